What follows belongs to an exercise in optimizing a design on an open flow for small area, a short achievable clock period and few clock cycles per item; a production flow would make more cautious choices. At most, simulation tests tie the RTL to the original design; equivalence was not proved. Order is by start time. A run may have started before the one above it ended, and the first run may already hold edits. Not every run is shown, and edits may drop behaviour that the tests do not exercise. Function not checked in runs 1 to 6, 12 to 14, 16, 17, 19 and 26: the RTL went through the layout flow alone.

### config.mk
export PLATFORM = sky130hd
export DESIGN_NAME = Binary_to_BCD
export DESIGN_NICKNAME = Binary_to_BCD
export VERILOG_FILES = /design/flow/design.v
export SDC_FILE = /design/flow/constraint.sdc
export NUM_CORES = 4
export LEC_CHECK = 0
export CAP_MARGIN = 20
export CORE_MARGIN = 2
export CORE_UTILIZATION = 40
export PLACE_DENSITY = 0.6
export SLEW_MARGIN = 20
### constraint.sdc
create_clock -name core_clock -period 5.0 [get_ports {clk}]
set_input_delay 1.0000 -clock core_clock [delete_from_list [all_inputs] [get_ports {clk}]]
set_output_delay 1.0000 -clock core_clock [all_outputs]
set_load 0.01 [all_outputs]
### design.v
module Binary_to_BCD
  #(parameter INPUT_WIDTH = 28,
    parameter DECIMAL_DIGITS = 8,
    parameter s_IDLE              = 3'b000,
    parameter s_SHIFT             = 3'b001,
    parameter s_CHECK_SHIFT_INDEX = 3'b010,
    parameter s_ADD               = 3'b011,
    parameter s_CHECK_DIGIT_INDEX = 3'b100,
    parameter s_BCD_DONE          = 3'b101
    )
  (
   input                         clk,  
   input                         rst,  
   input [INPUT_WIDTH-1:0]       i_Binary,  
   input                         i_Start,  
   output [DECIMAL_DIGITS*4-1:0] o_BCD,  
   output                        o_DV    
   );
 reg [2:0] r_SM_Main;
  reg [DECIMAL_DIGITS*4-1:0] r_BCD;
  reg [INPUT_WIDTH-1:0]      r_Binary;
  reg [DECIMAL_DIGITS-1:0]   r_Digit_Index;
  reg [7:0]                  r_Loop_Count;
  wire [3:0]                 w_BCD_Digit;
  reg                        r_DV;                       
  always @(posedge clk)
    begin
     if (rst)
      begin
        r_SM_Main     <= s_IDLE;
        r_BCD         <= 0;
        r_Binary      <= 0;
        r_Digit_Index <= 0;
        r_Loop_Count  <= 0;
        r_DV          <= 1'b0;
      end
     else
      case (r_SM_Main) 
        s_IDLE :
          begin
            r_DV <= 1'b0;
            if (i_Start == 1'b1)
              begin
                r_Binary  <= i_Binary;
                r_SM_Main <= s_SHIFT;
                r_BCD     <= 0;
              end
            else
              r_SM_Main <= s_IDLE;
          end
        s_SHIFT :
          begin
            r_BCD     <= r_BCD << 1;
            r_BCD[0]  <= r_Binary[INPUT_WIDTH-1];
            r_Binary  <= r_Binary << 1;
            r_SM_Main <= s_CHECK_SHIFT_INDEX;
          end          
        s_CHECK_SHIFT_INDEX :
          begin
            if (r_Loop_Count == INPUT_WIDTH-1)
              begin
                r_Loop_Count <= 0;
                r_SM_Main    <= s_BCD_DONE;
              end
            else
              begin
                r_Loop_Count <= r_Loop_Count + 1;
                r_SM_Main    <= s_ADD;
              end
          end
        s_ADD :
          begin
            if (w_BCD_Digit > 4)
              begin                                     
                r_BCD[(r_Digit_Index*4)+:4] <= w_BCD_Digit + 3;  
              end
            r_SM_Main <= s_CHECK_DIGIT_INDEX; 
          end       
        s_CHECK_DIGIT_INDEX :
          begin
            if (r_Digit_Index == DECIMAL_DIGITS-1)
              begin
                r_Digit_Index <= 0;
                r_SM_Main     <= s_SHIFT;
              end
            else
              begin
                r_Digit_Index <= r_Digit_Index + 1;
                r_SM_Main     <= s_ADD;
              end
          end
        s_BCD_DONE :
          begin
            r_DV      <= 1'b1;
            r_SM_Main <= s_IDLE;
          end
        default :
          r_SM_Main <= s_IDLE;
      endcase
    end  
  assign w_BCD_Digit = r_BCD[r_Digit_Index*4 +: 4];
  assign o_BCD = r_BCD;
  assign o_DV  = r_DV;
endmodule  
### run.sh
#!/bin/bash
# synth_recipe.tcl (not shown) runs the flow's synth.tcl, then flattens the netlist and writes it again
# the make line also repeats each setting of config.mk as NAME=value (left out here)
make -C /OpenROAD-flow-scripts/flow DESIGN_CONFIG=/design/flow/config.mk WORK_HOME=/design/flow/orfs CLKGATE_MAP_FILE= SYNTH_SCRIPT=/design/flow/synth_recipe.tcl finish
==> results.cfg, run 1 <==
[setup_path]
timing.rr.end = r_BCD[15]
timing.rr.start = r_Digit_Index[1]
arrival_ns = 4.28
r2r_slack_ns = 1.01
endpoint_kind = flip-flop
path_max_fanout = 34
crit_required_ns = 5.29
reg2reg_depth = 13
start_kind = flip-flop
critPathKind = reg -> reg

[clocking]
insertion_delay_ns = 0.35
cts_tree = built
clk_path_buf_depth = 2
h-tree-depth = 3
cts_setup_buffers = 0
ctsResizeCount = 0
cts.clk_slew.worst_paths_ns = 0.06
ctsHoldBuffers = 0
cts.sinks = 80
cts_buffers = 9
ctsRootBufferMaster = clkbuf_16

[global_route]
gr-total-overflow = 0
grt_usage = 0.212
grt_pass1_vias = 4172
grt_max_degree = 55
antenna_found_initial = 0
grt_pass1_wl_um = 21000

[worst_hold_path]
hp-class = reg -> reg
holdPathEnd = r_Binary[20]
hold_depth = 2
hp-start = r_Binary[20]

[die]
die_area_um2 = 12300
core_area_um2 = 11300
fp.dieW_um = 111
ios = 64
fp.dieH_um = 111
rows = 39
start_util = 0.406

[route]
drt_iter0_drc = 369
wl_um = 12900
wl_per_cell_um = 16.8
drcViolationCount = 0
vias = 4426
ant_nets = 0
vias_per_cell = 5.77
dr.pass1.iters = 6

[cells_and_area]
final_nets = 656
antenna_cells = 0
drive_gt1_frac = 0.0737
area_growth_pct = 21.2
post-route-util = 0.492

[sta]
setup_tns_ns = 0
period_minus_slack_ns = 3.99
tightestPinTransition_ns = 1.08
finalCritPeriodShare = 0.798
fin_skew_ns = 0.00626
slew_viol_final = 0
max-slew-margin-rel = 0.273
hold_violations = 0
setup_viol = 0
rsz0062_at_grt = false
clock.fmax_mhz = 251

[placed_design]
gp_congestion = 0.950
io_buffers = 63
place_hpwl_um = 9050

[synthesis]
yosysMostFrequentCell = nand2_1
yosys_warnings = 1
synthTopCellsByCount = nand2_1, dfxtp_1, nor2_1, clkbuf_1, a311oi_1
synthesis.area_um2 = 4570
ys_types = 62
ys.flop_type = dfxtp_1
syn_inst = 580
synth_edf_count = 0
ys_ff_latch = 80
synth_top_area_share = 0.350
async_flop_share = 0
syn_avg_cell_area_um2 = 7.88
yosysSeqAreaShare = 0.350
yosysTopAreaCell = dfxtp_1
synth_area_leaders = dfxtp_1, nand2_1, a311oi_1, nor2_1, mux2i_1

[status]
status = no timing/DRC/antenna violations

[flow_run]
drv_cap = 0
[state kept, by name, summed over array words and instances (netlist names)]
signal         flops
r_BCD             32
r_Binary          28
r_DV               1
r_Digit_Index      8
r_Loop_Count       8
r_SM_Main          3
[critical path: stages (launching register included)]
cell      delay [ns]
dfxtp_1         0.61
buf_4           0.33
mux4_2          0.22
nand2_1         0.04
o21ai_0         0.15
nand2_1         0.28
ha_1            0.29
a211oi_1        0.22
nand4_1         0.15
a311o_1         0.33
buf_4           0.24
or2_1           0.51
nor4_1          0.41
a211o_1         0.14
[placed cells by master, fill, tap and decap left out, types with 7 or more instances in the layout]
| cell type | Yosys | routed |
|---|---|---|
| a21oi_1 | 22 | 22 |
| a22oi_1 | 7 | 7 |
| a311oi_1 | 27 | 27 |
| buf_4 | 3 | 10 |
| clkbuf_16 | 0 | 9 |
| clkdlybuf4s50_1 | 0 | 63 |
| dfxtp_1 | 80 | 80 |
| inv_1 | 10 | 10 |
| mux2i_1 | 21 | 21 |
| nand2_1 | 121 | 121 |
| nand2b_1 | 12 | 12 |
| nand3_1 | 10 | 10 |
| nand4_1 | 14 | 14 |
| nor2_1 | 58 | 58 |
| nor2b_1 | 9 | 9 |
| nor3_1 | 15 | 15 |
| o21ai_0 | 17 | 17 |
| o221ai_1 | 17 | 17 |
| xor2_1 | 10 | 10 |
[cells by family after synthesis]
group           count (synthesis)  share of synthesized area
compound gates                126                      0.206
xor+xnor                       15                     0.0287
fa+ha+maj                       6                     0.0164
buf+inv                        55                     0.0514
flops                          80                      0.350
mux                            29                     0.0739
simple gates                  269                      0.273
[worst max-delay path by stage]
stage / startpoint / endpoint / slack, ns / cells after the start
after floorplan: r_Digit_Index[1] / r_BCD[15] / 1.79 / 15
after global placement: r_Digit_Index[1] / r_BCD[15] / 1.28 / 13
after detailed placement: r_Digit_Index[1] / r_BCD[15] / 1.11 / 13
after CTS: r_Digit_Index[1] / r_BCD[15] / 1.05 / 13
after global routing: r_Digit_Index[1] / r_BCD[15] / 0.68 / 13
final: r_Digit_Index[1] / r_BCD[15] / 1.01 / 13
[per-layer routing]
metal,track usage,share of wire,vias to the layer above
li1,-,-,2170
met1,0.280,0.46,2112
met2,0.338,0.46,123
met3,0.0355,0.059,21
met4,0.0983,0.023,0
met5,0,0,-
[cell type report]
class | count | area (µm²)
flip-flops and latches | 80 | 1600
fillers | 1109 | 5730
repair buffers | 73 | 706
inverters | 10 | 37.5
clock inverters | 5 | 32.5
well taps | 143 | 179
clock buffers | 11 | 243
multi-input cells | 445 | 2740
[through the flow]
| stage | setup WS, ns | cells | cell area (µm²) | hold slack (ns) |
|---|---|---|---|---|
| global placement | 1.28 | 751 | 5270 | 0.470 |
| global route | 0.680 | 767 | 5540 | 0.506 |
| finish | 1.01 | 767 | 5540 | 0.481 |
| floorplan | 1.79 | 580 | 4570 | 0.459 |
| CTS | 1.05 | 767 | 5540 | 0.485 |
| detailed placement | 1.11 | 751 | 5270 | 0.473 |
Power of run 1 is not shown: the default activity estimate is doubtful for this run.
==> run 2: changes to the inputs <==
==> design.v (replaced) <==
module Binary_to_BCD
  #(parameter INPUT_WIDTH = 28,
    parameter DECIMAL_DIGITS = 8)
  (
   input                         clk,
   input                         rst,
   input [INPUT_WIDTH-1:0]       i_Binary,
   input                         i_Start,
   output [DECIMAL_DIGITS*4-1:0] o_BCD,
   output                        o_DV
   );
  function [3:0] add3(input [3:0] d);
    reg c;
    begin
      c = d[3] | (d[2] & (d[1] | d[0]));
      add3 = {c, c ? d[3] & d[0] : d[2], c ? (d[3] ? ~d[0] : d[1] & d[0]) : d[1], d[0] ^ c};
    end
  endfunction
  reg r_DV;
  wire [3:0] c3_0;
  assign c3_0 = add3({1'b0, i_Binary[27], i_Binary[26], i_Binary[25]});
  wire [3:0] c4_0;
  assign c4_0 = add3({c3_0[2], c3_0[1], c3_0[0], i_Binary[24]});
  wire [3:0] c5_0;
  assign c5_0 = add3({c4_0[2], c4_0[1], c4_0[0], i_Binary[23]});
  wire [3:0] c6_0;
  assign c6_0 = add3({c5_0[2], c5_0[1], c5_0[0], i_Binary[22]});
  wire [3:0] c6_1;
  assign c6_1 = add3({1'b0, c3_0[3], c4_0[3], c5_0[3]});
  wire [3:0] c7_0;
  assign c7_0 = add3({c6_0[2], c6_0[1], c6_0[0], i_Binary[21]});
  wire [3:0] c7_1;
  assign c7_1 = add3({c6_1[2], c6_1[1], c6_1[0], c6_0[3]});
  wire [3:0] c8_0;
  assign c8_0 = add3({c7_0[2], c7_0[1], c7_0[0], i_Binary[20]});
  wire [3:0] c8_1;
  assign c8_1 = add3({c7_1[2], c7_1[1], c7_1[0], c7_0[3]});
  wire [3:0] c9_0;
  assign c9_0 = add3({c8_0[2], c8_0[1], c8_0[0], i_Binary[19]});
  wire [3:0] c9_1;
  assign c9_1 = add3({c8_1[2], c8_1[1], c8_1[0], c8_0[3]});
  wire [3:0] c9_2;
  assign c9_2 = add3({1'b0, c6_1[3], c7_1[3], c8_1[3]});
  wire [3:0] c10_0;
  assign c10_0 = add3({c9_0[2], c9_0[1], c9_0[0], i_Binary[18]});
  wire [3:0] c10_1;
  assign c10_1 = add3({c9_1[2], c9_1[1], c9_1[0], c9_0[3]});
  wire [3:0] c10_2;
  assign c10_2 = add3({c9_2[2], c9_2[1], c9_2[0], c9_1[3]});
  wire [3:0] c11_0;
  assign c11_0 = add3({c10_0[2], c10_0[1], c10_0[0], i_Binary[17]});
  wire [3:0] c11_1;
  assign c11_1 = add3({c10_1[2], c10_1[1], c10_1[0], c10_0[3]});
  wire [3:0] c11_2;
  assign c11_2 = add3({c10_2[2], c10_2[1], c10_2[0], c10_1[3]});
  wire [3:0] c12_0;
  assign c12_0 = add3({c11_0[2], c11_0[1], c11_0[0], i_Binary[16]});
  wire [3:0] c12_1;
  assign c12_1 = add3({c11_1[2], c11_1[1], c11_1[0], c11_0[3]});
  wire [3:0] c12_2;
  assign c12_2 = add3({c11_2[2], c11_2[1], c11_2[0], c11_1[3]});
  wire [3:0] c13_0;
  assign c13_0 = add3({c12_0[2], c12_0[1], c12_0[0], i_Binary[15]});
  wire [3:0] c13_1;
  assign c13_1 = add3({c12_1[2], c12_1[1], c12_1[0], c12_0[3]});
  wire [3:0] c13_2;
  assign c13_2 = add3({c12_2[2], c12_2[1], c12_2[0], c12_1[3]});
  wire [3:0] c13_3;
  assign c13_3 = add3({c9_2[3], c10_2[3], c11_2[3], c12_2[3]});
  wire [3:0] c14_0;
  assign c14_0 = add3({c13_0[2], c13_0[1], c13_0[0], i_Binary[14]});
  wire [3:0] c14_1;
  assign c14_1 = add3({c13_1[2], c13_1[1], c13_1[0], c13_0[3]});
  wire [3:0] c14_2;
  assign c14_2 = add3({c13_2[2], c13_2[1], c13_2[0], c13_1[3]});
  wire [3:0] c14_3;
  assign c14_3 = add3({c13_3[2], c13_3[1], c13_3[0], c13_2[3]});
  wire [3:0] c15_0;
  assign c15_0 = add3({c14_0[2], c14_0[1], c14_0[0], i_Binary[13]});
  wire [3:0] c15_1;
  assign c15_1 = add3({c14_1[2], c14_1[1], c14_1[0], c14_0[3]});
  wire [3:0] c15_2;
  assign c15_2 = add3({c14_2[2], c14_2[1], c14_2[0], c14_1[3]});
  wire [3:0] c15_3;
  assign c15_3 = add3({c14_3[2], c14_3[1], c14_3[0], c14_2[3]});
  reg [18:0] r_BCD;
  wire [18:0] w_BCD = {c13_3[3], c14_3[3], c15_3[3], c15_3[2], c15_3[1], c15_3[0], c15_2[3], c15_2[2], c15_2[1], c15_2[0], c15_1[3], c15_1[2], c15_1[1], c15_1[0], c15_0[3], c15_0[2], c15_0[1], c15_0[0], i_Binary[12]};
  reg [11:0] r_Bin;
  always @(posedge clk) begin
    r_BCD <= w_BCD;
    r_Bin <= i_Binary[11:0];
    r_DV  <= i_Start & ~rst;
  end
  wire [3:0] c16_0;
  assign c16_0 = add3({r_BCD[3], r_BCD[2], r_BCD[1], r_BCD[0]});
  wire [3:0] c16_1;
  assign c16_1 = add3({r_BCD[7], r_BCD[6], r_BCD[5], r_BCD[4]});
  wire [3:0] c16_2;
  assign c16_2 = add3({r_BCD[11], r_BCD[10], r_BCD[9], r_BCD[8]});
  wire [3:0] c16_3;
  assign c16_3 = add3({r_BCD[15], r_BCD[14], r_BCD[13], r_BCD[12]});
  wire [3:0] c16_4;
  assign c16_4 = add3({1'b0, r_BCD[18], r_BCD[17], r_BCD[16]});
  wire [3:0] c17_0;
  assign c17_0 = add3({c16_0[2], c16_0[1], c16_0[0], r_Bin[11]});
  wire [3:0] c17_1;
  assign c17_1 = add3({c16_1[2], c16_1[1], c16_1[0], c16_0[3]});
  wire [3:0] c17_2;
  assign c17_2 = add3({c16_2[2], c16_2[1], c16_2[0], c16_1[3]});
  wire [3:0] c17_3;
  assign c17_3 = add3({c16_3[2], c16_3[1], c16_3[0], c16_2[3]});
  wire [3:0] c17_4;
  assign c17_4 = add3({c16_4[2], c16_4[1], c16_4[0], c16_3[3]});
  wire [3:0] c18_0;
  assign c18_0 = add3({c17_0[2], c17_0[1], c17_0[0], r_Bin[10]});
  wire [3:0] c18_1;
  assign c18_1 = add3({c17_1[2], c17_1[1], c17_1[0], c17_0[3]});
  wire [3:0] c18_2;
  assign c18_2 = add3({c17_2[2], c17_2[1], c17_2[0], c17_1[3]});
  wire [3:0] c18_3;
  assign c18_3 = add3({c17_3[2], c17_3[1], c17_3[0], c17_2[3]});
  wire [3:0] c18_4;
  assign c18_4 = add3({c17_4[2], c17_4[1], c17_4[0], c17_3[3]});
  wire [3:0] c19_0;
  assign c19_0 = add3({c18_0[2], c18_0[1], c18_0[0], r_Bin[9]});
  wire [3:0] c19_1;
  assign c19_1 = add3({c18_1[2], c18_1[1], c18_1[0], c18_0[3]});
  wire [3:0] c19_2;
  assign c19_2 = add3({c18_2[2], c18_2[1], c18_2[0], c18_1[3]});
  wire [3:0] c19_3;
  assign c19_3 = add3({c18_3[2], c18_3[1], c18_3[0], c18_2[3]});
  wire [3:0] c19_4;
  assign c19_4 = add3({c18_4[2], c18_4[1], c18_4[0], c18_3[3]});
  wire [3:0] c19_5;
  assign c19_5 = add3({1'b0, c16_4[3], c17_4[3], c18_4[3]});
  wire [3:0] c20_0;
  assign c20_0 = add3({c19_0[2], c19_0[1], c19_0[0], r_Bin[8]});
  wire [3:0] c20_1;
  assign c20_1 = add3({c19_1[2], c19_1[1], c19_1[0], c19_0[3]});
  wire [3:0] c20_2;
  assign c20_2 = add3({c19_2[2], c19_2[1], c19_2[0], c19_1[3]});
  wire [3:0] c20_3;
  assign c20_3 = add3({c19_3[2], c19_3[1], c19_3[0], c19_2[3]});
  wire [3:0] c20_4;
  assign c20_4 = add3({c19_4[2], c19_4[1], c19_4[0], c19_3[3]});
  wire [3:0] c20_5;
  assign c20_5 = add3({c19_5[2], c19_5[1], c19_5[0], c19_4[3]});
  wire [3:0] c21_0;
  assign c21_0 = add3({c20_0[2], c20_0[1], c20_0[0], r_Bin[7]});
  wire [3:0] c21_1;
  assign c21_1 = add3({c20_1[2], c20_1[1], c20_1[0], c20_0[3]});
  wire [3:0] c21_2;
  assign c21_2 = add3({c20_2[2], c20_2[1], c20_2[0], c20_1[3]});
  wire [3:0] c21_3;
  assign c21_3 = add3({c20_3[2], c20_3[1], c20_3[0], c20_2[3]});
  wire [3:0] c21_4;
  assign c21_4 = add3({c20_4[2], c20_4[1], c20_4[0], c20_3[3]});
  wire [3:0] c21_5;
  assign c21_5 = add3({c20_5[2], c20_5[1], c20_5[0], c20_4[3]});
  wire [3:0] c22_0;
  assign c22_0 = add3({c21_0[2], c21_0[1], c21_0[0], r_Bin[6]});
  wire [3:0] c22_1;
  assign c22_1 = add3({c21_1[2], c21_1[1], c21_1[0], c21_0[3]});
  wire [3:0] c22_2;
  assign c22_2 = add3({c21_2[2], c21_2[1], c21_2[0], c21_1[3]});
  wire [3:0] c22_3;
  assign c22_3 = add3({c21_3[2], c21_3[1], c21_3[0], c21_2[3]});
  wire [3:0] c22_4;
  assign c22_4 = add3({c21_4[2], c21_4[1], c21_4[0], c21_3[3]});
  wire [3:0] c22_5;
  assign c22_5 = add3({c21_5[2], c21_5[1], c21_5[0], c21_4[3]});
  wire [3:0] c23_0;
  assign c23_0 = add3({c22_0[2], c22_0[1], c22_0[0], r_Bin[5]});
  wire [3:0] c23_1;
  assign c23_1 = add3({c22_1[2], c22_1[1], c22_1[0], c22_0[3]});
  wire [3:0] c23_2;
  assign c23_2 = add3({c22_2[2], c22_2[1], c22_2[0], c22_1[3]});
  wire [3:0] c23_3;
  assign c23_3 = add3({c22_3[2], c22_3[1], c22_3[0], c22_2[3]});
  wire [3:0] c23_4;
  assign c23_4 = add3({c22_4[2], c22_4[1], c22_4[0], c22_3[3]});
  wire [3:0] c23_5;
  assign c23_5 = add3({c22_5[2], c22_5[1], c22_5[0], c22_4[3]});
  wire [3:0] c23_6;
  assign c23_6 = add3({c19_5[3], c20_5[3], c21_5[3], c22_5[3]});
  wire [3:0] c24_0;
  assign c24_0 = add3({c23_0[2], c23_0[1], c23_0[0], r_Bin[4]});
  wire [3:0] c24_1;
  assign c24_1 = add3({c23_1[2], c23_1[1], c23_1[0], c23_0[3]});
  wire [3:0] c24_2;
  assign c24_2 = add3({c23_2[2], c23_2[1], c23_2[0], c23_1[3]});
  wire [3:0] c24_3;
  assign c24_3 = add3({c23_3[2], c23_3[1], c23_3[0], c23_2[3]});
  wire [3:0] c24_4;
  assign c24_4 = add3({c23_4[2], c23_4[1], c23_4[0], c23_3[3]});
  wire [3:0] c24_5;
  assign c24_5 = add3({c23_5[2], c23_5[1], c23_5[0], c23_4[3]});
  wire [3:0] c24_6;
  assign c24_6 = add3({c23_6[2], c23_6[1], c23_6[0], c23_5[3]});
  wire [3:0] c25_0;
  assign c25_0 = add3({c24_0[2], c24_0[1], c24_0[0], r_Bin[3]});
  wire [3:0] c25_1;
  assign c25_1 = add3({c24_1[2], c24_1[1], c24_1[0], c24_0[3]});
  wire [3:0] c25_2;
  assign c25_2 = add3({c24_2[2], c24_2[1], c24_2[0], c24_1[3]});
  wire [3:0] c25_3;
  assign c25_3 = add3({c24_3[2], c24_3[1], c24_3[0], c24_2[3]});
  wire [3:0] c25_4;
  assign c25_4 = add3({c24_4[2], c24_4[1], c24_4[0], c24_3[3]});
  wire [3:0] c25_5;
  assign c25_5 = add3({c24_5[2], c24_5[1], c24_5[0], c24_4[3]});
  wire [3:0] c25_6;
  assign c25_6 = add3({c24_6[2], c24_6[1], c24_6[0], c24_5[3]});
  wire [3:0] c26_0;
  assign c26_0 = add3({c25_0[2], c25_0[1], c25_0[0], r_Bin[2]});
  wire [3:0] c26_1;
  assign c26_1 = add3({c25_1[2], c25_1[1], c25_1[0], c25_0[3]});
  wire [3:0] c26_2;
  assign c26_2 = add3({c25_2[2], c25_2[1], c25_2[0], c25_1[3]});
  wire [3:0] c26_3;
  assign c26_3 = add3({c25_3[2], c25_3[1], c25_3[0], c25_2[3]});
  wire [3:0] c26_4;
  assign c26_4 = add3({c25_4[2], c25_4[1], c25_4[0], c25_3[3]});
  wire [3:0] c26_5;
  assign c26_5 = add3({c25_5[2], c25_5[1], c25_5[0], c25_4[3]});
  wire [3:0] c26_6;
  assign c26_6 = add3({c25_6[2], c25_6[1], c25_6[0], c25_5[3]});
  wire [3:0] c26_7;
  assign c26_7 = add3({1'b0, c23_6[3], c24_6[3], c25_6[3]});
  wire [3:0] c27_0;
  assign c27_0 = add3({c26_0[2], c26_0[1], c26_0[0], r_Bin[1]});
  wire [3:0] c27_1;
  assign c27_1 = add3({c26_1[2], c26_1[1], c26_1[0], c26_0[3]});
  wire [3:0] c27_2;
  assign c27_2 = add3({c26_2[2], c26_2[1], c26_2[0], c26_1[3]});
  wire [3:0] c27_3;
  assign c27_3 = add3({c26_3[2], c26_3[1], c26_3[0], c26_2[3]});
  wire [3:0] c27_4;
  assign c27_4 = add3({c26_4[2], c26_4[1], c26_4[0], c26_3[3]});
  wire [3:0] c27_5;
  assign c27_5 = add3({c26_5[2], c26_5[1], c26_5[0], c26_4[3]});
  wire [3:0] c27_6;
  assign c27_6 = add3({c26_6[2], c26_6[1], c26_6[0], c26_5[3]});
  wire [3:0] c27_7;
  assign c27_7 = add3({c26_7[2], c26_7[1], c26_7[0], c26_6[3]});
  assign o_BCD = {c27_7[2], c27_7[1], c27_7[0], c27_6[3], c27_6[2], c27_6[1], c27_6[0], c27_5[3], c27_5[2], c27_5[1], c27_5[0], c27_4[3], c27_4[2], c27_4[1], c27_4[0], c27_3[3], c27_3[2], c27_3[1], c27_3[0], c27_2[3], c27_2[2], c27_2[1], c27_2[0], c27_1[3], c27_1[2], c27_1[1], c27_1[0], c27_0[3], c27_0[2], c27_0[1], c27_0[0], r_Bin[0]};
  assign o_DV  = r_DV;
endmodule
--- a/config.mk
+++ b/config.mk
@@ -5,6 +5,7 @@
 export SDC_FILE = /design/flow/constraint.sdc
 export NUM_CORES = 4
 export LEC_CHECK = 0
+export ABC_AREA = 1
 export CAP_MARGIN = 20
 export CORE_MARGIN = 2
 export CORE_UTILIZATION = 40
==> results.cfg, run 2 <==
[status]
status = finished with violations
check.faults = negative setup slack

[die]
fp.dieW_um = 146
start_util = 0.404
rows = 52
die_area_um2 = 21400
core_area_um2 = 20100
ios = 64
fp.dieH_um = 146

[global_route]
antenna_found_initial = 0
grt_max_degree = 12
grt_usage = 0.183
gr-total-overflow = 0
grt_pass1_wl_um = 35900
grt_pass1_vias = 9339

[setup_path]
crit_buf_inv = 10
path_max_fanout = 5
endpoint_kind = output pin
critPathKind = reg -> out
crit_required_ns = 4.00
cp_common_cell = nand2_2
startpoint = r_BCD[8]
start_kind = flip-flop
cpPeakStageDelay_ns = 0.36
cp.depth = 47
arrival_ns = 5.15
critPathSlowestCell = dfxtp_4
critical_path.top_delay_family = simple AND/OR/NAND/NOR gates
crit_path_end = o_BCD[21]

[synthesis]
ys_types = 39
syn_inst = 1507
synthesis.area_um2 = 8120
ys.flop_type = dfxtp_1
yosys_warnings = 1
synthTopCellsByCount = nand2_1, nand2_2, nand3_1, inv_1, inv_2
async_flop_share = 0
yosysMostFrequentCell = nand2_1
yosysSeqAreaShare = 0.0789
synth_top_area_share = 0.253
syn_avg_cell_area_um2 = 5.39
ys_ff_latch = 32
yosysTopAreaCell = nand2_1
synth_area_leaders = nand2_1, nand2_2, nand3_1, dfxtp_1, inv_1
synth_edf_count = 0

[placed_design]
dp_slack_ns = -1.08
io_buffers = 63
gp_congestion = 0.807
place_hpwl_um = 15000
placed_area_um2 = 11300

[sta]
period_minus_slack_ns = 6.15
tightestPinTransition_ns = 0.621
slew_viol_final = 0
hold_violations = 0
setup_slack_ns = -1.15
setup_viol = 43
finalCritPeriodShare = 1.23
max-slew-margin-rel = 0.581
whs_ns = 1.15
clock.fmax_mhz = 163
rsz0062_at_grt = true

[clocking]
ctsHoldBuffers = 0
clk_path_buf_depth = 2
cts.clk_slew.worst_paths_ns = 0.06
h-tree-depth = 2
ctsRootBufferMaster = clkbuf_16
cts.sinks = 32
cts_tree = built
cts_buffers = 5

[cells_and_area]
multi_input_area_um2 = 9570
fillers = 1210
area_growth_pct = 97.9
post-route-util = 0.799
antenna_cells = 0
final_cell_area_um2 = 16100
mostFrequentLayoutCells = buf_4, nand2_2, nand2_1
top_regs = r_BCD: 19 flops, r_Bin: 12 flops, r_DV: 1 flops
mostFrequentLayoutCell = buf_4
top_register = r_BCD
final_nets = 2026
largest_reg_flops = 19
layout.area.seq_um2 = 658
drive_gt1_frac = 0.738

[route]
wl_per_cell_um = 12.3
drt_iter0_drc = 329
dr.pass1.iters = 4
ant_nets = 0
vias_per_cell = 4.88
wl_um = 27800
vias = 11100
drcViolationCount = 0

[flow_run]
drv_cap = 0

[worst_hold_path]
hp-class = in -> reg
==> run 2: timing repair <==
item	4_1_cts	5_1_grt
pin swaps	170	368
buffers inserted	72	94
gates resized for setup	421	696
setup endpoints to repair	48	48
==> run 2: stage by stage <==
stage / std cells / setup TNS, ns
after floorplan: 1507 / -2.10
after global placement: 2103 / -36.78
after detailed placement: 2103 / -40.52
after CTS: 2182 / -23.40
after global routing: 2266 / -48.98
final: 2266 / -33.10
==> run 2: layout make-up <==
class | count | area share
timing repair buffer | 482 | 0.246
sequential | 32 | 0.0410
tap | 270 | 0.0210
inverter | 281 | 0.0855
clock inverter | 3 | 0.00265
multi-input combinational | 1193 | 0.596
clock buffer | 5 | 0.00779
==> run 2: worst min path at each step <==
stage,cells past startpoint,from,slack (ns),endpoint
2_1_floorplan,0,i_Binary[0],1.03,r_Bin[0]
3_3_place_gp,1,i_Binary[0],1.45,r_Bin[0]
3_5_place_dp,1,i_Binary[12],1.45,r_BCD[0]
4_1_cts,1,i_Binary[12],1.15,r_BCD[0]
5_1_grt,1,i_Binary[4],1.16,r_Bin[4]
6_report,1,i_Binary[5],1.15,r_Bin[5]
==> run 2: routing by layer <==
layer / up-vias / global-route usage / wire [µm]
li1: 5709 / - / -
met1: 5151 / 0.226 / 11000
met2: 138 / 0.353 / 15800
met3: 65 / 0.0109 / 389
met4: 0 / 0.0316 / 620
met5: - / 0 / 0
==> run 2: cell families after synthesis <==
group,share of synthesized area
AO/OA/AOI/OAI,0.220
XOR/XNOR,0.00324
buffers and inverters,0.138
flip-flops,0.0789
AND/OR/NAND/NOR,0.560
Power of run 2 is left out: the tool's default activity adds up to more than one toggle a clock period on the data nets, which glitch-free logic cannot reach.
==> run 3: changes to the inputs <==
--- a/design.v
+++ b/design.v
@@ -83,26 +83,18 @@
   assign c15_2 = add3({c14_2[2], c14_2[1], c14_2[0], c14_1[3]});
   wire [3:0] c15_3;
   assign c15_3 = add3({c14_3[2], c14_3[1], c14_3[0], c14_2[3]});
-  reg [18:0] r_BCD;
-  wire [18:0] w_BCD = {c13_3[3], c14_3[3], c15_3[3], c15_3[2], c15_3[1], c15_3[0], c15_2[3], c15_2[2], c15_2[1], c15_2[0], c15_1[3], c15_1[2], c15_1[1], c15_1[0], c15_0[3], c15_0[2], c15_0[1], c15_0[0], i_Binary[12]};
-  reg [11:0] r_Bin;
-  always @(posedge clk) begin
-    r_BCD <= w_BCD;
-    r_Bin <= i_Binary[11:0];
-    r_DV  <= i_Start & ~rst;
-  end
   wire [3:0] c16_0;
-  assign c16_0 = add3({r_BCD[3], r_BCD[2], r_BCD[1], r_BCD[0]});
+  assign c16_0 = add3({c15_0[2], c15_0[1], c15_0[0], i_Binary[12]});
   wire [3:0] c16_1;
-  assign c16_1 = add3({r_BCD[7], r_BCD[6], r_BCD[5], r_BCD[4]});
+  assign c16_1 = add3({c15_1[2], c15_1[1], c15_1[0], c15_0[3]});
   wire [3:0] c16_2;
-  assign c16_2 = add3({r_BCD[11], r_BCD[10], r_BCD[9], r_BCD[8]});
+  assign c16_2 = add3({c15_2[2], c15_2[1], c15_2[0], c15_1[3]});
   wire [3:0] c16_3;
-  assign c16_3 = add3({r_BCD[15], r_BCD[14], r_BCD[13], r_BCD[12]});
+  assign c16_3 = add3({c15_3[2], c15_3[1], c15_3[0], c15_2[3]});
   wire [3:0] c16_4;
-  assign c16_4 = add3({1'b0, r_BCD[18], r_BCD[17], r_BCD[16]});
+  assign c16_4 = add3({1'b0, c13_3[3], c14_3[3], c15_3[3]});
   wire [3:0] c17_0;
-  assign c17_0 = add3({c16_0[2], c16_0[1], c16_0[0], r_Bin[11]});
+  assign c17_0 = add3({c16_0[2], c16_0[1], c16_0[0], i_Binary[11]});
   wire [3:0] c17_1;
   assign c17_1 = add3({c16_1[2], c16_1[1], c16_1[0], c16_0[3]});
   wire [3:0] c17_2;
@@ -111,16 +103,24 @@
   assign c17_3 = add3({c16_3[2], c16_3[1], c16_3[0], c16_2[3]});
   wire [3:0] c17_4;
   assign c17_4 = add3({c16_4[2], c16_4[1], c16_4[0], c16_3[3]});
+  reg [21:0] r_BCD;
+  wire [21:0] w_BCD = {c16_4[3], c17_4[3], c17_4[2], c17_4[1], c17_4[0], c17_3[3], c17_3[2], c17_3[1], c17_3[0], c17_2[3], c17_2[2], c17_2[1], c17_2[0], c17_1[3], c17_1[2], c17_1[1], c17_1[0], c17_0[3], c17_0[2], c17_0[1], c17_0[0], i_Binary[10]};
+  reg [9:0] r_Bin;
+  always @(posedge clk) begin
+    r_BCD <= w_BCD;
+    r_Bin <= i_Binary[9:0];
+    r_DV  <= i_Start & ~rst;
+  end
   wire [3:0] c18_0;
-  assign c18_0 = add3({c17_0[2], c17_0[1], c17_0[0], r_Bin[10]});
+  assign c18_0 = add3({r_BCD[3], r_BCD[2], r_BCD[1], r_BCD[0]});
   wire [3:0] c18_1;
-  assign c18_1 = add3({c17_1[2], c17_1[1], c17_1[0], c17_0[3]});
+  assign c18_1 = add3({r_BCD[7], r_BCD[6], r_BCD[5], r_BCD[4]});
   wire [3:0] c18_2;
-  assign c18_2 = add3({c17_2[2], c17_2[1], c17_2[0], c17_1[3]});
+  assign c18_2 = add3({r_BCD[11], r_BCD[10], r_BCD[9], r_BCD[8]});
   wire [3:0] c18_3;
-  assign c18_3 = add3({c17_3[2], c17_3[1], c17_3[0], c17_2[3]});
+  assign c18_3 = add3({r_BCD[15], r_BCD[14], r_BCD[13], r_BCD[12]});
   wire [3:0] c18_4;
-  assign c18_4 = add3({c17_4[2], c17_4[1], c17_4[0], c17_3[3]});
+  assign c18_4 = add3({r_BCD[19], r_BCD[18], r_BCD[17], r_BCD[16]});
   wire [3:0] c19_0;
   assign c19_0 = add3({c18_0[2], c18_0[1], c18_0[0], r_Bin[9]});
   wire [3:0] c19_1;
@@ -132,7 +132,7 @@
   wire [3:0] c19_4;
   assign c19_4 = add3({c18_4[2], c18_4[1], c18_4[0], c18_3[3]});
   wire [3:0] c19_5;
-  assign c19_5 = add3({1'b0, c16_4[3], c17_4[3], c18_4[3]});
+  assign c19_5 = add3({1'b0, r_BCD[21], r_BCD[20], c18_4[3]});
   wire [3:0] c20_0;
   assign c20_0 = add3({c19_0[2], c19_0[1], c19_0[0], r_Bin[8]});
   wire [3:0] c20_1;
==> results.cfg, run 3 <==
[status]
status = finished with violations
check.faults = negative setup slack

[die]
core_area_um2 = 16000
ios = 64
fp.dieH_um = 132
rows = 46
fp.dieW_um = 132
start_util = 0.412
die_area_um2 = 17500

[sta]
slew_viol_final = 0
finalCritPeriodShare = 1.29
setup_slack_ns = -1.47
tightestPinTransition_ns = 0.433
rsz0062_at_grt = true
setup_viol = 52
hold_violations = 0
max-slew-margin-rel = 0.709
period_minus_slack_ns = 6.47
clock.fmax_mhz = 154

[synthesis]
muxShareOfSynthArea = 0
ys_ff_latch = 33
ys_types = 36
synth_top_area_share = 0.282
async_flop_share = 0
synth_top_family_by_area = simple AND/OR/NAND/NOR gates
synth_xor_xnor_area_share = 0.0878
synth_edf_count = 0
synthTopCellsByCount = nand2_1, inv_1, a21oi_1, o21ai_0, nand3_1
synth-simple-area-share = 0.431
synth_area_leaders = nand2_1, inv_1, dfxtp_1, xor2_1, a21oi_1
ys.flop_type = dfxtp_1
synthesis.area_um2 = 6590
yosys_warnings = 1
syn_inst = 1295
yosysSeqAreaShare = 0.100
syn_avg_cell_area_um2 = 5.08
synth_compound_area_frac = 0.241
yosysMostFrequentCell = nand2_1
synthAdderAreaFrac = 0
yosysTopAreaCell = nand2_1

[route]
ant_nets = 0
wl_um = 29400
vias_per_cell = 5.11
dr.pass1.iters = 6
drt_iter0_drc = 429
drcViolationCount = 0
vias = 10600
wl_per_cell_um = 14.2

[setup_path]
path_max_fanout = 5
critPathKind = in -> reg
endpoint_kind = flip-flop
arrival_ns = 6.65
cpPeakStageDelay_ns = 0.25
cp_common_cell = nand2_2
start_kind = input port
critPathSlowestCell = o211ai_1
crit_required_ns = 5.18

[placed_design]
place_hpwl_um = 13400
io_buffers = 63
dpl.cell_count = 1921
gp_congestion = 0.807

[cells_and_area]
drive_gt1_frac = 0.629
area_growth_pct = 117
final_nets = 1883
mostFrequentLayoutCell = buf_4
top_register = r_BCD
antenna_cells = 0
post-route-util = 0.895
final_cells = 2069
mostFrequentLayoutCells = buf_4, nand2_1, nand2_2
top_regs = r_BCD: 22 flops, r_Bin: 10 flops, r_DV: 1 flops
largest_reg_flops = 22

[clocking]
h-tree-depth = 2
clk_path_buf_depth = 2
ctsRootBufferMaster = clkbuf_16
cts.clk_slew.worst_paths_ns = 0.06
cts_buffers = 5
cts_tree = built
cts.sinks = 33
ctsHoldBuffers = 0

[worst_hold_path]
holdPathEnd = r_Bin[0]
hp-class = in -> reg
hp-start = i_Binary[0]
hold_depth = 1

[global_route]
grt_max_degree = 11
grt_pass1_vias = 9105
grt_usage = 0.221
gr-total-overflow = 0
grt_pass1_wl_um = 34900
antenna_found_initial = 0

[flow_run]
drv_cap = 0
==> run 3: area by class of cell <==
cell class              instances  area [µm²]
multi-input cells            1019        7660
well taps                     216         270
repair buffers                551        4500
clock buffers                   7         143
flip-flops and latches         33         669
clock inverters                 1        30.0
inverters                     242        1050
fillers                       733        1680
==> run 3: critical path, delay by kind of cell <==
family                 cells  cell delay (ns)
and+or+nand+nor           46             3.96
AOI/OAI and AO/OA          4             0.81
buffers and inverters      8             0.87
==> run 3: logic make-up (layout without fill, tap and decap cells) <==
family,Yosys count,after routing
AO/OA/AOI/OAI,272,272
buffers and inverters,243,801
flip-flops,33,33
AND/OR/NAND/NOR,681,681
XOR/XNOR,66,66
==> run 3: through the flow <==
stage | setup WS, ns | TNS (ns) | hold WS (ns) | area, µm²
3_5_place_dp | -1.59 | -66.53 | 1.45 | 10700
3_3_place_gp | -1.47 | -61.94 | 1.45 | 10700
6_report | -1.47 | -65.23 | 1.16 | 14300
2_1_floorplan | -0.696 | -23.73 | 1.03 | 7170
5_1_grt | -1.78 | -81.17 | 1.16 | 14300
4_1_cts | -1.17 | -45.14 | 1.16 | 12500
==> run 3: per-layer routing <==
| metal | routed length [µm] | GRT usage | share of wire | vias up |
|---|---|---|---|---|
| li1 | - | - | - | 5157 |
| met2 | 16600 | 0.470 | 0.56 | 302 |
| met5 | 0 | 0 | 0 | - |
| met3 | 848 | 0.0123 | 0.029 | 151 |
| met1 | 10600 | 0.233 | 0.36 | 4954 |
| met4 | 1470 | 0.0472 | 0.050 | 0 |
==> run 3: how the worst max path moves through the flow <==
stage                     depth (start not counted)   endpoint         start
after floorplan                                  30  o_BCD[13]     r_BCD[12]
after global placement                           57   r_BCD[1]  i_Binary[27]
after detailed placement                         56   r_BCD[1]  i_Binary[27]
after CTS                                        32  o_BCD[13]      r_BCD[9]
after global routing                             62   r_BCD[9]  i_Binary[25]
final                                            58  r_BCD[13]  i_Binary[27]
==> run 3: repair_timing <==
action | in CTS | in global routing
endpoints found under the setup margin | 52 | 52
pin swaps | 212 | 271
cloned | 0 | 0
resized for setup | 424 | 389
setup buffers | 94 | 63
Power of run 3 is left out for the same reason.
==> run 4: changes to the inputs <==
==> design.v (replaced) <==
module bcd_step1 (input [3:0] d, output [3:0] o);
  wire c = d[3] | (d[2] & (d[1] | d[0]));
  assign o = {c, c ? d[3] & d[0] : d[2], c ? (d[3] ? ~d[0] : d[1] & d[0]) : d[1], d[0] ^ c};
endmodule
module Binary_to_BCD
  #(parameter INPUT_WIDTH = 28,
    parameter DECIMAL_DIGITS = 8)
  (
   input                         clk,
   input                         rst,
   input [INPUT_WIDTH-1:0]       i_Binary,
   input                         i_Start,
   output [DECIMAL_DIGITS*4-1:0] o_BCD,
   output                        o_DV
   );
  reg r_DV;
  wire [3:0] a3_0;
  bcd_step1 u_a3_0 (.d({1'b0, i_Binary[27], i_Binary[26], i_Binary[25]}), .o(a3_0));
  wire [3:0] a4_0;
  bcd_step1 u_a4_0 (.d({a3_0[2], a3_0[1], a3_0[0], i_Binary[24]}), .o(a4_0));
  wire [3:0] a5_0;
  bcd_step1 u_a5_0 (.d({a4_0[2], a4_0[1], a4_0[0], i_Binary[23]}), .o(a5_0));
  wire [3:0] a6_0;
  bcd_step1 u_a6_0 (.d({a5_0[2], a5_0[1], a5_0[0], i_Binary[22]}), .o(a6_0));
  wire [3:0] a6_1;
  bcd_step1 u_a6_1 (.d({1'b0, a3_0[3], a4_0[3], a5_0[3]}), .o(a6_1));
  wire [3:0] a7_0;
  bcd_step1 u_a7_0 (.d({a6_0[2], a6_0[1], a6_0[0], i_Binary[21]}), .o(a7_0));
  wire [3:0] a7_1;
  bcd_step1 u_a7_1 (.d({a6_1[2], a6_1[1], a6_1[0], a6_0[3]}), .o(a7_1));
  wire [3:0] a8_0;
  bcd_step1 u_a8_0 (.d({a7_0[2], a7_0[1], a7_0[0], i_Binary[20]}), .o(a8_0));
  wire [3:0] a8_1;
  bcd_step1 u_a8_1 (.d({a7_1[2], a7_1[1], a7_1[0], a7_0[3]}), .o(a8_1));
  wire [3:0] a9_0;
  bcd_step1 u_a9_0 (.d({a8_0[2], a8_0[1], a8_0[0], i_Binary[19]}), .o(a9_0));
  wire [3:0] a9_1;
  bcd_step1 u_a9_1 (.d({a8_1[2], a8_1[1], a8_1[0], a8_0[3]}), .o(a9_1));
  wire [3:0] a9_2;
  bcd_step1 u_a9_2 (.d({1'b0, a6_1[3], a7_1[3], a8_1[3]}), .o(a9_2));
  wire [3:0] a10_0;
  bcd_step1 u_a10_0 (.d({a9_0[2], a9_0[1], a9_0[0], i_Binary[18]}), .o(a10_0));
  wire [3:0] a10_1;
  bcd_step1 u_a10_1 (.d({a9_1[2], a9_1[1], a9_1[0], a9_0[3]}), .o(a10_1));
  wire [3:0] a10_2;
  bcd_step1 u_a10_2 (.d({a9_2[2], a9_2[1], a9_2[0], a9_1[3]}), .o(a10_2));
  wire [3:0] a11_0;
  bcd_step1 u_a11_0 (.d({a10_0[2], a10_0[1], a10_0[0], i_Binary[17]}), .o(a11_0));
  wire [3:0] a11_1;
  bcd_step1 u_a11_1 (.d({a10_1[2], a10_1[1], a10_1[0], a10_0[3]}), .o(a11_1));
  wire [3:0] a11_2;
  bcd_step1 u_a11_2 (.d({a10_2[2], a10_2[1], a10_2[0], a10_1[3]}), .o(a11_2));
  wire [3:0] a12_0;
  bcd_step1 u_a12_0 (.d({a11_0[2], a11_0[1], a11_0[0], i_Binary[16]}), .o(a12_0));
  wire [3:0] a12_1;
  bcd_step1 u_a12_1 (.d({a11_1[2], a11_1[1], a11_1[0], a11_0[3]}), .o(a12_1));
  wire [3:0] a12_2;
  bcd_step1 u_a12_2 (.d({a11_2[2], a11_2[1], a11_2[0], a11_1[3]}), .o(a12_2));
  wire [3:0] a13_0;
  bcd_step1 u_a13_0 (.d({a12_0[2], a12_0[1], a12_0[0], i_Binary[15]}), .o(a13_0));
  wire [3:0] a13_1;
  bcd_step1 u_a13_1 (.d({a12_1[2], a12_1[1], a12_1[0], a12_0[3]}), .o(a13_1));
  wire [3:0] a13_2;
  bcd_step1 u_a13_2 (.d({a12_2[2], a12_2[1], a12_2[0], a12_1[3]}), .o(a13_2));
  wire [3:0] a13_3;
  bcd_step1 u_a13_3 (.d({a9_2[3], a10_2[3], a11_2[3], a12_2[3]}), .o(a13_3));
  reg [16:0] r_BCD;
  wire [16:0] w_BCD = {a13_3[3], a13_3[2], a13_3[1], a13_3[0], a13_2[3], a13_2[2], a13_2[1], a13_2[0], a13_1[3], a13_1[2], a13_1[1], a13_1[0], a13_0[3], a13_0[2], a13_0[1], a13_0[0], i_Binary[14]};
  reg [13:0] r_Bin;
  always @(posedge clk) begin
    r_BCD <= w_BCD;
    r_Bin <= i_Binary[13:0];
    r_DV  <= i_Start & ~rst;
  end
  wire [3:0] a14_0;
  bcd_step1 u_a14_0 (.d({r_BCD[3], r_BCD[2], r_BCD[1], r_BCD[0]}), .o(a14_0));
  wire [3:0] a14_1;
  bcd_step1 u_a14_1 (.d({r_BCD[7], r_BCD[6], r_BCD[5], r_BCD[4]}), .o(a14_1));
  wire [3:0] a14_2;
  bcd_step1 u_a14_2 (.d({r_BCD[11], r_BCD[10], r_BCD[9], r_BCD[8]}), .o(a14_2));
  wire [3:0] a14_3;
  bcd_step1 u_a14_3 (.d({r_BCD[15], r_BCD[14], r_BCD[13], r_BCD[12]}), .o(a14_3));
  wire [3:0] a15_0;
  bcd_step1 u_a15_0 (.d({a14_0[2], a14_0[1], a14_0[0], r_Bin[13]}), .o(a15_0));
  wire [3:0] a15_1;
  bcd_step1 u_a15_1 (.d({a14_1[2], a14_1[1], a14_1[0], a14_0[3]}), .o(a15_1));
  wire [3:0] a15_2;
  bcd_step1 u_a15_2 (.d({a14_2[2], a14_2[1], a14_2[0], a14_1[3]}), .o(a15_2));
  wire [3:0] a15_3;
  bcd_step1 u_a15_3 (.d({a14_3[2], a14_3[1], a14_3[0], a14_2[3]}), .o(a15_3));
  wire [3:0] a16_0;
  bcd_step1 u_a16_0 (.d({a15_0[2], a15_0[1], a15_0[0], r_Bin[12]}), .o(a16_0));
  wire [3:0] a16_1;
  bcd_step1 u_a16_1 (.d({a15_1[2], a15_1[1], a15_1[0], a15_0[3]}), .o(a16_1));
  wire [3:0] a16_2;
  bcd_step1 u_a16_2 (.d({a15_2[2], a15_2[1], a15_2[0], a15_1[3]}), .o(a16_2));
  wire [3:0] a16_3;
  bcd_step1 u_a16_3 (.d({a15_3[2], a15_3[1], a15_3[0], a15_2[3]}), .o(a16_3));
  wire [3:0] a16_4;
  bcd_step1 u_a16_4 (.d({1'b0, r_BCD[16], a14_3[3], a15_3[3]}), .o(a16_4));
  wire [3:0] a17_0;
  bcd_step1 u_a17_0 (.d({a16_0[2], a16_0[1], a16_0[0], r_Bin[11]}), .o(a17_0));
  wire [3:0] a17_1;
  bcd_step1 u_a17_1 (.d({a16_1[2], a16_1[1], a16_1[0], a16_0[3]}), .o(a17_1));
  wire [3:0] a17_2;
  bcd_step1 u_a17_2 (.d({a16_2[2], a16_2[1], a16_2[0], a16_1[3]}), .o(a17_2));
  wire [3:0] a17_3;
  bcd_step1 u_a17_3 (.d({a16_3[2], a16_3[1], a16_3[0], a16_2[3]}), .o(a17_3));
  wire [3:0] a17_4;
  bcd_step1 u_a17_4 (.d({a16_4[2], a16_4[1], a16_4[0], a16_3[3]}), .o(a17_4));
  wire [3:0] a18_0;
  bcd_step1 u_a18_0 (.d({a17_0[2], a17_0[1], a17_0[0], r_Bin[10]}), .o(a18_0));
  wire [3:0] a18_1;
  bcd_step1 u_a18_1 (.d({a17_1[2], a17_1[1], a17_1[0], a17_0[3]}), .o(a18_1));
  wire [3:0] a18_2;
  bcd_step1 u_a18_2 (.d({a17_2[2], a17_2[1], a17_2[0], a17_1[3]}), .o(a18_2));
  wire [3:0] a18_3;
  bcd_step1 u_a18_3 (.d({a17_3[2], a17_3[1], a17_3[0], a17_2[3]}), .o(a18_3));
  wire [3:0] a18_4;
  bcd_step1 u_a18_4 (.d({a17_4[2], a17_4[1], a17_4[0], a17_3[3]}), .o(a18_4));
  wire [3:0] a19_0;
  bcd_step1 u_a19_0 (.d({a18_0[2], a18_0[1], a18_0[0], r_Bin[9]}), .o(a19_0));
  wire [3:0] a19_1;
  bcd_step1 u_a19_1 (.d({a18_1[2], a18_1[1], a18_1[0], a18_0[3]}), .o(a19_1));
  wire [3:0] a19_2;
  bcd_step1 u_a19_2 (.d({a18_2[2], a18_2[1], a18_2[0], a18_1[3]}), .o(a19_2));
  wire [3:0] a19_3;
  bcd_step1 u_a19_3 (.d({a18_3[2], a18_3[1], a18_3[0], a18_2[3]}), .o(a19_3));
  wire [3:0] a19_4;
  bcd_step1 u_a19_4 (.d({a18_4[2], a18_4[1], a18_4[0], a18_3[3]}), .o(a19_4));
  wire [3:0] a19_5;
  bcd_step1 u_a19_5 (.d({1'b0, a16_4[3], a17_4[3], a18_4[3]}), .o(a19_5));
  wire [3:0] a20_0;
  bcd_step1 u_a20_0 (.d({a19_0[2], a19_0[1], a19_0[0], r_Bin[8]}), .o(a20_0));
  wire [3:0] a20_1;
  bcd_step1 u_a20_1 (.d({a19_1[2], a19_1[1], a19_1[0], a19_0[3]}), .o(a20_1));
  wire [3:0] a20_2;
  bcd_step1 u_a20_2 (.d({a19_2[2], a19_2[1], a19_2[0], a19_1[3]}), .o(a20_2));
  wire [3:0] a20_3;
  bcd_step1 u_a20_3 (.d({a19_3[2], a19_3[1], a19_3[0], a19_2[3]}), .o(a20_3));
  wire [3:0] a20_4;
  bcd_step1 u_a20_4 (.d({a19_4[2], a19_4[1], a19_4[0], a19_3[3]}), .o(a20_4));
  wire [3:0] a20_5;
  bcd_step1 u_a20_5 (.d({a19_5[2], a19_5[1], a19_5[0], a19_4[3]}), .o(a20_5));
  wire [3:0] a21_0;
  bcd_step1 u_a21_0 (.d({a20_0[2], a20_0[1], a20_0[0], r_Bin[7]}), .o(a21_0));
  wire [3:0] a21_1;
  bcd_step1 u_a21_1 (.d({a20_1[2], a20_1[1], a20_1[0], a20_0[3]}), .o(a21_1));
  wire [3:0] a21_2;
  bcd_step1 u_a21_2 (.d({a20_2[2], a20_2[1], a20_2[0], a20_1[3]}), .o(a21_2));
  wire [3:0] a21_3;
  bcd_step1 u_a21_3 (.d({a20_3[2], a20_3[1], a20_3[0], a20_2[3]}), .o(a21_3));
  wire [3:0] a21_4;
  bcd_step1 u_a21_4 (.d({a20_4[2], a20_4[1], a20_4[0], a20_3[3]}), .o(a21_4));
  wire [3:0] a21_5;
  bcd_step1 u_a21_5 (.d({a20_5[2], a20_5[1], a20_5[0], a20_4[3]}), .o(a21_5));
  wire [3:0] a22_0;
  bcd_step1 u_a22_0 (.d({a21_0[2], a21_0[1], a21_0[0], r_Bin[6]}), .o(a22_0));
  wire [3:0] a22_1;
  bcd_step1 u_a22_1 (.d({a21_1[2], a21_1[1], a21_1[0], a21_0[3]}), .o(a22_1));
  wire [3:0] a22_2;
  bcd_step1 u_a22_2 (.d({a21_2[2], a21_2[1], a21_2[0], a21_1[3]}), .o(a22_2));
  wire [3:0] a22_3;
  bcd_step1 u_a22_3 (.d({a21_3[2], a21_3[1], a21_3[0], a21_2[3]}), .o(a22_3));
  wire [3:0] a22_4;
  bcd_step1 u_a22_4 (.d({a21_4[2], a21_4[1], a21_4[0], a21_3[3]}), .o(a22_4));
  wire [3:0] a22_5;
  bcd_step1 u_a22_5 (.d({a21_5[2], a21_5[1], a21_5[0], a21_4[3]}), .o(a22_5));
  wire [3:0] a23_0;
  bcd_step1 u_a23_0 (.d({a22_0[2], a22_0[1], a22_0[0], r_Bin[5]}), .o(a23_0));
  wire [3:0] a23_1;
  bcd_step1 u_a23_1 (.d({a22_1[2], a22_1[1], a22_1[0], a22_0[3]}), .o(a23_1));
  wire [3:0] a23_2;
  bcd_step1 u_a23_2 (.d({a22_2[2], a22_2[1], a22_2[0], a22_1[3]}), .o(a23_2));
  wire [3:0] a23_3;
  bcd_step1 u_a23_3 (.d({a22_3[2], a22_3[1], a22_3[0], a22_2[3]}), .o(a23_3));
  wire [3:0] a23_4;
  bcd_step1 u_a23_4 (.d({a22_4[2], a22_4[1], a22_4[0], a22_3[3]}), .o(a23_4));
  wire [3:0] a23_5;
  bcd_step1 u_a23_5 (.d({a22_5[2], a22_5[1], a22_5[0], a22_4[3]}), .o(a23_5));
  wire [3:0] a23_6;
  bcd_step1 u_a23_6 (.d({a19_5[3], a20_5[3], a21_5[3], a22_5[3]}), .o(a23_6));
  wire [3:0] a24_0;
  bcd_step1 u_a24_0 (.d({a23_0[2], a23_0[1], a23_0[0], r_Bin[4]}), .o(a24_0));
  wire [3:0] a24_1;
  bcd_step1 u_a24_1 (.d({a23_1[2], a23_1[1], a23_1[0], a23_0[3]}), .o(a24_1));
  wire [3:0] a24_2;
  bcd_step1 u_a24_2 (.d({a23_2[2], a23_2[1], a23_2[0], a23_1[3]}), .o(a24_2));
  wire [3:0] a24_3;
  bcd_step1 u_a24_3 (.d({a23_3[2], a23_3[1], a23_3[0], a23_2[3]}), .o(a24_3));
  wire [3:0] a24_4;
  bcd_step1 u_a24_4 (.d({a23_4[2], a23_4[1], a23_4[0], a23_3[3]}), .o(a24_4));
  wire [3:0] a24_5;
  bcd_step1 u_a24_5 (.d({a23_5[2], a23_5[1], a23_5[0], a23_4[3]}), .o(a24_5));
  wire [3:0] a24_6;
  bcd_step1 u_a24_6 (.d({a23_6[2], a23_6[1], a23_6[0], a23_5[3]}), .o(a24_6));
  wire [3:0] a25_0;
  bcd_step1 u_a25_0 (.d({a24_0[2], a24_0[1], a24_0[0], r_Bin[3]}), .o(a25_0));
  wire [3:0] a25_1;
  bcd_step1 u_a25_1 (.d({a24_1[2], a24_1[1], a24_1[0], a24_0[3]}), .o(a25_1));
  wire [3:0] a25_2;
  bcd_step1 u_a25_2 (.d({a24_2[2], a24_2[1], a24_2[0], a24_1[3]}), .o(a25_2));
  wire [3:0] a25_3;
  bcd_step1 u_a25_3 (.d({a24_3[2], a24_3[1], a24_3[0], a24_2[3]}), .o(a25_3));
  wire [3:0] a25_4;
  bcd_step1 u_a25_4 (.d({a24_4[2], a24_4[1], a24_4[0], a24_3[3]}), .o(a25_4));
  wire [3:0] a25_5;
  bcd_step1 u_a25_5 (.d({a24_5[2], a24_5[1], a24_5[0], a24_4[3]}), .o(a25_5));
  wire [3:0] a25_6;
  bcd_step1 u_a25_6 (.d({a24_6[2], a24_6[1], a24_6[0], a24_5[3]}), .o(a25_6));
  wire [3:0] a26_0;
  bcd_step1 u_a26_0 (.d({a25_0[2], a25_0[1], a25_0[0], r_Bin[2]}), .o(a26_0));
  wire [3:0] a26_1;
  bcd_step1 u_a26_1 (.d({a25_1[2], a25_1[1], a25_1[0], a25_0[3]}), .o(a26_1));
  wire [3:0] a26_2;
  bcd_step1 u_a26_2 (.d({a25_2[2], a25_2[1], a25_2[0], a25_1[3]}), .o(a26_2));
  wire [3:0] a26_3;
  bcd_step1 u_a26_3 (.d({a25_3[2], a25_3[1], a25_3[0], a25_2[3]}), .o(a26_3));
  wire [3:0] a26_4;
  bcd_step1 u_a26_4 (.d({a25_4[2], a25_4[1], a25_4[0], a25_3[3]}), .o(a26_4));
  wire [3:0] a26_5;
  bcd_step1 u_a26_5 (.d({a25_5[2], a25_5[1], a25_5[0], a25_4[3]}), .o(a26_5));
  wire [3:0] a26_6;
  bcd_step1 u_a26_6 (.d({a25_6[2], a25_6[1], a25_6[0], a25_5[3]}), .o(a26_6));
  wire [3:0] a26_7;
  bcd_step1 u_a26_7 (.d({1'b0, a23_6[3], a24_6[3], a25_6[3]}), .o(a26_7));
  wire [3:0] a27_0;
  bcd_step1 u_a27_0 (.d({a26_0[2], a26_0[1], a26_0[0], r_Bin[1]}), .o(a27_0));
  wire [3:0] a27_1;
  bcd_step1 u_a27_1 (.d({a26_1[2], a26_1[1], a26_1[0], a26_0[3]}), .o(a27_1));
  wire [3:0] a27_2;
  bcd_step1 u_a27_2 (.d({a26_2[2], a26_2[1], a26_2[0], a26_1[3]}), .o(a27_2));
  wire [3:0] a27_3;
  bcd_step1 u_a27_3 (.d({a26_3[2], a26_3[1], a26_3[0], a26_2[3]}), .o(a27_3));
  wire [3:0] a27_4;
  bcd_step1 u_a27_4 (.d({a26_4[2], a26_4[1], a26_4[0], a26_3[3]}), .o(a27_4));
  wire [3:0] a27_5;
  bcd_step1 u_a27_5 (.d({a26_5[2], a26_5[1], a26_5[0], a26_4[3]}), .o(a27_5));
  wire [3:0] a27_6;
  bcd_step1 u_a27_6 (.d({a26_6[2], a26_6[1], a26_6[0], a26_5[3]}), .o(a27_6));
  wire [3:0] a27_7;
  bcd_step1 u_a27_7 (.d({a26_7[2], a26_7[1], a26_7[0], a26_6[3]}), .o(a27_7));
  assign o_BCD = {{a27_7[2], a27_7[1], a27_7[0], a27_6[3]}, {a27_6[2], a27_6[1], a27_6[0], a27_5[3]}, {a27_5[2], a27_5[1], a27_5[0], a27_4[3]}, {a27_4[2], a27_4[1], a27_4[0], a27_3[3]}, {a27_3[2], a27_3[1], a27_3[0], a27_2[3]}, {a27_2[2], a27_2[1], a27_2[0], a27_1[3]}, {a27_1[2], a27_1[1], a27_1[0], a27_0[3]}, {a27_0[2], a27_0[1], a27_0[0], r_Bin[0]}};
  assign o_DV  = r_DV;
endmodule
--- a/config.mk
+++ b/config.mk
@@ -5,9 +5,10 @@
 export SDC_FILE = /design/flow/constraint.sdc
 export NUM_CORES = 4
 export LEC_CHECK = 0
-export ABC_AREA = 1
+export ABC_AREA = 0
 export CAP_MARGIN = 20
 export CORE_MARGIN = 2
 export CORE_UTILIZATION = 40
 export PLACE_DENSITY = 0.6
 export SLEW_MARGIN = 20
+export SYNTH_HIERARCHICAL = 1
==> results.cfg, run 4 <==
[status]
status = finished with violations
check.faults = negative setup slack

[setup_path]
arrival_ns = 6.55
cp_common_cell = buf_4
cpPeakStageDelay_ns = 0.40
path_max_fanout = 6
critPathKind = reg -> out
endpoint_kind = output pin
critPathSlowestCell = or3b_4
crit_required_ns = 4.00
start_kind = flip-flop
critical_path.top_delay_family = simple AND/OR/NAND/NOR gates
crit_buf_inv = 7

[clocking]
cts_tree = built
ctsRootBufferMaster = clkbuf_16
cts_buffers = 5
cts.clk_slew.worst_paths_ns = 0.06
h-tree-depth = 2
cts.sinks = 32
clk_path_buf_depth = 2
ctsHoldBuffers = 0

[synthesis]
syn_inst = 1337
yosys_warnings = 7
syn_avg_cell_area_um2 = 6.80
synthesis.area_um2 = 9090

[route]
vias_per_cell = 5.35
vias = 10300
drt_iter0_drc = 238
ant_nets = 0
wl_per_cell_um = 12.3
dr.pass1.iters = 4
drcViolationCount = 0
wl_um = 23700

[sta]
rsz0062_at_grt = true
period_minus_slack_ns = 7.55
slew_viol_final = 0
hold_violations = 0
setup_viol = 47
clock.fmax_mhz = 132
finalCritPeriodShare = 1.51
setup_slack_ns = -2.55
whs_ns = 1.14

[placed_design]
place_hpwl_um = 15400
io_buffers = 63
gp_congestion = 0.738
dp_slack_ns = -2.53

[global_route]
gr-total-overflow = 0
grt_usage = 0.175
grt_pass1_vias = 9366
grt_pass1_wl_um = 38000
antenna_found_initial = 0
grt_max_degree = 13

[die]
fp.dieW_um = 155
ios = 64
fp.dieH_um = 155
core_area_um2 = 22500
die_area_um2 = 23900
start_util = 0.404
rows = 55

[cells_and_area]
top_register = r_BCD
area_growth_pct = 66.7
antenna_cells = 0
final_nets = 1673
largest_reg_flops = 17
top_regs = r_BCD: 17 flops, r_Bin: 14 flops, r_DV: 1 flops
drive_gt1_frac = 0.649
mostFrequentLayoutCell = buf_4
mostFrequentLayoutCells = buf_4, and2b_2, nand2b_1

[flow_run]
drv_cap = 0

[worst_hold_path]
hp-class = in -> reg
## run 4: cell count changes in the layout (fill, tap and decap cells not counted), moves of 47 or more
cell      change
nand2_1     -226
o22ai_2      +60
nand2_2     -118
nand2b_1     +97
buf_6        -47
buf_4       -135
or3b_1       +66
nand2_4      -87
nor4b_2      +57
inv_1        -69
a21o_2       +96
and2b_2     +109
## run 4: per-layer routing
layer / wire length [µm] / global-route usage
met5: 0 / 0
met2: 12700 / 0.339
met3: 217 / 0.00869
met1: 10500 / 0.211
met4: 255 / 0.0366
## run 4: area by class of cell
class                   instances  area (µm²)
clock buffers                   5         125
clock inverters                 3        22.5
fillers                      1740        7350
inverters                     109         409
multi-input cells            1123       10700
flip-flops and latches         32         668
well taps                     285         357
repair buffers                371        2900
## run 4: path summary, 6_finish.rpt
kind,startpoint,to,slack (ns),depth (start not counted)
setup / recovery,r_BCD[0],o_BCD[11],-2.55,33
hold / removal,i_Binary[14],r_BCD[0],1.14,1
## run 4: what timing repair did
item / in CTS / in global routing
endpoints found under the setup margin: 47 / 47
buffers inserted: 76 / 34
pin swaps: 90 / 35
cloned: 0 / 0
resized for setup: 327 / 275
## run 4: metrics by stage
stage | utilization | setup TNS (ns) | area, µm² | std cells
floorplan | - | -46.09 | 10500 | 1372
detailed placement | 0.535 | -88.04 | 12000 | 1812
CTS | 0.599 | -70.17 | 13500 | 1894
global placement | 0.535 | -80.83 | 12000 | 1812
finish | 0.673 | -76.94 | 15200 | 1928
global route | 0.673 | -92.18 | 15200 | 1928
Power of run 4 is left out for the same reason.
==> run 5: changes to the inputs <==
--- a/config.mk
+++ b/config.mk
@@ -5,7 +5,7 @@
 export SDC_FILE = /design/flow/constraint.sdc
 export NUM_CORES = 4
 export LEC_CHECK = 0
-export ABC_AREA = 0
+export ABC_AREA = 1
 export CAP_MARGIN = 20
 export CORE_MARGIN = 2
 export CORE_UTILIZATION = 40
==> results.cfg, run 5 <==
[cells_and_area]
top_regs = r_BCD: 17 flops, r_Bin: 14 flops, r_DV: 1 flops
post-route-util = 0.726
antenna_cells = 0
mostFrequentLayoutCell = nand2_2
mostFrequentLayoutCells = nand2_2, buf_4, nand2_1
area_growth_pct = 76.7
fillers = 1424
final_nets = 1923
final_cell_area_um2 = 15400
drive_gt1_frac = 0.672
largest_reg_flops = 17
top_register = r_BCD

[clocking]
h-tree-depth = 2
cts.clk_slew.worst_paths_ns = 0.06
ctsRootBufferMaster = clkbuf_16
cts_tree = built
ctsHoldBuffers = 0
cts_buffers = 5
cts.sinks = 32
clk_path_buf_depth = 2

[setup_path]
critPathSlowestCell = dfxtp_4
start_kind = flip-flop
cpPeakStageDelay_ns = 0.36
path_max_fanout = 4
endpoint_kind = output pin
crit_required_ns = 4.00
cp_common_cell = nand2_2
critPathKind = reg -> out
arrival_ns = 6.56

[placed_design]
io_buffers = 63
dp_slack_ns = -2.27
placed_area_um2 = 10700
place_hpwl_um = 14500
gp_congestion = 0.800

[synthesis]
syn_avg_cell_area_um2 = 5.57
synthesis.area_um2 = 8690
syn_inst = 1560
yosys_warnings = 7

[die]
ios = 64
die_area_um2 = 22900
core_area_um2 = 21200
fp.dieH_um = 151
start_util = 0.411
rows = 53
fp.dieW_um = 151

[sta]
setup_viol = 40
setup_slack_ns = -2.56
rsz0062_at_grt = true
slew_viol_final = 0
hold_violations = 0
setup_tns_ns = -73.54
clock.fmax_mhz = 132
period_minus_slack_ns = 7.56
finalCritPeriodShare = 1.51

[route]
vias_per_cell = 5.02
vias = 10900
drt_iter0_drc = 314
wl_per_cell_um = 12.1
ant_nets = 0
drcViolationCount = 0
wl_um = 26200
dr.pass1.iters = 9

[global_route]
antenna_found_initial = 0
grt_pass1_wl_um = 36800
gr-total-overflow = 0
grt_max_degree = 12
grt_usage = 0.182
grt_pass1_vias = 9337

[worst_hold_path]
holdPathEnd = r_BCD[0]
hold_depth = 1
hp-start = i_Binary[14]
hp-class = in -> reg

[flow_run]
drv_cap = 0

[status]
status = finished with violations
check.faults = negative setup slack
run 5: per-layer routing:
| metal | vias up | share of wire | global-route usage |
|---|---|---|---|
| met1 | 5019 | 0.41 | 0.223 |
| met4 | 0 | 0.018 | 0.0388 |
| li1 | 5652 | - | - |
| met5 | - | 0 | 0 |
| met2 | 164 | 0.56 | 0.345 |
| met3 | 50 | 0.018 | 0.0111 |
run 5: stage by stage:
step | hold WS (ns) | cells
2_1_floorplan | 1.03 | 1571
3_3_place_gp | 1.45 | 1991
3_5_place_dp | 1.45 | 1991
4_1_cts | 1.14 | 2105
5_1_grt | 1.14 | 2168
6_report | 1.14 | 2168
run 5: worst max-delay path: cells and delay by family, from the launching register on:
family	cells	cell delay [ns]
AO/OA/AOI/OAI	12	1.91
multiplexers	1	0.23
AND/OR/NAND/NOR	32	2.81
buffers and inverters	8	0.91
flip-flops	1	0.36
run 5: final cells by class:
class / count / area [µm²] / share of cell area
Inverter: 219 / 892 / 0.0581
Timing Repair Buffer: 422 / 3690 / 0.240
Clock buffer: 5 / 125 / 0.00815
Clock inverter: 3 / 42.5 / 0.00277
Tap cell: 275 / 344 / 0.0224
Multi-Input combinational cell: 1212 / 9610 / 0.625
Sequential cell: 32 / 658 / 0.0428
run 5: how the worst max path moves through the flow:
| stage | cells after the start | to | startpoint |
|---|---|---|---|
| finish | 53 | o_BCD[13] | r_BCD[0] |
| global route | 54 | o_BCD[13] | r_BCD[0] |
| CTS | 55 | o_BCD[22] | r_BCD[0] |
| detailed placement | 56 | o_BCD[9] | r_BCD[8] |
| global placement | 56 | o_BCD[1] | r_BCD[1] |
| floorplan | 50 | o_BCD[29] | r_BCD[8] |
run 5: repair_timing:
action | CTS | global route
pin swaps | 169 | 212
setup buffers | 108 | 67
gates resized for setup | 483 | 459
endpoints found under the setup margin | 47 | 47
hold endpoints to repair | 0 | 0
Power of run 5 is left out for the same reason.
==> run 6: changes to the inputs <==
==> design.v (replaced) <==
module Binary_to_BCD
  #(parameter INPUT_WIDTH = 28,
    parameter DECIMAL_DIGITS = 8)
  (
   input                         clk,
   input                         rst,
   input [INPUT_WIDTH-1:0]       i_Binary,
   input                         i_Start,
   output [DECIMAL_DIGITS*4-1:0] o_BCD,
   output                        o_DV
   );
  function [3:0] add3(input [3:0] d, input en);
    reg c;
    begin
      c = en & (d[3] | (d[2] & (d[1] | d[0])));
      add3 = {c | d[3], c ? d[3] & d[0] : d[2], c ? (d[3] ? ~d[0] : d[1] & d[0]) : d[1], d[0] ^ c};
    end
  endfunction
  reg [33:0] r_R;
  reg        r_Busy, r_DV;
  reg [4:0] r_T;    
  reg [33:0] w_L;
  always @* begin
    w_L = {i_Binary, 6'b0};
    w_L = {w_L[32:0], w_L[33]};
    w_L = {w_L[32:0], w_L[33]};
    w_L = {w_L[32:0], w_L[33]};
    w_L[3:0] = add3(w_L[3:0], 1'b1);
    w_L = {w_L[32:0], w_L[33]};
  end
  reg [33:0] w_S;
  always @* begin
    w_S = r_R;
    w_S[3:0] = add3(w_S[3:0], 1'b1);
    w_S[7:4] = add3(w_S[7:4], 1'b1);
    w_S[11:8] = add3(w_S[11:8], r_T[0]);
    w_S[15:12] = add3(w_S[15:12], r_T[1]);
    w_S[19:16] = add3(w_S[19:16], r_T[2]);
    w_S[23:20] = add3(w_S[23:20], r_T[3]);
    w_S[27:24] = add3(w_S[27:24], r_T[4]);
    w_S = {w_S[32:0], w_S[33]};
    w_S[3:0] = add3(w_S[3:0], 1'b1);
    w_S[7:4] = add3(w_S[7:4], 1'b1);
    w_S[11:8] = add3(w_S[11:8], r_T[0]);
    w_S[15:12] = add3(w_S[15:12], r_T[1]);
    w_S[19:16] = add3(w_S[19:16], r_T[2]);
    w_S[23:20] = add3(w_S[23:20], r_T[3]);
    w_S[27:24] = add3(w_S[27:24], r_T[4]);
    w_S = {w_S[32:0], w_S[33]};
    w_S[3:0] = add3(w_S[3:0], 1'b1);
    w_S[7:4] = add3(w_S[7:4], 1'b1);
    w_S[11:8] = add3(w_S[11:8], 1'b1);
    w_S[15:12] = add3(w_S[15:12], r_T[0]);
    w_S[19:16] = add3(w_S[19:16], r_T[1]);
    w_S[23:20] = add3(w_S[23:20], r_T[2]);
    w_S[27:24] = add3(w_S[27:24], r_T[3]);
    w_S[31:28] = add3(w_S[31:28], r_T[4]);
    w_S = {w_S[32:0], w_S[33]};
    w_S[3:0] = add3(w_S[3:0], 1'b1);
    w_S[7:4] = add3(w_S[7:4], 1'b1);
    w_S[11:8] = add3(w_S[11:8], 1'b1);
    w_S[15:12] = add3(w_S[15:12], r_T[0]);
    w_S[19:16] = add3(w_S[19:16], r_T[1]);
    w_S[23:20] = add3(w_S[23:20], r_T[2]);
    w_S[27:24] = add3(w_S[27:24], r_T[3]);
    w_S[31:28] = add3(w_S[31:28], r_T[4]);
    w_S = {w_S[32:0], w_S[33]};
  end
  always @(posedge clk) begin
    r_R <= r_Busy ? w_S : w_L;
    r_T <= r_Busy ? {r_T[3:0], 1'b1} : 5'b0;
    if (rst) begin
      r_Busy <= 1'b0;
      r_DV   <= 1'b0;
    end else if (r_Busy) begin
      r_Busy <= ~r_T[4];
      r_DV   <= r_T[4];
    end else begin
      r_Busy <= i_Start;
      r_DV   <= 1'b0;
    end
  end
  assign o_BCD = r_R[31:0];
  assign o_DV  = r_DV;
endmodule
--- a/config.mk
+++ b/config.mk
@@ -11,4 +11,3 @@
 export CORE_UTILIZATION = 40
 export PLACE_DENSITY = 0.6
 export SLEW_MARGIN = 20
-export SYNTH_HIERARCHICAL = 1
==> results.cfg, run 6 <==
[status]
status = no timing/DRC/antenna violations

[setup_path]
r2r_slack_ns = 2.20
path_max_fanout = 17
critPathKind = reg -> reg
endpoint_kind = flip-flop
cp_common_cell = nand2_1
crit_required_ns = 5.24
cpPeakStageDelay_ns = 0.76
path_cells = nand2_1 > nand3_1 > nand2_1 > inv_1 > nand3_1 > o21ai_0 > nand3_1 > nand2_1 > nand2_2 > nand2_2 > nand2_2 > a21oi_2 > inv_1 > nand2_1 > nand2_1 > nand3_1 > nand3_1 > nand2_1
critPathSlowestCell = dfxtp_1
critical_path.top_delay_family = simple AND/OR/NAND/NOR gates
crit_buf_inv = 2
arrival_ns = 3.05
start_kind = flip-flop

[synthesis]
yosysSeqAreaShare = 0.214
synth_compound_area_frac = 0.145
muxShareOfSynthArea = 0
yosys_warnings = 1
yosysMostFrequentCell = nand2_1
synthesis.area_um2 = 3840
ys_ff_latch = 41
syn_inst = 656
synth_xor_xnor_area_share = 0.0156
syn_avg_cell_area_um2 = 5.85
synth_edf_count = 0
yosysTopAreaCell = dfxtp_1
synth_area_leaders = dfxtp_1, nand2_1, nand3_1, nand2_2, buf_4
synthTopCellsByCount = nand2_1, nand3_1, inv_1, nand2_2, dfxtp_1
ys.flop_type = dfxtp_1
synth-simple-area-share = 0.465
synthAdderAreaFrac = 0
synth_top_area_share = 0.214
ys_types = 37
synth_top_family_by_area = simple AND/OR/NAND/NOR gates
async_flop_share = 0

[die]
fp.dieH_um = 102
core_area_um2 = 9280
start_util = 0.413
rows = 35
fp.dieW_um = 102
ios = 64
die_area_um2 = 10400

[cells_and_area]
fillers = 993
mostFrequentLayoutCell = nand2_1
mostFrequentLayoutCells = nand2_1, nand3_1, inv_1
area_growth_pct = 16.0
drive_gt1_frac = 0.141
top_register = r_R
top_regs = r_R: 34 flops, r_T: 5 flops
largest_reg_flops = 34
final_nets = 711
antenna_cells = 0

[clocking]
ctsResizeCount = 0
insertion_delay_ns = 0.29
ctsHoldBuffers = 0
cts.sinks = 41
cts_buffers = 5
cts.clk_slew.worst_paths_ns = 0.09
ctsRootBufferMaster = clkbuf_8
h-tree-depth = 2
cts_setup_buffers = 0
clk_path_buf_depth = 2
cts_tree = built

[route]
wl_um = 9430
vias_per_cell = 4.93
drcViolationCount = 0
dr.pass1.iters = 4
drt_iter0_drc = 114
ant_nets = 0
vias = 3996
wl_per_cell_um = 11.6

[sta]
fin_skew_ns = 0.00564
max-slew-margin-rel = 0.268
setup_tns_ns = 0
slew_viol_final = 0
clock.fmax_mhz = 357
finalCritPeriodShare = 0.561
hold_violations = 0
tightestPinTransition_ns = 1.10
period_minus_slack_ns = 2.80
setup_viol = 0
rsz0062_at_grt = false

[global_route]
grt_max_degree = 40
gr-total-overflow = 0
grt_pass1_wl_um = 15700
antenna_found_initial = 0
grt_usage = 0.185
grt_pass1_vias = 3640

[placed_design]
io_buffers = 63
place_hpwl_um = 7370
gp_congestion = 0.936

[worst_hold_path]
hp-class = reg -> reg

[flow_run]
drv_cap = 0
==> run 6: cell types whose count changed in the layout (fill, tap and decap cells not counted), sizes merged, moves of 22 or more <==
cell,before,now
a21oi,0,22
buf,393,1
clkdlybuf4s50,28,63
inv,219,79
mux2i,109,0
nand2,545,265
nand3,218,94
nor2,110,34
o21ai,218,40
==> run 6: kinds of logic after synthesis <==
| family | Yosys count |
|---|---|
| AOI/OAI and AO/OA | 85 |
| xor gates and xnor gates | 6 |
| buffers and inverters | 126 |
| DFF | 41 |
| and+or+nand+nor | 398 |
==> run 6: final cells by class <==
type | instances | area [µm²] | area share
timing repair buffer | 64 | 638 | 0.143
sequential | 41 | 821 | 0.184
tap | 129 | 161 | 0.0362
multi-input combinational | 489 | 2400 | 0.539
clock buffer | 5 | 68.8 | 0.0155
clock inverter | 3 | 65.1 | 0.0146
inverter | 79 | 297 | 0.0666
==> run 6: path summary, 6_finish.rpt <==
| kind | start | to | depth (start not counted) |
|---|---|---|---|
| max | r_T[3] | r_R[22] | 18 |
| min | r_R[30] | r_R[0] | 2 |
| max reg2reg | r_T[3] | r_R[22] | 18 |
| min reg2reg | r_R[30] | r_R[0] | 2 |
==> run 6: metrics by stage <==
stage               std cells  cell area [µm²]  hold slack [ns]   util  setup WS [ns]
global placement          802             4320            0.485  0.465           2.32
global route              810             4450            0.497  0.480           1.86
finish                    810             4450            0.474  0.480           2.20
CTS                       810             4450            0.485  0.480           2.20
floorplan                 656             3840            0.361      -           2.99
detailed placement        802             4320            0.474  0.465           2.21
==> run 6: per-layer routing <==
| layer | GRT usage | up-vias | part of all wire | wire (µm) |
|---|---|---|---|---|
| li1 | - | 2100 | - | - |
| met1 | 0.233 | 1809 | 0.47 | 4450 |
| met2 | 0.331 | 73 | 0.49 | 4610 |
| met3 | 0.0239 | 14 | 0.024 | 229 |
| met4 | 0.0472 | 0 | 0.015 | 140 |
| met5 | 0 | - | 0 | 0 |
==> run 6: worst reg2reg max path: stages, from the launching register on <==
cell,delay (ns)
dfxtp_1,0.76
nand2_1,0.26
nand3_1,0.15
nand2_1,0.07
inv_1,0.11
nand3_1,0.07
o21ai_0,0.08
nand3_1,0.09
nand2_1,0.16
nand2_2,0.08
nand2_2,0.08
nand2_2,0.09
a21oi_2,0.27
inv_1,0.10
nand2_1,0.07
nand2_1,0.05
nand3_1,0.06
nand3_1,0.11
nand2_1,0.08
Power of run 6 is not shown: the default activity estimate is doubtful for this run.
==> run 7: changes to the inputs <==
==> design.v (replaced) <==
module Binary_to_BCD
  #(parameter INPUT_WIDTH = 28,
    parameter DECIMAL_DIGITS = 8)
  (
   input                         clk,
   input                         rst,
   input [INPUT_WIDTH-1:0]       i_Binary,
   input                         i_Start,
   output [DECIMAL_DIGITS*4-1:0] o_BCD,
   output                        o_DV
   );
  function [3:0] add3(input [3:0] d, input en);
    reg c;
    begin
      c = en & (d[3] | (d[2] & (d[1] | d[0])));
      add3 = {c | d[3], c ? d[3] & d[0] : d[2], c ? (d[3] ? ~d[0] : d[1] & d[0]) : d[1], d[0] ^ c};
    end
  endfunction
  reg [33:0] r_R;
  reg        r_Busy, r_DV;
  reg [6:0] r_T;    
  reg [33:0] w_L;
  always @* begin
    w_L = {i_Binary, 6'b0};
    w_L = {w_L[32:0], w_L[33]};
    w_L = {w_L[32:0], w_L[33]};
    w_L = {w_L[32:0], w_L[33]};
    w_L[3:0] = add3(w_L[3:0], 1'b1);
    w_L = {w_L[32:0], w_L[33]};
  end
  reg [33:0] w_S;
  always @* begin
    w_S = r_R;
    w_S[3:0] = add3(w_S[3:0], 1'b1);
    w_S[7:4] = add3(w_S[7:4], 1'b1);
    w_S[11:8] = add3(w_S[11:8], r_T[0]);
    w_S[15:12] = add3(w_S[15:12], r_T[1]);
    w_S[19:16] = add3(w_S[19:16], r_T[3]);
    w_S[23:20] = add3(w_S[23:20], r_T[4]);
    w_S[27:24] = add3(w_S[27:24], r_T[5]);
    w_S = {w_S[32:0], w_S[33]};
    w_S[3:0] = add3(w_S[3:0], 1'b1);
    w_S[7:4] = add3(w_S[7:4], 1'b1);
    w_S[11:8] = add3(w_S[11:8], r_T[0]);
    w_S[15:12] = add3(w_S[15:12], r_T[1]);
    w_S[19:16] = add3(w_S[19:16], r_T[2]);
    w_S[23:20] = add3(w_S[23:20], r_T[4]);
    w_S[27:24] = add3(w_S[27:24], r_T[5]);
    w_S[31:28] = add3(w_S[31:28], r_T[6]);
    w_S = {w_S[32:0], w_S[33]};
    w_S[3:0] = add3(w_S[3:0], 1'b1);
    w_S[7:4] = add3(w_S[7:4], 1'b1);
    w_S[11:8] = add3(w_S[11:8], 1'b1);
    w_S[15:12] = add3(w_S[15:12], r_T[1]);
    w_S[19:16] = add3(w_S[19:16], r_T[2]);
    w_S[23:20] = add3(w_S[23:20], r_T[3]);
    w_S[27:24] = add3(w_S[27:24], r_T[5]);
    w_S[31:28] = add3(w_S[31:28], r_T[6]);
    w_S = {w_S[32:0], w_S[33]};
  end
  always @(posedge clk) begin
    r_R <= r_Busy ? w_S : w_L;
    r_T <= r_Busy ? {r_T[5:0], 1'b1} : 7'b0;
    if (rst) begin
      r_Busy <= 1'b0;
      r_DV   <= 1'b0;
    end else if (r_Busy) begin
      r_Busy <= ~r_T[6];
      r_DV   <= r_T[6];
    end else begin
      r_Busy <= i_Start;
      r_DV   <= 1'b0;
    end
  end
  assign o_BCD = r_R[31:0];
  assign o_DV  = r_DV;
endmodule
==> results.cfg, run 7 <==
[cells_and_area]
top_regs = r_R: 34 flops, r_T: 7 flops
fillers = 856
area_growth_pct = 18.0
mostFrequentLayoutCell = nand2_1
multi_input_area_um2 = 1880
drive_gt1_frac = 0.0939
largest_reg_flops = 34
top_register = r_R
mostFrequentLayoutCells = nand2_1, nand3_1, clkdlybuf4s50_1
final_nets = 605
antenna_cells = 0
layout.area.seq_um2 = 861

[setup_path]
critPathKind = reg -> out
endpoint_kind = output pin
crit_required_ns = 4.00
path_max_fanout = 7
cp.depth = 1
arrival_ns = 1.32
crit_buf_inv = 1
critical_path.top_delay_family = buffers and inverters
start_kind = flip-flop
cpPeakStageDelay_ns = 0.58
critPathSlowestCell = clkdlybuf4s50_1
reg2reg_depth = 13
path_cells = clkdlybuf4s50_1

[global_route]
grt_usage = 0.173
antenna_found_initial = 0
gr-total-overflow = 0
grt_pass1_wl_um = 12400
grt_pass1_vias = 2875
grt_max_degree = 49

[synthesis]
synth_area_leaders = dfxtp_1, nand2_1, nand3_1, buf_4, inv_1
yosysMostFrequentCell = nand2_1
ys_types = 33
synth_edf_count = 0
ys_ff_latch = 43
ys.flop_type = dfxtp_1
yosysTopAreaCell = dfxtp_1
yosysSeqAreaShare = 0.262
synthTopCellsByCount = nand2_1, nand3_1, inv_1, dfxtp_1, buf_4
syn_inst = 544
syn_avg_cell_area_um2 = 6.03
synth_top_area_share = 0.262
async_flop_share = 0
yosys_warnings = 1
synthesis.area_um2 = 3280

[sta]
setup_tns_ns = 0
setup_viol = 0
clock.fmax_mhz = 430
period_minus_slack_ns = 2.32
slew_viol_final = 0
fin_skew_ns = 0.0105
hold_violations = 0
max-slew-margin-rel = 0.433
rsz0062_at_grt = false
finalCritPeriodShare = 0.465
tightestPinTransition_ns = 0.849

[route]
dr.pass1.iters = 4
vias = 3322
drcViolationCount = 0
vias_per_cell = 4.89
wl_per_cell_um = 11.1
drt_iter0_drc = 113
wl_um = 7580
ant_nets = 0

[worst_hold_path]
hold_depth = 2
hp-class = reg -> reg

[die]
rows = 33
fp.dieW_um = 94.5
ios = 64
core_area_um2 = 8090
die_area_um2 = 8940
fp.dieH_um = 94.5
start_util = 0.405

[clocking]
ctsResizeCount = 0
ctsHoldBuffers = 0
clk_path_buf_depth = 2
insertion_delay_ns = 0.30
cts_setup_buffers = 0
cts_tree = built
cts.sinks = 43
h-tree-depth = 2
cts.clk_slew.worst_paths_ns = 0.10
ctsRootBufferMaster = clkbuf_8
cts_buffers = 5

[placed_design]
gp_congestion = 0.871
io_buffers = 63
place_hpwl_um = 5790

[status]
status = no timing/DRC/antenna violations

[flow_run]
drv_cap = 0
[run 7: cell types whose count changed after synthesis, moves of 4 or more]
cell / change
nand2_2: -29
nand2_1: -25
nand3_1: -25
inv_2: -9
o21ai_1: -8
inv_1: -7
o211ai_1: -4
[run 7: cell type report]
cell class,count,area share
clock inverters,3,0.0113
well taps,105,0.0340
clock buffers,5,0.0178
multi-input cells,395,0.486
repair buffers,64,0.165
flip-flops and latches,43,0.223
inverters,65,0.0634
[run 7: cell families after synthesis]
kind of cell,share of synthesized area
compound gates,0.116
xor+xnor,0.0107
buf+inv,0.164
flops,0.262
simple gates,0.447
[run 7: layer usage]
layer / track usage / vias up / share of wire
met3: 0.0279 / 11 / 0.042
met4: 0.0592 / 0 / 0.016
met1: 0.219 / 1472 / 0.48
met5: 0 / - / 0
li1: - / 1765 / -
met2: 0.298 / 74 / 0.47
[run 7: worst paths after layout]
kind | start | endpoint | slack [ns]
max | r_R[12] | o_BCD[12] | 2.68
min | r_T[4] | r_T[5] | 0.43
max reg2reg | r_R[23] | r_R[22] | 2.92
min reg2reg | r_T[4] | r_T[5] | 0.43
[run 7: stage by stage]
stage	hold slack [ns]	cells	area, µm²	utilization	worst slack, ns
2_1_floorplan	0.374	544	3280	-	3.28
3_3_place_gp	0.438	672	3760	0.464	2.85
3_5_place_dp	0.440	672	3760	0.464	2.82
4_1_cts	0.442	680	3870	0.478	2.66
5_1_grt	0.456	680	3870	0.478	2.61
6_report	0.434	680	3870	0.478	2.68
Testbench counts for the RTL of run 7, summed over its fixed seeds: cycles 11,520, items 1,280.
Power of run 7 is not shown: the default activity estimate is doubtful for this run.
==> run 8: changes to the inputs <==
--- a/config.mk
+++ b/config.mk
@@ -10,4 +10,5 @@
 export CORE_MARGIN = 2
 export CORE_UTILIZATION = 40
 export PLACE_DENSITY = 0.6
+export SETUP_SLACK_MARGIN = 3.1
 export SLEW_MARGIN = 20
==> results.cfg, run 8 <==
[status]
status = no timing/DRC/antenna violations

[sta]
fin_skew_ns = 0.0104
max-slew-margin-rel = 0.436
setup_tns_ns = 0
hold_violations = 0
slew_viol_final = 0
rsz0062_at_grt = true
tightestPinTransition_ns = 0.845
finalCritPeriodShare = 0.398
clock.fmax_mhz = 502
period_minus_slack_ns = 1.99
setup_viol = 0

[route]
drt_iter0_drc = 88
top_layer = met4
dr_wl_met2_um = 4880
vias = 3695
wl_um = 9590
wl_per_cell_um = 13.1
ant_nets = 0
wl_met3_um = 305
dr.pass1.iters = 4
drcViolationCount = 0
wl_met1_um = 4210
vias_per_cell = 5.05

[global_route]
antenna_found_initial = 0
grt_usage = 0.184
grt_pass1_vias = 2988
grt_max_degree = 49
gr-total-overflow = 0
grt_pass1_wl_um = 13200

[setup_path]
start_kind = flip-flop
path_cells = inv_4 > nand3b_1 > nand2_4 > nand2_1 > nand2_2 > nand3_4 > nand2_8 > buf_4 > nand2_1 > o21ai_1 > nand2_1 > nand2_1 > nand3_2 > nand3_2 > nand2_1
critical_path.top_delay_family = simple AND/OR/NAND/NOR gates
reg2reg_depth = 15
timing.rr.start = r_R[23]
r2r_slack_ns = 3.01
endpoint_kind = flip-flop
cpPeakStageDelay_ns = 0.38
crit_buf_inv = 2
critPathSlowestCell = dfxtp_4
cp_common_cell = nand2_1
path_max_fanout = 5
arrival_ns = 2.19
critPathKind = reg -> reg
crit_required_ns = 5.20
timing.rr.end = r_R[22]

[cells_and_area]
top_register = r_R
largest_reg_flops = 34
mostFrequentLayoutCells = nand2_1, buf_4, nand2_2
mostFrequentLayoutCell = nand2_1
drive_gt1_frac = 0.472
antenna_cells = 0
top_regs = r_R: 34 flops, r_T: 7 flops
final_nets = 657
fillers = 760
area_growth_pct = 48.3

[synthesis]
synthAdderAreaFrac = 0
muxShareOfSynthArea = 0
yosysMostFrequentCell = nand2_1
synth_xor_xnor_area_share = 0.0107
synth_compound_area_frac = 0.116
ys.flop_type = dfxtp_1
synthesis.area_um2 = 3280
syn_inst = 544
yosysSeqAreaShare = 0.262
synthTopCellsByCount = nand2_1, nand3_1, inv_1, dfxtp_1, buf_4
ys_types = 33
synth-simple-area-share = 0.447
async_flop_share = 0
yosysTopAreaCell = dfxtp_1
yosys_warnings = 1
synth_top_area_share = 0.262
synth_edf_count = 0
synth_area_leaders = dfxtp_1, nand2_1, nand3_1, buf_4, inv_1
ys_ff_latch = 43
synth_top_family_by_area = simple AND/OR/NAND/NOR gates
syn_avg_cell_area_um2 = 6.03

[clocking]
cts_buffers = 5
h-tree-depth = 2
clk_path_buf_depth = 2
insertion_delay_ns = 0.31
cts.clk_slew.worst_paths_ns = 0.10
cts.sinks = 43
ctsRootBufferMaster = clkbuf_8
cts_tree = built

[die]
core_area_um2 = 8090
start_util = 0.405
rows = 33
fp.dieW_um = 94.5
ios = 64
die_area_um2 = 8940
fp.dieH_um = 94.5

[worst_hold_path]
hp-start = r_T[4]
hp-class = reg -> reg
hold_depth = 2
holdPathEnd = r_T[5]

[placed_design]
place_hpwl_um = 5790
io_buffers = 63
gp_congestion = 0.871

[flow_run]
drv_cap = 0
## run 8: worst reg2reg max path, stage by stage (launching register included)
cell,delay (ns)
dfxtp_4,0.38
inv_4,0.06
nand3b_1,0.13
nand2_4,0.16
nand2_1,0.11
nand2_2,0.12
nand3_4,0.12
nand2_8,0.13
buf_4,0.11
nand2_1,0.04
o21ai_1,0.12
nand2_1,0.08
nand2_1,0.09
nand3_2,0.08
nand3_2,0.08
nand2_1,0.05
## run 8: worst max-delay path by stage
stage / startpoint / end / slack (ns) / cells after the start
after global routing: r_R[23] / r_R[22] / 2.91 / 15
final: r_R[23] / r_R[22] / 3.01 / 15
after global placement: i_Binary[26] / r_R[1] / 2.85 / 7
after CTS: r_R[12] / o_BCD[12] / 3.08 / 1
after floorplan: r_T[5] / r_R[25] / 3.28 / 15
after detailed placement: i_Binary[26] / r_R[1] / 2.82 / 7
## run 8: final cells by class
type                    count  area, µm²  share of cell area
clock buffers               5       68.8              0.0142
well taps                 105        131              0.0270
inverters                  65        268              0.0551
clock inverters             3       43.8             0.00901
multi-input cells         395       2520               0.519
repair buffers            116        886               0.182
flip-flops and latches     43        942               0.194
## run 8: logic make-up after synthesis
| family | count (synthesis) |
|---|---|
| buf+inv | 106 |
| xor+xnor | 4 |
| flops | 43 |
| compound gates | 63 |
| simple gates | 328 |
## run 8: what timing repair did
action	CTS	global route
buffers inserted	16	36
hold buffers	0	0
gates resized for setup	176	190
pin swaps	12	75
endpoints found under the setup margin	58	59
## run 8: metal layers
layer,up-vias,track usage
met3,19,0.0279
met5,-,0
met1,1720,0.224
met4,0,0.0568
li1,1882,-
met2,74,0.332
## run 8: metrics by stage
| stage | utilization | cell area (µm²) | instances | hold slack [ns] | worst slack (ns) |
|---|---|---|---|---|---|
| after floorplan | - | 3280 | 544 | 0.374 | 3.28 |
| after global placement | 0.464 | 3760 | 672 | 0.438 | 2.85 |
| after detailed placement | 0.464 | 3760 | 672 | 0.440 | 2.82 |
| after CTS | 0.515 | 4170 | 696 | 0.432 | 3.08 |
| after global routing | 0.601 | 4860 | 732 | 0.448 | 2.91 |
| final | 0.601 | 4860 | 732 | 0.421 | 3.01 |
Power of run 8 is not shown: the default activity estimate is doubtful for this run.
==> run 9: changes to the inputs <==
--- a/config.mk
+++ b/config.mk
@@ -5,10 +5,9 @@
 export SDC_FILE = /design/flow/constraint.sdc
 export NUM_CORES = 4
 export LEC_CHECK = 0
-export ABC_AREA = 1
+export ABC_AREA = 0
 export CAP_MARGIN = 20
 export CORE_MARGIN = 2
 export CORE_UTILIZATION = 40
 export PLACE_DENSITY = 0.6
-export SETUP_SLACK_MARGIN = 3.1
 export SLEW_MARGIN = 20
==> results.cfg, run 9 <==
[status]
status = no timing/DRC/antenna violations

[synthesis]
synthesis.area_um2 = 3930
yosysTopAreaCell = dfxtp_1
synth_edf_count = 0
async_flop_share = 0
ys.flop_type = dfxtp_1
synth_area_leaders = dfxtp_1, buf_4, a21oi_1, nor2_1, o21ai_0
yosysSeqAreaShare = 0.219
synth_top_area_share = 0.219
syn_inst = 560
yosysMostFrequentCell = nor2_1
ys_ff_latch = 43
ys_types = 75
synthTopCellsByCount = nor2_1, a21oi_1, dfxtp_1, o21ai_0, nand2_1
syn_avg_cell_area_um2 = 7.02
yosys_warnings = 1

[setup_path]
r2r_slack_ns = 2.43
cpPeakStageDelay_ns = 0.72
arrival_ns = 1.68
path_cells = clkdlybuf4s50_1
start_kind = flip-flop
timing.rr.start = r_T[3]
critPathKind = reg -> out
reg2reg_depth = 7
crit_buf_inv = 1
critical_path.top_delay_family = flip-flops
timing.rr.end = r_R[21]
crit_required_ns = 4.00
endpoint_kind = output pin
path_max_fanout = 18
critPathSlowestCell = dfxtp_1

[global_route]
grt_pass1_wl_um = 16500
grt_pass1_vias = 3485
gr-total-overflow = 0
grt_usage = 0.189
grt_max_degree = 55
antenna_found_initial = 0

[sta]
setup_viol = 0
whs_ns = 0.555
hold_violations = 0
rsz0062_at_grt = false
clock.fmax_mhz = 373
tightestPinTransition_ns = 0.832
period_minus_slack_ns = 2.68
max-slew-margin-rel = 0.445
finalCritPeriodShare = 0.537
slew_viol_final = 0
setup_tns_ns = 0
fin_skew_ns = 0.00500

[clocking]
cts_buffers = 5
ctsResizeCount = 0
ctsRootBufferMaster = clkbuf_8
cts_tree = built
cts.clk_slew.worst_paths_ns = 0.09
clk_path_buf_depth = 2
cts_setup_buffers = 0
ctsHoldBuffers = 0
cts.sinks = 43
insertion_delay_ns = 0.30
h-tree-depth = 2

[cells_and_area]
mostFrequentLayoutCells = clkdlybuf4s50_1, nor2_1, a21oi_1
final_cell_area_um2 = 4420
mostFrequentLayoutCell = clkdlybuf4s50_1
final_nets = 584
area_growth_pct = 12.4
largest_reg_flops = 34
antenna_cells = 0
top_register = r_R
post-route-util = 0.459
top_regs = r_R: 34 flops, r_T: 7 flops
drive_gt1_frac = 0.0542

[die]
start_util = 0.408
fp.dieH_um = 103
fp.dieW_um = 103
rows = 36
die_area_um2 = 10600
core_area_um2 = 9640
ios = 64

[worst_hold_path]
hold_depth = 1
hp-start = r_R[31]
holdPathEnd = r_R[0]
hp-class = reg -> reg

[placed_design]
place_hpwl_um = 6720
io_buffers = 63
gp_congestion = 0.870
placed_area_um2 = 4300

[route]
wl_um = 10000
wl_per_cell_um = 14.6
drt_iter0_drc = 203
vias = 4051
ant_nets = 0
dr.pass1.iters = 6
drcViolationCount = 0
vias_per_cell = 5.90

[flow_run]
drv_cap = 0
==> run 9: logic make-up (layout without fill, tap and decap cells) <==
group	after synthesis	after routing	synth area share
flip-flops	43	43	0.219
multiplexers	5	5	0.0137
AND/OR/NAND/NOR	180	180	0.225
adder cells (fa/ha/maj)	2	2	0.00509
AO/OA/AOI/OAI	218	218	0.384
XOR/XNOR	8	8	0.0178
buffers and inverters	104	98	0.135
==> run 9: area by class of cell <==
class                      count  area, µm²
clock inverter                 2       35.0
sequential                    43        862
multi-input combinational    413       2540
fill                         997       5220
tap                          133        166
clock buffer                   6       82.6
timing repair buffer          64        638
inverter                      26       97.6
==> run 9: worst max path at each step <==
stage             from        to  slack (ns)  depth (start not counted)
5_1_grt         r_R[2]  o_BCD[2]        2.20                          1
2_1_floorplan  r_R[17]   r_R[17]        2.87                          7
4_1_cts         r_R[2]  o_BCD[2]        2.29                          1
6_report        r_R[2]  o_BCD[2]        2.32                          1
3_5_place_dp   r_R[20]   r_R[25]        2.47                          7
3_3_place_gp   r_R[20]   r_R[25]        2.51                          7
==> run 9: metrics by stage <==
step,worst slack [ns],cells
final,2.32,687
after global routing,2.20,687
after CTS,2.29,687
after detailed placement,2.47,679
after global placement,2.51,679
after floorplan,2.87,560
==> run 9: per-layer routing <==
metal	share of wire	wire length [µm]	track usage
met5	0	0	0
met3	0.055	552	0.0292
met4	0.0075	75	0.0445
met1	0.48	4760	0.262
met2	0.46	4610	0.307
Power of run 9 is not shown: the default activity estimate is doubtful for this run.
==> run 10: changes to the inputs <==
==> flow/run.sh (new file) <==
#!/bin/bash
# The standard layout (standard.sh, unchanged synthesis and steps), with
# the port buffers that buffer_ports inserts made sky130_fd_sc_hd__buf_1 cells
# instead of its default pick. Every tool's output goes to standard_flow.log here;
# ORFS also keeps each step's log under orfs/logs.
set -euo pipefail
bash standard.sh 'BUFFER_PORTS_ARGS=-buffer_cell sky130_fd_sc_hd__buf_1' finish > standard_flow.log 2>&1
==> standard.sh (new file) <==
#!/bin/bash
# synth_recipe.tcl (not shown) runs the flow's synth.tcl, then flattens the netlist and writes it again
# the make line also repeats each setting of config.mk as NAME=value (left out here)
make -C /OpenROAD-flow-scripts/flow DESIGN_CONFIG=/design/flow/config.mk WORK_HOME=/design/flow/orfs CLKGATE_MAP_FILE= SYNTH_SCRIPT=/design/flow/synth_recipe.tcl "${@:-finish}"
--- a/config.mk
+++ b/config.mk
@@ -5,7 +5,7 @@
 export SDC_FILE = /design/flow/constraint.sdc
 export NUM_CORES = 4
 export LEC_CHECK = 0
-export ABC_AREA = 0
+export ABC_AREA = 1
 export CAP_MARGIN = 20
 export CORE_MARGIN = 2
 export CORE_UTILIZATION = 40
removed: run.sh
==> results.cfg, run 10 <==
[synthesis]
synthTopCellsByCount = nand2_1, nand3_1, inv_1, dfxtp_1, buf_4
synth_area_leaders = dfxtp_1, nand2_1, nand3_1, buf_4, inv_1
ys.flop_type = dfxtp_1
syn_avg_cell_area_um2 = 6.03
syn_inst = 544
ys_types = 33
yosysTopAreaCell = dfxtp_1
muxShareOfSynthArea = 0
yosysSeqAreaShare = 0.262
async_flop_share = 0
synthAdderAreaFrac = 0
synth_compound_area_frac = 0.116
synthesis.area_um2 = 3280
synth_top_area_share = 0.262
ys_ff_latch = 43
yosys_warnings = 1
synth_edf_count = 0
synth_xor_xnor_area_share = 0.0107
yosysMostFrequentCell = nand2_1
synth-simple-area-share = 0.447
synth_top_family_by_area = simple AND/OR/NAND/NOR gates

[die]
fp.dieW_um = 94.5
ios = 64
die_area_um2 = 8940
core_area_um2 = 8090
fp.dieH_um = 94.5
rows = 33
start_util = 0.405

[cells_and_area]
drive_gt1_frac = 0.0939
fillers = 916
top_regs = r_R: 34 flops, r_T: 7 flops
final_nets = 605
top_register = r_R
mostFrequentLayoutCells = nand2_1, nand3_1, buf_1
largest_reg_flops = 34
multi_input_area_um2 = 1880
antenna_cells = 0
layout.area.seq_um2 = 861
area_growth_pct = 6.10
mostFrequentLayoutCell = nand2_1

[route]
dr_wl_met2_um = 3730
wl_per_cell_um = 11.0
drt_iter0_drc = 111
vias = 3285
vias_per_cell = 4.83
dr.pass1.iters = 4
wl_met3_um = 229
drcViolationCount = 0
wl_um = 7510
wl_met1_um = 3500
top_layer = met4
ant_nets = 0

[setup_path]
start_kind = flip-flop
crit_buf_inv = 2
critical_path.top_delay_family = simple AND/OR/NAND/NOR gates
startpoint = r_T[1]
crit_required_ns = 5.18
cp_common_cell = nand2_1
critPathSlowestCell = dfxtp_1
critPathKind = reg -> reg
cpPeakStageDelay_ns = 0.61
timing.rr.start = r_T[1]
path_cells = nand2_1 > nand2_1 > nand2_1 > inv_1 > nand2_2 > nand2_2 > nand2_1 > inv_1 > nand2_1 > nand2_1 > nand2_2 > nand2_2 > nand2_1 > nand3_1 > nand2_1
arrival_ns = 2.29
endpoint_kind = flip-flop
path_max_fanout = 13

[placed_design]
io_buffers = 63
gp_congestion = 0.836
dp_slack_ns = 2.92
place_hpwl_um = 5910

[sta]
tightestPinTransition_ns = 0.759
clock.fmax_mhz = 475
hold_violations = 0
max-slew-margin-rel = 0.493
setup_slack_ns = 2.90
finalCritPeriodShare = 0.421
setup_viol = 0
period_minus_slack_ns = 2.10
slew_viol_final = 0
setup_tns_ns = 0
fin_skew_ns = 0.0102
rsz0062_at_grt = false

[clocking]
ctsHoldBuffers = 0
ctsRootBufferMaster = clkbuf_8
cts_setup_buffers = 0
ctsResizeCount = 0
h-tree-depth = 2
insertion_delay_ns = 0.29
cts.sinks = 43
cts.clk_slew.worst_paths_ns = 0.09
clk_path_buf_depth = 2
cts_buffers = 5
cts_tree = built

[worst_hold_path]
hp-start = r_T[4]
hp-class = reg -> reg

[global_route]
grt_max_degree = 49
antenna_found_initial = 0
gr-total-overflow = 0
grt_usage = 0.177
grt_pass1_vias = 3111
grt_pass1_wl_um = 12900

[flow_run]
drv_cap = 0

[status]
status = no timing/DRC/antenna violations
run 10: changes by cell type in the layout (fill, tap and decap cells not counted), moves of 16 or more:
cell / delta
buf_1: +63
nand3_1: +52
inv_1: +34
a21oi_1: -35
o21ai_0: -19
nand2_2: +16
nand2_1: +156
nor2_1: -29
clkdlybuf4s50_1: -63
run 10: cells by family (layout without fill, tap and decap cells):
logic type	count (synthesis)	after routing
compound gates	63	63
xor+xnor	4	4
buf+inv	106	137
flops	43	43
simple gates	328	328
run 10: metal layers:
metal | GRT usage | vias up
met5 | 0 | -
met4 | 0.0447 | 0
met3 | 0.0351 | 4
met2 | 0.318 | 44
met1 | 0.215 | 1478
li1 | - | 1759
run 10: final cells by class:
cell class                 count  share of cell area
clock inverter                 2              0.0101
timing repair buffer          64              0.0701
tap                          105              0.0378
multi-input combinational    395               0.540
inverter                      65              0.0705
sequential                    43               0.247
clock buffer                   6              0.0237
run 10: final timing paths:
| kind | end | slack, ns | cells past startpoint |
|---|---|---|---|
| hold / removal | r_T[5] | 0.44 | 2 |
| setup / recovery | r_R[18] | 2.90 | 15 |
| hold reg to reg | r_T[5] | 0.44 | 2 |
| setup reg to reg | r_R[18] | 2.90 | 15 |
run 10: metrics by stage:
stage	std cells	hold WS (ns)	utilization	instance area, µm²
floorplan	544	0.374	-	3280
global placement	672	0.440	0.415	3360
detailed placement	672	0.442	0.415	3360
CTS	680	0.445	0.430	3480
global route	680	0.469	0.430	3480
finish	680	0.441	0.430	3480
run 10: worst register-to-register path, delay by kind of cell, from the launching register on:
| kind | cells | cell delay [ns] |
|---|---|---|
| simple gates | 13 | 1.16 |
| flops | 1 | 0.61 |
| buf+inv | 2 | 0.22 |
Power of run 10 is not shown: the default activity estimate is doubtful for this run.
==> run 11: changes to the inputs <==
--- a/config.mk
+++ b/config.mk
@@ -8,6 +8,6 @@
 export ABC_AREA = 1
 export CAP_MARGIN = 20
 export CORE_MARGIN = 2
-export CORE_UTILIZATION = 40
-export PLACE_DENSITY = 0.6
+export CORE_UTILIZATION = 60
+export PLACE_DENSITY = 0.75
 export SLEW_MARGIN = 20
==> results.cfg, run 11 <==
[placed_design]
gp_congestion = 0.943
place_hpwl_um = 5380
io_buffers = 63
dpl.cell_count = 637
dp_slack_ns = 2.92

[global_route]
grt_usage = 0.239
grt_pass1_vias = 2953
grt_pass1_wl_um = 12100
gr-total-overflow = 0
antenna_found_initial = 0
grt_max_degree = 49

[setup_path]
path_max_fanout = 13
arrival_ns = 2.33
critPathKind = reg -> reg
crit_required_ns = 5.19
start_kind = flip-flop
endpoint_kind = flip-flop

[synthesis]
yosysSeqAreaShare = 0.262
ys.flop_type = dfxtp_1
syn_inst = 544
syn_avg_cell_area_um2 = 6.03
ys_types = 33
synth_top_area_share = 0.262
async_flop_share = 0
yosysMostFrequentCell = nand2_1
synthesis.area_um2 = 3280
synthTopCellsByCount = nand2_1, nand3_1, inv_1, dfxtp_1, buf_4
yosys_warnings = 1
synth_area_leaders = dfxtp_1, nand2_1, nand3_1, buf_4, inv_1
yosysTopAreaCell = dfxtp_1
ys_ff_latch = 43
synth_edf_count = 0

[clocking]
cts_setup_buffers = 0
clk_path_buf_depth = 2
cts_buffers = 5
insertion_delay_ns = 0.30
cts_tree = built
ctsHoldBuffers = 0
cts.clk_slew.worst_paths_ns = 0.09
ctsResizeCount = 0
h-tree-depth = 2
cts.sinks = 43
ctsRootBufferMaster = clkbuf_8

[cells_and_area]
drive_gt1_frac = 0.0939
area_growth_pct = 4.35
final_cells = 645
largest_reg_flops = 34
fillers = 542
mostFrequentLayoutCell = nand2_1
mostFrequentLayoutCells = nand2_1, nand3_1, buf_1
final_nets = 605
top_regs = r_R: 34 flops, r_T: 7 flops
antenna_cells = 0
top_register = r_R

[route]
ant_nets = 0
vias = 3292
drcViolationCount = 0
wl_um = 6980
vias_per_cell = 5.10
drt_iter0_drc = 137
dr.pass1.iters = 4
wl_per_cell_um = 10.8

[sta]
hold_violations = 0
tightestPinTransition_ns = 0.733
finalCritPeriodShare = 0.428
slew_viol_final = 0
clock.fmax_mhz = 467
setup_slack_ns = 2.86
fin_skew_ns = 0.00941
setup_viol = 0
setup_tns_ns = 0
period_minus_slack_ns = 2.14
rsz0062_at_grt = false
max-slew-margin-rel = 0.511

[die]
rows = 26
fp.dieW_um = 77.9
ios = 64
fp.dieH_um = 77.9
start_util = 0.630
core_area_um2 = 5200
die_area_um2 = 6070

[status]
status = no timing/DRC/antenna violations

[flow_run]
drv_cap = 0

[worst_hold_path]
hp-class = reg -> reg
==> run 11: cell types whose count changed in the layout (fill, tap and decap cells not counted), sizes merged <==
cell      before  now
bufinv         1    0
clkbuf         6    7
clkinv         3    2
clkinvlp       0    1
==> run 11: final cells by class <==
cell class	count	area (µm²)	area share
well taps	70	87.6	0.0256
clock inverters	1	7.51	0.00219
clock buffers	7	96.3	0.0282
multi-input cells	395	1880	0.550
inverters	65	245	0.0717
flip-flops and latches	43	861	0.252
repair buffers	64	244	0.0713
==> run 11: cells by family after synthesis <==
| kind of cell | count (synthesis) | synth area share |
|---|---|---|
| AOI/OAI and AO/OA | 63 | 0.116 |
| xor gates and xnor gates | 4 | 0.0107 |
| and+or+nand+nor | 328 | 0.447 |
| buffers and inverters | 106 | 0.164 |
| DFF | 43 | 0.262 |
==> run 11: through the flow <==
step	hold WS, ns	util	cell area, µm²
floorplan	0.374	-	3280
global placement	0.435	0.638	3320
detailed placement	0.447	0.638	3320
CTS	0.460	0.657	3420
global route	0.480	0.657	3420
finish	0.457	0.657	3420
==> run 11: metal layers <==
| metal | GRT usage | part of all wire |
|---|---|---|
| met5 | 0 | 0 |
| met4 | 0.0614 | 0.011 |
| met3 | 0.0407 | 0.043 |
| met2 | 0.402 | 0.45 |
| met1 | 0.319 | 0.50 |
==> run 11: worst paths after layout <==
kind / from / end / slack (ns) / cells after the start
worst max register to register: r_T[1] / r_R[18] / 2.86 / 15
worst min-delay path: r_T[4] / r_T[5] / 0.46 / 2
worst max-delay path: r_T[1] / r_R[18] / 2.86 / 15
worst min register to register: r_T[4] / r_T[5] / 0.46 / 2
==> run 11: critical path, cell delays in order, from the launching register on <==
cell     delay [ns]
dfxtp_1        0.59
nand2_1        0.19
nand2_1        0.09
nand2_1        0.06
inv_1          0.11
nand2_2        0.10
nand2_2        0.11
nand2_1        0.16
inv_1          0.11
nand2_1        0.06
nand2_1        0.07
nand2_2        0.07
nand2_2        0.10
nand2_1        0.05
nand3_1        0.09
nand2_1        0.06
Power of run 11 is not shown: the default activity estimate is doubtful for this run.
==> run 12: changes to the inputs <==
==> design.v (replaced) <==
module Binary_to_BCD
  #(parameter INPUT_WIDTH = 28,
    parameter DECIMAL_DIGITS = 8)
  (
   input                         clk,
   input                         rst,
   input [INPUT_WIDTH-1:0]       i_Binary,
   input                         i_Start,
   output [DECIMAL_DIGITS*4-1:0] o_BCD,
   output                        o_DV
   );
  function [3:0] add3(input [3:0] d, input en);
    reg c;
    begin
      c = en & (d[3] | (d[2] & (d[1] | d[0])));
      add3 = {c | d[3], c ? d[3] & d[0] : d[2], c ? (d[3] ? ~d[0] : d[1] & d[0]) : d[1], d[0] ^ c};
    end
  endfunction
  reg [33:0] r_R;
  reg        r_Busy, r_DV;
  reg [2:0] r_C;    
  reg [33:0] w_L;
  always @* begin
    w_L = {i_Binary, 6'b0};
    w_L = {w_L[32:0], w_L[33]};
    w_L = {w_L[32:0], w_L[33]};
    w_L = {w_L[32:0], w_L[33]};
    w_L[3:0] = add3(w_L[3:0], 1'b1);
    w_L = {w_L[32:0], w_L[33]};
  end
  reg [33:0] w_S;
  always @* begin
    w_S = r_R;
    w_S[3:0] = add3(w_S[3:0], 1'b1);
    w_S[7:4] = add3(w_S[7:4], 1'b1);
    w_S[11:8] = add3(w_S[11:8], (r_C >= 1));
    w_S[15:12] = add3(w_S[15:12], (r_C >= 2));
    w_S[19:16] = add3(w_S[19:16], (r_C >= 4));
    w_S[23:20] = add3(w_S[23:20], (r_C >= 5));
    w_S[27:24] = add3(w_S[27:24], (r_C >= 6));
    w_S = {w_S[32:0], w_S[33]};
    w_S[3:0] = add3(w_S[3:0], 1'b1);
    w_S[7:4] = add3(w_S[7:4], 1'b1);
    w_S[11:8] = add3(w_S[11:8], (r_C >= 1));
    w_S[15:12] = add3(w_S[15:12], (r_C >= 2));
    w_S[19:16] = add3(w_S[19:16], (r_C >= 3));
    w_S[23:20] = add3(w_S[23:20], (r_C >= 5));
    w_S[27:24] = add3(w_S[27:24], (r_C >= 6));
    w_S[31:28] = add3(w_S[31:28], (r_C >= 7));
    w_S = {w_S[32:0], w_S[33]};
    w_S[3:0] = add3(w_S[3:0], 1'b1);
    w_S[7:4] = add3(w_S[7:4], 1'b1);
    w_S[11:8] = add3(w_S[11:8], 1'b1);
    w_S[15:12] = add3(w_S[15:12], (r_C >= 2));
    w_S[19:16] = add3(w_S[19:16], (r_C >= 3));
    w_S[23:20] = add3(w_S[23:20], (r_C >= 4));
    w_S[27:24] = add3(w_S[27:24], (r_C >= 6));
    w_S[31:28] = add3(w_S[31:28], (r_C >= 7));
    w_S = {w_S[32:0], w_S[33]};
  end
  always @(posedge clk) begin
    r_R <= r_Busy ? w_S : w_L;
    r_C <= r_Busy ? r_C + 1'b1 : 3'd0;
    if (rst) begin
      r_Busy <= 1'b0;
      r_DV   <= 1'b0;
    end else if (r_Busy) begin
      r_Busy <= ~(r_C == 3'd7);
      r_DV   <= (r_C == 3'd7);
    end else begin
      r_Busy <= i_Start;
      r_DV   <= 1'b0;
    end
  end
  assign o_BCD = r_R[31:0];
  assign o_DV  = r_DV;
endmodule
--- a/config.mk
+++ b/config.mk
@@ -8,6 +8,6 @@
 export ABC_AREA = 1
 export CAP_MARGIN = 20
 export CORE_MARGIN = 2
-export CORE_UTILIZATION = 60
-export PLACE_DENSITY = 0.75
+export CORE_UTILIZATION = 40
+export PLACE_DENSITY = 0.6
 export SLEW_MARGIN = 20
==> results.cfg, run 12 <==
[global_route]
grt_use_met2 = 0.308
grt_pass1_vias = 3009
globalRouteMet3Util = 0.0316
grt_max_degree = 41
gr-total-overflow = 0
antenna_found_initial = 0
grt_pass1_wl_um = 12900
grt-busiest-layer = met2
grtUsageMet1 = 0.219
grt_usage = 0.175

[cells_and_area]
largest_reg_flops = 34
top_register = r_R
top_regs = r_R: 34 flops, r_C: 3 flops
final_cells = 681
final_nets = 611
drive_gt1_frac = 0.120
antenna_cells = 0
mostFrequentLayoutCells = nand2_1, nand3_1, buf_1
fillers = 917
mostFrequentLayoutCell = nand2_1
area_growth_pct = 5.69

[sta]
hold_violations = 0
setup_viol = 0
fin_skew_ns = 0.00388
period_minus_slack_ns = 2.44
max-slew-margin-rel = 0.430
setup_tns_ns = 0
clock.fmax_mhz = 411
finalCritPeriodShare = 0.487
slew_viol_final = 0
rsz0062_at_grt = false
tightestPinTransition_ns = 0.850

[clocking]
ctsResizeCount = 0
ctsRootBufferMaster = clkbuf_8
cts.sinks = 39
ctsHoldBuffers = 0
insertion_delay_ns = 0.30
cts.clk_slew.worst_paths_ns = 0.09
cts_tree = built
cts_buffers = 5
cts_setup_buffers = 0
h-tree-depth = 2
clk_path_buf_depth = 2

[synthesis]
yosysSeqAreaShare = 0.235
yosysMostFrequentCell = nand2_1
synthesis.area_um2 = 3320
syn_avg_cell_area_um2 = 6.11
synthTopCellsByCount = nand2_1, nand3_1, inv_1, dfxtp_1, nor2_1
synth_edf_count = 0
ys_types = 34
syn_inst = 544
ys.flop_type = dfxtp_1
synth_top_area_share = 0.235
synth_area_leaders = dfxtp_1, nand2_1, nand3_1, buf_4, inv_1
yosysTopAreaCell = dfxtp_1
ys_ff_latch = 39
yosys_warnings = 1
async_flop_share = 0

[die]
fp.dieH_um = 95.1
rows = 33
start_util = 0.408
core_area_um2 = 8130
die_area_um2 = 9050
fp.dieW_um = 95.1
ios = 64

[setup_path]
reg2reg_depth = 17
path_max_fanout = 6
critPathKind = reg -> reg
startpoint = r_C[1]
endpoint_kind = flip-flop
start_kind = flip-flop
arrival_ns = 2.63
crit_path_end = r_R[17]
timing.rr.start = r_C[1]
r2r_slack_ns = 2.56
crit_required_ns = 5.20
timing.rr.end = r_R[17]

[placed_design]
dpl.cell_count = 673
place_hpwl_um = 5960
gp_congestion = 0.828
io_buffers = 63

[route]
drt_iter0_drc = 99
wl_per_cell_um = 11.2
ant_nets = 0
drcViolationCount = 0
wl_um = 7660
vias = 3342
vias_per_cell = 4.91
dr.pass1.iters = 4

[flow_run]
drv_cap = 0

[status]
status = no timing/DRC/antenna violations

[worst_hold_path]
hp-class = reg -> reg
-- run 12: final cells by class --
| cell class | instances | area [µm²] | share of cell area |
|---|---|---|---|
| timing repair buffer | 64 | 244 | 0.0695 |
| multi-input combinational | 396 | 2000 | 0.570 |
| sequential | 39 | 781 | 0.222 |
| tap | 105 | 131 | 0.0374 |
| inverter | 69 | 262 | 0.0745 |
| clock inverter | 3 | 23.8 | 0.00677 |
| clock buffer | 5 | 68.8 | 0.0196 |
-- run 12: how the worst min path moves through the flow --
stage,to,slack (ns),from,depth (start not counted)
5_1_grt,r_R[0],0.48,r_R[31],2
3_5_place_dp,r_R[0],0.45,r_R[31],2
3_3_place_gp,r_R[0],0.43,r_R[31],2
4_1_cts,r_R[0],0.46,r_R[31],2
6_report,r_R[0],0.46,r_R[31],2
2_1_floorplan,r_R[0],0.43,r_R[31],2
-- run 12: logic make-up after synthesis --
kind of cell	count (synthesis)	synth area share
XOR/XNOR	6	0.0158
AO/OA/AOI/OAI	76	0.144
buffers and inverters	109	0.163
flip-flops	39	0.235
AND/OR/NAND/NOR	309	0.424
adder cells (fa/ha/maj)	5	0.0188
-- run 12: critical path, stage by stage, from the launching register on --
cell and delay, ns:
dfxtp_1 0.53, inv_1 0.12, ha_1 0.21, nor2_1 0.23
nand2_4 0.11, nand2_2 0.13, nand2_2 0.09, inv_2 0.07
nand3_1 0.08, nand3_2 0.10, and2_4 0.18, nand3_1 0.08
nand2_1 0.09, nand2_2 0.07, nand2_2 0.08, nand2_1 0.05
nand3_1 0.06, nand2_1 0.05
-- run 12: per-stage QoR --
step	worst slack [ns]	area, µm²	utilization	hold WS [ns]
6_report	2.56	3510	0.432	0.463
5_1_grt	2.35	3510	0.432	0.478
4_1_cts	2.58	3510	0.432	0.461
3_5_place_dp	2.63	3420	0.420	0.446
3_3_place_gp	2.66	3420	0.420	0.435
2_1_floorplan	2.90	3320	-	0.427
-- run 12: per-layer routing --
metal / share of wire / wire [µm] / up-vias
li1: - / - / 1767
met2: 0.48 / 3710 / 60
met4: 0.0094 / 72 / 0
met1: 0.47 / 3570 / 1508
met3: 0.040 / 306 / 7
met5: 0 / 0 / -
Power of run 12 is not shown: the default activity estimate is doubtful for this run.
==> run 13: changes to the inputs <==
==> design.v: back to that of run 6 <==
==> results.cfg, run 13 <==
[clocking]
cts_setup_buffers = 0
ctsRootBufferMaster = clkbuf_8
ctsResizeCount = 0
clk_path_buf_depth = 2
insertion_delay_ns = 0.30
cts_buffers = 5
cts.sinks = 41
cts_tree = built
ctsHoldBuffers = 0
cts.clk_slew.worst_paths_ns = 0.10
h-tree-depth = 2

[die]
ios = 64
start_util = 0.413
rows = 35
fp.dieW_um = 102
core_area_um2 = 9280
die_area_um2 = 10400
fp.dieH_um = 102

[placed_design]
gp_congestion = 0.935
io_buffers = 63
place_hpwl_um = 7230
dp_slack_ns = 2.20
dpl.cell_count = 802

[cells_and_area]
area_growth_pct = 4.76
fillers = 1003
mostFrequentLayoutCell = nand2_1
final_cells = 810
drive_gt1_frac = 0.141
largest_reg_flops = 34
top_register = r_R
multi_input_area_um2 = 2400
mostFrequentLayoutCells = nand2_1, nand3_1, inv_1
top_regs = r_R: 34 flops, r_T: 5 flops
layout.area.seq_um2 = 821
final_nets = 711
antenna_cells = 0

[route]
drt_iter0_drc = 119
wl_met3_um = 300
dr.pass1.iters = 4
vias = 3945
dr_wl_met2_um = 4460
vias_per_cell = 4.87
wl_um = 9260
ant_nets = 0
wl_per_cell_um = 11.4
top_layer = met4
drcViolationCount = 0
wl_met1_um = 4370

[synthesis]
syn_inst = 656
yosysSeqAreaShare = 0.214
ys_ff_latch = 41
ys_types = 37
yosys_warnings = 1
ys.flop_type = dfxtp_1
syn_avg_cell_area_um2 = 5.85
yosysMostFrequentCell = nand2_1
synth_area_leaders = dfxtp_1, nand2_1, nand3_1, nand2_2, buf_4
synth_top_area_share = 0.214
async_flop_share = 0
synth_edf_count = 0
synthTopCellsByCount = nand2_1, nand3_1, inv_1, nand2_2, dfxtp_1
synthesis.area_um2 = 3840
yosysTopAreaCell = dfxtp_1

[setup_path]
path_max_fanout = 17
critPathKind = reg -> reg
critical_path.top_delay_family = simple AND/OR/NAND/NOR gates
critPathSlowestCell = dfxtp_1
crit_required_ns = 5.21
endpoint_kind = flip-flop
cpPeakStageDelay_ns = 0.77
arrival_ns = 3.06
crit_buf_inv = 0
path_cells = nand2_1 > nand3_2 > nand2_1 > nand2_2 > nand2_1 > nand2_2 > nand2_2 > a21oi_2 > nand3_1 > o21ai_0 > nand3_1 > nand2_1 > nand2_1 > nand2_2 > nand2_2 > a31oi_1
start_kind = flip-flop

[sta]
tightestPinTransition_ns = 0.986
fin_skew_ns = 0.0131
max-slew-margin-rel = 0.342
rsz0062_at_grt = false
setup_tns_ns = 0
slew_viol_final = 0
clock.fmax_mhz = 351
hold_violations = 0
period_minus_slack_ns = 2.85
setup_slack_ns = 2.15
whs_ns = 0.505
setup_viol = 0
finalCritPeriodShare = 0.570

[global_route]
grt_pass1_wl_um = 15500
grt_usage = 0.183
antenna_found_initial = 0
grt_pass1_vias = 3569
gr-total-overflow = 0
grt_max_degree = 40

[worst_hold_path]
hp-class = reg -> reg

[status]
status = no timing/DRC/antenna violations

[flow_run]
drv_cap = 0
==> run 13: cell types whose count changed after synthesis, moves of 3 or more <==
cell and delta:
a21boi_2 +3, ha_1 -5, o21ai_0 -8, inv_1 +7
nand3_1 +21, nand2_4 -5, o21ai_1 +9, nand2_1 +51
inv_2 +5, buf_2 +4, nand2_2 +20
==> run 13: area by class of cell <==
class / count / area share
well taps: 129 / 0.0401
multi-input cells: 489 / 0.597
repair buffers: 64 / 0.0607
flip-flops and latches: 41 / 0.204
inverters: 79 / 0.0737
clock inverters: 2 / 0.00342
clock buffers: 6 / 0.0205
==> run 13: logic make-up after synthesis <==
| group | count (synthesis) | synth area share |
|---|---|---|
| AOI/OAI and AO/OA | 85 | 0.145 |
| xor gates and xnor gates | 6 | 0.0156 |
| and+or+nand+nor | 398 | 0.465 |
| DFF | 41 | 0.214 |
| buffers and inverters | 126 | 0.160 |
==> run 13: path summary, 6_finish.rpt <==
check / from / to / slack, ns / depth (start not counted)
hold reg to reg: r_R[30] / r_R[0] / 0.50 / 2
hold / removal: r_R[30] / r_R[0] / 0.50 / 2
setup reg to reg: r_T[3] / r_R[24] / 2.15 / 16
setup / recovery: r_T[3] / r_R[24] / 2.15 / 16
==> run 13: worst reg2reg max path, stage by stage (launching register included) <==
cell and delay, ns:
dfxtp_1 0.77, nand2_1 0.25, nand3_2 0.13, nand2_1 0.09
nand2_2 0.07, nand2_1 0.06, nand2_2 0.10, nand2_2 0.08
a21oi_2 0.31, nand3_1 0.11, o21ai_0 0.10, nand3_1 0.09
nand2_1 0.12, nand2_1 0.07, nand2_2 0.08, nand2_2 0.08
a31oi_1 0.25
==> run 13: per-layer routing <==
metal | up-vias | track usage
met1 | 1762 | 0.235
met5 | - | 0
met4 | 0 | 0.0533
met2 | 65 | 0.319
met3 | 11 | 0.0246
li1 | 2107 | -
==> run 13: through the flow <==
| step | util | cell area, µm² |
|---|---|---|
| after floorplan | - | 3840 |
| after global placement | 0.423 | 3930 |
| after detailed placement | 0.423 | 3930 |
| after CTS | 0.433 | 4020 |
| after global routing | 0.433 | 4020 |
| final | 0.433 | 4020 |
Power of run 13 is not shown: the default activity estimate is doubtful for this run.
==> run 14: changes to the inputs <==
==> design.v (replaced) <==
module Binary_to_BCD
  #(parameter INPUT_WIDTH = 28,
    parameter DECIMAL_DIGITS = 8)
  (
   input                         clk,
   input                         rst,
   input [INPUT_WIDTH-1:0]       i_Binary,
   input                         i_Start,
   output [DECIMAL_DIGITS*4-1:0] o_BCD,
   output                        o_DV
   );
  function [3:0] add3(input [3:0] d, input en);
    reg c;
    begin
      c = en & (d[3] | (d[2] & (d[1] | d[0])));
      add3 = {c | d[3], c ? d[3] & d[0] : d[2], c ? (d[3] ? ~d[0] : d[1] & d[0]) : d[1], d[0] ^ c};
    end
  endfunction
  reg [33:0] r_R;
  reg        r_Busy, r_DV;
  reg [3:0] r_J;    
  reg [33:0] w_L;
  always @* begin
    w_L = {i_Binary, 6'b0};
    w_L = {w_L[32:0], w_L[33]};
    w_L = {w_L[32:0], w_L[33]};
    w_L = {w_L[32:0], w_L[33]};
    w_L[3:0] = add3(w_L[3:0], 1'b1);
    w_L = {w_L[32:0], w_L[33]};
  end
  reg [33:0] w_S;
  always @* begin
    w_S = r_R;
    w_S[3:0] = add3(w_S[3:0], 1'b1);
    w_S[7:4] = add3(w_S[7:4], 1'b1);
    w_S[11:8] = add3(w_S[11:8], (r_J[0] | r_J[3]));
    w_S[15:12] = add3(w_S[15:12], (r_J[1] | r_J[3]));
    w_S[19:16] = add3(w_S[19:16], r_J[3]);
    w_S[23:20] = add3(w_S[23:20], (r_J[3] & ~r_J[0]));
    w_S[27:24] = add3(w_S[27:24], (r_J[3] & ~r_J[1]));
    w_S = {w_S[32:0], w_S[33]};
    w_S[3:0] = add3(w_S[3:0], 1'b1);
    w_S[7:4] = add3(w_S[7:4], 1'b1);
    w_S[11:8] = add3(w_S[11:8], (r_J[0] | r_J[3]));
    w_S[15:12] = add3(w_S[15:12], (r_J[1] | r_J[3]));
    w_S[19:16] = add3(w_S[19:16], (r_J[2] | r_J[3]));
    w_S[23:20] = add3(w_S[23:20], (r_J[3] & ~r_J[0]));
    w_S[27:24] = add3(w_S[27:24], (r_J[3] & ~r_J[1]));
    w_S[31:28] = add3(w_S[31:28], (r_J[3] & ~r_J[2]));
    w_S = {w_S[32:0], w_S[33]};
    w_S[3:0] = add3(w_S[3:0], 1'b1);
    w_S[7:4] = add3(w_S[7:4], 1'b1);
    w_S[11:8] = add3(w_S[11:8], 1'b1);
    w_S[15:12] = add3(w_S[15:12], (r_J[1] | r_J[3]));
    w_S[19:16] = add3(w_S[19:16], (r_J[2] | r_J[3]));
    w_S[23:20] = add3(w_S[23:20], r_J[3]);
    w_S[27:24] = add3(w_S[27:24], (r_J[3] & ~r_J[1]));
    w_S[31:28] = add3(w_S[31:28], (r_J[3] & ~r_J[2]));
    w_S = {w_S[32:0], w_S[33]};
  end
  always @(posedge clk) begin
    r_R <= r_Busy ? w_S : w_L;
    r_J <= r_Busy ? {r_J[2:0], ~r_J[3]} : 4'd0;
    if (rst) begin
      r_Busy <= 1'b0;
      r_DV   <= 1'b0;
    end else if (r_Busy) begin
      r_Busy <= ~(r_J[3] & ~r_J[2]);
      r_DV   <= (r_J[3] & ~r_J[2]);
    end else begin
      r_Busy <= i_Start;
      r_DV   <= 1'b0;
    end
  end
  assign o_BCD = r_R[31:0];
  assign o_DV  = r_DV;
endmodule
==> results.cfg, run 14 <==
[status]
status = no timing/DRC/antenna violations

[placed_design]
placed_area_um2 = 3340
gp_congestion = 0.830
place_hpwl_um = 5880
io_buffers = 63
dp_slack_ns = 2.55

[clocking]
clk_path_buf_depth = 2
cts_buffers = 5
ctsRootBufferMaster = clkbuf_8
ctsResizeCount = 0
cts_tree = built
cts_setup_buffers = 0
insertion_delay_ns = 0.30
h-tree-depth = 2
ctsHoldBuffers = 0
cts.sinks = 40
cts.clk_slew.worst_paths_ns = 0.09

[cells_and_area]
drive_gt1_frac = 0.105
final_cell_area_um2 = 3440
top_register = r_R
mostFrequentLayoutCells = nand2_1, nand3_1, buf_1
antenna_cells = 0
top_regs = r_R: 34 flops, r_J: 4 flops
layout.area.seq_um2 = 801
largest_reg_flops = 34
final_nets = 604
fillers = 856
area_growth_pct = 5.49
multi_input_area_um2 = 1950
mostFrequentLayoutCell = nand2_1

[sta]
finalCritPeriodShare = 0.491
tightestPinTransition_ns = 0.752
clock.fmax_mhz = 408
setup_viol = 0
rsz0062_at_grt = false
whs_ns = 0.458
setup_slack_ns = 2.55
slew_viol_final = 0
hold_violations = 0
max-slew-margin-rel = 0.498
setup_tns_ns = 0
period_minus_slack_ns = 2.45
fin_skew_ns = 0.00962

[setup_path]
endpoint_kind = flip-flop
path_max_fanout = 14
crit_required_ns = 5.19
start_kind = flip-flop
r2r_slack_ns = 2.55
arrival_ns = 2.65
critPathKind = reg -> reg

[flow_run]
drv_cap = 0

[die]
start_util = 0.418
fp.dieW_um = 94.3
die_area_um2 = 8890
ios = 64
core_area_um2 = 7810
fp.dieH_um = 94.3
rows = 32

[synthesis]
yosysTopAreaCell = dfxtp_1
syn_inst = 543
synthTopCellsByCount = nand2_1, nand3_1, inv_1, nor2_1, dfxtp_1
yosys_warnings = 1
synth_top_area_share = 0.245
yosysSeqAreaShare = 0.245
synthesis.area_um2 = 3260
ys_types = 37
yosysMostFrequentCell = nand2_1
async_flop_share = 0
synth_area_leaders = dfxtp_1, nand2_1, nand3_1, buf_4, inv_1
ys_ff_latch = 40
syn_avg_cell_area_um2 = 6.01
ys.flop_type = dfxtp_1
synth_edf_count = 0

[route]
dr.pass1.iters = 4
drt_iter0_drc = 157
vias_per_cell = 4.87
ant_nets = 0
wl_um = 7560
drcViolationCount = 0
wl_per_cell_um = 11.2
vias = 3291

[global_route]
grt_use_met2 = 0.292
grt_pass1_vias = 2962
grt_usage = 0.176
grtUsageMet1 = 0.235
antenna_found_initial = 0
globalRouteMet3Util = 0.0321
grt-busiest-layer = met2
grt_pass1_wl_um = 12900
grt_max_degree = 47
gr-total-overflow = 0

[worst_hold_path]
hp-class = reg -> reg
[run 14: path summary, 6_finish.rpt]
kind                             start  endpoint  cells after the start
worst max-delay path            r_J[3]   r_R[15]                     15
worst min register to register  r_J[0]    r_J[1]                      2
worst max register to register  r_J[3]   r_R[15]                     15
worst min-delay path            r_J[0]    r_J[1]                      2
[run 14: cell families (layout without fill, tap and decap cells)]
logic type | after synthesis | count (layout) | share of synthesized area
xor gates and xnor gates | 5 | 5 | 0.0134
buffers and inverters | 99 | 130 | 0.157
and+or+nand+nor | 318 | 318 | 0.433
AOI/OAI and AO/OA | 81 | 81 | 0.152
DFF | 40 | 40 | 0.245
[run 14: cell type report]
type / instances / area share
multi-input combinational: 404 / 0.567
sequential: 40 / 0.233
timing repair buffer: 64 / 0.0709
inverter: 58 / 0.0640
tap: 102 / 0.0371
clock buffer: 6 / 0.0240
clock inverter: 2 / 0.00436
[run 14: routing by layer]
| layer | part of all wire | vias to the layer above |
|---|---|---|
| met5 | 0 | - |
| met4 | 0.0081 | 0 |
| met3 | 0.032 | 8 |
| met2 | 0.47 | 58 |
| met1 | 0.49 | 1459 |
| li1 | - | 1766 |
[run 14: per-stage QoR]
step / util / cells
4_1_cts: 0.441 / 676
3_5_place_dp: 0.428 / 668
2_1_floorplan: - / 543
3_3_place_gp: 0.428 / 668
6_report: 0.441 / 676
5_1_grt: 0.441 / 676
[run 14: worst max-delay path, stage by stage, from the launching register on]
cell     delay (ns)
dfxtp_1        0.69
nor2_1         0.17
inv_2          0.25
nand2_1        0.14
nand2_1        0.07
nand2_1        0.10
nand2_1        0.11
nand2_2        0.08
nand2_2        0.12
nand2_1        0.06
nand2_1        0.10
nand2_1        0.07
nand2_2        0.08
nand2_2        0.08
a21oi_1        0.16
nor2_1         0.05
Power of run 14 is not shown: the default activity estimate is doubtful for this run.
==> run 15: changes to the inputs <==
==> design.v (replaced) <==
module Binary_to_BCD
  #(parameter INPUT_WIDTH = 28,
    parameter DECIMAL_DIGITS = 8)
  (
   input                         clk,
   input                         rst,
   input [INPUT_WIDTH-1:0]       i_Binary,
   input                         i_Start,
   output [DECIMAL_DIGITS*4-1:0] o_BCD,
   output                        o_DV
   );
  function [3:0] add3(input [3:0] d, input en);
    reg c;
    begin
      c = en & (d[3] | (d[2] & (d[1] | d[0])));
      add3 = {c | d[3], c ? d[3] & d[0] : d[2], c ? (d[3] ? ~d[0] : d[1] & d[0]) : d[1], d[0] ^ c};
    end
  endfunction
  reg [33:0] r_R;
  reg        r_Busy, r_DV;
  reg [6:0] r_T;    
  reg [33:0] w_L;
  always @* begin
    w_L = {i_Binary, 6'b0};
    w_L = {w_L[32:0], w_L[33]};
    w_L = {w_L[32:0], w_L[33]};
    w_L = {w_L[32:0], w_L[33]};
    w_L[3:0] = add3(w_L[3:0], 1'b1);
    w_L = {w_L[32:0], w_L[33]};
  end
  reg [33:0] w_S;
  always @* begin
    w_S = r_R;
    w_S[3:0] = add3(w_S[3:0], 1'b1);
    w_S[7:4] = add3(w_S[7:4], 1'b1);
    w_S[11:8] = add3(w_S[11:8], r_T[0]);
    w_S[15:12] = add3(w_S[15:12], r_T[1]);
    w_S[19:16] = add3(w_S[19:16], r_T[3]);
    w_S[23:20] = add3(w_S[23:20], r_T[4]);
    w_S[27:24] = add3(w_S[27:24], r_T[5]);
    w_S = {w_S[32:0], w_S[33]};
    w_S[3:0] = add3(w_S[3:0], 1'b1);
    w_S[7:4] = add3(w_S[7:4], 1'b1);
    w_S[11:8] = add3(w_S[11:8], r_T[0]);
    w_S[15:12] = add3(w_S[15:12], r_T[1]);
    w_S[19:16] = add3(w_S[19:16], r_T[2]);
    w_S[23:20] = add3(w_S[23:20], r_T[4]);
    w_S[27:24] = add3(w_S[27:24], r_T[5]);
    w_S[31:28] = add3(w_S[31:28], r_T[6]);
    w_S = {w_S[32:0], w_S[33]};
    w_S[3:0] = add3(w_S[3:0], 1'b1);
    w_S[7:4] = add3(w_S[7:4], 1'b1);
    w_S[11:8] = add3(w_S[11:8], 1'b1);
    w_S[15:12] = add3(w_S[15:12], r_T[1]);
    w_S[19:16] = add3(w_S[19:16], r_T[2]);
    w_S[23:20] = add3(w_S[23:20], r_T[3]);
    w_S[27:24] = add3(w_S[27:24], r_T[5]);
    w_S[31:28] = add3(w_S[31:28], r_T[6]);
    w_S = {w_S[32:0], w_S[33]};
  end
  always @(posedge clk) begin
    r_R <= r_Busy ? w_S : w_L;
    r_T <= r_Busy ? {r_T[5:0], 1'b1} : 7'b0;
    if (rst) begin
      r_Busy <= 1'b0;
      r_DV   <= 1'b0;
    end else if (r_Busy) begin
      r_Busy <= ~r_T[6];
      r_DV   <= r_T[6];
    end else begin
      r_Busy <= i_Start;
      r_DV   <= 1'b0;
    end
  end
  assign o_BCD = r_R[31:0];
  assign o_DV  = r_DV;
endmodule
--- a/config.mk
+++ b/config.mk
@@ -10,4 +10,5 @@
 export CORE_MARGIN = 2
 export CORE_UTILIZATION = 40
 export PLACE_DENSITY = 0.6
+export SETUP_SLACK_MARGIN = 3.05
 export SLEW_MARGIN = 20
==> results.cfg, run 15 <==
[die]
ios = 64
core_area_um2 = 8090
die_area_um2 = 8940
rows = 33
fp.dieW_um = 94.5
fp.dieH_um = 94.5
start_util = 0.405

[cells_and_area]
antenna_cells = 0
layout.area.seq_um2 = 923
largest_reg_flops = 34
final_nets = 633
area_growth_pct = 29.6
multi_input_area_um2 = 2370
drive_gt1_frac = 0.325
top_register = r_R
fillers = 837
top_regs = r_R: 34 flops, r_T: 7 flops
mostFrequentLayoutCells = nand2_1, buf_1, nand3_1
mostFrequentLayoutCell = nand2_1

[sta]
setup_viol = 0
setup_tns_ns = 0
tightestPinTransition_ns = 0.785
finalCritPeriodShare = 0.387
hold_violations = 0
fin_skew_ns = 0.0113
clock.fmax_mhz = 516
max-slew-margin-rel = 0.476
rsz0062_at_grt = true
period_minus_slack_ns = 1.94
slew_viol_final = 0

[clocking]
insertion_delay_ns = 0.30
cts_tree = built
h-tree-depth = 2
cts.clk_slew.worst_paths_ns = 0.09
clk_path_buf_depth = 2
ctsHoldBuffers = 0
cts_buffers = 5
cts.sinks = 43
ctsRootBufferMaster = clkbuf_8

[synthesis]
synth_area_leaders = dfxtp_1, nand2_1, nand3_1, buf_4, inv_1
async_flop_share = 0
yosysSeqAreaShare = 0.262
yosysTopAreaCell = dfxtp_1
synthTopCellsByCount = nand2_1, nand3_1, inv_1, dfxtp_1, buf_4
synthesis.area_um2 = 3280
ys_types = 33
yosys_warnings = 1
syn_avg_cell_area_um2 = 6.03
synth_top_area_share = 0.262
synth_edf_count = 0
ys.flop_type = dfxtp_1
ys_ff_latch = 43
syn_inst = 544
yosysMostFrequentCell = nand2_1

[route]
vias_per_cell = 4.98
wl_met3_um = 276
drt_iter0_drc = 149
wl_um = 8500
vias = 3524
wl_per_cell_um = 12.0
dr.pass1.iters = 4
top_layer = met4
wl_met1_um = 3740
dr_wl_met2_um = 4400
drcViolationCount = 0
ant_nets = 0

[setup_path]
endpoint_kind = output pin
critPathKind = reg -> out
path_max_fanout = 3
cpPeakStageDelay_ns = 0.38
reg2reg_depth = 15
critPathSlowestCell = dfxtp_4
startpoint = r_R[8]
start_kind = flip-flop
timing.rr.start = r_R[21]
arrival_ns = 0.94
path_cells = buf_4 > buf_1
crit_required_ns = 4.00

[status]
status = no timing/DRC/antenna violations

[placed_design]
io_buffers = 63
place_hpwl_um = 5910
gp_congestion = 0.836

[global_route]
grt_pass1_wl_um = 13000
grt_usage = 0.179
gr-total-overflow = 0
antenna_found_initial = 0
grt_pass1_vias = 3120
grt_max_degree = 49

[flow_run]
drv_cap = 0

[worst_hold_path]
hp-class = reg -> reg
hold_depth = 2
hp-start = r_T[4]
## run 15: cell count changes after synthesis, sizes merged, moves of 3 or more
cell and change:
nand4 +4, dfxtp +3, nand3 +3, o21ai -7
inv +7, nand2 +10, a21boi -3, nor2 -8
a21oi -5
## run 15: kinds of logic (layout without fill, tap and decap cells)
group | after synthesis | after routing | synth area share
AOI/OAI and AO/OA | 63 | 63 | 0.116
buffers and inverters | 106 | 165 | 0.164
and+or+nand+nor | 328 | 328 | 0.447
xor gates and xnor gates | 4 | 4 | 0.0107
DFF | 43 | 43 | 0.262
## run 15: layout make-up
| class | count | share of cell area |
|---|---|---|
| Tap cell | 105 | 0.0309 |
| Sequential cell | 43 | 0.217 |
| Inverter | 65 | 0.0592 |
| Clock buffer | 6 | 0.0194 |
| Clock inverter | 2 | 0.00824 |
| Multi-Input combinational cell | 395 | 0.557 |
| Timing Repair Buffer | 92 | 0.108 |
## run 15: per-stage QoR
step	utilization	area (µm²)	hold slack, ns	instances	worst slack [ns]
2_1_floorplan	-	3280	0.374	544	3.28
3_3_place_gp	0.415	3360	0.440	672	2.95
3_5_place_dp	0.415	3360	0.442	672	2.92
4_1_cts	0.437	3540	0.438	682	3.05
5_1_grt	0.525	4250	0.453	708	2.94
6_report	0.525	4250	0.430	708	3.06
## run 15: what timing repair did
| item | in CTS | in global routing |
|---|---|---|
| pin swaps | 3 | 50 |
| resized for setup | 21 | 159 |
| setup buffers | 2 | 26 |
| endpoints found under the setup margin | 21 | 35 |
## run 15: worst max-delay path: cells and delay by family, from the launching register on
| family | cells | cell delay (ns) |
|---|---|---|
| buffers and inverters | 2 | 0.26 |
| flip-flops | 1 | 0.38 |
## run 15: path summary, 6_finish.rpt
path	slack, ns	endpoint
setup / recovery	3.06	o_BCD[8]
hold / removal	0.43	r_T[5]
setup reg to reg	3.08	r_R[22]
hold reg to reg	0.43	r_T[5]
## run 15: layer usage
metal | track usage | up-vias
li1 | - | 1818
met1 | 0.218 | 1632
met2 | 0.326 | 66
met3 | 0.0327 | 8
met4 | 0.0411 | 0
met5 | 0 | -
Testbench counts for the RTL of run 15, summed over its fixed seeds: cycles 11,520, items 1,280.
Power of run 15 is not shown: the default activity estimate is doubtful for this run.
==> run 16: changes to the inputs <==
--- a/design.v
+++ b/design.v
@@ -17,7 +17,7 @@
     end
   endfunction
   reg [33:0] r_R;
-  reg        r_Busy, r_DV;
+  reg        r_Busy;
   reg [6:0] r_T;    
   reg [33:0] w_L;
   always @* begin
@@ -60,18 +60,15 @@
   end
   always @(posedge clk) begin
     r_R <= r_Busy ? w_S : w_L;
-    r_T <= r_Busy ? {r_T[5:0], 1'b1} : 7'b0;
+    r_T <= r_Busy & ~rst ? {r_T[5:0], 1'b1} : 7'b0;
     if (rst) begin
       r_Busy <= 1'b0;
-      r_DV   <= 1'b0;
     end else if (r_Busy) begin
       r_Busy <= ~r_T[6];
-      r_DV   <= r_T[6];
     end else begin
       r_Busy <= i_Start;
-      r_DV   <= 1'b0;
     end
   end
   assign o_BCD = r_R[31:0];
-  assign o_DV  = r_DV;
+  assign o_DV  = r_T[6] & ~r_Busy;
 endmodule
--- a/config.mk
+++ b/config.mk
@@ -10,5 +10,4 @@
 export CORE_MARGIN = 2
 export CORE_UTILIZATION = 40
 export PLACE_DENSITY = 0.6
-export SETUP_SLACK_MARGIN = 3.05
 export SLEW_MARGIN = 20
==> results.cfg, run 16 <==
[cells_and_area]
area_growth_pct = 5.25
drive_gt1_frac = 0.101
largest_reg_flops = 34
top_regs = r_R: 34 flops, r_T: 7 flops, r_Busy: 1 flops
final_cell_area_um2 = 3390
top_register = r_R
mostFrequentLayoutCell = nand2_1
final_nets = 594
fillers = 880
mostFrequentLayoutCells = nand2_1, buf_1, nand3_1
final_cells = 666
antenna_cells = 0

[clocking]
cts_tree = built
ctsRootBufferMaster = clkbuf_8
cts.sinks = 42
cts_buffers = 5
h-tree-depth = 2
ctsResizeCount = 0
cts.clk_slew.worst_paths_ns = 0.08
insertion_delay_ns = 0.29
ctsHoldBuffers = 0
cts_setup_buffers = 0
clk_path_buf_depth = 2

[die]
fp.dieW_um = 93.7
die_area_um2 = 8780
fp.dieH_um = 93.7
core_area_um2 = 7770
start_util = 0.414
ios = 64
rows = 32

[setup_path]
critPathKind = reg -> out
arrival_ns = 1.61
cpPeakStageDelay_ns = 0.95
r2r_slack_ns = 2.53
critPathSlowestCell = dfxtp_1
timing.rr.start = r_Busy
endpoint_kind = output pin
crit_required_ns = 4.00
path_cells = nor2_1 > buf_1
reg2reg_depth = 4
start_kind = flip-flop
timing.rr.end = r_R[2]
path_max_fanout = 28

[synthesis]
synthesis.area_um2 = 3220
ys.flop_type = dfxtp_1
ys_ff_latch = 42
synthAdderAreaFrac = 0
yosysTopAreaCell = dfxtp_1
synthTopCellsByCount = nand2_1, nand3_1, inv_1, nor2_1, dfxtp_1
syn_inst = 533
synth_xor_xnor_area_share = 0.0109
async_flop_share = 0
synth_top_family_by_area = simple AND/OR/NAND/NOR gates
muxShareOfSynthArea = 0
synth_edf_count = 0
yosysMostFrequentCell = nand2_1
synth-simple-area-share = 0.431
yosys_warnings = 1
ys_types = 34
synth_top_area_share = 0.261
synth_compound_area_frac = 0.138
syn_avg_cell_area_um2 = 6.04
yosysSeqAreaShare = 0.261
synth_area_leaders = dfxtp_1, nand2_1, nand3_1, buf_4, inv_1

[global_route]
grt_pass1_wl_um = 12400
grt_pass1_vias = 2853
grt_max_degree = 29
grt_usage = 0.173
gr-total-overflow = 0
antenna_found_initial = 0

[route]
dr.pass1.iters = 4
wl_um = 7390
drt_iter0_drc = 135
ant_nets = 0
drcViolationCount = 0
wl_per_cell_um = 11.1
vias = 3229
vias_per_cell = 4.85

[sta]
fin_skew_ns = 0.00579
period_minus_slack_ns = 2.61
rsz0062_at_grt = false
hold_violations = 0
slew_viol_final = 0
setup_viol = 0
max-slew-margin-rel = 0.370
clock.fmax_mhz = 384
setup_tns_ns = 0
finalCritPeriodShare = 0.521
tightestPinTransition_ns = 0.944

[worst_hold_path]
hp-class = reg -> reg
hp-start = r_R[31]
hold_depth = 2
holdPathEnd = r_R[0]

[placed_design]
placed_area_um2 = 3300
gp_congestion = 0.831
io_buffers = 63
place_hpwl_um = 5820
dpl.cell_count = 658

[flow_run]
drv_cap = 0

[status]
status = no timing/DRC/antenna violations
## run 16: worst max-delay path, delay by kind of cell, from the launching register on
kind | cells | cell delay, ns
and+or+nand+nor | 1 | 0.18
DFF | 1 | 0.95
buffers and inverters | 1 | 0.18
## run 16: kinds of logic (layout without fill, tap and decap cells)
| logic type | after synthesis | count (layout) |
|---|---|---|
| DFF | 42 | 42 |
| buffers and inverters | 99 | 130 |
| xor gates and xnor gates | 4 | 4 |
| AOI/OAI and AO/OA | 74 | 74 |
| and+or+nand+nor | 314 | 314 |
## run 16: metal layers
layer  part of all wire  routed length [µm]  up-vias  track usage
met3              0.039                 287        8       0.0297
met1               0.49                3600     1430        0.233
met4              0.013                  97        0       0.0399
li1                   -                   -     1732            -
met5                  0                   0        -            0
met2               0.46                3400       59        0.288
## run 16: worst max path at each step
stage                     endpoint  slack [ns]  depth (start not counted)  startpoint
final                         o_DV        2.39                          2      r_Busy
after global routing        r_T[2]        2.17                          4      r_Busy
after CTS                     o_DV        2.41                          2      r_Busy
after detailed placement    r_T[5]        2.54                          4      r_Busy
after global placement      r_R[2]        2.59                          4      r_Busy
after floorplan               o_DV        3.23                          3      r_T[6]
## run 16: area by class of cell
class	count	area [µm²]	area share
Clock buffer	7	86.3	0.0255
Clock inverter	1	5.00	0.00148
Inverter	58	219	0.0646
Multi-Input combinational cell	392	1860	0.550
Sequential cell	42	841	0.248
Tap cell	102	128	0.0377
Timing Repair Buffer	64	244	0.0720
## run 16: stage by stage
step	hold slack, ns	worst slack [ns]	utilization
after floorplan	0.427	3.23	-
after global placement	0.462	2.59	0.424
after detailed placement	0.461	2.54	0.424
after CTS	0.473	2.41	0.436
after global routing	0.497	2.17	0.436
final	0.466	2.39	0.436
Power of run 16 is not shown: the default activity estimate is doubtful for this run.
==> run 17: changes to the inputs <==
--- a/config.mk
+++ b/config.mk
@@ -10,4 +10,5 @@
 export CORE_MARGIN = 2
 export CORE_UTILIZATION = 40
 export PLACE_DENSITY = 0.6
+export SETUP_SLACK_MARGIN = 2.95
 export SLEW_MARGIN = 20
==> results.cfg, run 17 <==
[setup_path]
path_cells = nor2_1 > buf_2
arrival_ns = 1.03
cpPeakStageDelay_ns = 0.41
start_kind = flip-flop
endpoint_kind = output pin
critPathSlowestCell = dfxtp_4
path_max_fanout = 15
crit_required_ns = 4.00
critPathKind = reg -> out

[worst_hold_path]
hp-class = reg -> reg

[placed_design]
dpl.cell_count = 658
placed_area_um2 = 3300
place_hpwl_um = 5820
gp_congestion = 0.831
io_buffers = 63

[cells_and_area]
drive_gt1_frac = 0.262
mostFrequentLayoutCells = nand2_1, buf_1, nand3_1
final_cell_area_um2 = 3890
final_nets = 611
antenna_cells = 0
top_regs = r_R: 34 flops, r_T: 7 flops, r_Busy: 1 flops
largest_reg_flops = 34
top_register = r_R
mostFrequentLayoutCell = nand2_1
post-route-util = 0.501
fillers = 851
area_growth_pct = 20.8
final_cells = 683

[synthesis]
synthesis.area_um2 = 3220
yosysSeqAreaShare = 0.261
yosys_warnings = 1
yosysTopAreaCell = dfxtp_1
ys.flop_type = dfxtp_1
async_flop_share = 0
yosysMostFrequentCell = nand2_1
syn_inst = 533
syn_avg_cell_area_um2 = 6.04
synth_top_area_share = 0.261
synthTopCellsByCount = nand2_1, nand3_1, inv_1, nor2_1, dfxtp_1
ys_ff_latch = 42
ys_types = 34
synth_area_leaders = dfxtp_1, nand2_1, nand3_1, buf_4, inv_1
synth_edf_count = 0

[route]
ant_nets = 0
top_layer = met4
wl_per_cell_um = 12.0
wl_met1_um = 3740
wl_met3_um = 292
dr_wl_met2_um = 4020
vias_per_cell = 4.97
drcViolationCount = 0
drt_iter0_drc = 148
dr.pass1.iters = 4
vias = 3397
wl_um = 8180

[global_route]
gr-total-overflow = 0
grt_pass1_vias = 2889
grt_pass1_wl_um = 12500
grt_max_degree = 21
grt_usage = 0.174
antenna_found_initial = 0

[sta]
setup_tns_ns = 0
rsz0062_at_grt = true
finalCritPeriodShare = 0.405
tightestPinTransition_ns = 0.684
max-slew-margin-rel = 0.541
clock.fmax_mhz = 493
period_minus_slack_ns = 2.03
hold_violations = 0
fin_skew_ns = 0.00466
setup_viol = 0
slew_viol_final = 0

[clocking]
clk_path_buf_depth = 2
h-tree-depth = 2
cts_buffers = 5
cts.sinks = 42
insertion_delay_ns = 0.29
cts.clk_slew.worst_paths_ns = 0.08
ctsRootBufferMaster = clkbuf_8
cts_tree = built

[die]
core_area_um2 = 7770
rows = 32
start_util = 0.414
fp.dieH_um = 93.7
fp.dieW_um = 93.7
die_area_um2 = 8780
ios = 64

[status]
status = no timing/DRC/antenna violations

[flow_run]
drv_cap = 0
## run 17: cell count changes in the layout (fill, tap and decap cells not counted), moves of 8 or more
cell     delta
nand2_4     +9
nand2_2    +22
dfxtp_2    +11
buf_4      +16
dfxtp_4     +8
dfxtp_1    -19
nand2_1    -33
## run 17: critical path: cells and delay by family (launching register included)
| family | cells | cell delay, ns |
|---|---|---|
| flip-flops | 1 | 0.41 |
| AND/OR/NAND/NOR | 1 | 0.17 |
| buffers and inverters | 1 | 0.16 |
## run 17: through the flow
step / worst slack (ns) / hold slack, ns
floorplan: 3.23 / 0.427
global placement: 2.59 / 0.462
detailed placement: 2.54 / 0.461
CTS: 2.97 / 0.473
global route: 2.89 / 0.481
finish: 2.97 / 0.459
## run 17: cell families after synthesis
kind of cell / share of synthesized area
buf+inv: 0.159
compound gates: 0.138
xor+xnor: 0.0109
flops: 0.261
simple gates: 0.431
## run 17: timing repair
action	CTS	global route
endpoints found under the hold margin	0	0
buffers inserted	1	16
pin swaps	0	34
hold buffers	0	0
gates resized for setup	8	112
setup endpoints to repair	28	27
## run 17: area by class of cell
type	instances	area [µm²]	area share
multi-input combinational	392	2180	0.562
sequential	42	885	0.227
timing repair buffer	81	377	0.0968
inverter	58	224	0.0576
tap	102	128	0.0328
clock buffer	7	86.3	0.0222
clock inverter	1	5.00	0.00129
## run 17: final timing paths
kind / cells after the start / slack, ns / start / end
setup reg to reg: 14 / 3.01 / r_R[23] / r_R[23]
hold reg to reg: 1 / 0.46 / r_T[6] / r_Busy
setup / recovery: 2 / 2.97 / r_Busy / o_DV
hold / removal: 1 / 0.46 / r_T[6] / r_Busy
## run 17: layer usage
metal,vias up,global-route usage
met1,1541,0.231
met5,-,0
met3,12,0.0297
met4,0,0.0423
li1,1775,-
met2,69,0.295
Power of run 17 is not shown: the default activity estimate is doubtful for this run.
==> run 18: changes to the inputs <==
--- a/design.v
+++ b/design.v
@@ -17,7 +17,7 @@
     end
   endfunction
   reg [33:0] r_R;
-  reg        r_Busy;
+  reg        r_Busy, r_DV;
   reg [6:0] r_T;    
   reg [33:0] w_L;
   always @* begin
@@ -60,15 +60,18 @@
   end
   always @(posedge clk) begin
     r_R <= r_Busy ? w_S : w_L;
-    r_T <= r_Busy & ~rst ? {r_T[5:0], 1'b1} : 7'b0;
+    r_T <= r_Busy ? {r_T[5:0], 1'b1} : 7'b0;
     if (rst) begin
       r_Busy <= 1'b0;
+      r_DV   <= 1'b0;
     end else if (r_Busy) begin
       r_Busy <= ~r_T[6];
+      r_DV   <= r_T[6];
     end else begin
       r_Busy <= i_Start;
+      r_DV   <= 1'b0;
     end
   end
   assign o_BCD = r_R[31:0];
-  assign o_DV  = r_T[6] & ~r_Busy;
+  assign o_DV  = r_DV;
 endmodule
==> results.cfg, run 18 <==
[placed_design]
gp_congestion = 0.836
io_buffers = 63
dpl.cell_count = 672
place_hpwl_um = 5910

[cells_and_area]
top_register = r_R
mostFrequentLayoutCells = nand2_1, nand3_1, buf_1
multi_input_area_um2 = 2040
final_cells = 685
drive_gt1_frac = 0.200
top_regs = r_R: 34 flops, r_T: 7 flops
largest_reg_flops = 34
layout.area.seq_um2 = 898
final_nets = 610
fillers = 908
antenna_cells = 0
area_growth_pct = 13.3
mostFrequentLayoutCell = nand2_1

[die]
start_util = 0.405
die_area_um2 = 8940
core_area_um2 = 8090
fp.dieH_um = 94.5
ios = 64
rows = 33
fp.dieW_um = 94.5

[sta]
fin_skew_ns = 0.0110
max-slew-margin-rel = 0.492
rsz0062_at_grt = true
slew_viol_final = 0
period_minus_slack_ns = 1.94
tightestPinTransition_ns = 0.761
setup_viol = 0
clock.fmax_mhz = 515
setup_tns_ns = 0
finalCritPeriodShare = 0.388
hold_violations = 0
whs_ns = 0.430

[global_route]
grt_usage = 0.177
gr-total-overflow = 0
grt_pass1_wl_um = 12900
antenna_found_initial = 0
grt_pass1_vias = 3111
grt_max_degree = 49

[route]
ant_nets = 0
wl_met3_um = 290
vias_per_cell = 4.87
top_layer = met4
wl_met1_um = 3520
dr_wl_met2_um = 3940
wl_um = 7810
wl_per_cell_um = 11.4
drt_iter0_drc = 107
drcViolationCount = 0
vias = 3339
dr.pass1.iters = 4

[status]
status = no timing/DRC/antenna violations

[flow_run]
drv_cap = 0

[synthesis]
async_flop_share = 0
yosysTopAreaCell = dfxtp_1
synth_top_area_share = 0.262
syn_avg_cell_area_um2 = 6.03
ys.flop_type = dfxtp_1
ys_types = 33
synth_edf_count = 0
ys_ff_latch = 43
synthesis.area_um2 = 3280
synth_area_leaders = dfxtp_1, nand2_1, nand3_1, buf_4, inv_1
yosysSeqAreaShare = 0.262
yosys_warnings = 1
syn_inst = 544
synthTopCellsByCount = nand2_1, nand3_1, inv_1, dfxtp_1, buf_4
yosysMostFrequentCell = nand2_1

[setup_path]
crit_required_ns = 5.18
critPathKind = reg -> reg
arrival_ns = 2.12
path_max_fanout = 5
start_kind = flip-flop
endpoint_kind = flip-flop

[clocking]
ctsRootBufferMaster = clkbuf_8
cts.sinks = 43
cts_buffers = 5
cts_tree = built
h-tree-depth = 2
cts.clk_slew.worst_paths_ns = 0.08
clk_path_buf_depth = 2
insertion_delay_ns = 0.29

[worst_hold_path]
hp-class = reg -> reg
## run 18: changes by cell type after synthesis, moves of 4 or more
| cell | before | now |
|---|---|---|
| nor2_1 | 45 | 31 |
| inv_1 | 46 | 59 |
| inv_2 | 8 | 4 |
| nand3_1 | 58 | 66 |
| o21ai_1 | 9 | 4 |
| nand2_1 | 176 | 192 |
| a21oi_1 | 18 | 14 |
## run 18: kinds of logic after synthesis
family | share of synthesized area
simple gates | 0.447
buf+inv | 0.164
compound gates | 0.116
flops | 0.262
xor+xnor | 0.0107
## run 18: layout make-up
class | count | area share
Clock buffer | 6 | 0.0222
Clock inverter | 2 | 0.00943
Inverter | 65 | 0.0660
Multi-Input combinational cell | 395 | 0.549
Sequential cell | 43 | 0.242
Tap cell | 105 | 0.0354
Timing Repair Buffer | 69 | 0.0758
## run 18: worst max-delay path: stages, from the launching register on
cell      delay (ns)
dfxtp_2         0.34
inv_1           0.10
nand3b_1        0.13
nand2_2         0.14
nand2_1         0.13
inv_2           0.11
nand3_2         0.13
nand2_4         0.14
nand2_2         0.07
nand2_1         0.08
nand2_1         0.05
nand2_1         0.06
nand2_2         0.08
nand2_4         0.08
nand2_1         0.05
nand3_1         0.07
nand2_1         0.06
## run 18: final timing paths
kind | from | endpoint | slack [ns] | cells after the start
setup / recovery | r_R[19] | r_R[21] | 3.06 | 16
setup reg to reg | r_R[19] | r_R[21] | 3.06 | 16
hold reg to reg | r_T[4] | r_T[5] | 0.43 | 2
hold / removal | r_T[4] | r_T[5] | 0.43 | 2
## run 18: what timing repair did
action                     CTS  global route
pin swaps                    0            19
buffers inserted             0             5
gates resized for setup      2            80
setup endpoints to repair    4            30
hold buffers                 0             0
## run 18: routing by layer
layer / global-route usage / vias up
met1: 0.215 / 1509
met3: 0.0351 / 4
li1: - / 1774
met2: 0.318 / 52
met4: 0.0447 / 0
met5: 0 / -
## run 18: stage by stage
step,utilization,setup WS (ns),cell area [µm²]
5_1_grt,0.459,2.88,3720
4_1_cts,0.430,2.96,3480
3_5_place_dp,0.415,2.92,3360
6_report,0.459,3.06,3720
3_3_place_gp,0.415,2.95,3360
2_1_floorplan,-,3.28,3280
Testbench counts for the RTL of run 18, summed over its fixed seeds: cycles 11,520, items 1,280.
Power of run 18 is not shown: the default activity estimate is doubtful for this run.
==> run 19: changes to the inputs <==
==> design.v: back to that of run 14 <==
==> results.cfg, run 19 <==
[cells_and_area]
final_nets = 636
multi_input_area_um2 = 2280
antenna_cells = 0
fillers = 812
post-route-util = 0.517
mostFrequentLayoutCells = nand2_1, buf_1, nand3_1
largest_reg_flops = 34
area_growth_pct = 23.8
top_regs = r_R: 34 flops, r_J: 4 flops
drive_gt1_frac = 0.252
final_cells = 708
layout.area.seq_um2 = 812
top_register = r_R
mostFrequentLayoutCell = nand2_1

[clocking]
insertion_delay_ns = 0.30
ctsHoldBuffers = 0
cts_tree = built
clk_path_buf_depth = 2
h-tree-depth = 2
cts.clk_slew.worst_paths_ns = 0.09
cts.sinks = 40
ctsRootBufferMaster = clkbuf_8
cts_buffers = 5

[synthesis]
yosysMostFrequentCell = nand2_1
synth_top_area_share = 0.245
synthTopCellsByCount = nand2_1, nand3_1, inv_1, nor2_1, dfxtp_1
syn_inst = 543
yosys_warnings = 1
synth_area_leaders = dfxtp_1, nand2_1, nand3_1, buf_4, inv_1
async_flop_share = 0
ys_types = 37
yosysTopAreaCell = dfxtp_1
yosysSeqAreaShare = 0.245
syn_avg_cell_area_um2 = 6.01
synth_edf_count = 0
synthesis.area_um2 = 3260
ys_ff_latch = 40
ys.flop_type = dfxtp_1

[global_route]
grt_pass1_wl_um = 13000
grt_usage = 0.177
grt_max_degree = 47
grt_pass1_vias = 2981
gr-total-overflow = 0
antenna_found_initial = 0

[sta]
tightestPinTransition_ns = 0.768
fin_skew_ns = 0.00813
max-slew-margin-rel = 0.487
clock.fmax_mhz = 483
setup_slack_ns = 2.93
slew_viol_final = 0
period_minus_slack_ns = 2.07
finalCritPeriodShare = 0.414
rsz0062_at_grt = true
hold_violations = 0
setup_tns_ns = 0
setup_viol = 0

[route]
vias_per_cell = 5.01
dr.pass1.iters = 4
wl_per_cell_um = 12.0
drcViolationCount = 0
drt_iter0_drc = 123
ant_nets = 0
vias = 3548
wl_um = 8500

[die]
fp.dieW_um = 94.3
rows = 32
ios = 64
die_area_um2 = 8890
start_util = 0.418
fp.dieH_um = 94.3
core_area_um2 = 7810

[placed_design]
dpl.cell_count = 668
dp_slack_ns = 2.55
place_hpwl_um = 5880
gp_congestion = 0.830
io_buffers = 63

[setup_path]
critPathKind = reg -> reg
reg2reg_depth = 15
path_max_fanout = 7
start_kind = flip-flop
crit_required_ns = 5.20
timing.rr.start = r_J[3]
arrival_ns = 2.27
timing.rr.end = r_R[22]
endpoint_kind = flip-flop
r2r_slack_ns = 2.93

[worst_hold_path]
holdPathEnd = r_R[0]
hold_depth = 2
hp-start = r_R[31]
hp-class = reg -> reg

[status]
status = no timing/DRC/antenna violations

[flow_run]
drv_cap = 0
## run 19: cell count changes in the layout (fill, tap and decap cells not counted), sizes merged, moves of 2 or more
cell      change
inv           -7
nand4         -4
nand3         -3
nor2          +8
nand2        -10
a21boi        +3
a21oi         +5
clkinvlp      +2
dfxtp         -3
nand3b        -2
buf          +27
o21ai         +7
a31oi         +2
## run 19: what timing repair did
item | CTS | global route
pin swaps | 1 | 36
gates cloned | 0 | 0
setup buffers | 2 | 30
endpoints found under the setup margin | 25 | 32
endpoints found under the hold margin | 0 | 0
gates resized for setup | 9 | 97
## run 19: kinds of logic after synthesis
kind of cell	share of synthesized area
simple gates	0.433
buf+inv	0.157
compound gates	0.152
flops	0.245
xor+xnor	0.0134
## run 19: worst max-delay path by stage
stage,start,end,slack [ns],depth (start not counted)
finish,r_J[3],r_R[22],2.93,15
global route,r_J[3],r_R[21],2.82,15
CTS,r_J[3],r_R[21],2.94,16
detailed placement,r_J[3],r_R[15],2.55,15
global placement,r_J[3],r_R[15],2.63,15
floorplan,r_J[3],r_R[22],3.20,15
## run 19: final cells by class
cell class / count / area share
Multi-Input combinational cell: 404 / 0.566
Sequential cell: 40 / 0.201
Timing Repair Buffer: 96 / 0.121
Inverter: 58 / 0.0564
Tap cell: 102 / 0.0316
Clock buffer: 6 / 0.0205
Clock inverter: 2 / 0.00372
## run 19: critical path: stages (launching register included)
cell	delay (ns)
dfxtp_4	0.47
nand2_8	0.09
nor2_4	0.17
nand2_4	0.10
a21oi_4	0.27
nand3_4	0.16
nand2_4	0.12
nand2_4	0.05
nand2_2	0.08
nand2_2	0.05
nand2_2	0.07
nand2_4	0.06
nand2_4	0.10
nand2_1	0.07
nand3_2	0.07
nand2_1	0.05
## run 19: stage by stage
step	hold slack (ns)	cell area, µm²
floorplan	0.427	3260
global placement	0.438	3340
detailed placement	0.451	3340
CTS	0.464	3490
global route	0.503	4040
finish	0.466	4040
## run 19: per-layer routing
metal	GRT usage	up-vias	wire (µm)	part of all wire
met4	0.0459	0	102	0.012
li1	-	1835	-	-
met2	0.295	86	4180	0.49
met3	0.0321	14	341	0.040
met5	0	-	0	0
met1	0.237	1613	3880	0.46
Power of run 19 is not shown: the default activity estimate is doubtful for this run.
==> run 20: changes to the inputs <==
==> design.v (replaced) <==
module Binary_to_BCD
  #(parameter INPUT_WIDTH = 28,
    parameter DECIMAL_DIGITS = 8)
  (
   input                         clk,
   input                         rst,
   input [INPUT_WIDTH-1:0]       i_Binary,
   input                         i_Start,
   output [DECIMAL_DIGITS*4-1:0] o_BCD,
   output                        o_DV
   );
  function [3:0] add3(input [3:0] d, input en);
    reg c;
    begin
      c = en & (d[3] | (d[2] & (d[1] | d[0])));
      add3 = {c | d[3], c ? d[3] & d[0] : d[2], c ? (d[3] ? ~d[0] : d[1] & d[0]) : d[1], d[0] ^ c};
    end
  endfunction
  reg [33:0] r_R;
  reg        r_Busy, r_DV;
  reg [6:0] r_T;    
  reg [33:0] w_L;
  always @* begin
    w_L = {i_Binary, 6'b0};
    w_L = {w_L[32:0], w_L[33]};
    w_L = {w_L[32:0], w_L[33]};
    w_L = {w_L[32:0], w_L[33]};
    w_L[3:0] = add3(w_L[3:0], 1'b1);
    w_L = {w_L[32:0], w_L[33]};
  end
  reg [33:0] w_S;
  always @* begin
    w_S = r_R;
    w_S[3:0] = add3(w_S[3:0], 1'b1);
    w_S[7:4] = add3(w_S[7:4], 1'b1);
    w_S[11:8] = add3(w_S[11:8], r_T[0]);
    w_S[15:12] = add3(w_S[15:12], r_T[1]);
    w_S[19:16] = add3(w_S[19:16], r_T[3]);
    w_S[23:20] = add3(w_S[23:20], r_T[4]);
    w_S[27:24] = add3(w_S[27:24], r_T[5]);
    w_S = {w_S[32:0], w_S[33]};
    w_S[3:0] = add3(w_S[3:0], 1'b1);
    w_S[7:4] = add3(w_S[7:4], 1'b1);
    w_S[11:8] = add3(w_S[11:8], r_T[0]);
    w_S[15:12] = add3(w_S[15:12], r_T[1]);
    w_S[19:16] = add3(w_S[19:16], r_T[2]);
    w_S[23:20] = add3(w_S[23:20], r_T[4]);
    w_S[27:24] = add3(w_S[27:24], r_T[5]);
    w_S[31:28] = add3(w_S[31:28], r_T[6]);
    w_S = {w_S[32:0], w_S[33]};
    w_S[3:0] = add3(w_S[3:0], 1'b1);
    w_S[7:4] = add3(w_S[7:4], 1'b1);
    w_S[11:8] = add3(w_S[11:8], 1'b1);
    w_S[15:12] = add3(w_S[15:12], r_T[1]);
    w_S[19:16] = add3(w_S[19:16], r_T[2]);
    w_S[23:20] = add3(w_S[23:20], r_T[3]);
    w_S[27:24] = add3(w_S[27:24], r_T[5]);
    w_S[31:28] = add3(w_S[31:28], r_T[6]);
    w_S = {w_S[32:0], w_S[33]};
  end
  always @(posedge clk) begin
    r_R <= r_Busy ? w_S : w_L;
    r_T <= r_Busy ? {r_T[5:0], 1'b1} : 7'b0;
    if (rst) begin
      r_Busy <= 1'b0;
      r_DV   <= 1'b0;
    end else if (r_Busy) begin
      r_Busy <= ~r_T[6];
      r_DV   <= r_T[6];
    end else begin
      r_Busy <= i_Start;
      r_DV   <= 1'b0;
    end
  end
  assign o_BCD = r_R[31:0];
  assign o_DV  = r_DV;
endmodule
==> flow/run.sh (replaced) <==
#!/bin/bash
# The standard layout (standard.sh: ORFS with the standard flow's synthesis script),
# with two changes:
#  - synthesis maps the logic with the ABC script flow/abc_area.script (an
#    area-first mapping) in place of ORFS's abc_area.script; everything else in
#    ORFS's scripts folder is used as it is, from a copy made here;
#  - the port buffers that buffer_ports inserts are sky130_fd_sc_hd__buf_1.
# Every tool's output goes to standard_flow.log here; ORFS also keeps each
# step's log under orfs/logs.
set -euo pipefail
rm -rf scripts_abc
cp -r "$FLOW_HOME/scripts" scripts_abc
cp flow/abc_area.script scripts_abc/abc_area.script
bash standard.sh "SCRIPTS_DIR=$PWD/scripts_abc" 'BUFFER_PORTS_ARGS=-buffer_cell sky130_fd_sc_hd__buf_1' finish > standard_flow.log 2>&1
==> flow/abc_area.script (new file) <==
strash
dch
map -a
topo
stime -c
buffer -c
upsize -c
dnsize -c
==> results.cfg, run 20 <==
[clocking]
cts_buffers = 5
insertion_delay_ns = 0.30
cts.clk_slew.worst_paths_ns = 0.08
cts.sinks = 43
cts_tree = built
ctsHoldBuffers = 0
h-tree-depth = 2
ctsRootBufferMaster = clkbuf_8
clk_path_buf_depth = 2

[route]
dr.pass1.iters = 4
vias = 3209
wl_um = 8620
wl_per_cell_um = 13.5
vias_per_cell = 5.01
ant_nets = 0
drt_iter0_drc = 96
drcViolationCount = 0

[sta]
fin_skew_ns = 0.00605
finalCritPeriodShare = 0.458
period_minus_slack_ns = 2.29
whs_ns = 0.483
setup_viol = 0
rsz0062_at_grt = true
tightestPinTransition_ns = 0.498
slew_viol_final = 0
clock.fmax_mhz = 436
setup_tns_ns = 0
hold_violations = 0
max-slew-margin-rel = 0.668

[global_route]
grt_pass1_vias = 2953
grt_max_degree = 28
antenna_found_initial = 0
grt_pass1_wl_um = 12700
gr-total-overflow = 0
grt_usage = 0.200

[setup_path]
path_max_fanout = 4
r2r_slack_ns = 2.71
critPathKind = reg -> reg
arrival_ns = 2.48
endpoint_kind = flip-flop
crit_required_ns = 5.19
start_kind = flip-flop

[synthesis]
ys_types = 39
ys.flop_type = dfxtp_1
async_flop_share = 0
yosysTopAreaCell = dfxtp_1
synthesis.area_um2 = 2930
synth_edf_count = 0
yosys_warnings = 1
synthTopCellsByCount = nor2_1, nand2_1, inv_1, dfxtp_1, a21oi_1
synth_top_area_share = 0.294
yosysSeqAreaShare = 0.294
synth_area_leaders = dfxtp_1, nor2_1, buf_4, nand2_1, a21oi_1
syn_avg_cell_area_um2 = 6.59
syn_inst = 445
yosysMostFrequentCell = nor2_1
ys_ff_latch = 43

[die]
core_area_um2 = 7180
start_util = 0.409
fp.dieH_um = 89.6
ios = 64
rows = 31
fp.dieW_um = 89.6
die_area_um2 = 8030

[cells_and_area]
final_nets = 571
fillers = 646
area_growth_pct = 50.0
drive_gt1_frac = 0.453
top_register = r_R
mostFrequentLayoutCells = buf_1, buf_4, nor2_1
antenna_cells = 0
top_regs = r_R: 34 flops, r_T: 7 flops
largest_reg_flops = 34
mostFrequentLayoutCell = buf_1

[placed_design]
gp_congestion = 0.826
place_hpwl_um = 5250
io_buffers = 63

[flow_run]
drv_cap = 0

[status]
status = no timing/DRC/antenna violations

[worst_hold_path]
hp-class = reg -> reg
## run 20: cell count changes after synthesis, moves of 4 or more
cell	delta
a21oi_1	+20
a22o_1	+5
a22oi_1	+4
a31oi_1	-4
inv_2	+14
nand2_1	-112
nand2_2	-25
nand2_4	-4
nand3_1	-54
nor2_1	+23
nor2_2	+5
o21ai_0	-11
o21ai_1	+21
xor2_1	+10
## run 20: final cells by class
cell class	count	area [µm²]	share of cell area
multi-input combinational	293	2170	0.494
sequential	43	921	0.209
timing repair buffer	127	759	0.173
inverter	70	288	0.0655
tap	99	124	0.0282
clock buffer	6	72.6	0.0165
clock inverter	2	60.1	0.0137
## run 20: layer usage
layer,global-route usage,vias up,share of wire
met5,0,-,0
met4,0.0638,0,0.021
li1,-,1598,-
met1,0.236,1525,0.43
met3,0.0338,16,0.034
met2,0.368,70,0.52
## run 20: cells by family (layout without fill, tap and decap cells)
group,count (synthesis),in the layout,share of synthesized area
xor+xnor,17,17,0.0508
compound gates,123,123,0.258
simple gates,153,153,0.217
buf+inv,109,205,0.181
flops,43,43,0.294
## run 20: worst paths after layout
check                           startpoint      end  cells past startpoint
worst min register to register      r_T[0]   r_T[1]                      2
worst max register to register     r_R[16]  r_R[18]                     14
worst max-delay path               r_R[16]  r_R[18]                     14
worst min-delay path                r_T[0]   r_T[1]                      2
## run 20: repair_timing
item | in CTS | in global routing
pin swaps | 42 | 58
setup endpoints to repair | 40 | 31
setup buffers | 40 | 23
gates resized for setup | 102 | 100
## run 20: critical path: stages (launching register included)
cell,delay (ns)
dfxtp_4,0.37
o31ai_4,0.38
inv_2,0.12
o21ai_4,0.19
inv_2,0.06
nand3_2,0.09
nand3_4,0.14
nand2_1,0.09
o21a_1,0.17
inv_2,0.07
a21oi_4,0.13
nor2_4,0.07
inv_2,0.07
a21oi_2,0.05
a22o_1,0.18
## run 20: through the flow
step                cell area, µm²  utilization  instances  worst slack [ns]
floorplan                     2960            -        445              2.90
global placement              3070        0.427        569              2.48
detailed placement            3070        0.427        569              2.44
CTS                           3840        0.535        617              2.75
global route                  4400        0.613        640              2.61
finish                        4400        0.613        640              2.71
Testbench counts for the RTL of run 20, summed over its fixed seeds: cycles 11,520, items 1,280.
Power of run 20 is not shown: the default activity estimate is doubtful for this run.
==> run 21: changes to the inputs <==
==> flow/abc_area.script (replaced) <==
strash
dch
map -a
topo
stime -c
upsize -c
dnsize -c
==> results.cfg, run 21 <==
[synthesis]
syn_inst = 438
yosysTopAreaCell = dfxtp_1
synth-simple-area-share = 0.218
yosysSeqAreaShare = 0.298
synth_top_area_share = 0.298
synth_area_leaders = dfxtp_1, nor2_1, buf_4, nand2_1, a21oi_1
muxShareOfSynthArea = 0
synth_edf_count = 0
yosysMostFrequentCell = nor2_1
synthTopCellsByCount = nor2_1, nand2_1, dfxtp_1, a21oi_1, clkinv_1
synthesis.area_um2 = 2890
synth_xor_xnor_area_share = 0.0516
yosys_warnings = 1
ys_ff_latch = 43
synthAdderAreaFrac = 0
async_flop_share = 0
ys_types = 36
syn_avg_cell_area_um2 = 6.59
ys.flop_type = dfxtp_1
synth_compound_area_frac = 0.258
synth_top_family_by_area = compound AO/OA/AOI/OAI gates

[setup_path]
start_kind = flip-flop
startpoint = r_R[9]
timing.rr.start = r_R[9]
path_max_fanout = 4
endpoint_kind = flip-flop
arrival_ns = 2.47
path_cells = o21ai_4 > a21oi_4 > inv_4 > nor3_4 > a21oi_4 > inv_2 > nor2_2 > nor2_2 > buf_4 > nor2_4 > a21boi_2 > o21ai_2 > o21bai_1 > a22o_1
critPathKind = reg -> reg
cpPeakStageDelay_ns = 0.36
crit_required_ns = 5.19
critPathSlowestCell = dfxtp_2

[global_route]
grt_pass1_vias = 2966
grt_usage = 0.200
grt_pass1_wl_um = 12600
gr-total-overflow = 0
antenna_found_initial = 0
grt_max_degree = 46

[route]
dr.pass1.iters = 4
vias_per_cell = 4.94
vias = 3204
drcViolationCount = 0
ant_nets = 0
wl_um = 8470
wl_per_cell_um = 13.1
drt_iter0_drc = 94

[cells_and_area]
fillers = 608
final_nets = 582
antenna_cells = 0
largest_reg_flops = 34
top_regs = r_R: 34 flops, r_T: 7 flops
mostFrequentLayoutCells = buf_4, buf_1, nand2_1
mostFrequentLayoutCell = buf_4
top_register = r_R
area_growth_pct = 53.2
drive_gt1_frac = 0.471

[clocking]
ctsHoldBuffers = 0
cts_buffers = 5
ctsRootBufferMaster = clkbuf_8
insertion_delay_ns = 0.30
cts.sinks = 43
cts.clk_slew.worst_paths_ns = 0.08
clk_path_buf_depth = 2
cts_tree = built
h-tree-depth = 2

[die]
rows = 30
start_util = 0.420
fp.dieH_um = 88.9
fp.dieW_um = 88.9
ios = 64
die_area_um2 = 7910
core_area_um2 = 6870

[sta]
rsz0062_at_grt = true
max-slew-margin-rel = 0.470
slew_viol_final = 0
clock.fmax_mhz = 439
hold_violations = 0
setup_viol = 0
fin_skew_ns = 0.00357
whs_ns = 0.458
finalCritPeriodShare = 0.456
setup_tns_ns = 0
tightestPinTransition_ns = 0.794
period_minus_slack_ns = 2.28

[placed_design]
gp_congestion = 0.835
io_buffers = 63
place_hpwl_um = 5050

[status]
status = no timing/DRC/antenna violations

[worst_hold_path]
hp-class = reg -> reg
hp-start = r_R[31]

[flow_run]
drv_cap = 0
-- run 21: changes by cell type after synthesis, sizes merged --
cell	before	now
clkinv	4	36
inv	66	34
clkbuf	6	0
buf	33	32
-- run 21: path summary, 6_finish.rpt --
path / cells after the start / end / slack [ns]
worst max-delay path: 14 / r_R[14] / 2.72
worst min-delay path: 2 / r_R[0] / 0.46
worst max register to register: 14 / r_R[14] / 2.72
worst min register to register: 2 / r_R[0] / 0.46
-- run 21: cell families after synthesis --
family | after synthesis
compound gates | 123
flops | 43
xor+xnor | 17
buf+inv | 102
simple gates | 153
-- run 21: final cells by class --
class,count,area (µm²),area share
multi-input cells,293,2120,0.481
clock buffers,8,100,0.0227
repair buffers,138,852,0.193
flip-flops and latches,43,933,0.211
well taps,96,120,0.0272
inverters,70,289,0.0654
-- run 21: critical path: cells and delay by family, from the launching register on --
| kind | cells | cell delay, ns |
|---|---|---|
| AO/OA/AOI/OAI | 7 | 0.94 |
| buffers and inverters | 3 | 0.32 |
| flip-flops | 1 | 0.36 |
| AND/OR/NAND/NOR | 4 | 0.55 |
-- run 21: metal layers --
layer  part of all wire  vias to the layer above  track usage
met3              0.038                       14       0.0379
met1               0.43                     1491        0.247
met5                  0                        -            0
li1                   -                     1627            -
met4              0.014                        0       0.0488
met2               0.52                       72        0.360
-- run 21: stage by stage --
| stage | setup WS, ns | std cells | utilization | instance area (µm²) |
|---|---|---|---|---|
| 2_1_floorplan | 2.90 | 438 | - | 2960 |
| 3_3_place_gp | 2.67 | 565 | 0.448 | 3080 |
| 3_5_place_dp | 2.65 | 565 | 0.448 | 3080 |
| 4_1_cts | 2.82 | 616 | 0.555 | 3810 |
| 5_1_grt | 2.56 | 648 | 0.643 | 4420 |
| 6_report | 2.72 | 648 | 0.643 | 4420 |
-- run 21: timing repair --
item,in CTS,in global routing
gates resized for setup,94,106
pin swaps,37,49
setup buffers,43,32
endpoints found under the setup margin,31,33
hold endpoints to repair,0,0
Power of run 21 is not shown: the default activity estimate is doubtful for this run.
==> run 22: changes to the inputs <==
==> flow/run.sh (replaced) <==
#!/bin/bash
# The standard layout (standard.sh, unchanged synthesis and steps), with
# the port buffers that buffer_ports inserts made sky130_fd_sc_hd__buf_1 cells
# instead of its default pick. Every tool's output goes to standard_flow.log here;
# ORFS also keeps each step's log under orfs/logs.
set -euo pipefail
bash standard.sh 'BUFFER_PORTS_ARGS=-buffer_cell sky130_fd_sc_hd__buf_1' finish > standard_flow.log 2>&1
--- a/config.mk
+++ b/config.mk
@@ -10,5 +10,5 @@
 export CORE_MARGIN = 2
 export CORE_UTILIZATION = 40
 export PLACE_DENSITY = 0.6
-export SETUP_SLACK_MARGIN = 2.95
+export SETUP_SLACK_MARGIN = 2.9
 export SLEW_MARGIN = 20
removed: flow/abc_area.script
==> results.cfg, run 22 <==
[die]
fp.dieH_um = 94.5
rows = 33
fp.dieW_um = 94.5
ios = 64
core_area_um2 = 8090
die_area_um2 = 8940
start_util = 0.405

[clocking]
insertion_delay_ns = 0.29
cts_tree = built
clk_path_buf_depth = 2
ctsHoldBuffers = 0
h-tree-depth = 2
ctsRootBufferMaster = clkbuf_8
cts.sinks = 43
cts.clk_slew.worst_paths_ns = 0.08
cts_buffers = 5

[route]
wl_per_cell_um = 11.4
dr.pass1.iters = 4
ant_nets = 0
vias = 3344
wl_um = 7750
drt_iter0_drc = 124
drcViolationCount = 0
vias_per_cell = 4.90

[cells_and_area]
mostFrequentLayoutCells = nand2_1, nand3_1, buf_1
area_growth_pct = 10.6
largest_reg_flops = 34
top_register = r_R
mostFrequentLayoutCell = nand2_1
final_cell_area_um2 = 3630
drive_gt1_frac = 0.172
top_regs = r_R: 34 flops, r_T: 7 flops
antenna_cells = 0
final_nets = 607

[synthesis]
yosysSeqAreaShare = 0.262
synthesis.area_um2 = 3280
ys.flop_type = dfxtp_1
synthTopCellsByCount = nand2_1, nand3_1, inv_1, dfxtp_1, buf_4
syn_avg_cell_area_um2 = 6.03
synth_top_area_share = 0.262
async_flop_share = 0
ys_ff_latch = 43
yosys_warnings = 1
yosysMostFrequentCell = nand2_1
synth_area_leaders = dfxtp_1, nand2_1, nand3_1, buf_4, inv_1
ys_types = 33
synth_edf_count = 0
yosysTopAreaCell = dfxtp_1
syn_inst = 544

[sta]
period_minus_slack_ns = 1.96
fin_skew_ns = 0.0105
clock.fmax_mhz = 510
hold_violations = 0
setup_tns_ns = 0
tightestPinTransition_ns = 0.764
setup_viol = 0
slew_viol_final = 0
finalCritPeriodShare = 0.392
max-slew-margin-rel = 0.490
whs_ns = 0.431
rsz0062_at_grt = false

[setup_path]
endpoint_kind = flip-flop
reg2reg_depth = 16
path_max_fanout = 5
critPathKind = reg -> reg
arrival_ns = 2.14
timing.rr.start = r_R[19]
timing.rr.end = r_R[22]
start_kind = flip-flop
crit_required_ns = 5.18
r2r_slack_ns = 3.04

[global_route]
antenna_found_initial = 0
grt_pass1_wl_um = 12900
gr-total-overflow = 0
grt_pass1_vias = 3111
grt_usage = 0.177
grt_max_degree = 49

[placed_design]
place_hpwl_um = 5910
placed_area_um2 = 3360
io_buffers = 63
gp_congestion = 0.836

[worst_hold_path]
hold_depth = 2
holdPathEnd = r_T[5]
hp-class = reg -> reg
hp-start = r_T[4]

[status]
status = no timing/DRC/antenna violations

[flow_run]
drv_cap = 0
-- run 22: changes by cell type in the layout (fill, tap and decap cells not counted), sizes merged, moves of 11 or more --
cell,before,now
nand3,13,69
xor2,15,4
nand2,61,212
a21oi,43,18
clkinv,31,2
o21ai,47,31
nor2,72,38
buf,138,66
inv,39,64
-- run 22: worst max path at each step --
stage	slack, ns	endpoint	cells after the start	from
floorplan	3.28	r_R[25]	15	r_T[5]
global placement	2.95	r_R[17]	15	r_T[1]
detailed placement	2.92	r_R[18]	15	r_T[1]
CTS	2.93	r_R[18]	17	r_R[12]
global route	2.89	r_R[14]	16	r_R[12]
finish	3.04	r_R[22]	16	r_R[19]
-- run 22: worst max-delay path: stages (launching register included) --
cell and delay [ns]:
dfxtp_2 0.34, inv_1 0.10, nand3b_1 0.13, nand2_2 0.14, nand2_1 0.14, inv_2 0.11, nand3_2 0.14, nand2_4 0.13
nand2_2 0.06, nand2_1 0.09, nand2_1 0.06, nand2_1 0.06, nand2_2 0.08, nand2_4 0.08, nand2_1 0.05, nand3_1 0.09
nand2_1 0.06
-- run 22: cell type report --
class	instances	area, µm²
clock buffers	6	82.6
clock inverters	2	35.0
fillers	917	4460
inverters	65	245
multi-input cells	395	1990
flip-flops and latches	43	887
well taps	105	131
repair buffers	66	259
-- run 22: through the flow --
step,util,instances,worst slack (ns)
2_1_floorplan,-,544,3.28
3_3_place_gp,0.415,672,2.95
3_5_place_dp,0.415,672,2.92
4_1_cts,0.430,680,2.93
5_1_grt,0.448,682,2.89
6_report,0.448,682,3.04
-- run 22: what timing repair did --
item / CTS / global route
endpoints found under the hold margin: 0 / 0
setup buffers: 0 / 2
setup endpoints to repair: 2 / 26
resized for setup: 1 / 58
pin swaps: 0 / 12
-- run 22: cell families after synthesis --
kind of cell / Yosys count / share of synthesized area
simple gates: 328 / 0.447
xor+xnor: 4 / 0.0107
compound gates: 63 / 0.116
flops: 43 / 0.262
buf+inv: 106 / 0.164
-- run 22: routing by layer --
metal / vias up / routed length (µm) / GRT usage
met4: 0 / 57 / 0.0447
met5: - / 0 / 0
met2: 57 / 3910 / 0.318
met3: 4 / 279 / 0.0351
met1: 1512 / 3500 / 0.215
li1: 1771 / - / -
Power of run 22 is not shown: the default activity estimate is doubtful for this run.
==> run 23: changes to the inputs <==
--- a/config.mk
+++ b/config.mk
@@ -8,7 +8,7 @@
 export ABC_AREA = 1
 export CAP_MARGIN = 20
 export CORE_MARGIN = 2
-export CORE_UTILIZATION = 40
-export PLACE_DENSITY = 0.6
-export SETUP_SLACK_MARGIN = 2.9
+export CORE_UTILIZATION = 55
+export PLACE_DENSITY = 0.7
+export SETUP_SLACK_MARGIN = 2.95
 export SLEW_MARGIN = 20
==> results.cfg, run 23 <==
[synthesis]
synthTopCellsByCount = nand2_1, nand3_1, inv_1, dfxtp_1, buf_4
async_flop_share = 0
synth_area_leaders = dfxtp_1, nand2_1, nand3_1, buf_4, inv_1
yosysSeqAreaShare = 0.262
syn_inst = 544
ys_ff_latch = 43
yosysMostFrequentCell = nand2_1
synth_edf_count = 0
syn_avg_cell_area_um2 = 6.03
synthesis.area_um2 = 3280
ys.flop_type = dfxtp_1
yosysTopAreaCell = dfxtp_1
ys_types = 33
yosys_warnings = 1
synth_top_area_share = 0.262

[global_route]
grtUsageMet1 = 0.290
grt_pass1_wl_um = 12000
grt_max_degree = 49
gr-total-overflow = 0
globalRouteMet3Util = 0.0422
grt_pass1_vias = 2883
grt-busiest-layer = met2
grt_usage = 0.227
grt_use_met2 = 0.392
antenna_found_initial = 0

[cells_and_area]
multi_input_area_um2 = 2070
mostFrequentLayoutCells = nand2_1, nand3_1, buf_1
final_nets = 618
mostFrequentLayoutCell = nand2_1
top_regs = r_R: 34 flops, r_T: 7 flops
largest_reg_flops = 34
antenna_cells = 0
fillers = 559
drive_gt1_frac = 0.207
area_growth_pct = 13.8
layout.area.seq_um2 = 900
top_register = r_R

[sta]
slew_viol_final = 0
setup_slack_ns = 3.10
max-slew-margin-rel = 0.476
hold_violations = 0
period_minus_slack_ns = 1.90
finalCritPeriodShare = 0.380
clock.fmax_mhz = 526
setup_viol = 0
setup_tns_ns = 0
fin_skew_ns = 0.00936
tightestPinTransition_ns = 0.785
rsz0062_at_grt = true

[setup_path]
crit_required_ns = 5.19
arrival_ns = 2.10
start_kind = flip-flop
endpoint_kind = flip-flop
critPathKind = reg -> reg
path_max_fanout = 7

[route]
vias = 3419
ant_nets = 0
vias_per_cell = 5.16
dr.pass1.iters = 5
drt_iter0_drc = 149
wl_um = 7660
wl_per_cell_um = 11.5
drcViolationCount = 0

[clocking]
insertion_delay_ns = 0.30
ctsRootBufferMaster = clkbuf_8
cts.clk_slew.worst_paths_ns = 0.08
h-tree-depth = 2
ctsHoldBuffers = 0
cts.sinks = 43
cts_buffers = 5
clk_path_buf_depth = 2
cts_tree = built

[die]
ios = 64
core_area_um2 = 5850
fp.dieH_um = 81.2
die_area_um2 = 6600
start_util = 0.561
fp.dieW_um = 81.2
rows = 28

[worst_hold_path]
hp-class = reg -> reg

[flow_run]
drv_cap = 0

[status]
status = no timing/DRC/antenna violations

[placed_design]
dp_slack_ns = 2.93
place_hpwl_um = 5520
gp_congestion = 0.909
io_buffers = 63
[run 23: cell families after synthesis]
family,count (synthesis),synth area share
buf+inv,106,0.164
compound gates,63,0.116
flops,43,0.262
xor+xnor,4,0.0107
simple gates,328,0.447
[run 23: area by class of cell]
cell class	instances	area share
clock buffers	6	0.0194
clock inverters	2	0.00335
inverters	65	0.0657
multi-input cells	395	0.554
flip-flops and latches	43	0.241
well taps	75	0.0251
repair buffers	77	0.0915
[run 23: path summary, 6_finish.rpt]
check | slack, ns | cells after the start | endpoint | start
max | 3.10 | 15 | r_R[29] | r_T[5]
min | 0.44 | 2 | r_T[5] | r_T[4]
min reg2reg | 0.44 | 2 | r_T[5] | r_T[4]
max reg2reg | 3.10 | 15 | r_R[29] | r_T[5]
[run 23: what timing repair did]
item                       in CTS  in global routing
setup endpoints to repair       3                 29
pin swaps                       1                 20
resized for setup               4                 80
setup buffers                   0                 13
[run 23: metrics by stage]
stage	hold slack [ns]	instances	util	cell area [µm²]
6_report	0.443	663	0.638	3730
4_1_cts	0.453	650	0.584	3420
2_1_floorplan	0.374	544	-	3280
3_3_place_gp	0.437	642	0.568	3320
5_1_grt	0.451	663	0.638	3730
3_5_place_dp	0.446	642	0.568	3320
[run 23: per-layer routing]
metal  share of wire  vias to the layer above  wire length (µm)
li1                -                     1795                 -
met1            0.47                     1519              3590
met2            0.47                       89              3610
met3           0.042                       16               321
met4           0.017                        0               132
met5               0                        -                 0
[run 23: worst max-delay path: stages, from the launching register on]
cell and delay, ns:
dfxtp_4 0.39, inv_2 0.08, nor2_4 0.14, nand2_4 0.09, nand2_1 0.11, o21ai_4 0.09, nor2_2 0.13, nor2_4 0.06
nand2_4 0.13, nand2_4 0.08, o21ai_2 0.13, nand2_2 0.08, nand2_2 0.09, nand3_1 0.07, nand3_1 0.08, nand2_1 0.05
Power of run 23 is not shown: the default activity estimate is doubtful for this run.
==> run 24: changes to the inputs <==
--- a/config.mk
+++ b/config.mk
@@ -8,7 +8,7 @@
 export ABC_AREA = 1
 export CAP_MARGIN = 20
 export CORE_MARGIN = 2
-export CORE_UTILIZATION = 55
-export PLACE_DENSITY = 0.7
-export SETUP_SLACK_MARGIN = 2.95
+export CORE_UTILIZATION = 40
+export PLACE_DENSITY = 0.6
+export SETUP_SLACK_MARGIN = 2.85
 export SLEW_MARGIN = 20
==> results.cfg, run 24 <==
[clocking]
clk_path_buf_depth = 2
cts.sinks = 43
cts_tree = built
cts.clk_slew.worst_paths_ns = 0.09
ctsHoldBuffers = 0
cts_buffers = 5
ctsRootBufferMaster = clkbuf_8
h-tree-depth = 2
insertion_delay_ns = 0.29

[die]
core_area_um2 = 8090
ios = 64
rows = 33
start_util = 0.405
die_area_um2 = 8940
fp.dieH_um = 94.5
fp.dieW_um = 94.5

[setup_path]
critPathKind = reg -> reg
crit_required_ns = 5.19
start_kind = flip-flop
arrival_ns = 2.19
path_max_fanout = 4
endpoint_kind = flip-flop

[route]
vias_per_cell = 4.88
ant_nets = 0
drt_iter0_drc = 117
dr.pass1.iters = 4
drcViolationCount = 0
wl_per_cell_um = 11.2
vias = 3330
wl_um = 7620

[synthesis]
ys_types = 33
yosys_warnings = 1
synthTopCellsByCount = nand2_1, nand3_1, inv_1, dfxtp_1, buf_4
syn_avg_cell_area_um2 = 6.03
yosysSeqAreaShare = 0.262
yosysTopAreaCell = dfxtp_1
synth_edf_count = 0
ys.flop_type = dfxtp_1
syn_inst = 544
yosysMostFrequentCell = nand2_1
synth_top_area_share = 0.262
synthesis.area_um2 = 3280
synth_area_leaders = dfxtp_1, nand2_1, nand3_1, buf_4, inv_1
ys_ff_latch = 43
async_flop_share = 0

[sta]
clock.fmax_mhz = 500
finalCritPeriodShare = 0.400
fin_skew_ns = 0.00900
tightestPinTransition_ns = 0.766
max-slew-margin-rel = 0.489
period_minus_slack_ns = 2.00
setup_slack_ns = 3.00
slew_viol_final = 0
hold_violations = 0
setup_tns_ns = 0
setup_viol = 0
rsz0062_at_grt = true

[cells_and_area]
final_nets = 607
area_growth_pct = 7.90
mostFrequentLayoutCells = nand2_1, nand3_1, buf_1
final_cells = 682
top_register = r_R
drive_gt1_frac = 0.132
mostFrequentLayoutCell = nand2_1
antenna_cells = 0
top_regs = r_R: 34 flops, r_T: 7 flops
fillers = 915
final_cell_area_um2 = 3540
largest_reg_flops = 34

[placed_design]
gp_congestion = 0.836
place_hpwl_um = 5910
dp_slack_ns = 2.92
dpl.cell_count = 672
placed_area_um2 = 3360
io_buffers = 63

[worst_hold_path]
hp-class = reg -> reg

[global_route]
grt_pass1_vias = 3111
grt_max_degree = 49
antenna_found_initial = 0
grt_pass1_wl_um = 12900
grt_usage = 0.177
gr-total-overflow = 0

[flow_run]
drv_cap = 0

[status]
status = no timing/DRC/antenna violations
run 24: routing by layer:
layer	vias to the layer above	GRT usage	wire length, µm
li1	1764	-	-
met1	1503	0.215	3430
met2	59	0.318	3840
met3	4	0.0351	289
met4	0	0.0447	57
met5	-	0	0
run 24: cell type report:
class	instances	area, µm²	share of cell area
clock buffers	6	82.6	0.0233
clock inverters	2	35.0	0.00990
inverters	65	245	0.0693
multi-input cells	395	1910	0.540
flip-flops and latches	43	873	0.247
well taps	105	131	0.0371
repair buffers	66	259	0.0732
run 24: final timing paths:
path | start | endpoint | slack, ns | depth (start not counted)
worst max-delay path | r_R[10] | r_R[9] | 3.00 | 14
worst min-delay path | r_T[4] | r_T[5] | 0.43 | 2
worst max register to register | r_R[10] | r_R[9] | 3.00 | 14
worst min register to register | r_T[4] | r_T[5] | 0.43 | 2
run 24: metrics by stage:
stage | utilization | hold WS (ns)
3_5_place_dp | 0.415 | 0.442
2_1_floorplan | - | 0.374
4_1_cts | 0.430 | 0.445
5_1_grt | 0.437 | 0.462
6_report | 0.437 | 0.434
3_3_place_gp | 0.415 | 0.440
run 24: what timing repair did:
action,4_1_cts,5_1_grt
endpoints found under the hold margin,0,0
buffers inserted,0,2
setup endpoints to repair,0,21
gates resized for setup,0,25
run 24: logic make-up after synthesis:
| group | synth area share |
|---|---|
| xor+xnor | 0.0107 |
| buf+inv | 0.164 |
| flops | 0.262 |
| simple gates | 0.447 |
| compound gates | 0.116 |
run 24: critical path, stage by stage (launching register included):
cell     delay (ns)
dfxtp_1        0.39
inv_1          0.08
o21ai_2        0.19
nand2_1        0.13
a21oi_2        0.21
buf_4          0.14
nand2_1        0.04
nand2_1        0.12
inv_1          0.08
nand2_1        0.06
nand2_1        0.07
o21ai_2        0.18
nand3_1        0.10
nand2_1        0.07
nor2_1         0.04
Power of run 24 is not shown: the default activity estimate is doubtful for this run.
==> run 25: changes to the inputs <==
--- a/config.mk
+++ b/config.mk
@@ -8,7 +8,7 @@
 export ABC_AREA = 1
 export CAP_MARGIN = 20
 export CORE_MARGIN = 2
-export CORE_UTILIZATION = 40
-export PLACE_DENSITY = 0.6
-export SETUP_SLACK_MARGIN = 2.85
+export CORE_UTILIZATION = 55
+export PLACE_DENSITY = 0.7
+export SETUP_SLACK_MARGIN = 2.9
 export SLEW_MARGIN = 20
==> results.cfg, run 25 <==
[status]
status = no timing/DRC/antenna violations

[clocking]
ctsHoldBuffers = 0
cts_tree = built
cts.sinks = 43
cts.clk_slew.worst_paths_ns = 0.08
ctsRootBufferMaster = clkbuf_8
clk_path_buf_depth = 2
cts_buffers = 5
h-tree-depth = 2
insertion_delay_ns = 0.30

[synthesis]
synthesis.area_um2 = 3280
ys_types = 33
synth_edf_count = 0
yosysMostFrequentCell = nand2_1
yosysSeqAreaShare = 0.262
ys_ff_latch = 43
syn_avg_cell_area_um2 = 6.03
synthTopCellsByCount = nand2_1, nand3_1, inv_1, dfxtp_1, buf_4
ys.flop_type = dfxtp_1
async_flop_share = 0
syn_inst = 544
yosysTopAreaCell = dfxtp_1
synth_top_area_share = 0.262
synth_area_leaders = dfxtp_1, nand2_1, nand3_1, buf_4, inv_1
yosys_warnings = 1

[sta]
clock.fmax_mhz = 519
tightestPinTransition_ns = 0.803
finalCritPeriodShare = 0.386
slew_viol_final = 0
fin_skew_ns = 0.00821
period_minus_slack_ns = 1.93
setup_tns_ns = 0
max-slew-margin-rel = 0.464
setup_viol = 0
hold_violations = 0
rsz0062_at_grt = true

[global_route]
gr-total-overflow = 0
grt_usage = 0.227
grt_max_degree = 49
antenna_found_initial = 0
grt_pass1_vias = 2883
grt_pass1_wl_um = 12000

[placed_design]
io_buffers = 63
gp_congestion = 0.909
place_hpwl_um = 5520

[cells_and_area]
mostFrequentLayoutCell = nand2_1
area_growth_pct = 10.1
top_register = r_R
largest_reg_flops = 34
final_nets = 610
fillers = 575
top_regs = r_R: 34 flops, r_T: 7 flops
mostFrequentLayoutCells = nand2_1, nand3_1, buf_1
antenna_cells = 0
drive_gt1_frac = 0.183

[worst_hold_path]
hp-class = reg -> reg

[setup_path]
crit_required_ns = 5.19
path_cells = inv_2 > nor2_4 > nand2_4 > nand2_1 > o21ai_4 > nor2_2 > nor2_4 > nand2_4 > nand2_4 > o21ai_2 > nand2_2 > nand2_2 > nand3_1 > nand3_1 > nand2_1
arrival_ns = 2.12
start_kind = flip-flop
path_max_fanout = 7
cp_common_cell = nand2_4
cpPeakStageDelay_ns = 0.40
critPathSlowestCell = dfxtp_2
endpoint_kind = flip-flop
critPathKind = reg -> reg

[route]
dr.pass1.iters = 4
vias_per_cell = 5.16
vias = 3381
wl_um = 7550
wl_per_cell_um = 11.5
ant_nets = 0
drcViolationCount = 0
drt_iter0_drc = 163

[die]
core_area_um2 = 5850
start_util = 0.561
die_area_um2 = 6600
fp.dieW_um = 81.2
fp.dieH_um = 81.2
rows = 28
ios = 64

[flow_run]
drv_cap = 0
-- run 25: cell counts after synthesis --
No cell type changed its count.
-- run 25: area by class of cell --
class | instances | area, µm² | area share
Clock inverter | 2 | 12.5 | 0.00346
Sequential cell | 43 | 893 | 0.247
Inverter | 65 | 245 | 0.0679
Tap cell | 75 | 93.8 | 0.0260
Multi-Input combinational cell | 395 | 2010 | 0.557
Timing Repair Buffer | 69 | 282 | 0.0779
Clock buffer | 6 | 72.6 | 0.0201
-- run 25: through the flow --
step                      instance area (µm²)  setup WS (ns)  hold slack [ns]  cells   util
after floorplan                          3280           3.28            0.374    544      -
after global placement                   3320           2.93            0.437    642  0.568
after detailed placement                 3320           2.93            0.446    642  0.568
after CTS                                3410           2.90            0.453    650  0.583
after global routing                     3610           2.87            0.453    655  0.617
final                                    3610           3.07            0.447    655  0.617
-- run 25: logic make-up (layout without fill, tap and decap cells) --
group           count (synthesis)  after routing  share of synthesized area
compound gates                 63             63                      0.116
xor+xnor                        4              4                     0.0107
simple gates                  328            328                      0.447
flops                          43             43                      0.262
buf+inv                       106            142                      0.164
-- run 25: timing repair --
action / 4_1_cts / 5_1_grt
pin swaps: 0 / 16
buffers inserted: 0 / 5
endpoints found under the setup margin: 1 / 27
resized for setup: 1 / 65
-- run 25: metal layers --
| metal | wire length, µm | vias to the layer above | GRT usage |
|---|---|---|---|
| met3 | 312 | 10 | 0.0422 |
| met4 | 99 | 0 | 0.0644 |
| met5 | 0 | - | 0 |
| li1 | - | 1770 | - |
| met2 | 3630 | 77 | 0.392 |
| met1 | 3520 | 1524 | 0.290 |
-- run 25: critical path: cells and delay by family (launching register included) --
family | cells | cell delay (ns)
simple gates | 12 | 1.11
flops | 1 | 0.40
compound gates | 2 | 0.22
buf+inv | 1 | 0.09
-- run 25: path summary, 6_finish.rpt --
path	startpoint	endpoint	slack, ns	depth (start not counted)
worst max-delay path	r_T[5]	r_R[29]	3.07	15
worst max register to register	r_T[5]	r_R[29]	3.07	15
worst min register to register	r_T[4]	r_T[5]	0.45	2
worst min-delay path	r_T[4]	r_T[5]	0.45	2
Power of run 25 is not shown: the default activity estimate is doubtful for this run.
==> run 26: changes to the inputs <==
--- a/design.v
+++ b/design.v
@@ -16,21 +16,32 @@
       add3 = {c | d[3], c ? d[3] & d[0] : d[2], c ? (d[3] ? ~d[0] : d[1] & d[0]) : d[1], d[0] ^ c};
     end
   endfunction
-  reg [33:0] r_R;
+  function [2:0] mod5(input en, input [2:0] v);
+    mod5 = (en & v[2] & (v[1] | v[0])) ? v - 3'd5 : v;
+  endfunction
+  reg [32:0] r_R;
   reg        r_Busy, r_DV;
   reg [6:0] r_T;    
-  reg [33:0] w_L;
+  reg [32:0] w_L;
   always @* begin
-    w_L = {i_Binary, 6'b0};
-    w_L = {w_L[32:0], w_L[33]};
-    w_L = {w_L[32:0], w_L[33]};
-    w_L = {w_L[32:0], w_L[33]};
+    w_L = {i_Binary, 5'b0};
+    w_L = {w_L[31:0], w_L[32]};
+    w_L = {w_L[31:0], w_L[32]};
+    w_L = {w_L[31:0], w_L[32]};
     w_L[3:0] = add3(w_L[3:0], 1'b1);
-    w_L = {w_L[32:0], w_L[33]};
+    w_L = {w_L[31:0], w_L[32]};
   end
-  reg [33:0] w_S;
+  reg [32:0] w_S;
   always @* begin
     w_S = r_R;
+    w_S[3:0] = add3(w_S[3:0], 1'b1);
+    w_S[7:4] = add3(w_S[7:4], 1'b1);
+    w_S[11:8] = add3(w_S[11:8], r_T[0]);
+    w_S[15:12] = add3(w_S[15:12], r_T[2]);
+    w_S[19:16] = add3(w_S[19:16], r_T[3]);
+    w_S[23:20] = add3(w_S[23:20], r_T[4]);
+    w_S[27:24] = add3(w_S[27:24], r_T[6]);
+    w_S = {w_S[31:0], w_S[32]};
     w_S[3:0] = add3(w_S[3:0], 1'b1);
     w_S[7:4] = add3(w_S[7:4], 1'b1);
     w_S[11:8] = add3(w_S[11:8], r_T[0]);
@@ -38,7 +49,8 @@
     w_S[19:16] = add3(w_S[19:16], r_T[3]);
     w_S[23:20] = add3(w_S[23:20], r_T[4]);
     w_S[27:24] = add3(w_S[27:24], r_T[5]);
-    w_S = {w_S[32:0], w_S[33]};
+    w_S[30:28] = mod5(r_T[6], w_S[30:28]);
+    w_S = {w_S[31:0], w_S[32]};
     w_S[3:0] = add3(w_S[3:0], 1'b1);
     w_S[7:4] = add3(w_S[7:4], 1'b1);
     w_S[11:8] = add3(w_S[11:8], r_T[0]);
@@ -47,16 +59,7 @@
     w_S[23:20] = add3(w_S[23:20], r_T[4]);
     w_S[27:24] = add3(w_S[27:24], r_T[5]);
     w_S[31:28] = add3(w_S[31:28], r_T[6]);
-    w_S = {w_S[32:0], w_S[33]};
-    w_S[3:0] = add3(w_S[3:0], 1'b1);
-    w_S[7:4] = add3(w_S[7:4], 1'b1);
-    w_S[11:8] = add3(w_S[11:8], 1'b1);
-    w_S[15:12] = add3(w_S[15:12], r_T[1]);
-    w_S[19:16] = add3(w_S[19:16], r_T[2]);
-    w_S[23:20] = add3(w_S[23:20], r_T[3]);
-    w_S[27:24] = add3(w_S[27:24], r_T[5]);
-    w_S[31:28] = add3(w_S[31:28], r_T[6]);
-    w_S = {w_S[32:0], w_S[33]};
+    w_S = {w_S[31:0], w_S[32]};
   end
   always @(posedge clk) begin
     r_R <= r_Busy ? w_S : w_L;
==> results.cfg, run 26 <==
[status]
status = no timing/DRC/antenna violations

[setup_path]
arrival_ns = 2.18
path_max_fanout = 6
critPathKind = reg -> reg
reg2reg_depth = 13
endpoint_kind = flip-flop
start_kind = flip-flop
timing.rr.end = r_R[29]
timing.rr.start = r_R[24]
crit_required_ns = 5.20
r2r_slack_ns = 3.02

[worst_hold_path]
hp-class = reg -> reg
holdPathEnd = r_T[4]
hp-start = r_T[3]
hold_depth = 2

[global_route]
grt_pass1_vias = 2833
antenna_found_initial = 0
grt_pass1_wl_um = 12000
gr-total-overflow = 0
grt_max_degree = 50
grt_usage = 0.224

[synthesis]
ys.flop_type = dfxtp_1
yosysTopAreaCell = dfxtp_1
ys_types = 36
yosys_warnings = 1
synthTopCellsByCount = nand2_1, nand3_1, inv_1, dfxtp_1, buf_4
async_flop_share = 0
ys_ff_latch = 42
yosysSeqAreaShare = 0.252
syn_inst = 549
syn_avg_cell_area_um2 = 6.08
synthesis.area_um2 = 3340
synth_top_area_share = 0.252
synth_area_leaders = dfxtp_1, nand2_1, nand3_1, buf_4, inv_1
yosysMostFrequentCell = nand2_1
synth_edf_count = 0

[route]
wl_um = 7470
drcViolationCount = 0
vias_per_cell = 5.15
ant_nets = 0
vias = 3376
wl_per_cell_um = 11.4
drt_iter0_drc = 177
dr.pass1.iters = 5

[die]
die_area_um2 = 6710
core_area_um2 = 5890
ios = 64
rows = 28
fp.dieH_um = 81.9
fp.dieW_um = 81.9
start_util = 0.567

[sta]
whs_ns = 0.459
max-slew-margin-rel = 0.490
setup_tns_ns = 0
finalCritPeriodShare = 0.397
rsz0062_at_grt = true
slew_viol_final = 0
hold_violations = 0
setup_viol = 0
fin_skew_ns = 0.00729
period_minus_slack_ns = 1.98
clock.fmax_mhz = 504
tightestPinTransition_ns = 0.764

[flow_run]
drv_cap = 0

[clocking]
cts.sinks = 42
cts_tree = built
clk_path_buf_depth = 2
h-tree-depth = 2
cts.clk_slew.worst_paths_ns = 0.09
insertion_delay_ns = 0.30
cts_buffers = 5
ctsRootBufferMaster = clkbuf_8

[cells_and_area]
post-route-util = 0.619
final_cell_area_um2 = 3640
mostFrequentLayoutCell = nand2_1
mostFrequentLayoutCells = nand2_1, nand3_1, buf_1
final_nets = 611
antenna_cells = 0
top_register = r_R
drive_gt1_frac = 0.193
top_regs = r_R: 33 flops, r_T: 7 flops
largest_reg_flops = 33
area_growth_pct = 9.10

[placed_design]
gp_congestion = 0.857
place_hpwl_um = 5600
io_buffers = 63
placed_area_um2 = 3380
-- run 26: metal layers --
| layer | vias up | track usage | routed length, µm |
|---|---|---|---|
| met5 | - | 0 | 0 |
| met4 | 0 | 0.0517 | 56 |
| met3 | 7 | 0.0374 | 406 |
| met2 | 74 | 0.372 | 3490 |
| met1 | 1495 | 0.301 | 3520 |
| li1 | 1800 | - | - |
-- run 26: timing repair --
action,CTS,global route
gates resized for setup,8,42
gates cloned,0,0
pin swaps,0,7
buffers inserted,0,2
endpoints found under the setup margin,3,25
hold buffers,0,0
-- run 26: worst max path at each step --
stage,start,to,slack [ns],cells after the start
2_1_floorplan,r_R[24],r_R[29],3.07,13
3_3_place_gp,r_R[24],r_R[30],2.94,14
3_5_place_dp,r_R[24],r_R[30],2.82,14
4_1_cts,r_R[24],r_R[29],2.95,13
5_1_grt,r_R[15],r_R[13],2.88,17
6_report,r_R[24],r_R[29],3.02,13
-- run 26: logic make-up (layout without fill, tap and decap cells) --
logic type / count (synthesis) / in the layout / synth area share
and+or+nand+nor: 335 / 335 / 0.462
buffers and inverters: 105 / 136 / 0.158
AOI/OAI and AO/OA: 61 / 61 / 0.111
DFF: 42 / 42 / 0.252
xor gates and xnor gates: 4 / 4 / 0.0105
adders and majority gates: 1 / 1 / 0.00375
muxes: 1 / 1 / 0.00300
-- run 26: per-stage QoR --
stage / setup WS, ns / instances
floorplan: 3.07 / 549
global placement: 2.94 / 645
detailed placement: 2.82 / 645
CTS: 2.95 / 653
global route: 2.88 / 655
finish: 3.02 / 655
-- run 26: layout make-up --
type	count	area, µm²
Inverter	62	233
Tap cell	75	93.8
Clock inverter	2	12.5
Fill cell	565	2240
Timing Repair Buffer	66	259
Sequential cell	42	867
Multi-Input combinational cell	402	2100
Clock buffer	6	82.6
-- run 26: critical path, cell delays in order (launching register included) --
cell and delay, ns:
dfxtp_4 0.37, o21ai_1 0.08, nand2_2 0.13, a21oi_4 0.08, ha_1 0.19, nor3_2 0.21, inv_2 0.10, xor2_2 0.19
o21ai_1 0.12, nand2_1 0.11, nand2_2 0.11, nand3_1 0.08, nand3_1 0.07, nand2_1 0.05
Power of run 26 is not shown: the default activity estimate is doubtful for this run.
==> run 27: changes to the inputs <==
--- a/design.v
+++ b/design.v
@@ -16,32 +16,21 @@
       add3 = {c | d[3], c ? d[3] & d[0] : d[2], c ? (d[3] ? ~d[0] : d[1] & d[0]) : d[1], d[0] ^ c};
     end
   endfunction
-  function [2:0] mod5(input en, input [2:0] v);
-    mod5 = (en & v[2] & (v[1] | v[0])) ? v - 3'd5 : v;
-  endfunction
-  reg [32:0] r_R;
+  reg [33:0] r_R;
   reg        r_Busy, r_DV;
   reg [6:0] r_T;    
-  reg [32:0] w_L;
+  reg [33:0] w_L;
   always @* begin
-    w_L = {i_Binary, 5'b0};
-    w_L = {w_L[31:0], w_L[32]};
-    w_L = {w_L[31:0], w_L[32]};
-    w_L = {w_L[31:0], w_L[32]};
+    w_L = {i_Binary, 6'b0};
+    w_L = {w_L[32:0], w_L[33]};
+    w_L = {w_L[32:0], w_L[33]};
+    w_L = {w_L[32:0], w_L[33]};
     w_L[3:0] = add3(w_L[3:0], 1'b1);
-    w_L = {w_L[31:0], w_L[32]};
+    w_L = {w_L[32:0], w_L[33]};
   end
-  reg [32:0] w_S;
+  reg [33:0] w_S;
   always @* begin
     w_S = r_R;
-    w_S[3:0] = add3(w_S[3:0], 1'b1);
-    w_S[7:4] = add3(w_S[7:4], 1'b1);
-    w_S[11:8] = add3(w_S[11:8], r_T[0]);
-    w_S[15:12] = add3(w_S[15:12], r_T[2]);
-    w_S[19:16] = add3(w_S[19:16], r_T[3]);
-    w_S[23:20] = add3(w_S[23:20], r_T[4]);
-    w_S[27:24] = add3(w_S[27:24], r_T[6]);
-    w_S = {w_S[31:0], w_S[32]};
     w_S[3:0] = add3(w_S[3:0], 1'b1);
     w_S[7:4] = add3(w_S[7:4], 1'b1);
     w_S[11:8] = add3(w_S[11:8], r_T[0]);
@@ -49,8 +38,7 @@
     w_S[19:16] = add3(w_S[19:16], r_T[3]);
     w_S[23:20] = add3(w_S[23:20], r_T[4]);
     w_S[27:24] = add3(w_S[27:24], r_T[5]);
-    w_S[30:28] = mod5(r_T[6], w_S[30:28]);
-    w_S = {w_S[31:0], w_S[32]};
+    w_S = {w_S[32:0], w_S[33]};
     w_S[3:0] = add3(w_S[3:0], 1'b1);
     w_S[7:4] = add3(w_S[7:4], 1'b1);
     w_S[11:8] = add3(w_S[11:8], r_T[0]);
@@ -59,7 +47,16 @@
     w_S[23:20] = add3(w_S[23:20], r_T[4]);
     w_S[27:24] = add3(w_S[27:24], r_T[5]);
     w_S[31:28] = add3(w_S[31:28], r_T[6]);
-    w_S = {w_S[31:0], w_S[32]};
+    w_S = {w_S[32:0], w_S[33]};
+    w_S[3:0] = add3(w_S[3:0], 1'b1);
+    w_S[7:4] = add3(w_S[7:4], 1'b1);
+    w_S[11:8] = add3(w_S[11:8], 1'b1);
+    w_S[15:12] = add3(w_S[15:12], r_T[1]);
+    w_S[19:16] = add3(w_S[19:16], r_T[2]);
+    w_S[23:20] = add3(w_S[23:20], r_T[3]);
+    w_S[27:24] = add3(w_S[27:24], r_T[5]);
+    w_S[31:28] = add3(w_S[31:28], r_T[6]);
+    w_S = {w_S[32:0], w_S[33]};
   end
   always @(posedge clk) begin
     r_R <= r_Busy ? w_S : w_L;
--- a/config.mk
+++ b/config.mk
@@ -9,6 +9,7 @@
 export CAP_MARGIN = 20
 export CORE_MARGIN = 2
 export CORE_UTILIZATION = 55
+export GPL_TIMING_DRIVEN = 1
 export PLACE_DENSITY = 0.7
 export SETUP_SLACK_MARGIN = 2.9
 export SLEW_MARGIN = 20
==> results.cfg, run 27 <==
[synthesis]
synth_top_area_share = 0.262
yosys_warnings = 1
syn_avg_cell_area_um2 = 6.03
syn_inst = 544
synth_area_leaders = dfxtp_1, nand2_1, nand3_1, buf_4, inv_1
synthTopCellsByCount = nand2_1, nand3_1, inv_1, dfxtp_1, buf_4
synth_edf_count = 0
async_flop_share = 0
ys_ff_latch = 43
ys.flop_type = dfxtp_1
synthesis.area_um2 = 3280
ys_types = 33
yosysSeqAreaShare = 0.262
yosysTopAreaCell = dfxtp_1
yosysMostFrequentCell = nand2_1

[route]
ant_nets = 0
drt_iter0_drc = 163
wl_per_cell_um = 11.5
drcViolationCount = 0
dr.pass1.iters = 4
vias_per_cell = 5.16
wl_met1_um = 3520
wl_um = 7550
top_layer = met4
wl_met3_um = 312
dr_wl_met2_um = 3630
vias = 3381

[die]
rows = 28
fp.dieW_um = 81.2
fp.dieH_um = 81.2
start_util = 0.561
ios = 64
die_area_um2 = 6600
core_area_um2 = 5850

[sta]
setup_tns_ns = 0
finalCritPeriodShare = 0.386
clock.fmax_mhz = 519
fin_skew_ns = 0.00821
setup_slack_ns = 3.07
setup_viol = 0
period_minus_slack_ns = 1.93
hold_violations = 0
max-slew-margin-rel = 0.464
slew_viol_final = 0
tightestPinTransition_ns = 0.803
rsz0062_at_grt = true

[global_route]
grt_pass1_wl_um = 12000
gr-total-overflow = 0
grt_usage = 0.227
grt_max_degree = 49
grt_pass1_vias = 2883
antenna_found_initial = 0

[placed_design]
io_buffers = 63
dp_slack_ns = 2.93
gp_congestion = 0.909
place_hpwl_um = 5520

[setup_path]
cp_common_cell = nand2_4
path_cells = inv_2 > nor2_4 > nand2_4 > nand2_1 > o21ai_4 > nor2_2 > nor2_4 > nand2_4 > nand2_4 > o21ai_2 > nand2_2 > nand2_2 > nand3_1 > nand3_1 > nand2_1
arrival_ns = 2.12
start_kind = flip-flop
path_max_fanout = 7
critPathSlowestCell = dfxtp_2
crit_required_ns = 5.19
endpoint_kind = flip-flop
critPathKind = reg -> reg
cpPeakStageDelay_ns = 0.40

[cells_and_area]
antenna_cells = 0
top_regs = r_R: 34 flops, r_T: 7 flops
mostFrequentLayoutCells = nand2_1, nand3_1, buf_1
final_nets = 610
top_register = r_R
multi_input_area_um2 = 2010
drive_gt1_frac = 0.183
mostFrequentLayoutCell = nand2_1
largest_reg_flops = 34
fillers = 575
area_growth_pct = 10.1
layout.area.seq_um2 = 893

[clocking]
cts.clk_slew.worst_paths_ns = 0.08
h-tree-depth = 2
cts_tree = built
insertion_delay_ns = 0.30
cts_buffers = 5
clk_path_buf_depth = 2
cts.sinks = 43
ctsHoldBuffers = 0
ctsRootBufferMaster = clkbuf_8

[flow_run]
drv_cap = 0

[status]
status = no timing/DRC/antenna violations

[worst_hold_path]
hp-class = reg -> reg
-- run 27: changes by cell type after synthesis, moves of 3 or more --
| cell | before | now |
|---|---|---|
| inv_1 | 47 | 59 |
| nand3_1 | 77 | 66 |
| nor2_1 | 20 | 31 |
| inv_2 | 14 | 4 |
| nand2_2 | 24 | 16 |
| o21ai_0 | 13 | 21 |
| nand2_1 | 185 | 192 |
| o21ai_1 | 11 | 4 |
| nand4_1 | 9 | 4 |
| nand3_2 | 6 | 2 |
| buf_4 | 35 | 32 |
-- run 27: layout make-up --
class | instances | area share
multi-input cells | 395 | 0.557
flip-flops and latches | 43 | 0.247
repair buffers | 69 | 0.0779
inverters | 65 | 0.0679
well taps | 75 | 0.0260
clock buffers | 6 | 0.0201
clock inverters | 2 | 0.00346
-- run 27: worst paths after layout --
check	startpoint	to	slack, ns	depth (start not counted)
setup / recovery	r_T[5]	r_R[29]	3.07	15
hold / removal	r_T[4]	r_T[5]	0.45	2
setup reg to reg	r_T[5]	r_R[29]	3.07	15
hold reg to reg	r_T[4]	r_T[5]	0.45	2
-- run 27: per-layer routing --
layer,global-route usage,up-vias
met2,0.392,77
met5,0,-
met1,0.290,1524
met4,0.0644,0
met3,0.0422,10
li1,-,1770
-- run 27: critical path: cells and delay by family (launching register included) --
family	cells	cell delay, ns
and+or+nand+nor	12	1.11
DFF	1	0.40
AOI/OAI and AO/OA	2	0.22
buffers and inverters	1	0.09
-- run 27: repair_timing --
item	4_1_cts	5_1_grt
pin swaps	0	16
resized for setup	1	65
setup endpoints to repair	1	27
endpoints found under the hold margin	0	0
buffers inserted	0	5
-- run 27: logic make-up after synthesis --
logic type / after synthesis / synth area share
xor+xnor: 4 / 0.0107
simple gates: 328 / 0.447
compound gates: 63 / 0.116
flops: 43 / 0.262
buf+inv: 106 / 0.164
-- run 27: per-stage QoR --
step	utilization	instance area, µm²	hold slack [ns]	instances
after floorplan	-	3280	0.374	544
after global placement	0.568	3320	0.437	642
after detailed placement	0.568	3320	0.446	642
after CTS	0.583	3410	0.453	650
after global routing	0.617	3610	0.453	655
final	0.617	3610	0.447	655
Testbench counts for the RTL of run 27, summed over its fixed seeds: cycles 11,520, items 1,280.
Power of run 27 is not shown: the default activity estimate is doubtful for this run.
==> run 28: changes to the inputs <==
--- a/config.mk
+++ b/config.mk
@@ -8,8 +8,7 @@
 export ABC_AREA = 1
 export CAP_MARGIN = 20
 export CORE_MARGIN = 2
-export CORE_UTILIZATION = 55
-export GPL_TIMING_DRIVEN = 1
-export PLACE_DENSITY = 0.7
+export CORE_UTILIZATION = 65
+export PLACE_DENSITY = 0.8
 export SETUP_SLACK_MARGIN = 2.9
 export SLEW_MARGIN = 20
==> results.cfg, run 28 <==
[cells_and_area]
final_nets = 608
antenna_cells = 0
fillers = 454
drive_gt1_frac = 0.156
mostFrequentLayoutCell = nand2_1
top_register = r_R
largest_reg_flops = 34
layout.area.seq_um2 = 881
final_cells = 645
area_growth_pct = 7.67
multi_input_area_um2 = 1950
mostFrequentLayoutCells = nand2_1, nand3_1, buf_1
top_regs = r_R: 34 flops, r_T: 7 flops

[synthesis]
yosys_warnings = 1
yosysMostFrequentCell = nand2_1
yosysTopAreaCell = dfxtp_1
ys_types = 33
synthesis.area_um2 = 3280
ys_ff_latch = 43
syn_avg_cell_area_um2 = 6.03
synthTopCellsByCount = nand2_1, nand3_1, inv_1, dfxtp_1, buf_4
yosysSeqAreaShare = 0.262
async_flop_share = 0
syn_inst = 544
synth_top_area_share = 0.262
synth_edf_count = 0
synth_area_leaders = dfxtp_1, nand2_1, nand3_1, buf_4, inv_1
ys.flop_type = dfxtp_1

[global_route]
grt_max_degree = 49
gr-total-overflow = 0
grt_pass1_wl_um = 11900
grt_usage = 0.268
grt_pass1_vias = 2981
antenna_found_initial = 0

[setup_path]
start_kind = flip-flop
path_max_fanout = 5
arrival_ns = 2.16
timing.rr.start = r_R[23]
reg2reg_depth = 15
critPathKind = reg -> reg
cpPeakStageDelay_ns = 0.36
crit_required_ns = 5.18
cp_common_cell = nand2_2
path_cells = inv_1 > nand3b_1 > nand2_2 > o21ai_2 > nor2_1 > nor2_2 > nand2_2 > nand2_2 > inv_1 > nand2_1 > nand2_1 > nand2_2 > nand2_2 > nand3_1 > nand3_1
endpoint_kind = flip-flop
timing.rr.end = r_R[27]
r2r_slack_ns = 3.02
critPathSlowestCell = dfxtp_2

[route]
drt_iter0_drc = 153
vias = 3399
drcViolationCount = 0
wl_per_cell_um = 11.6
vias_per_cell = 5.27
dr.pass1.iters = 6
ant_nets = 0
top_layer = met4
wl_met1_um = 3290
dr_wl_met2_um = 3680
wl_met3_um = 337
wl_um = 7470

[sta]
tightestPinTransition_ns = 0.769
fin_skew_ns = 0.0139
slew_viol_final = 0
finalCritPeriodShare = 0.395
clock.fmax_mhz = 506
period_minus_slack_ns = 1.98
rsz0062_at_grt = true
setup_viol = 0
setup_tns_ns = 0
whs_ns = 0.445
max-slew-margin-rel = 0.487
hold_violations = 0

[clocking]
cts_tree = built
ctsRootBufferMaster = clkbuf_8
cts_buffers = 5
insertion_delay_ns = 0.30
cts.clk_slew.worst_paths_ns = 0.08
clk_path_buf_depth = 2
h-tree-depth = 2
cts.sinks = 43

[die]
core_area_um2 = 4790
rows = 25
die_area_um2 = 5630
fp.dieW_um = 75.0
fp.dieH_um = 75.0
start_util = 0.685
ios = 64

[placed_design]
io_buffers = 63
gp_congestion = 0.905
place_hpwl_um = 5590
dpl.cell_count = 634

[worst_hold_path]
hold_depth = 2
holdPathEnd = r_T[5]
hp-start = r_T[4]
hp-class = reg -> reg

[flow_run]
drv_cap = 0

[status]
status = no timing/DRC/antenna violations
run 28: cell counts after synthesis:
No cell type changed its count.
run 28: worst max-delay path by stage:
stage,start,endpoint,cells past startpoint,slack (ns)
2_1_floorplan,r_T[5],r_R[25],15,3.28
3_3_place_gp,r_R[12],r_R[13],14,3.07
3_5_place_dp,r_T[1],r_R[17],15,2.98
4_1_cts,r_T[1],r_R[18],15,2.95
5_1_grt,r_R[23],r_R[23],15,2.85
6_report,r_R[23],r_R[27],15,3.02
run 28: critical path, delay by kind of cell, from the launching register on:
kind,cells,cell delay (ns)
flip-flops,1,0.36
buffers and inverters,2,0.13
AO/OA/AOI/OAI,1,0.23
AND/OR/NAND/NOR,12,1.12
run 28: final cells by class:
type,instances,area share
Tap cell,67,0.0237
Multi-Input combinational cell,395,0.554
Clock buffer,8,0.0283
Timing Repair Buffer,67,0.0755
Sequential cell,43,0.249
Inverter,65,0.0695
run 28: timing repair:
action                                  in CTS  in global routing
endpoints found under the setup margin       0                 25
hold buffers                                 0                  0
gates resized for setup                      0                 43
buffers inserted                             0                  3
run 28: through the flow:
stage / setup slack [ns] / cell area (µm²) / utilization
6_report: 3.02 / 3530 / 0.738
5_1_grt: 2.85 / 3530 / 0.738
4_1_cts: 2.95 / 3410 / 0.713
3_5_place_dp: 2.98 / 3310 / 0.693
3_3_place_gp: 3.07 / 3310 / 0.693
2_1_floorplan: 3.28 / 3280 / -
run 28: metal layers:
metal,up-vias,GRT usage
li1,1769,-
met4,0,0.0833
met2,97,0.486
met1,1515,0.317
met5,-,0
met3,18,0.0509
run 28: logic make-up after synthesis:
family | share of synthesized area
AO/OA/AOI/OAI | 0.116
XOR/XNOR | 0.0107
flip-flops | 0.262
buffers and inverters | 0.164
AND/OR/NAND/NOR | 0.447
Power of run 28 is not shown: the default activity estimate is doubtful for this run.

==> port drivers added, routing unchanged <==
No port has a modelled driver above. Below, the same layouts with a new extraction and two added sets of constraints.
Step 1 sets driving cells, clkbuf_16 on the clock port and buf_2 on the other inputs (assumed; they add their load-dependent delay and slew).
Step 2 times the ports against the registers' clock, not the clock port: input delays grow and output delays shrink by t, the midpoint of the rising clock arrivals with the driver on.
Slacks: ideal / step 1 / step 2; pairs: ideal / step 1.
| run | t (ns) | slack for setup (ns) | worst setup path at the end | worst slew at a driven data input, ns | pins driven straight from the clock port |
|---|---|---|---|---|---|
| run 1 | 0.384 | 1.013 / 1.013 / 1.013 | register to register | 0.04 | 1 |
| run 2 | 0.319 | -1.153 / -1.189 / -0.870 | register to output | 0.06 | 1 |
| run 3 | 0.320 | -1.474 / -1.492 / -1.812 | input to register | 0.06 | 1 |
| run 4 | 0.325 | -2.550 / -2.592 / -2.268 | register to output | 0.05 | 1 |
| run 5 | 0.326 | -2.558 / -2.602 / -2.276 | register to output | 0.05 | 1 |
| run 6 | 0.324 | 2.196 / 2.196 / 2.196 | register to register | 0.04 | 1 |
| run 7 | 0.331 | 2.676 / 2.645 / 2.806 | input to register | 0.04 | 1 |
| run 8 | 0.337 | 3.008 / 3.008 / 2.832 | input to register | 0.04 | 1 |
| run 9 | 0.331 | 2.316 / 2.286 / 2.426 | register to register | 0.04 | 1 |
| run 10 | 0.319 | 2.896 / 2.896 / 2.896 | register to register | 0.04 | 1 |
| run 11 | 0.324 | 2.859 / 2.859 / 2.859 | register to register | 0.03 | 1 |
| run 12 | 0.326 | 2.564 / 2.564 / 2.564 | register to register | 0.03 | 1 |
| run 13 | 0.329 | 2.149 / 2.149 / 2.149 | register to register | 0.04 | 1 |
| run 14 | 0.323 | 2.546 / 2.546 / 2.546 | register to register | 0.04 | 1 |
| run 15 | 0.323 | 3.063 / 3.030 / 3.081 | register to register | 0.04 | 1 |
| run 16 | 0.317 | 2.393 / 2.365 / 2.530 | register to register | 0.04 | 1 |
| run 17 | 0.319 | 2.973 / 2.944 / 3.012 | register to register | 0.04 | 1 |
| run 18 | 0.319 | 3.060 / 3.060 / 3.060 | register to register | 0.04 | 1 |
| run 19 | 0.326 | 2.931 / 2.931 / 2.931 | register to register | 0.04 | 1 |
| run 20 | 0.327 | 2.708 / 2.708 / 2.708 | register to register | 0.04 | 1 |
| run 21 | 0.324 | 2.722 / 2.722 / 2.722 | register to register | 0.04 | 1 |
| run 22 | 0.320 | 3.041 / 3.041 / 3.041 | register to register | 0.04 | 1 |
| run 23 | 0.322 | 3.098 / 3.096 / 3.098 | register to register | 0.03 | 1 |
| run 24 | 0.319 | 3.001 / 3.001 / 3.001 | register to register | 0.04 | 1 |
| run 25 | 0.321 | 3.072 / 3.072 / 3.072 | register to register | 0.03 | 1 |
| run 26 | 0.322 | 3.016 / 3.016 / 3.016 | register to register | 0.03 | 1 |
| run 27 | 0.321 | 3.072 / 3.072 / 3.072 | register to register | 0.03 | 1 |
| run 28 | 0.323 | 3.025 / 3.025 / 3.025 | register to register | 0.03 | 1 |
The setup slack of run 3, which loses most, moves by -0.018 ns with the drivers and by -0.338 ns with both steps.
